What follows belongs to an exercise in optimizing a design on an open flow for small area, a short achievable clock period and few clock cycles per item; a production flow would make more cautious choices.
Where RTL was checked, it was by simulation tests only, not by an equivalence proof against the original.
Order is by start time. A run may have started before the one above it ended, and the first run may already hold edits.
The series may have gaps, and a smaller design here may also do less where the tests do not look.
No functional check of the RTL was part of run 7.
Power and IR drop assume default switching activity.

==> design.v <==
module modinv(clk, reset, number, prime, finished, gcd, inverse);
    input [31:0] number, prime;
    input wire clk,reset;
    output reg[31:0] gcd, inverse;
    output reg finished;
    parameter [2:0] IDLE = 3'b001, COMPUTING = 3'b010, COMPUTED = 3'b100;
    reg [2:0] state, state_next;
    integer a, b, c, q, p, r;
    integer a_next, b_next, p_next, r_next;
    always @ (posedge clk, posedge reset)
    begin
        if (reset == 1)
            begin
                state <= IDLE;
                a <= 0;
                b <= 0;
                p <= 0;
                r <= 0;
            end
        else
            begin              
                state <= state_next;
                a     <= a_next;
                b     <= b_next;
                p     <= p_next;
                r     <= r_next;
            end
    end
    always @*
    begin
        finished = 0;
        gcd = a;
        inverse = (p + prime) % prime;
        state_next = state;
        a_next = a;
        b_next = b;
        p_next = p;
        r_next = r;
        c = 0;
        q = 0;
        case (state)
            IDLE:
                begin
                    a_next = number;
                    b_next = prime;
                    p_next = 1;
                    r_next = 0;
                    state_next = COMPUTING;
                end
            COMPUTING:
                begin
                    c = a % b;
                    q = a / b;
                    a_next = b;
                    b_next = c;
                    r_next = p - q * r;
                    p_next = r;
                    if (b_next == 0)
                        begin
                            state_next = COMPUTED;
                        end
                    else
                        begin
                            state_next = COMPUTING;
                        end
                end
            COMPUTED:
                begin
                    finished = 1;
                end
            default:
                begin
                    state_next = state;
                end
        endcase
    end
endmodule
==> run.sh <==
#!/bin/bash
# synth_recipe.tcl (not shown) runs the flow's synth.tcl, then flattens the netlist and writes it again
# the make line also repeats each setting of config.mk as NAME=value (left out here)
make -C /OpenROAD-flow-scripts/flow DESIGN_CONFIG=/design/flow/config.mk WORK_HOME=/design/flow/orfs CLKGATE_MAP_FILE= SYNTH_SCRIPT=/design/flow/synth_recipe.tcl finish
==> config.mk <==
export PLATFORM = sky130hd
export DESIGN_NAME = modinv
export DESIGN_NICKNAME = modinv
export VERILOG_FILES = /design/flow/design.v
export SDC_FILE = /design/flow/constraint.sdc
export NUM_CORES = 4
export LEC_CHECK = 0
export CAP_MARGIN = 20
export CORE_MARGIN = 2
export CORE_UTILIZATION = 40
export SLEW_MARGIN = 20
==> constraint.sdc <==
create_clock -name core_clock -period 140.0 [get_ports {clk}]
set_input_delay 28.0000 -clock core_clock [delete_from_list [all_inputs] [get_ports {clk}]]
set_output_delay 28.0000 -clock core_clock [all_outputs]
set_load 0.01 [all_outputs]
==> summary.md, run 1 <==
| Metric | Value |
|---|---|
| H-tree lvl count | `4` |
| Main synth FF type | `dfrtp_1` |
| Final wirelength | `~390000 um` |
| Vias per cell | `about 6.2` |
| Critical path required time | `112.00 ns` |
| Clock power frac | `0.175` |
| Fin. max-slew vios | `0` |
| Clk buf depth | `2` |
| Placer Congestion | `approximately 1` |
| Sequential power share | `0.127` |
| # port buffers | `130` |
| Clock skew | `roughly 0.016 ns` |
| DP Worst Slack | `-2.11 ns` |
| Yosys top cell area share | `0.183` |
| Post-synthesis sequential area ratio | `0.0382` |
| Switching Fraction | `0.472` |
| RR Startpoint | `b[0]` |
| Top Ports | `131` |
| Synth top area cells | `ha_1 (18%), fa_1 (10%), nand2_1 (6.3%)` |
| Avg WL per Cell | `25.9 um` |
| Share of cells above drive strength 1 | `0.0855` |
| Number of synthesized flops with an enable pin | `0` |
| Hold Crit Start | `r[7]` |
| Pre-antenna DRT Iters | `7` |
| Maxcap violations | `0` |
| Int Power | `0.158 mW` |
| Most common cell in the netlist | `nand2_1` |
| DP Wirelength | `313000 um` |
| Ys async rst share | `1.00` |
| Worst Tran Pin Value | `1.25 ns` |
| Core Area | `around 210000 um^2` |
| WP data arrival | `107.11 ns` |
| Setup TNS | `0 ns` |
| Worst hold path class | `reg2reg` |
| Clock Latency Late Sink | `~0.45 ns` |
| Number of synthesized register bits | `131` |
| # fillers | `about 22k` |
| Synth Cell Area | `85800 um^2` |
| Switching power | `0.141 mW` |
| Top cells by count, synth | `nand2_1 (1439), ha_1 (1256), nor2_1 (1097)` |
| Min-Delay Path Depth | `2` |
| R2R setup slack | `around 31 ns` |
| Achievable frequency | `7.40 MHz` |
| Die area | `218000 um^2` |
| Die Ht | `467 um` |
| Worst hold endpoint | `r[7]` |
| # DRC | `0` |
| Worst R2R End | `r[30]` |
| Clock root cell | `clkbuf_16` |
| Initial DRC count | `8897` |
| Relative slew slack | `0.158` |
| Gate power share | `0.697` |
| Yosys warns | `1` |
| Cell Pwr Density | `3.16 nW/um^2` |
| CTS Buf Count | `17` |
| Die width | `467 um` |
| Initial antenna violation count | `16` |
| Avg Inst Size Synth | `around 7.1 um^2` |
| Endpoints failing setup | `0` |
| Number of global-route vias before repair | `90.0k` |
| Max VDD drop | `roughly 0.000012 V` |
| GRT Util Overall | `0.344` |
| Critical path class | `in2out` |
| Final Hold Viols | `0` |
| CTS sink cnt | `131` |
| CTS tree | `built` |
| Global route total overflow | `0` |
| Largest net degree at the start of global routing | `81` |
| Global-route wire length before repair | `574000 um` |
| R2R cell count | `about 360` |
| Most used cell, CP | `o21a_1` |
| Post-CTS Hold Buffers | `0` |
| Final Power | `0.299 mW` |
| Largest area contributor in the netlist | `ha_1` |
| Clk slew on worst S/H paths | `0.06 ns` |
| Max incr delay on CP | `0.62 ns` |
| Slowest cell on crit path | `or4b_2` |
| Row count | `between 150 and 200` |
| Period minus WS final | `135.11 ns` |
| Tcrit/Tclk final | `0.965` |
| Worst-path maximum fanout | `31` |
| Initial Util | `0.404` |
| Synth cell types | `about 120` |
| Setup WS post-layout | `4.89 ns` |
| Outcome | `no timing/DRC/antenna violations` |
| Static Leak | `between 40 and 50 nW` |
| Startpoint Class | `primary input` |
| Remaining antenna violation count | `0` |
| NumNets Final | `14.0k` |
| Vias | `93.2k` |
| Cells after synthesis | `12.0k` |
| Critical Path End Type | `output port` |
| Area grow syn2layout | `10.2%` |
[cells in the final DEF (no fill, tap or decap), types with 135 or more instances in the layout]
master / count
a21o_1: 335
a21oi_1: 824
a31oi_1: 183
and2_1: 251
buf_4: 447
fa_1: 443
ha_1: 1247
inv_1: 928
mux2_2: 135
nand2_1: 1439
nand3_1: 264
nor2_1: 1089
nor3_1: 382
o21a_1: 304
o21ai_0: 584
or3_1: 139
xnor2_1: 552
xor2_1: 311
[worst max-delay path by stage]
| stage | end | depth (start not counted) | startpoint |
|---|---|---|---|
| after global placement | inverse[31] | 389 | prime[18] |
| after global routing | inverse[24] | 401 | prime[21] |
| after detailed placement | inverse[31] | 384 | prime[18] |
| final | inverse[31] | 389 | prime[21] |
| after floorplan | inverse[12] | 413 | prime[18] |
| after CTS | inverse[25] | 394 | prime[17] |
[critical path: cells and delay by family]
kind | cells | cell delay (ns)
AND/OR/NAND/NOR | 64 | 12.53
XOR/XNOR | 1 | 0.19
buffers and inverters | 28 | 5.36
multiplexers | 10 | 2.48
AO/OA/AOI/OAI | 253 | 48.44
adder cells (fa/ha/maj) | 33 | 9.86
[per-layer routing]
layer | vias to the layer above | part of all wire | global-route usage
li1 | 43100 | - | -
met1 | 45400 | 0.43 | 0.466
met2 | 3973 | 0.44 | 0.551
met3 | 766 | 0.073 | 0.0393
met4 | 2 | 0.052 | 0.144
met5 | - | 0.000031 | 0
[cells by family (layout without fill, tap and decap cells)]
logic type                 Yosys count  after routing  synth area share
other                                0              4                 0
xor gates and xnor gates           901            901            0.0922
adders and majority gates         1699           1699             0.287
buffers and inverters             1374           1565            0.0609
AOI/OAI and AO/OA                 3372           3372             0.258
and+or+nand+nor                   4346           4347             0.239
muxes                              200            200            0.0254
DFF                                131            131            0.0382
[final cells by class]
class                      count  area, um^2  area share
sequential                   131        3280      0.0347
tap                         2821        3530      0.0374
clock inverter                15         229     0.00242
timing repair buffer         592        4890      0.0518
multi-input combinational  10500       78600       0.832
antenna                        4        10.0    0.000106
clock buffer                  17         425     0.00450
inverter                     941        3540      0.0374
[power by group through the flow]
| stage | logic [mW] | clock network, mW | registers [mW] |
|---|---|---|---|
| floorplan | 0.131 | 0 | 0.0386 |
| global placement | 0.197 | 0 | 0.0387 |
| detailed placement | 0.198 | 0 | 0.0387 |
| CTS | 0.200 | 0.0524 | 0.0380 |
| global route | 0.227 | 0.0541 | 0.0380 |
| finish | 0.208 | 0.0524 | 0.0380 |
[timing repair]
item	4_1_cts	5_1_grt
cloned	0	3
buffers inserted	0	18
gates resized for setup	35	209
pin swaps	1	33
setup endpoints to repair	32	32
[stage by stage]
step | util | std cells | hold slack (ns) | instance area, um^2
4_1_cts | 0.441 | 15000 | 0.485 | 93600
5_1_grt | 0.445 | 15000 | 0.533 | 94500
2_1_floorplan | - | 12000 | 0.485 | 85800
6_report | 0.445 | 15000 | 0.482 | 94500
3_3_place_gp | 0.437 | 15000 | 0.466 | 92800
3_5_place_dp | 0.437 | 15000 | 0.472 | 92800
[registers in the layout (all words and copies together), names as in the netlist]
| name | count |
|---|---|
| b | 32 |
| a | 32 |
| r | 32 |
| state | 3 |
| p | 32 |
Testbench counts, summed over its fixed seeds: cycles 7,218, items 480.
==> inputs of run 2 (changes only) <==
==> design.v (replaced) <==
module modinv(clk, reset, number, prime, finished, gcd, inverse);
    input [31:0] number, prime;
    input wire clk, reset;
    output [31:0] gcd, inverse;
    output finished;
    reg [30:0] A, B, PA, PB, P0;
    reg par;
    reg done;
    function [4:0] blen;
        input [30:0] v;
        integer i;
        begin
            blen = 0;
            for (i = 0; i < 31; i = i + 1)
                if (v[i]) blen = i + 1;
        end
    endfunction
    wire [4:0] la = blen(A);
    wire [4:0] lb = blen(B);
    wire [5:0] kd = {1'b0, la} - {1'b0, lb};
    wire [4:0] k = kd[4:0];
    wire [30:0] Bk = B << k;
    wire [31:0] PBk = {1'b0, PB} << k;
    wire [31:0] d1 = {1'b0, A} - {1'b0, Bk};
    wire [31:0] d0 = {1'b0, A} - {2'b0, Bk[30:1]};
    wire sel1 = ~d1[31];
    wire lt = kd[5] | ((la == lb) & d1[31]);    
    wire [30:0] nA = lt ? A : (sel1 ? d1[30:0] : d0[30:0]);
    wire [30:0] nPA = PA + (sel1 ? PBk[30:0] : PBk[31:1]);
    wire swap = lt | (nA < B);
    wire fin = swap & (nA == 0);
    wire [30:0] inv = par ? PB : ((PB == 0) ? 31'd0 : P0 - PB);
    always @(posedge clk) begin
        if (reset) begin
            A <= number[30:0];
            B <= prime[30:0];
            PA <= 31'd1;
            PB <= 31'd0;
            P0 <= prime[30:0];
            par <= 1'b0;
        end else if (!done) begin
            if (swap) begin
                A <= B;
                B <= nA;
                PA <= fin ? inv : PB;
                PB <= lt ? PA : nPA;
                par <= ~par;
            end else begin
                A <= nA;
                PA <= nPA;
            end
        end
    end
    always @(posedge clk or posedge reset) begin
        if (reset)
            done <= 1'b0;
        else if (fin)
            done <= 1'b1;
    end
    assign finished = done;
    assign gcd = {1'b0, A};
    assign inverse = {1'b0, PA};
endmodule
==> run 2 against run 1 <==
  * Via count decreased by 79%
  * Synthesized area decreased by 78%
  * Critical path depth shrank 387
  * Critical endpoint is now finished
  * Critical path type is now reg2out
  * First-iteration DRC count shrank 73%
  * Fmax grew to 4.5 times the previous value
==> summary.md, run 2 <==
| Metric | Value |
|---|---|
| Clock root cell | `clkbuf_16` |
| Die Ht | `roughly 220 um` |
| Final Hold Viols | `0` |
| Top Ports | `approximately 130` |
| # fillers | `4655` |
| Row count | `approximately 80` |
| Worst Tran Pin Value | `1.08 ns` |
| Hold Crit Start | `PA[16]` |
| Maxcap violations | `0` |
| Pre-antenna DRT Iters | `6` |
| Number of global-route vias before repair | `around 19k` |
| Met3 routed WL | `between 6000 and 7000 um` |
| Most common cell in the netlist | `nand2_1` |
| Yosys top cell area share | `0.148` |
| Post-synthesis sequential area ratio | `0.216` |
| Startpoint Class | `flip-flop` |
| Avg Inst Size Synth | `7.84 um^2` |
| Global route total overflow | `0` |
| Synth cell types | `96` |
| Core Area | `roughly 47000 um^2` |
| Remaining antenna violation count | `0` |
| WP data arrival | `1.98 ns` |
| R2R cell count | `47` |
| H-tree lvl count | `4` |
| Clk buf depth | `2` |
| Avg WL per Cell | `24.4 um` |
| RR Startpoint | `B[2]` |
| Worst hold endpoint | `PA[16]` |
| NumNets Final | `approximately 2.7k` |
| Setup TNS | `0 ns` |
| Post-cts sizing count | `0` |
| CTS Buf Count | `17` |
| R2R setup slack | `around 130 ns` |
| Area grow syn2layout | `12.8%` |
| Metal2 WL | `34200 um` |
| Die area | `just under 50000 um^2` |
| Post-CTS Hold Buffers | `0` |
| Number of synthesized flops with an enable pin | `93` |
| CTS tree | `built` |
| Tcrit/Tclk final | `0.214` |
| Ant diodes | `0` |
| Global-route wire length before repair | `about 110000 um` |
| # DRC | `0` |
| Clk slew on worst S/H paths | `~0.070 ns` |
| GRT Util Overall | `0.298` |
| DP Wirelength | `55900 um` |
| Critical path required time | `~110 ns` |
| Initial Util | `0.406` |
| CTS sink cnt | `157` |
| Post-Route M1 WL | `32300 um` |
| RSZ-0062 raised after global routing | `no` |
| Most frequent cells in the layout | `nand2_1 (299), nor2_1 (198), a21oi_1 (190)` |
| Largest net degree at the start of global routing | `roughly 90` |
| Largest area contributor in the netlist | `edfxtp_1` |
| Critical path class | `reg2out` |
| Initial antenna violation count | `0` |
| Main synth FF type | `edfxtp_1` |
| Die width | `about 220 um` |
| # port buffers | `126` |
| Outcome | `no timing/DRC/antenna violations` |
| Min-Delay Path Depth | `2` |
| Worst hold path class | `reg2reg` |
| Commonest non-fill, non-tap cell in the layout | `nand2_1` |
| Cells after synthesis | `approximately 2.4k` |
| Clock Latency Late Sink | `approximately 0.50 ns` |
| Top cells by count, synth | `nand2_1 (299), nor2_1 (200), a21oi_1 (191)` |
| Relative slew slack | `0.277` |
| Achievable frequency | `33.4 MHz` |
| Synth top area cells | `edfxtp_1 (15%), ha_1 (10%), dfxtp_1 (6.7%)` |
| Fin. max-slew vios | `0` |
| Vias | `19.9k` |
| Post-CTS Repair Setup Buffers | `0` |
| Initial DRC count | `2437` |
| Critical Path End Type | `output port` |
| Vias per cell | `6.49` |
| Endpoints failing setup | `0` |
| Number of synthesized register bits | `roughly 160` |
| Worst-path maximum fanout | `40` |
| Period minus WS final | `approximately 30 ns` |
| Launch point of the worst path | `done` |
| Worst R2R End | `B[3]` |
| Max layer used | `met4` |
| Ys async rst share | `0.00637` |
| Placer Congestion | `roughly 0.96` |
| Share of cells above drive strength 1 | `0.0692` |
| Clock skew | `0.00948 ns` |
| Final wirelength | `roughly 75000 um` |
| Synth Cell Area | `18900 um^2` |
| Yosys warns | `1` |
-- run 2: cell count changes after synthesis, moves of 438 or more --
cell     delta
nand2_1  -1140
ha_1     -1100
nor2_1    -897
inv_1     -834
a21oi_1   -661
xnor2_1   -504
o21ai_0   -458
fa_1      -438
-- run 2: how the worst max path moves through the flow --
stage	end	slack, ns	depth (start not counted)
2_1_floorplan	B[0]	109.79	4
3_3_place_gp	B[17]	109.87	5
3_5_place_dp	A[29]	109.84	4
4_1_cts	finished	109.99	2
5_1_grt	finished	109.97	2
6_report	finished	110.02	2
-- run 2: cell type report --
| class | count | area, um^2 | area share |
|---|---|---|---|
| Sequential cell | 157 | 4080 | 0.191 |
| Timing Repair Buffer | 154 | 1490 | 0.0700 |
| Tap cell | 607 | 759 | 0.0356 |
| Multi-Input combinational cell | 2009 | 14000 | 0.656 |
| Clock inverter | 7 | 71.3 | 0.00334 |
| Clock buffer | 25 | 531 | 0.0249 |
| Inverter | 105 | 394 | 0.0185 |
-- run 2: logic make-up (layout without fill, tap and decap cells) --
| kind of cell | after synthesis | after routing | share of synthesized area |
|---|---|---|---|
| compound gates | 811 | 811 | 0.284 |
| simple gates | 787 | 787 | 0.191 |
| buf+inv | 245 | 291 | 0.0504 |
| fa+ha+maj | 161 | 161 | 0.109 |
| flops | 157 | 157 | 0.216 |
| mux | 140 | 140 | 0.0998 |
| xor+xnor | 108 | 108 | 0.0500 |
| other cells | 1 | 2 | 0.000198 |
-- run 2: per-stage QoR --
step | instance area, um^2 | setup WS (ns) | utilization | cells | hold slack (ns)
floorplan | 18900 | 109.79 | - | 2411 | 0.486
global placement | 20700 | 109.87 | 0.445 | 3031 | 0.506
detailed placement | 20700 | 109.84 | 0.445 | 3032 | 0.518
CTS | 21300 | 109.99 | 0.458 | 3064 | 0.526
global route | 21300 | 109.97 | 0.458 | 3064 | 0.544
finish | 21300 | 110.02 | 0.458 | 3064 | 0.525
-- run 2: worst max-delay path, cell delays in order, from the launching register on --
cell and delay [ns]:
dfrtp_1 0.32, buf_4 0.47, clkdlybuf4s50_1 0.65
-- run 2: metal layers --
layer  GRT usage  vias up
met1       0.405     9672
met2       0.476      930
li1            -     9156
met5           0        -
met4       0.104        0
met3      0.0538      122
Testbench counts for the RTL of run 2, summed over its fixed seeds: cycles 11,263, items 480.
Power of run 2 is not shown: default switching activity piles up to over one toggle a cycle in this logic, so the estimate is an artifact.
==> inputs of run 3 (changes only) <==
==> design.v (replaced) <==
module modinv(clk, reset, number, prime, finished, gcd, inverse);
    input [31:0] number, prime;
    input wire clk, reset;
    output [31:0] gcd, inverse;
    output finished;
    reg [30:0] A, B, PA, PB, P0;
    reg par;
    reg done;
    function [4:0] blen;
        input [30:0] v;
        integer i;
        begin
            blen = 0;
            for (i = 0; i < 31; i = i + 1)
                if (v[i]) blen = i + 1;
        end
    endfunction
    function [32:0] radd;
        input [31:0] a, b;
        input ci;
        integer i;
        reg c;
        begin
            c = ci;
            for (i = 0; i < 32; i = i + 1) begin
                radd[i] = a[i] ^ b[i] ^ c;
                c = (a[i] & b[i]) | (c & (a[i] ^ b[i]));
            end
            radd[32] = c;
        end
    endfunction
    wire [4:0] la = blen(A);
    wire [4:0] lb = blen(B);
    wire [5:0] kd = {1'b0, la} - {1'b0, lb};
    wire [4:0] k = kd[4:0];
    wire [30:0] Bk = B << k;
    wire [31:0] PBk = {1'b0, PB} << k;
    wire [32:0] gex = radd({1'b0, A}, ~{1'b0, Bk}, 1'b1);
    wire ge1 = gex[32];                        
    wire lt = kd[5] | ((kd[4:0] == 0) & ~ge1);   
    wire [30:0] Bs = lt ? 31'd0 : (ge1 ? Bk : {1'b0, Bk[30:1]});
    wire [30:0] PBs = (lt | done) ? 31'd0 : (ge1 ? PBk[30:0] : PBk[31:1]);
    wire [32:0] nAx = radd({1'b0, A}, ~{1'b0, Bs}, 1'b1);
    wire [30:0] nA = nAx[30:0];
    wire [32:0] nPAx = radd({1'b0, PA}, {1'b0, PBs}, 1'b0);
    wire [30:0] nPA = nPAx[30:0];
    wire swap = nA < B;
    wire fin = swap & (nA == 0);
    wire [32:0] p0x = radd({1'b0, P0}, ~{1'b0, PB}, 1'b1);
    wire [30:0] inv = par ? PB : ((PB == 0) ? 31'd0 : p0x[30:0]);
    always @(posedge clk) begin
        if (reset) begin
            A <= number[30:0];
            B <= prime[30:0];
            PA <= 31'd1;
            PB <= 31'd0;
            P0 <= prime[30:0];
            par <= 1'b0;
        end else if (swap) begin
            A <= B;
            B <= nA;
            PA <= fin ? inv : PB;
            PB <= nPA;
            par <= ~par;
        end else begin
            A <= nA;
            PA <= nPA;
        end
    end
    always @(posedge clk or posedge reset) begin
        if (reset)
            done <= 1'b0;
        else if (fin)
            done <= 1'b1;
    end
    assign finished = done;
    assign gcd = {1'b0, A};
    assign inverse = {1'b0, PA};
endmodule
==> run 3 against run 2 <==
  * Synthesized area fell by 25%
  * Clock skew up 0.0047 ns
  * Sequential share of layout area grew 3.8 points
  * Count of clock-buffer cells in the layout decreased by 7
  * Fmax increased by 0.11%
  * Flip-flop and latch count is the same
  * Cell area shrank 23%
  * Still clean
  * Core utilization grew 0.72 points
  * Critical endpoint is now B[5]
  * Synthesized cell count is 36% lower
  * Register-to-register slack worse by 13 ns
==> summary.md, run 3 <==
| Metric | Value |
|---|---|
| Outcome | `no timing/DRC/antenna violations` |
| Vias per cell | `5.93` |
| Global route total overflow | `0` |
| DP Wirelength | `roughly 35000 um` |
| Achievable frequency | `33.4 MHz` |
| Final Hold Viols | `0` |
| Remaining antenna violation count | `0` |
| Dpl cell area | `15800 um^2` |
| Relative slew slack | `0.245` |
| Slowest cell on crit path | `buf_4` |
| CTS sink cnt | `157` |
| Max incr delay on CP | `roughly 0.67 ns` |
| Area grow syn2layout | `15.6%` |
| Die area | `37100 um^2` |
| Endpoints failing setup | `0` |
| Clock root cell | `clkbuf_16` |
| Synth Cell Area | `approximately 14000 um^2` |
| # port buffers | `126` |
| Placer Congestion | `~0.93` |
| Initial antenna violation count | `0` |
| Commonest non-fill, non-tap cell in the layout | `nand2_1` |
| Initial DRC count | `between 1k and 1.5k` |
| Period minus WS final | `29.95 ns` |
| Worst-path maximum fanout | `70` |
| Top cells by count, synth | `nand2_1 (234), nor2_1 (123), inv_1 (113)` |
| Crit-path cells | `buf_4 -> buf_4 -> buf_4 -> mux2_2` |
| Vias | `12.3k` |
| Clock skew | `between 0.01 and 0.015 ns` |
| Top Ports | `131` |
| Synth cell types | `73` |
| Post-CTS Repair Setup Buffers | `0` |
| Main synth FF type | `dfxtp_1` |
| Delay-heaviest family, CP | `buffers and inverters` |
| Number of global-route vias before repair | `11.9k` |
| # fillers | `3443` |
| Number of synthesized register bits | `157` |
| Cells after synthesis | `between 1.5k and 2k` |
| Post-Route Utilization | `0.465` |
| Row count | `69` |
| # DRC | `0` |
| Synth top area cells | `dfxtp_1 (13%), edfxtp_1 (13%), fa_1 (12%)` |
| Final wirelength | `46600 um` |
| Critical path class | `in2reg` |
| Most common cell in the netlist | `nand2_1` |
| RSZ-0062 raised after global routing | `no` |
| Maxcap violations | `0` |
| Worst hold path class | `reg2reg` |
| Largest area contributor in the netlist | `dfxtp_1` |
| Avg WL per Cell | `22.4 um` |
| Yosys top cell area share | `0.132` |
| Tcrit/Tclk final | `0.214` |
| Startpoint Class | `primary input` |
| CTS tree | `built` |
| Post-CTS Hold Buffers | `0` |
| Share of cells above drive strength 1 | `0.103` |
| Fin. max-slew vios | `0` |
| Critical path required time | `140.21 ns` |
| Die Ht | `between 150 and 200 um` |
| WP data arrival | `30.16 ns` |
| Setup TNS | `0 ns` |
| Pre-antenna DRT Iters | `6` |
| Post-synthesis sequential area ratio | `0.265` |
| Clk buf depth | `2` |
| Post-cts sizing count | `0` |
| Initial Util | `0.403` |
| Most frequent cells in the layout | `nand2_1 (234), clkdlybuf4s50_1 (125), nor2_1 (123)` |
| Buf/Inv on CP | `3` |
| Ant diodes | `0` |
| Most used cell, CP | `buf_4` |
| Ys async rst share | `0.00637` |
| Clk slew on worst S/H paths | `0.07 ns` |
| Post-route cell area | `16400 um^2` |
| Number of synthesized flops with an enable pin | `between 60 and 70` |
| CTS Buf Count | `17` |
| Avg Inst Size Synth | `9.18 um^2` |
| NumNets Final | `1831` |
| Worst Tran Pin Value | `1.13 ns` |
| Die width | `193 um` |
| GRT Util Overall | `0.258` |
| Core Area | `35300 um^2` |
| Global-route wire length before repair | `71800 um` |
| Critical Path End Type | `flip-flop` |
| Yosys warns | `1` |
| Clock Latency Late Sink | `approximately 0.46 ns` |
| H-tree lvl count | `4` |
| Largest net degree at the start of global routing | `71` |
## run 3: cell types whose count changed after synthesis, moves of 65 or more
cell     change
a21oi_1    -139
xnor2_1     -66
nor2_1      -77
fa_1        +83
o21ai_0    -110
nand2_1     -65
ha_1        -88
## run 3: per-layer routing
layer | GRT usage | routed length [um]
met1 | 0.346 | 20000
met2 | 0.432 | 22700
met3 | 0.0426 | 2850
met4 | 0.0690 | 1030
met5 | 0 | 0
## run 3: worst paths after layout
path | from | slack, ns | to | depth (start not counted)
max | reset | 110.05 | B[5] | 4
min | PB[21] | 0.58 | PB[21] | 2
max reg2reg | B[1] | 114.14 | PA[22] | 69
min reg2reg | PB[21] | 0.58 | PB[21] | 2
max in group asynchronous | reset | 112.04 | done | 2
min in group asynchronous | reset | 27.75 | done | 2
## run 3: final cells by class
class / count / area [um^2] / area share
clock buffers: 18 / 429 / 0.0261
clock inverters: 13 / 168 / 0.0102
inverters: 115 / 432 / 0.0263
multi-input cells: 1171 / 9640 / 0.587
flip-flops and latches: 157 / 3770 / 0.229
well taps: 461 / 577 / 0.0351
repair buffers: 147 / 1420 / 0.0862
## run 3: kinds of logic (layout without fill, tap and decap cells)
family | Yosys count | count (layout) | share of synthesized area
simple gates | 519 | 519 | 0.161
compound gates | 309 | 309 | 0.145
buf+inv | 222 | 293 | 0.0632
mux | 174 | 174 | 0.174
flops | 157 | 157 | 0.265
fa+ha+maj | 156 | 156 | 0.184
xor+xnor | 11 | 11 | 0.00783
other cells | 1 | 2 | 0.000264
## run 3: worst reg2reg max path, delay by kind of cell (launching register included)
family / cells / cell delay [ns]
AOI/OAI and AO/OA: 16 / 4.49
DFF: 1 / 0.52
xor gates and xnor gates: 1 / 0.43
muxes: 4 / 1.36
and+or+nand+nor: 9 / 3.13
buffers and inverters: 7 / 2.07
adders and majority gates: 32 / 13.76
## run 3: per-stage QoR
stage / hold WS [ns] / cells / setup WS, ns
global placement: 0.552 / 2051 / 109.55
CTS: 0.580 / 2082 / 109.99
global route: 0.598 / 2082 / 109.90
detailed placement: 0.561 / 2051 / 109.49
floorplan: 0.507 / 1550 / 110.05
finish: 0.583 / 2082 / 110.05
Testbench counts for the RTL of run 3, summed over its fixed seeds: cycles 11,263, items 480.
Power of run 3 is left out for the same reason.
==> inputs of run 4 (changes only) <==
==> flow/run.sh (new file) <==
#!/bin/bash
set -euo pipefail
cd "$(dirname "$0")/.."
export BUFFER_PORTS_ARGS="-buffer_cell sky130_fd_sc_hd__buf_1"
bash standard.sh > standard.log 2>&1
==> standard.sh (new file) <==
#!/bin/bash
# synth_recipe.tcl (not shown) runs the flow's synth.tcl, then flattens the netlist and writes it again
# the make line also repeats each setting of config.mk as NAME=value (left out here)
make -C /OpenROAD-flow-scripts/flow DESIGN_CONFIG=/design/flow/config.mk WORK_HOME=/design/flow/orfs CLKGATE_MAP_FILE= SYNTH_SCRIPT=/design/flow/synth_recipe.tcl "${@:-finish}"
removed: run.sh
==> run 4 against run 3 <==
  * First-iteration DRC count rose by 3.7%
  * Count of clock-buffer cells in the layout grew 2
  * Non-clock buffer count fell by 1
  * Core utilization decreased by 2.3 points
  * Via count down 0.38%
  * Critical path depth did not move
  * Worst setup slack lost 0.041 ns
  * Wire length fell by 3.0%
  * Cell count did not move
  * Register-to-register slack better by 0.03 ns
  * Hold slack worse by 0.0094 ns
==> summary.md, run 4 <==
| Metric | Value |
|---|---|
| Worst-path maximum fanout | `85` |
| Startpoint Class | `primary input` |
| Critical path class | `in2reg` |
| Largest net degree at the start of global routing | `86` |
| Post-synthesis sequential area ratio | `0.265` |
| Yosys top cell area share | `0.132` |
| Clock root cell | `clkbuf_16` |
| Endpoints failing setup | `0` |
| Ys async rst share | `0.00637` |
| Dpl cell area | `between 15000 and 20000 um^2` |
| Core Area | `35300 um^2` |
| Top Ports | `131` |
| Die Ht | `193 um` |
| Clk slew on worst S/H paths | `0.08 ns` |
| Ant diodes | `0` |
| Largest area contributor in the netlist | `dfxtp_1` |
| Avg Inst Size Synth | `9.18 um^2` |
| Post-route cell area | `15600 um^2` |
| Number of global-route vias before repair | `between 10k and 15k` |
| Worst Tran Pin Value | `~1.0 ns` |
| DP Wirelength | `approximately 35000 um` |
| Global-route wire length before repair | `70200 um` |
| Critical path required time | `140.21 ns` |
| Synth Cell Area | `14200 um^2` |
| Synth cell types | `between 70 and 80` |
| Initial Util | `0.403` |
| Post-CTS Hold Buffers | `0` |
| Maxcap violations | `0` |
| Synth top area cells | `dfxtp_1 (13%), edfxtp_1 (13%), fa_1 (12%)` |
| Relative slew slack | `0.301` |
| Number of synthesized register bits | `157` |
| Final Hold Viols | `0` |
| Number of synthesized flops with an enable pin | `62` |
| Initial antenna violation count | `0` |
| Avg WL per Cell | `21.7 um` |
| RSZ-0062 raised after global routing | `no` |
| Vias per cell | `5.90` |
| Most used cell, CP | `buf_4` |
| Die area | `around 37000 um^2` |
| Outcome | `no timing/DRC/antenna violations` |
| NumNets Final | `1830` |
| Post-CTS Repair Setup Buffers | `0` |
| Pre-antenna DRT Iters | `5` |
| H-tree lvl count | `4` |
| Row count | `69` |
| CTS Buf Count | `17` |
| Share of cells above drive strength 1 | `0.103` |
| Fin. max-slew vios | `0` |
| Crit-path cells | `clkbuf_4 -> buf_4 -> buf_4 -> mux2_2` |
| Remaining antenna violation count | `0` |
| Yosys warns | `1` |
| WP data arrival | `30.19 ns` |
| Global route total overflow | `0` |
| Cells after synthesis | `about 1.5k` |
| # port buffers | `around 130` |
| Clk buf depth | `2` |
| Slowest cell on crit path | `buf_4` |
| Final wirelength | `45200 um` |
| Max incr delay on CP | `0.73 ns` |
| # DRC | `0` |
| Die width | `193 um` |
| Initial DRC count | `1217` |
| Critical Path End Type | `flip-flop` |
| Vias | `12.3k` |
| GRT Util Overall | `0.252` |
| Achievable frequency | `about 33 MHz` |
| Delay-heaviest family, CP | `buffers and inverters` |
| CTS sink cnt | `157` |
| Tcrit/Tclk final | `0.214` |
| Commonest non-fill, non-tap cell in the layout | `nand2_1` |
| Worst hold path class | `reg2reg` |
| Placer Congestion | `0.942` |
| Clock skew | `0.0168 ns` |
| Top cells by count, synth | `nand2_1 (234), nor2_1 (123), inv_1 (113)` |
| Period minus WS final | `roughly 30 ns` |
| Most frequent cells in the layout | `nand2_1 (234), buf_1 (125), nor2_1 (122)` |
| Main synth FF type | `dfxtp_1` |
| Setup TNS | `0 ns` |
| Clock Latency Late Sink | `0.47 ns` |
| Area grow syn2layout | `9.87%` |
| CTS tree | `built` |
| Buf/Inv on CP | `3` |
| Post-cts sizing count | `0` |
| Most common cell in the netlist | `nand2_1` |
run 4: cell counts after synthesis:
No cell type changed its count.
run 4: kinds of logic after synthesis:
| kind of cell | Yosys count | share of synthesized area |
|---|---|---|
| and+or+nand+nor | 519 | 0.161 |
| AOI/OAI and AO/OA | 309 | 0.145 |
| buffers and inverters | 222 | 0.0632 |
| muxes | 174 | 0.174 |
| DFF | 157 | 0.265 |
| adders and majority gates | 156 | 0.184 |
| xor gates and xnor gates | 11 | 0.00783 |
| other | 1 | 0.000264 |
run 4: stage by stage:
| step | std cells | worst slack [ns] | utilization | hold slack [ns] |
|---|---|---|---|---|
| 2_1_floorplan | 1550 | 110.05 | - | 0.507 |
| 3_3_place_gp | 2050 | 109.55 | 0.426 | 0.553 |
| 3_5_place_dp | 2050 | 109.50 | 0.426 | 0.564 |
| 4_1_cts | 2082 | 110.00 | 0.442 | 0.576 |
| 5_1_grt | 2082 | 109.86 | 0.442 | 0.592 |
| 6_report | 2082 | 110.01 | 0.442 | 0.574 |
run 4: worst reg2reg max path, delay by kind of cell (launching register included):
kind	cells	cell delay, ns
xor+xnor	2	0.59
fa+ha+maj	33	14.04
flops	1	0.53
compound gates	15	4.22
simple gates	9	3.39
mux	2	0.94
buf+inv	7	2.03
run 4: worst paths after layout:
| kind | startpoint | end | slack (ns) | cells after the start |
|---|---|---|---|---|
| max in group asynchronous | reset | done | 111.96 | 2 |
| min in group asynchronous | reset | done | 27.82 | 2 |
| worst min-delay path | par | par | 0.57 | 2 |
| worst max register to register | B[1] | PA[18] | 114.17 | 68 |
| worst min register to register | par | par | 0.57 | 2 |
| worst max-delay path | reset | B[24] | 110.01 | 4 |
run 4: final cells by class:
cell class	instances	area [um^2]
Clock buffer	20	458
Clock inverter	12	111
Fill cell	3495	19700
Inverter	115	432
Multi-Input combinational cell	1171	9650
Sequential cell	157	3770
Tap cell	461	577
Timing Repair Buffer	146	627
run 4: routing by layer:
metal / global-route usage / share of wire
met5: 0 / 0
met4: 0.0784 / 0.026
met3: 0.0486 / 0.066
met2: 0.410 / 0.48
met1: 0.339 / 0.43
Power of run 4 is left out for the same reason.
==> inputs of run 5 (changes only) <==
--- a/design.v
+++ b/design.v
@@ -54,7 +54,6 @@
             B <= prime[30:0];
             PA <= 31'd1;
             PB <= 31'd0;
-            P0 <= prime[30:0];
             par <= 1'b0;
         end else if (swap) begin
             A <= B;
@@ -67,6 +66,8 @@
             PA <= nPA;
         end
     end
+    always @(posedge clk)
+        P0 <= prime[30:0];
     always @(posedge clk or posedge reset) begin
         if (reset)
             done <= 1'b0;
==> flow/run.sh (replaced) <==
#!/bin/bash
# The standard layout with three changes, none to the design or constraints:
#  - ABC maps for area (flow/abc_area.script replaces the speed script),
#    and adders are left to ABC instead of being mapped to full-adder cells
#    first (ADDER_MAP_FILE empty); registers are mapped exactly as before;
#  - the port buffers are the smallest buffer (buf_1).
set -euo pipefail
cd "$(dirname "$0")/.."
rm -rf scripts_area
cp -r "$FLOW_HOME/scripts" scripts_area
cp flow/abc_area.script scripts_area/abc_speed.script
export SCRIPTS_DIR="$PWD/scripts_area"
export BUFFER_PORTS_ARGS="-buffer_cell sky130_fd_sc_hd__buf_1"
bash standard.sh ADDER_MAP_FILE= finish > standard.log 2>&1
==> flow/abc_area.script (new file) <==
strash
dch
amap
topo
stime -c
upsize -c -D 22000
dnsize -c -D 22000
stime -c
==> run 5 against run 4 <==
  * Worst setup slack worse by 0.038 ns
  * Register-to-register slack better by 6.6 ns
  * Hold slack got worse by 0.13 ns
  * Cell area down 13%
  * Critical path depth increased by 3
  * Sequential share of layout area rose by 1.4 points
  * Still clean
==> summary.md, run 5 <==
| Metric | Value |
|---|---|
| CTS sink cnt | `157` |
| Most common cell in the netlist | `nor2_1` |
| Register area | `3460 um^2` |
| Ant diodes | `0` |
| R2R cell count | `137` |
| Fin. max-slew vios | `0` |
| CTS Buf Count | `17` |
| Global route total overflow | `0` |
| Final Hold Viols | `0` |
| GRT Util Overall | `0.278` |
| Vias | `13.9k` |
| H-tree lvl count | `4` |
| Hold Crit Start | `par` |
| Post-cts sizing count | `0` |
| Commonest non-fill, non-tap cell in the layout | `nor2_1` |
| Top cells by count, synth | `nor2_1 (274), o21ai_0 (197), nand2_1 (181)` |
| Top Ports | `131` |
| Core Area | `28900 um^2` |
| CTS tree | `built` |
| Maxcap violations | `0` |
| Largest area contributor in the netlist | `dfxtp_1` |
| Critical Path End Type | `flip-flop` |
| Number of synthesized register bits | `157` |
| Avg Inst Size Synth | `between 7 and 8 um^2` |
| Synth top area cells | `dfxtp_1 (21%), nor2_1 (8.7%), o21ai_0 (8.3%)` |
| M2 GR Usage | `0.485` |
| Setup WS post-layout | `approximately 110 ns` |
| # fillers | `3116` |
| Clk buf depth | `2` |
| GRT busiest layer | `met2` |
| Worst Tran Pin Value | `about 0.83 ns` |
| Post-CTS Repair Setup Buffers | `0` |
| # DRC | `0` |
| Global-route wire length before repair | `68400 um` |
| Clock skew | `0.0136 ns` |
| Met3 Track Usage GR | `0.0349` |
| Post-CTS Hold Buffers | `0` |
| Relative slew slack | `0.441` |
| Row count | `62` |
| Remaining antenna violation count | `0` |
| Synth Cell Area | `between 10000 and 15000 um^2` |
| Initial Util | `0.409` |
| Outcome | `no timing/DRC/antenna violations` |
| RR Startpoint | `B[1]` |
| Area grow syn2layout | `14.3%` |
| Endpoints failing setup | `0` |
| Critical path required time | `about 140 ns` |
| Synth cell types | `46` |
| Multi-input logic area | `7760 um^2` |
| Critical path class | `in2reg` |
| Worst R2R End | `PA[25]` |
| Startpoint Class | `primary input` |
| Achievable frequency | `33.3 MHz` |
| Number of synthesized flops with an enable pin | `31` |
| Cells after synthesis | `1690` |
| RSZ-0062 raised after global routing | `no` |
| Initial antenna violation count | `1` |
| Die width | `~180 um` |
| R2R setup slack | `roughly 120 ns` |
| Placer Congestion | `0.959` |
| Clk slew on worst S/H paths | `0.07 ns` |
| # port buffers | `between 100 and 150` |
| DP Wirelength | `31900 um` |
| Period minus WS final | `roughly 30 ns` |
| Ys async rst share | `0.00637` |
| Min-Delay Path Depth | `1` |
| Worst hold endpoint | `par` |
| Vias per cell | `6.16` |
| WP data arrival | `30.36 ns` |
| Pre-antenna DRT Iters | `6` |
| Yosys warns | `1` |
| Worst-path maximum fanout | `62` |
| NumNets Final | `1919` |
| Main synth FF type | `dfxtp_1` |
| Post-synthesis sequential area ratio | `0.292` |
| Final wirelength | `43300 um` |
| M1 GR Usage | `0.361` |
| Share of cells above drive strength 1 | `0.0322` |
| Worst hold path class | `reg2reg` |
| Die Ht | `176 um` |
| Setup TNS | `0 ns` |
| Largest net degree at the start of global routing | `64` |
| Clock root cell | `clkbuf_16` |
| Yosys top cell area share | `0.211` |
| Die area | `31000 um^2` |
| Tcrit/Tclk final | `0.214` |
| Avg WL per Cell | `19.3 um` |
| Number of global-route vias before repair | `12.8k` |
| Initial DRC count | `1082` |
| Most frequent cells in the layout | `nor2_1 (272), o21ai_0 (196), nand2_1 (180)` |
| Clock Latency Late Sink | `0.45 ns` |
| DP Worst Slack | `approximately 110 ns` |
==> run 5: changes by cell type in the layout (fill, tap and decap cells not counted), sizes merged, moves of 56 or more <==
cell    delta
ha        -68
o22ai    +133
nor2     +151
fa        -88
clkinv   +178
o22a      +56
mux2i     -78
a22oi     +76
o221ai    +62
o21ai    +137
inv      -112
==> run 5: critical path, cell delays in order <==
cell	delay (ns)
clkbuf_4	0.44
clkinv_1	0.31
nand2_4	0.43
buf_4	0.70
clkinv_1	0.25
nand2_1	0.12
nand2_1	0.05
==> run 5: worst max-delay path by stage <==
stage	start	to	slack (ns)	depth (start not counted)
2_1_floorplan	reset	PA[0]	109.66	4
3_3_place_gp	reset	PA[0]	109.60	6
3_5_place_dp	reset	PA[0]	109.53	6
4_1_cts	reset	PA[0]	109.98	6
5_1_grt	reset	PA[1]	109.77	7
6_report	reset	PA[1]	109.97	7
==> run 5: cell families (layout without fill, tap and decap cells) <==
| family | after synthesis | count (layout) | share of synthesized area |
|---|---|---|---|
| compound gates | 823 | 823 | 0.469 |
| simple gates | 529 | 529 | 0.180 |
| buf+inv | 180 | 355 | 0.0582 |
| flops | 157 | 157 | 0.292 |
| other cells | 1 | 2 | 0.000317 |
==> run 5: layer usage <==
metal	part of all wire	wire [um]
met1	0.44	19100
met2	0.49	21300
met3	0.050	2150
met4	0.018	777
met5	0	0
==> run 5: area by class of cell <==
cell class	count	area share
clock buffer	19	0.0320
clock inverter	13	0.00731
inverter	178	0.0498
multi-input combinational	1354	0.574
sequential	157	0.256
tap	384	0.0355
timing repair buffer	145	0.0458
==> run 5: stage by stage <==
stage / hold slack [ns] / area (um^2) / utilization / instances
floorplan: 0.423 / 11800 / - / 1691
global placement: 0.433 / 13000 / 0.449 / 2218
detailed placement: 0.440 / 13000 / 0.449 / 2218
CTS: 0.451 / 13500 / 0.467 / 2250
global route: 0.483 / 13500 / 0.467 / 2250
finish: 0.446 / 13500 / 0.467 / 2250
Testbench counts for the RTL of run 5, summed over its fixed seeds: cycles 11,263, items 480.
Power of run 5 is left out for the same reason.
==> inputs of run 6 (changes only) <==
--- a/config.mk
+++ b/config.mk
@@ -8,4 +8,5 @@
 export CAP_MARGIN = 20
 export CORE_MARGIN = 2
 export CORE_UTILIZATION = 40
+export CTS_BUF_LIST = sky130_fd_sc_hd__clkbuf_8
 export SLEW_MARGIN = 20
==> run 6 against run 5 <==
  * Core utilization shrank 0.66 points
  * Via count hardly changed
  * Worst setup slack worse by 0.010 ns
  * Fmax about the same
  * Register-to-register slack worse by 0.03 ns
  * Sequential share of layout area rose by 0.37 points
  * Wire length is essentially flat
  * Synthesized cell count is the same
  * Critical path depth is the same
  * Critical path type unchanged
  * Largest cell class unchanged
==> summary.md, run 6 <==
| Metric | Value |
|---|---|
| # DRC | `0` |
| Top Ports | `131` |
| Remaining antenna violation count | `0` |
| Post-synthesis sequential area ratio | `0.292` |
| Synth Cell Area | `about 12000 um^2` |
| GRT Util Overall | `0.277` |
| Worst hold path class | `reg2reg` |
| Worst Tran Pin Value | `roughly 0.86 ns` |
| Avg Inst Size Synth | `7.00 um^2` |
| H-tree lvl count | `4` |
| CTS Buf Count | `17` |
| Clk buf depth | `2` |
| # port buffers | `126` |
| Ant diodes | `0` |
| Largest net degree at the start of global routing | `64` |
| Setup WS post-layout | `109.96 ns` |
| Outcome | `no timing/DRC/antenna violations` |
| Vias | `13.8k` |
| RSZ-0062 raised after global routing | `no` |
| Setup TNS | `0 ns` |
| NumNets Final | `~1.9k` |
| Final Hold Viols | `0` |
| Core Area | `28900 um^2` |
| DP Wirelength | `31900 um` |
| Most frequent cells in the layout | `nor2_1 (272), o21ai_0 (196), nand2_1 (180)` |
| DP Worst Slack | `109.53 ns` |
| Global-route wire length before repair | `68300 um` |
| Relative slew slack | `0.426` |
| Critical path class | `in2reg` |
| Period minus WS final | `30.04 ns` |
| CTS tree | `built` |
| Area grow syn2layout | `12.7%` |
| Crit-path cells | `clkbuf_4 -> clkinv_1 -> nand2_4 -> buf_4 -> clkinv_1 -> nand2_1 -> nand2_1` |
| Buf/Inv on CP | `4` |
| Largest area contributor in the netlist | `dfxtp_1` |
| Final wirelength | `43400 um` |
| Critical Path End Type | `flip-flop` |
| Vias per cell | `roughly 6.2` |
| Post-cts sizing count | `0` |
| Clk slew on worst S/H paths | `roughly 0.1 ns` |
| Post-CTS Repair Setup Buffers | `0` |
| Most common cell in the netlist | `nor2_1` |
| Initial DRC count | `1031` |
| Slowest cell on crit path | `buf_4` |
| Commonest non-fill, non-tap cell in the layout | `nor2_1` |
| Yosys warns | `1` |
| Avg WL per Cell | `19.3 um` |
| Number of global-route vias before repair | `12.8k` |
| Top cells by count, synth | `nor2_1 (274), o21ai_0 (197), nand2_1 (181)` |
| Fin. max-slew vios | `0` |
| Initial Util | `0.409` |
| Share of cells above drive strength 1 | `0.0322` |
| CTS sink cnt | `157` |
| Yosys top cell area share | `0.211` |
| Clock root cell | `clkbuf_8` |
| Post-CTS Hold Buffers | `0` |
| Max incr delay on CP | `about 0.71 ns` |
| Row count | `62` |
| Startpoint Class | `primary input` |
| Post-route cell area | `13300 um^2` |
| Critical path required time | `140.38 ns` |
| Cells after synthesis | `between 1.5k and 2k` |
| Global route total overflow | `0` |
| Die area | `just over 30000 um^2` |
| Synth cell types | `between 40 and 50` |
| Die width | `176 um` |
| Synth top area cells | `dfxtp_1 (21%), nor2_1 (8.7%), o21ai_0 (8.3%)` |
| Maxcap violations | `0` |
| Main synth FF type | `dfxtp_1` |
| WP data arrival | `between 30 and 40 ns` |
| Endpoints failing setup | `0` |
| Dpl cell area | `13000 um^2` |
| Clock Latency Late Sink | `roughly 0.48 ns` |
| Achievable frequency | `33.3 MHz` |
| Pre-antenna DRT Iters | `7` |
| Placer Congestion | `0.959` |
| Number of synthesized flops with an enable pin | `31` |
| Number of synthesized register bits | `between 150 and 200` |
| Ys async rst share | `0.00637` |
| Die Ht | `176 um` |
| Delay-heaviest family, CP | `buffers and inverters` |
| Tcrit/Tclk final | `0.215` |
| Initial antenna violation count | `1` |
| Clock skew | `0.0186 ns` |
| Worst-path maximum fanout | `62` |
| Post-Route Utilization | `0.461` |
## run 6: cells by family after synthesis
logic type | Yosys count | share of synthesized area
AOI/OAI and AO/OA | 823 | 0.469
buffers and inverters | 180 | 0.0582
DFF | 157 | 0.292
other | 1 | 0.000317
and+or+nand+nor | 529 | 0.180
## run 6: stage by stage
stage	instances	hold slack [ns]
after CTS	2250	0.456
after detailed placement	2218	0.440
after global routing	2250	0.488
final	2250	0.450
after floorplan	1691	0.423
after global placement	2218	0.433
## run 6: metal layers
metal | vias to the layer above | part of all wire | global-route usage
met1 | 6464 | 0.44 | 0.361
met4 | 0 | 0.016 | 0.0761
met2 | 455 | 0.49 | 0.486
met5 | - | 0 | 0
li1 | 6868 | - | -
met3 | 54 | 0.049 | 0.0317
## run 6: final cells by class
class | count | area (um^2)
clock buffers | 17 | 234
clock inverters | 15 | 106
fillers | 3133 | 15600
inverters | 178 | 673
multi-input cells | 1354 | 7760
flip-flops and latches | 157 | 3460
well taps | 384 | 480
repair buffers | 145 | 619
## run 6: final timing paths
path	startpoint	to	slack (ns)	cells after the start
setup / recovery	reset	PA[1]	109.96	7
hold / removal	par	par	0.45	1
setup reg to reg	B[1]	PA[25]	120.77	137
hold reg to reg	par	par	0.45	1
max in group asynchronous	reset	done	112.13	2
min in group asynchronous	reset	done	27.72	2
## run 6: worst register-to-register path: cells and delay by family (launching register included)
family / cells / cell delay [ns]
AO/OA/AOI/OAI: 77 / 10.88
buffers and inverters: 10 / 3.52
flip-flops: 1 / 0.41
AND/OR/NAND/NOR: 50 / 4.27
Power of run 6 is left out for the same reason.
==> inputs of run 7 (changes only) <==
--- a/design.v
+++ b/design.v
@@ -52,17 +52,23 @@
         if (reset) begin
             A <= number[30:0];
             B <= prime[30:0];
+        end else if (swap) begin
+            A <= B;
+            B <= nA;
+        end else begin
+            A <= nA;
+        end
+    end
+    always @(posedge clk or posedge reset) begin
+        if (reset) begin
             PA <= 31'd1;
             PB <= 31'd0;
             par <= 1'b0;
         end else if (swap) begin
-            A <= B;
-            B <= nA;
             PA <= fin ? inv : PB;
             PB <= nPA;
             par <= ~par;
         end else begin
-            A <= nA;
             PA <= nPA;
         end
     end
==> run 7 against run 6 <==
  * Clock skew shrank 0.0030 ns
  * Cell count up 1.9%
  * Critical path depth decreased by 1
  * Global-route usage fell by 1.1 points
  * Sequential share of layout area grew 1.7 points
  * Cell area rose by 2.3%
  * Synthesized area grew 2.8%
  * Hold slack better by 0.084 ns
  * First-iteration DRC count rose by 0.48%
  * Count of clock-buffer cells in the layout up 1
  * Worst setup slack gained 0.26 ns
  * Largest cell class unchanged
==> summary.md, run 7 <==
| Metric | Value |
|---|---|
| Cells after synthesis | `1727` |
| Period minus WS final | `between 20 and 30 ns` |
| Crit-path cells | `clkbuf_2 -> buf_4 -> inv_4 -> buf_4 -> nand2_1 -> buf_4` |
| Vias | `13.9k` |
| Avg WL per Cell | `about 18 um` |
| Tcrit/Tclk final | `0.213` |
| # DRC | `0` |
| Final wirelength | `42200 um` |
| Slowest cell on crit path | `buf_4` |
| Placer Congestion | `between 0.9 and 1` |
| Final Hold Viols | `0` |
| Critical path required time | `140.13 ns` |
| CTS Buf Count | `17` |
| # port buffers | `126` |
| Ys async rst share | `0.408` |
| Initial Util | `0.408` |
| CTS sink cnt | `approximately 160` |
| Largest area contributor in the netlist | `dfrtp_1` |
| Clock root cell | `clkbuf_8` |
| RSZ-0062 raised after global routing | `no` |
| Post-CTS Hold Buffers | `0` |
| DP Wirelength | `31000 um` |
| Setup TNS | `0 ns` |
| Multiplexer share of the synthesized area | `0` |
| Worst-path maximum fanout | `63` |
| WP data arrival | `29.90 ns` |
| Avg Inst Size Synth | `about 7 um^2` |
| Endpoints failing setup | `0` |
| Clk buf depth | `2` |
| Remaining antenna violation count | `0` |
| GRT Util Overall | `0.266` |
| Die width | `between 150 and 200 um` |
| Die area | `31800 um^2` |
| Post-synthesis compound-gate area fraction | `0.437` |
| Pre-antenna DRT Iters | `6` |
| Outcome | `no timing/DRC/antenna violations` |
| Number of synthesized flops with an enable pin | `31` |
| Row count | `63` |
| Vias per cell | `6.08` |
| CTS tree | `built` |
| Startpoint Class | `primary input` |
| Post-CTS Repair Setup Buffers | `0` |
| Core Area | `a little under 30000 um^2` |
| Synth Cell Area | `12200 um^2` |
| Ant diodes | `0` |
| Max incr delay on CP | `0.48 ns` |
| Worst Tran Pin Value | `1.07 ns` |
| Relative slew slack | `0.284` |
| Critical Path End Type | `flip-flop` |
| Top cells by count, synth | `nor2_1 (257), nand2_1 (216), o21ai_0 (194)` |
| Post-cts sizing count | `0` |
| Yosys warns | `1` |
| Critical path class | `in2reg` |
| Die Ht | `178 um` |
| Post-synthesis sequential area ratio | `0.310` |
| H-tree lvl count | `4` |
| Worst hold path class | `reg2reg` |
| Share of cells above drive strength 1 | `0.0358` |
| Achievable frequency | `between 30 and 40 MHz` |
| Synth cell types | `50` |
| Global-route wire length before repair | `66500 um` |
| Number of global-route vias before repair | `12.7k` |
| Synth top area cells | `dfrtp_1 (13%), dfxtp_1 (10%), o22ai_1 (9.4%)` |
| Fin. max-slew vios | `0` |
| Initial DRC count | `1036` |
| Clk slew on worst S/H paths | `0.09 ns` |
| Main synth FF type | `dfrtp_1` |
| Clock Latency Late Sink | `0.49 ns` |
| Commonest non-fill, non-tap cell in the layout | `nor2_1` |
| Top Ports | `~130` |
| Most common cell in the netlist | `nor2_1` |
| Number of synthesized register bits | `157` |
| Maxcap violations | `0` |
| Area grow syn2layout | `12.1%` |
| Adder-cell share of the synthesized area | `0` |
| Most frequent cells in the layout | `nor2_1 (256), nand2_1 (216), o21ai_0 (190)` |
| Post-synthesis xor/xnor area fraction | `0` |
| Main combinational cell family by area after synthesis | `compound AO/OA/AOI/OAI gates` |
| Area share of and/or/nand/nor cells after synthesis | `0.198` |
| Yosys top cell area share | `0.130` |
| Clock skew | `0.0155 ns` |
| Global route total overflow | `0` |
| Most used cell, CP | `buf_4` |
| NumNets Final | `1955` |
| Largest net degree at the start of global routing | `94` |
| Initial antenna violation count | `1` |
-- run 7: cell families (layout without fill, tap and decap cells) --
kind of cell / after synthesis / in the layout
DFF: 157 / 157
buffers and inverters: 171 / 345
AOI/OAI and AO/OA: 813 / 813
and+or+nand+nor: 585 / 585
other: 1 / 2
-- run 7: per-stage QoR --
step           area, um^2  setup WS [ns]  hold slack [ns]   util  instances
4_1_cts             13600         110.22            0.508  0.458       2292
6_report            13600         110.22            0.534  0.458       2292
3_5_place_dp        13300         109.68            0.492  0.447       2260
3_3_place_gp        13300         109.72            0.478  0.447       2260
5_1_grt             13600         110.05            0.558  0.458       2292
2_1_floorplan       12200         107.57            0.462      -       1728
-- run 7: final cells by class --
cell class                 instances  area, um^2
clock buffer                      18         248
clock inverter                    14        80.1
fill                            3159       16200
inverter                         169         647
multi-input combinational       1400        7780
sequential                       157        3770
tap                              390         488
timing repair buffer             144         609
-- run 7: worst max-delay path: cells and delay by family --
family / cells / cell delay, ns
buffers and inverters: 5 / 1.69
AND/OR/NAND/NOR: 1 / 0.12
-- run 7: worst paths after layout --
path / cells past startpoint / from / slack (ns) / end
worst max-delay path: 6 / reset / 110.22 / B[28]
worst min-delay path: 1 / par / 0.53 / par
worst max register to register: 127 / B[2] / 120.92 / PA[30]
worst min register to register: 1 / par / 0.53 / par
max in group asynchronous: 4 / reset / 111.19 / PB[11]
min in group asynchronous: 3 / reset / 27.88 / done
-- run 7: per-layer routing --
layer	track usage	share of wire	up-vias
li1	-	-	6963
met1	0.356	0.45	6464
met5	0	0	-
met3	0.0324	0.053	69
met4	0.0959	0.026	0
met2	0.441	0.47	450
Power of run 7 is left out for the same reason.
==> inputs of run 8 (changes only) <==
--- a/design.v
+++ b/design.v
@@ -52,23 +52,17 @@
         if (reset) begin
             A <= number[30:0];
             B <= prime[30:0];
-        end else if (swap) begin
-            A <= B;
-            B <= nA;
-        end else begin
-            A <= nA;
-        end
-    end
-    always @(posedge clk or posedge reset) begin
-        if (reset) begin
             PA <= 31'd1;
             PB <= 31'd0;
             par <= 1'b0;
         end else if (swap) begin
+            A <= B;
+            B <= nA;
             PA <= fin ? inv : PB;
             PB <= nPA;
             par <= ~par;
         end else begin
+            A <= nA;
             PA <= nPA;
         end
     end
--- a/config.mk
+++ b/config.mk
@@ -9,4 +9,6 @@
 export CORE_MARGIN = 2
 export CORE_UTILIZATION = 40
 export CTS_BUF_LIST = sky130_fd_sc_hd__clkbuf_8
+export CTS_CLUSTER_DIAMETER = 100
+export CTS_CLUSTER_SIZE = 40
 export SLEW_MARGIN = 20
==> run 8 against run 7 <==
  * Hold slack got worse by 0.084 ns
  * Synthesized cell count fell by 2.1%
  * Cell area fell by 2.2%
  * Via count fell by 0.75%
  * Global-route usage rose by 1.1 points
  * Largest cell class unchanged
  * First-iteration DRC count fell by 0.48%
==> summary.md, run 8 <==
| Metric | Value |
|---|---|
| Outcome | `no timing/DRC/antenna violations` |
| Post-synthesis xor/xnor area fraction | `0` |
| Clock skew | `between 0.015 and 0.02 ns` |
| Vias | `around 14k` |
| Area grow syn2layout | `12.7%` |
| Period minus WS final | `30.04 ns` |
| Tcrit/Tclk final | `0.215` |
| Crit-path cells | `clkbuf_4 -> clkinv_1 -> nand2_4 -> buf_4 -> clkinv_1 -> nand2_1 -> nand2_1` |
| Most common cell in the netlist | `nor2_1` |
| Global-route wire length before repair | `68300 um` |
| RSZ-0062 raised after global routing | `no` |
| Area share of and/or/nand/nor cells after synthesis | `0.180` |
| Cells after synthesis | `1690` |
| Final Hold Viols | `0` |
| Endpoints failing setup | `0` |
| Top cells by count, synth | `nor2_1 (274), o21ai_0 (197), nand2_1 (181)` |
| Worst hold path class | `reg2reg` |
| Synth top area cells | `dfxtp_1 (21%), nor2_1 (8.7%), o21ai_0 (8.3%)` |
| Post-cts sizing count | `0` |
| Critical Path End Type | `flip-flop` |
| Main synth FF type | `dfxtp_1` |
| Vias per cell | `6.15` |
| Multiplexer share of the synthesized area | `0` |
| Fin Hold WS | `0.450 ns` |
| Clock root cell | `clkbuf_8` |
| Row count | `62` |
| WP data arrival | `between 30 and 40 ns` |
| Post-synthesis sequential area ratio | `0.292` |
| Largest area contributor in the netlist | `dfxtp_1` |
| CTS sink cnt | `between 150 and 200` |
| Slowest cell on crit path | `buf_4` |
| RR Startpoint | `B[1]` |
| Ys async rst share | `0.00637` |
| CTS Buf Count | `17` |
| Fin. max-slew vios | `0` |
| Worst-path maximum fanout | `62` |
| Global route total overflow | `0` |
| Number of synthesized flops with an enable pin | `31` |
| Relative slew slack | `0.426` |
| Number of global-route vias before repair | `12.8k` |
| Achievable frequency | `33.3 MHz` |
| Worst Tran Pin Value | `0.856 ns` |
| Largest net degree at the start of global routing | `64` |
| Max incr delay on CP | `0.71 ns` |
| Yosys top cell area share | `0.211` |
| Avg Inst Size Synth | `7.00 um^2` |
| Clk slew on worst S/H paths | `0.10 ns` |
| Post-CTS Repair Setup Buffers | `0` |
| Commonest non-fill, non-tap cell in the layout | `nor2_1` |
| Yosys warns | `1` |
| Share of cells above drive strength 1 | `0.0322` |
| Remaining antenna violation count | `0` |
| H-tree lvl count | `4` |
| Launch point of the worst path | `reset` |
| Initial antenna violation count | `1` |
| Maxcap violations | `0` |
| Post-CTS Hold Buffers | `0` |
| Adder-cell share of the synthesized area | `0` |
| # port buffers | `126` |
| Die width | `176 um` |
| Initial Util | `0.409` |
| Startpoint Class | `primary input` |
| Main combinational cell family by area after synthesis | `compound AO/OA/AOI/OAI gates` |
| DP Wirelength | `between 30000 and 40000 um` |
| Placer Congestion | `0.959` |
| Core Area | `28900 um^2` |
| Initial DRC count | `slightly above 1k` |
| Synth cell types | `46` |
| NumNets Final | `1919` |
| Final wirelength | `43400 um` |
| GRT Util Overall | `0.277` |
| Avg WL per Cell | `19.3 um` |
| Top Ports | `~130` |
| Critical path required time | `140.38 ns` |
| Buf/Inv on CP | `4` |
| Pre-antenna DRT Iters | `7` |
| Die Ht | `~180 um` |
| Post-synthesis compound-gate area fraction | `0.469` |
| Die area | `31000 um^2` |
| Critical path class | `in2reg` |
| Hold Crit Start | `par` |
| # DRC | `0` |
| CTS tree | `built` |
| Number of synthesized register bits | `157` |
| # fillers | `3133` |
| Delay-heaviest family, CP | `buffers and inverters` |
| Clk buf depth | `2` |
| Setup TNS | `0 ns` |
| Clock Latency Late Sink | `0.48 ns` |
| Synth Cell Area | `11800 um^2` |
| Ant diodes | `0` |
| Most frequent cells in the layout | `nor2_1 (272), o21ai_0 (196), nand2_1 (180)` |
run 8: area by class of cell:
cell class,instances,area (um^2),area share
timing repair buffer,145,619,0.0465
inverter,178,673,0.0505
tap,384,480,0.0360
sequential,157,3460,0.259
multi-input combinational,1354,7760,0.582
clock inverter,15,106,0.00798
clock buffer,17,234,0.0176
run 8: final timing paths:
kind | to | slack (ns) | depth (start not counted)
min in group asynchronous | done | 27.72 | 2
worst min register to register | par | 0.45 | 1
worst max register to register | PA[25] | 120.77 | 137
worst max-delay path | PA[1] | 109.96 | 7
worst min-delay path | par | 0.45 | 1
max in group asynchronous | done | 112.13 | 2
run 8: stage by stage:
step	cell area [um^2]	setup WS, ns	instances	utilization
final	13300	109.96	2250	0.461
after global routing	13300	109.83	2250	0.461
after CTS	13300	110.04	2250	0.461
after detailed placement	13000	109.53	2218	0.449
after global placement	13000	109.60	2218	0.449
after floorplan	11800	109.66	1691	-
run 8: worst reg2reg max path: cells and delay by family, from the launching register on:
kind / cells / cell delay [ns]
AOI/OAI and AO/OA: 77 / 10.88
DFF: 1 / 0.41
buffers and inverters: 10 / 3.52
and+or+nand+nor: 50 / 4.27
run 8: logic make-up after synthesis:
logic type | Yosys count
AOI/OAI and AO/OA | 823
other | 1
DFF | 157
buffers and inverters | 180
and+or+nand+nor | 529
run 8: metal layers:
metal | global-route usage | vias up | wire length, um
met4 | 0.0761 | 0 | 690
met3 | 0.0317 | 54 | 2140
met2 | 0.486 | 455 | 21400
met5 | 0 | - | 0
met1 | 0.361 | 6464 | 19200
li1 | - | 6868 | -
Testbench counts for the RTL of run 8, summed over its fixed seeds: cycles 11,263, items 480.
Power of run 8 is left out for the same reason.
==> inputs of run 9 (changes only) <==
--- a/config.mk
+++ b/config.mk
@@ -7,8 +7,6 @@
 export LEC_CHECK = 0
 export CAP_MARGIN = 20
 export CORE_MARGIN = 2
-export CORE_UTILIZATION = 40
+export CORE_UTILIZATION = 65
 export CTS_BUF_LIST = sky130_fd_sc_hd__clkbuf_8
-export CTS_CLUSTER_DIAMETER = 100
-export CTS_CLUSTER_SIZE = 40
 export SLEW_MARGIN = 20
==> run 9 against run 8 <==
  * Sequential share of layout area is 0.20 points higher
  * Cell count is 6.9% lower
  * Via count is 5.5% higher
  * Global-route usage is 13 points higher
  * Non-clock buffer count stayed put
  * Critical endpoint is now PA[0]
  * Worst setup slack better by 0.47 ns
  * Still clean on timing, DRC and antenna
  * Wire length is 6.9% lower
  * Hold slack better by 0.065 ns
  * Clock skew is 0.0018 ns lower
==> summary.md, run 9 <==
| Metric | Value |
|---|---|
| Buf/Inv on CP | `4` |
| Largest net degree at the start of global routing | `94` |
| Top cells by count, synth | `nor2_1 (274), o21ai_0 (197), nand2_1 (181)` |
| Largest area contributor in the netlist | `dfxtp_1` |
| Worst Tran Pin Value | `0.808 ns` |
| Post-CTS Hold Buffers | `0` |
| Clk slew on worst S/H paths | `0.09 ns` |
| Number of synthesized flops with an enable pin | `31` |
| Delay-heaviest family, CP | `buffers and inverters` |
| Period minus WS final | `29.57 ns` |
| RSZ-0062 raised after global routing | `no` |
| Critical Path End Type | `flip-flop` |
| Pre-antenna DRT Iters | `8` |
| Most common cell in the netlist | `nor2_1` |
| Die width | `139 um` |
| Area grow syn2layout | `11.8%` |
| Synth cell types | `46` |
| Clk buf depth | `2` |
| Initial DRC count | `1632` |
| Main synth FF type | `dfxtp_1` |
| Yosys warns | `1` |
| WP data arrival | `29.95 ns` |
| Endpoints failing setup | `0` |
| Final Hold Viols | `0` |
| Setup TNS | `0 ns` |
| Global route total overflow | `0` |
| Number of global-route vias before repair | `13.6k` |
| NumNets Final | `1919` |
| Number of synthesized register bits | `157` |
| Worst-path maximum fanout | `93` |
| Tcrit/Tclk final | `0.211` |
| Startpoint Class | `primary input` |
| Post-cts sizing count | `0` |
| Global-route wire length before repair | `between 60000 and 70000 um` |
| Die Ht | `between 100 and 150 um` |
| # DRC | `0` |
| CTS sink cnt | `157` |
| Synth Cell Area | `11800 um^2` |
| Post-synthesis sequential area ratio | `0.292` |
| Die area | `19300 um^2` |
| Critical path required time | `140.39 ns` |
| Avg Inst Size Synth | `7.00 um^2` |
| Maxcap violations | `0` |
| Most used cell, CP | `clkinv_1` |
| Post-CTS Repair Setup Buffers | `0` |
| Ant diodes | `0` |
| Critical path class | `in2reg` |
| Cells after synthesis | `1690` |
| Final wirelength | `40300 um` |
| Clock Latency Late Sink | `0.47 ns` |
| Vias per cell | `6.97` |
| Crit-path cells | `buf_2 -> buf_4 -> clkinv_1 -> nand2_8 -> clkinv_1 -> a32oi_1` |
| Yosys top cell area share | `0.211` |
| Fin. max-slew vios | `0` |
| # port buffers | `126` |
| H-tree lvl count | `4` |
| Remaining antenna violation count | `0` |
| CTS tree | `built` |
| Max incr delay on CP | `0.55 ns` |
| Slowest cell on crit path | `nand2_8` |
| Outcome | `no timing/DRC/antenna violations` |
| Initial Util | `0.661` |
| Avg WL per Cell | `a little under 20 um` |
| Row count | `49` |
| Clock skew | `0.0167 ns` |
| Share of cells above drive strength 1 | `0.0349` |
| CTS Buf Count | `17` |
| Core Area | `17900 um^2` |
| Vias | `14.6k` |
| Ys async rst share | `0.00637` |
| Worst hold path class | `reg2reg` |
| DP Wirelength | `a little under 30000 um` |
| Initial antenna violation count | `0` |
| GRT Util Overall | `0.406` |
| Synth top area cells | `dfxtp_1 (21%), nor2_1 (8.7%), o21ai_0 (8.3%)` |
| Most frequent cells in the layout | `nor2_1 (272), o21ai_0 (196), nand2_1 (180)` |
| Placer Congestion | `approximately 1` |
| Top Ports | `about 130` |
| Achievable frequency | `33.8 MHz` |
| Commonest non-fill, non-tap cell in the layout | `nor2_1` |
| Clock root cell | `clkbuf_8` |
| Relative slew slack | `0.458` |
-- run 9: cell counts after synthesis --
No cell type changed its count.
-- run 9: stage by stage --
| step | hold slack (ns) | setup slack, ns | util | area [um^2] | instances |
|---|---|---|---|---|---|
| 2_1_floorplan | 0.423 | 109.66 | - | 11800 | 1691 |
| 3_3_place_gp | 0.433 | 109.83 | 0.715 | 12800 | 2063 |
| 3_5_place_dp | 0.490 | 109.76 | 0.715 | 12800 | 2063 |
| 4_1_cts | 0.505 | 110.14 | 0.738 | 13200 | 2094 |
| 5_1_grt | 0.527 | 110.30 | 0.739 | 13200 | 2094 |
| 6_report | 0.515 | 110.43 | 0.739 | 13200 | 2094 |
-- run 9: layout make-up --
class / instances / area (um^2)
multi-input combinational: 1354 / 7770
sequential: 157 / 3460
clock inverter: 13 / 178
tap: 229 / 287
inverter: 178 / 673
clock buffer: 18 / 248
timing repair buffer: 145 / 617
fill: 1524 / 4670
-- run 9: kinds of logic after synthesis --
logic type	Yosys count	share of synthesized area
compound gates	823	0.469
simple gates	529	0.180
other cells	1	0.000317
buf+inv	180	0.0582
flops	157	0.292
-- run 9: path summary, 6_finish.rpt --
kind	start	to	slack [ns]	depth (start not counted)
setup / recovery	reset	PA[0]	110.43	6
hold / removal	par	par	0.51	1
setup reg to reg	B[1]	PA[17]	120.52	139
hold reg to reg	par	par	0.51	1
max in group asynchronous	reset	done	112.08	3
min in group asynchronous	reset	done	27.76	3
-- run 9: metal layers --
layer  part of all wire  track usage  vias up
met5                  0            0        -
met4              0.041        0.186        0
met3              0.090       0.0711      176
met2               0.48        0.701      847
met1               0.39        0.495     6707
li1                   -            -     6866
Power of run 9 is left out for the same reason.
==> inputs of run 10 (changes only) <==
==> flow/run.sh (replaced) <==
#!/bin/bash
# The standard layout with three changes, none to the design or constraints:
#  - ABC maps for area (flow/abc_area.script replaces the speed script),
#    and adders are left to ABC instead of being mapped to full-adder cells
#    first (ADDER_MAP_FILE empty); registers are mapped exactly as before;
#  - the port buffers are the smallest buffer (buf_1);
#  - clock tree synthesis inserts no dummy loads.
set -euo pipefail
cd "$(dirname "$0")/.."
rm -rf scripts_area
cp -r "$FLOW_HOME/scripts" scripts_area
cp flow/abc_area.script scripts_area/abc_speed.script
export SCRIPTS_DIR="$PWD/scripts_area"
export BUFFER_PORTS_ARGS="-buffer_cell sky130_fd_sc_hd__buf_1"
export CTS_ARGS="-sink_clustering_enable -repair_clock_nets -buf_list sky130_fd_sc_hd__clkbuf_8 -dont_use_dummy_load"
bash standard.sh ADDER_MAP_FILE= finish > standard.log 2>&1
==> run 10 against run 9 <==
  * Critical path depth stayed put
  * Sequential share of layout area is 0.38 points higher
  * Wire length is 1.4% lower
  * Count of clock-buffer cells in the layout is 1 lower
  * Cell count is 0.67% lower
  * Worst setup slack better by 0.041 ns
  * Largest cell class unchanged
  * Hold slack worse by 0.0028 ns
  * Clock skew is 0.025 ns higher
  * Global-route usage is 0.59 points lower
  * Fmax is 0.14% higher
  * Non-clock buffer count stayed put
==> summary.md, run 10 <==
| Metric | Value |
|---|---|
| Global-route wire length before repair | `63800 um` |
| Maxcap violations | `0` |
| Critical path class | `in2reg` |
| Clock skew | `0.0422 ns` |
| GRT Util Overall | `0.400` |
| NumNets Final | `1919` |
| Core Area | `between 15000 and 20000 um^2` |
| Vias per cell | `6.95` |
| Placer Congestion | `0.987` |
| Global route total overflow | `0` |
| Most common cell in the netlist | `nor2_1` |
| Critical Path End Type | `flip-flop` |
| Commonest non-fill, non-tap cell in the layout | `nor2_1` |
| Relative slew slack | `0.468` |
| Period minus WS final | `29.53 ns` |
| Main synth FF type | `dfxtp_1` |
| Row count | `49` |
| Clock Latency Late Sink | `0.48 ns` |
| Worst hold path class | `reg2reg` |
| Post-CTS Repair Setup Buffers | `0` |
| Adder-cell share of the synthesized area | `0` |
| Area share of and/or/nand/nor cells after synthesis | `0.180` |
| Die Ht | `139 um` |
| Post-cts sizing count | `0` |
| Critical path required time | `140.38 ns` |
| Startpoint Class | `primary input` |
| Share of cells above drive strength 1 | `0.0276` |
| Number of synthesized register bits | `157` |
| Tcrit/Tclk final | `0.211` |
| Cells after synthesis | `1690` |
| Top cells by count, synth | `nor2_1 (274), o21ai_0 (197), nand2_1 (181)` |
| Outcome | `no timing/DRC/antenna violations` |
| Initial antenna violation count | `0` |
| Fin. max-slew vios | `0` |
| Achievable frequency | `approximately 34 MHz` |
| Ys async rst share | `0.00637` |
| Post-synthesis xor/xnor area fraction | `0` |
| Remaining antenna violation count | `0` |
| Post-CTS Hold Buffers | `0` |
| Most frequent cells in the layout | `nor2_1 (272), o21ai_0 (196), nand2_1 (180)` |
| Synth top area cells | `dfxtp_1 (21%), nor2_1 (8.7%), o21ai_0 (8.3%)` |
| Initial Util | `0.661` |
| Endpoints failing setup | `0` |
| Number of global-route vias before repair | `13.4k` |
| Clk buf depth | `2` |
| Synth cell types | `46` |
| Yosys warns | `1` |
| Die width | `139 um` |
| Largest area contributor in the netlist | `dfxtp_1` |
| Pre-antenna DRT Iters | `8` |
| R2R setup slack | `around 120 ns` |
| Largest net degree at the start of global routing | `94` |
| # DRC | `0` |
| Worst Tran Pin Value | `0.793 ns` |
| Avg Inst Size Synth | `between 7 and 8 um^2` |
| DP Wirelength | `28800 um` |
| Yosys top cell area share | `0.211` |
| Final Hold Viols | `0` |
| Multiplexer share of the synthesized area | `0` |
| Clock root cell | `clkbuf_8` |
| Setup TNS | `0 ns` |
| CTS sink cnt | `~160` |
| Synth Cell Area | `11800 um^2` |
| Post-synthesis compound-gate area fraction | `0.469` |
| Number of synthesized flops with an enable pin | `31` |
| Main combinational cell family by area after synthesis | `compound AO/OA/AOI/OAI gates` |
| Area grow syn2layout | `10.2%` |
| WP data arrival | `29.91 ns` |
| Avg WL per Cell | `19.1 um` |
| Initial DRC count | `1623` |
| RSZ-0062 raised after global routing | `no` |
| CTS tree | `built` |
| # fillers | `1547` |
| Ant diodes | `0` |
| Top Ports | `between 100 and 150` |
| Vias | `roughly 14k` |
| Post-synthesis sequential area ratio | `0.292` |
| # port buffers | `126` |
| H-tree lvl count | `4` |
| Final wirelength | `39800 um` |
| Clk slew on worst S/H paths | `0.08 ns` |
| Worst-path maximum fanout | `93` |
| Die area | `19300 um^2` |
| CTS Buf Count | `17` |
==> run 10: changes by cell type in the layout (fill, tap and decap cells not counted), sizes merged <==
cell / before / now
inv: 11 / 5
clkinv: 177 / 173
bufinv: 3 / 0
clkbuf: 18 / 17
==> run 10: kinds of logic after synthesis <==
logic type,after synthesis
compound gates,823
simple gates,529
flops,157
other cells,1
buf+inv,180
==> run 10: area by class of cell <==
class | count | area (um^2) | area share
multi-input combinational | 1354 | 7770 | 0.596
tap | 229 | 287 | 0.0220
clock buffer | 17 | 234 | 0.0179
timing repair buffer | 145 | 617 | 0.0473
sequential | 157 | 3460 | 0.265
inverter | 178 | 673 | 0.0516
==> run 10: layer usage <==
metal / track usage / wire, um
met1: 0.493 / 15400
met2: 0.692 / 19300
met3: 0.0701 / 3580
met4: 0.167 / 1490
met5: 0 / 0
==> run 10: worst paths after layout <==
kind | startpoint | to | depth (start not counted)
max in group asynchronous | reset | done | 3
min in group asynchronous | reset | done | 3
max reg2reg | B[1] | PA[17] | 139
max | reset | PA[0] | 6
min reg2reg | par | par | 1
min | par | par | 1
==> run 10: per-stage QoR <==
stage | utilization | instance area, um^2 | hold slack [ns] | std cells | setup WS (ns)
5_1_grt | 0.728 | 13000 | 0.526 | 2080 | 110.34
2_1_floorplan | - | 11800 | 0.423 | 1691 | 109.66
6_report | 0.728 | 13000 | 0.512 | 2080 | 110.48
4_1_cts | 0.728 | 13000 | 0.503 | 2080 | 110.21
3_5_place_dp | 0.715 | 12800 | 0.490 | 2063 | 109.76
3_3_place_gp | 0.715 | 12800 | 0.433 | 2063 | 109.83
==> run 10: worst max-delay path, cell delays in order <==
cell and delay (ns):
buf_2 0.08, buf_4 0.39, clkinv_1 0.36, nand2_8 0.55, clkinv_1 0.24, a32oi_1 0.20
Power of run 10 is left out for the same reason.
==> inputs of run 11 (changes only) <==
--- a/design.v
+++ b/design.v
@@ -40,9 +40,20 @@
     wire lt = kd[5] | ((kd[4:0] == 0) & ~ge1);   
     wire [30:0] Bs = lt ? 31'd0 : (ge1 ? Bk : {1'b0, Bk[30:1]});
     wire [30:0] PBs = (lt | done) ? 31'd0 : (ge1 ? PBk[30:0] : PBk[31:1]);
-    wire [32:0] nAx = radd({1'b0, A}, ~{1'b0, Bs}, 1'b1);
-    wire [30:0] nA = nAx[30:0];
-    wire [32:0] nPAx = radd({1'b0, PA}, {1'b0, PBs}, 1'b0);
+    wire kk0 = ge1 ? (k == 0) : (k == 1);       
+    wire [30:0] Bh = {1'b0, Bs[30:1]};
+    wire [30:0] PBh = {1'b0, PBs[30:1]};
+    wire [32:0] r1x = radd({1'b0, A}, ~{1'b0, Bs}, 1'b1);
+    wire [31:0] t1 = {1'b0, A}, t2 = ~{1'b0, Bs}, t3 = ~{1'b0, Bh};
+    wire [31:0] ts = t1 ^ t2 ^ t3;
+    wire [31:0] tc = (t1 & t2) | (t1 & t3) | (t2 & t3);
+    wire [32:0] r2x = radd(ts, {tc[30:0], 1'b1}, 1'b1);
+    wire q2 = ~r2x[31] & ~kk0 & ~lt;
+    wire [30:0] nA = q2 ? r2x[30:0] : r1x[30:0];
+    wire [31:0] u1 = {1'b0, PA}, u2 = {1'b0, PBs}, u3 = q2 ? {1'b0, PBh} : 32'd0;
+    wire [31:0] us = u1 ^ u2 ^ u3;
+    wire [31:0] uc = (u1 & u2) | (u1 & u3) | (u2 & u3);
+    wire [32:0] nPAx = radd(us, {uc[30:0], 1'b0}, 1'b0);
     wire [30:0] nPA = nPAx[30:0];
     wire swap = nA < B;
     wire fin = swap & (nA == 0);
--- a/flow/run.sh
+++ b/flow/run.sh
@@ -1,5 +1,5 @@
 #!/bin/bash
-# The standard layout with three changes, none to the design or constraints:
+# The standard layout with these changes, none to the design or constraints:
 #  - ABC maps for area (flow/abc_area.script replaces the speed script),
 #    and adders are left to ABC instead of being mapped to full-adder cells
 #    first (ADDER_MAP_FILE empty); registers are mapped exactly as before;
==> flow/abc_area.script (replaced) <==
strash
dch
amap
topo
stime -c
upsize -c -D 27000
dnsize -c -D 27000
stime -c
==> run 11 against run 10 <==
  * Still clean on timing, DRC and antenna
  * Cell area increased by 20%
  * Synthesized cell count up 29%
  * Non-clock buffer count is 3 lower
  * Synthesized area is 22% higher
  * Count of clock-buffer cells in the layout is the same
  * Fmax fell by 3.0%
  * Worst setup slack worse by 0.90 ns
  * Global-route usage is 0.059 points lower
  * Clock skew is 0.015 ns lower
  * Via count increased by 25%
  * Register-to-register slack lost 4.3 ns
  * Wire length grew 23%
  * Largest cell class unchanged
==> summary.md, run 11 <==
| Metric | Value |
|---|---|
| Outcome | `no timing/DRC/antenna violations` |
| Initial antenna violation count | `0` |
| Post-cts sizing count | `0` |
| Initial DRC count | `~2.3k` |
| Slowest cell on crit path | `clkinv_1` |
| Setup WS post-layout | `109.57 ns` |
| Critical Path End Type | `flip-flop` |
| H-tree lvl count | `4` |
| Main synth FF type | `dfxtp_1` |
| # DRC | `0` |
| CTS Buf Count | `17` |
| Most used cell, CP | `buf_4` |
| Vias | `18.1k` |
| Clk buf depth | `2` |
| Critical path class | `in2reg` |
| GRT Util Overall | `0.400` |
| Die width | `153 um` |
| Initial Util | `0.662` |
| Worst R2R End | `PA[30]` |
| Vias per cell | `6.91` |
| Worst-path maximum fanout | `36` |
| Largest area contributor in the netlist | `dfxtp_1` |
| Core Area | `around 22000 um^2` |
| Ant diodes | `0` |
| Critical path required time | `140.33 ns` |
| Avg Inst Size Synth | `6.63 um^2` |
| Final Hold Viols | `0` |
| Clock root cell | `clkbuf_8` |
| WP data arrival | `30.76 ns` |
| Final wirelength | `between 40000 and 50000 um` |
| Setup TNS | `0 ns` |
| Row count | `54` |
| Global route total overflow | `0` |
| Synth cell types | `54` |
| Die area | `around 23000 um^2` |
| Avg WL per Cell | `18.7 um` |
| Max incr delay on CP | `about 0.87 ns` |
| CTS sink cnt | `157` |
| Top Ports | `131` |
| Global-route wire length before repair | `around 77000 um` |
| Most common cell in the netlist | `nor2_1` |
| Post-CTS Repair Setup Buffers | `0` |
| Share of cells above drive strength 1 | `0.0252` |
| R2R setup slack | `~120 ns` |
| Endpoints failing setup | `0` |
| Die Ht | `153 um` |
| Worst hold path class | `reg2reg` |
| Clock skew | `0.0268 ns` |
| Synth top area cells | `dfxtp_1 (17%), nor2_1 (9.9%), o22ai_1 (8.3%)` |
| Tcrit/Tclk final | `0.217` |
| Yosys warns | `1` |
| Number of synthesized flops with an enable pin | `31` |
| Commonest non-fill, non-tap cell in the layout | `nor2_1` |
| DP Worst Slack | `approximately 110 ns` |
| Cells after synthesis | `2179` |
| Number of synthesized register bits | `around 160` |
| RR Startpoint | `B[2]` |
| Post-CTS Hold Buffers | `0` |
| R2R cell count | `about 160` |
| Relative slew slack | `0.295` |
| Achievable frequency | `32.9 MHz` |
| CTS tree | `built` |
| Remaining antenna violation count | `0` |
| # fillers | `1915` |
| Largest net degree at the start of global routing | `95` |
| Yosys top cell area share | `0.173` |
| Ys async rst share | `0.00637` |
| # port buffers | `around 130` |
| Fin. max-slew vios | `0` |
| Clock Latency Late Sink | `0.48 ns` |
| Most frequent cells in the layout | `nor2_1 (378), nand2_1 (282), o21ai_0 (214)` |
| Number of global-route vias before repair | `16.0k` |
| Pre-antenna DRT Iters | `7` |
| NumNets Final | `around 2.4k` |
| Launch point of the worst path | `reset` |
| Setup crit end | `A[19]` |
| Top cells by count, synth | `nor2_1 (379), nand2_1 (283), o21ai_0 (218)` |
| Post-synthesis sequential area ratio | `0.240` |
| Placer Congestion | `0.998` |
| Maxcap violations | `0` |
| DP Wirelength | `36500 um` |
| Synth Cell Area | `14400 um^2` |
| RSZ-0062 raised after global routing | `no` |
| Period minus WS final | `30.43 ns` |
| Area grow syn2layout | `8.79%` |
| Crit-path cells | `buf_2 -> nor2_2 -> buf_4 -> clkinv_1 -> buf_4 -> o21ai_0` |
| Clk slew on worst S/H paths | `0.07 ns` |
| Worst Tran Pin Value | `approximately 1.1 ns` |
| Startpoint Class | `primary input` |
run 11: cell type report:
type                            instances  area (um^2)  share of cell area
Tap cell                              280          350              0.0223
Clock buffer                           17          234              0.0149
Inverter                              214          813              0.0518
Sequential cell                       157         3460               0.220
Timing Repair Buffer                  142          594              0.0378
Multi-Input combinational cell       1807        10300               0.653
run 11: how the worst min path moves through the flow:
| stage | startpoint | to | slack [ns] | depth (start not counted) |
|---|---|---|---|---|
| global placement | par | par | 0.44 | 1 |
| detailed placement | par | par | 0.45 | 1 |
| CTS | par | par | 0.46 | 1 |
| floorplan | par | par | 0.43 | 1 |
| global route | par | par | 0.50 | 1 |
| finish | par | par | 0.46 | 1 |
run 11: through the flow:
step / cell area (um^2) / utilization / hold slack [ns] / instances
after floorplan: 14400 / - / 0.434 / 2180
after global placement: 15500 / 0.708 / 0.443 / 2600
after detailed placement: 15500 / 0.708 / 0.450 / 2600
after CTS: 15700 / 0.719 / 0.462 / 2617
after global routing: 15700 / 0.720 / 0.498 / 2617
final: 15700 / 0.720 / 0.464 / 2617
run 11: layer usage:
| layer | vias up | share of wire | wire, um | GRT usage |
|---|---|---|---|---|
| met4 | 0 | 0.049 | 2390 | 0.190 |
| met5 | - | 0 | 0 | 0 |
| met2 | 1039 | 0.46 | 22700 | 0.675 |
| met1 | 8170 | 0.39 | 19200 | 0.510 |
| li1 | 8659 | - | - | - |
| met3 | 204 | 0.094 | 4580 | 0.0462 |
run 11: kinds of logic after synthesis:
| logic type | count (synthesis) | share of synthesized area |
|---|---|---|
| flip-flops | 157 | 0.240 |
| AO/OA/AOI/OAI | 1031 | 0.484 |
| buffers and inverters | 216 | 0.0574 |
| AND/OR/NAND/NOR | 774 | 0.219 |
| other | 1 | 0.000260 |
run 11: worst max-delay path: cells and delay by family:
family,cells,cell delay (ns)
AO/OA/AOI/OAI,1,0.40
buffers and inverters,4,2.14
AND/OR/NAND/NOR,1,0.18
Testbench counts for the RTL of run 11, summed over its fixed seeds: cycles 9,142, items 480.
Power of run 11 is left out for the same reason.
==> inputs of run 12 (changes only) <==
--- a/design.v
+++ b/design.v
@@ -40,20 +40,9 @@
     wire lt = kd[5] | ((kd[4:0] == 0) & ~ge1);   
     wire [30:0] Bs = lt ? 31'd0 : (ge1 ? Bk : {1'b0, Bk[30:1]});
     wire [30:0] PBs = (lt | done) ? 31'd0 : (ge1 ? PBk[30:0] : PBk[31:1]);
-    wire kk0 = ge1 ? (k == 0) : (k == 1);       
-    wire [30:0] Bh = {1'b0, Bs[30:1]};
-    wire [30:0] PBh = {1'b0, PBs[30:1]};
-    wire [32:0] r1x = radd({1'b0, A}, ~{1'b0, Bs}, 1'b1);
-    wire [31:0] t1 = {1'b0, A}, t2 = ~{1'b0, Bs}, t3 = ~{1'b0, Bh};
-    wire [31:0] ts = t1 ^ t2 ^ t3;
-    wire [31:0] tc = (t1 & t2) | (t1 & t3) | (t2 & t3);
-    wire [32:0] r2x = radd(ts, {tc[30:0], 1'b1}, 1'b1);
-    wire q2 = ~r2x[31] & ~kk0 & ~lt;
-    wire [30:0] nA = q2 ? r2x[30:0] : r1x[30:0];
-    wire [31:0] u1 = {1'b0, PA}, u2 = {1'b0, PBs}, u3 = q2 ? {1'b0, PBh} : 32'd0;
-    wire [31:0] us = u1 ^ u2 ^ u3;
-    wire [31:0] uc = (u1 & u2) | (u1 & u3) | (u2 & u3);
-    wire [32:0] nPAx = radd(us, {uc[30:0], 1'b0}, 1'b0);
+    wire [32:0] nAx = radd({1'b0, A}, ~{1'b0, Bs}, 1'b1);
+    wire [30:0] nA = nAx[30:0];
+    wire [32:0] nPAx = radd({1'b0, PA}, {1'b0, PBs}, 1'b0);
     wire [30:0] nPA = nPAx[30:0];
     wire swap = nA < B;
     wire fin = swap & (nA == 0);
==> flow/abc_area.script (replaced) <==
strash
dch
amap
topo
stime -c
upsize -c -D 22000
dnsize -c -D 22000
stime -c
==> run 12 against run 11 <==
  * Core utilization grew 0.84 points
  * Flip-flop and latch count unchanged
  * Register-to-register slack improved by 4.3 ns
  * Wire length is 19% lower
  * Synthesized cell count down 22%
  * Via count is 20% lower
  * Synthesized area is 18% lower
  * Critical endpoint is now PA[0]
  * Largest cell class unchanged
  * Highest routed layer unchanged
==> summary.md, run 12 <==
| Metric | Value |
|---|---|
| Most common cell in the netlist | `nor2_1` |
| # fillers | `1547` |
| Number of synthesized register bits | `about 160` |
| Top Ports | `131` |
| Setup TNS | `0 ns` |
| Largest area contributor in the netlist | `dfxtp_1` |
| Die area | `19300 um^2` |
| Post-cts sizing count | `0` |
| Worst Tran Pin Value | `0.793 ns` |
| Clk slew on worst S/H paths | `0.08 ns` |
| Post-CTS Hold Buffers | `0` |
| Dpl cell area | `12800 um^2` |
| Main synth FF type | `dfxtp_1` |
| Row count | `about 50` |
| GRT Util Overall | `0.400` |
| RSZ-0062 raised after global routing | `no` |
| Largest net degree at the start of global routing | `94` |
| Synth top area cells | `dfxtp_1 (21%), nor2_1 (8.7%), o21ai_0 (8.3%)` |
| Startpoint Class | `primary input` |
| Critical path class | `in2reg` |
| Post-CTS Repair Setup Buffers | `0` |
| Ys async rst share | `0.00637` |
| Final wirelength | `approximately 40000 um` |
| Vias per cell | `roughly 7.0` |
| Critical Path End Type | `flip-flop` |
| Period minus WS final | `around 30 ns` |
| Top cells by count, synth | `nor2_1 (274), o21ai_0 (197), nand2_1 (181)` |
| Die width | `139 um` |
| Register area | `3460 um^2` |
| Commonest non-fill, non-tap cell in the layout | `nor2_1` |
| Global-route wire length before repair | `between 60000 and 70000 um` |
| NumNets Final | `1919` |
| Tcrit/Tclk final | `0.211` |
| Yosys top cell area share | `0.211` |
| DP Wirelength | `28800 um` |
| Max incr delay on CP | `0.55 ns` |
| Clock root cell | `clkbuf_8` |
| Achievable frequency | `33.9 MHz` |
| Relative slew slack | `0.468` |
| Core Area | `approximately 18000 um^2` |
| Clk buf depth | `2` |
| Maxcap violations | `0` |
| Buf/Inv on CP | `4` |
| Yosys warns | `1` |
| Initial DRC count | `1623` |
| Post-route cell area | `13000 um^2` |
| Vias | `14.5k` |
| Multi-input logic area | `between 7000 and 8000 um^2` |
| Share of cells above drive strength 1 | `0.0276` |
| Clock skew | `0.0422 ns` |
| Endpoints failing setup | `0` |
| Most frequent cells in the layout | `nor2_1 (272), o21ai_0 (196), nand2_1 (180)` |
| Clock Latency Late Sink | `0.48 ns` |
| Number of synthesized flops with an enable pin | `31` |
| # port buffers | `126` |
| # DRC | `0` |
| Delay-heaviest family, CP | `buffers and inverters` |
| Crit-path cells | `buf_2 -> buf_4 -> clkinv_1 -> nand2_8 -> clkinv_1 -> a32oi_1` |
| Avg WL per Cell | `19.1 um` |
| Slowest cell on crit path | `nand2_8` |
| H-tree lvl count | `4` |
| CTS sink cnt | `~160` |
| Critical path required time | `140.38 ns` |
| Die Ht | `139 um` |
| Number of global-route vias before repair | `around 13k` |
| Most used cell, CP | `clkinv_1` |
| Remaining antenna violation count | `0` |
| Fin. max-slew vios | `0` |
| Initial Util | `0.661` |
| Post-Route Utilization | `0.728` |
| Ant diodes | `0` |
| Post-synthesis sequential area ratio | `0.292` |
| Worst hold path class | `reg2reg` |
| Placer Congestion | `0.987` |
| CTS tree | `built` |
| Synth Cell Area | `11800 um^2` |
| Synth cell types | `46` |
| Global route total overflow | `0` |
| Initial antenna violation count | `0` |
| Outcome | `no timing/DRC/antenna violations` |
| Area grow syn2layout | `10.2%` |
| Final Hold Viols | `0` |
| WP data arrival | `29.91 ns` |
| CTS Buf Count | `17` |
| Cells after synthesis | `1690` |
| Pre-antenna DRT Iters | `8` |
| Avg Inst Size Synth | `~7 um^2` |
| Worst-path maximum fanout | `93` |
-- run 12: worst paths after layout --
kind                            startpoint      to  slack [ns]  cells past startpoint
max in group asynchronous            reset    done      112.04                      3
worst min-delay path                   par     par        0.51                      1
worst max register to register        B[1]  PA[17]      120.64                    139
worst min register to register         par     par        0.51                      1
worst max-delay path                 reset   PA[0]      110.48                      6
min in group asynchronous            reset    done       27.79                      3
-- run 12: logic make-up after synthesis --
| logic type | Yosys count | synth area share |
|---|---|---|
| buffers and inverters | 180 | 0.0582 |
| and+or+nand+nor | 529 | 0.180 |
| AOI/OAI and AO/OA | 823 | 0.469 |
| other | 1 | 0.000317 |
| DFF | 157 | 0.292 |
-- run 12: worst reg2reg max path, delay by kind of cell, from the launching register on --
family	cells	cell delay (ns)
buf+inv	9	3.37
simple gates	56	5.13
compound gates	74	10.36
flops	1	0.40
-- run 12: final cells by class --
cell class                 instances  area share
multi-input combinational       1354       0.596
inverter                         178      0.0516
timing repair buffer             145      0.0473
tap                              229      0.0220
sequential                       157       0.265
clock buffer                      17      0.0179
-- run 12: through the flow --
stage / hold slack [ns] / worst slack (ns) / std cells
6_report: 0.512 / 110.48 / 2080
5_1_grt: 0.526 / 110.34 / 2080
4_1_cts: 0.503 / 110.21 / 2080
3_5_place_dp: 0.490 / 109.76 / 2063
3_3_place_gp: 0.433 / 109.83 / 2063
2_1_floorplan: 0.423 / 109.66 / 1691
-- run 12: metal layers --
| layer | global-route usage | wire length (um) |
|---|---|---|
| met5 | 0 | 0 |
| met2 | 0.692 | 19300 |
| met3 | 0.0701 | 3580 |
| met4 | 0.167 | 1490 |
| met1 | 0.493 | 15400 |
Testbench counts for the RTL of run 12, summed over its fixed seeds: cycles 11,263, items 480.
Power of run 12 is left out for the same reason.
==> inputs of run 13 (changes only) <==
--- a/design.v
+++ b/design.v
@@ -40,9 +40,20 @@
     wire lt = kd[5] | ((kd[4:0] == 0) & ~ge1);   
     wire [30:0] Bs = lt ? 31'd0 : (ge1 ? Bk : {1'b0, Bk[30:1]});
     wire [30:0] PBs = (lt | done) ? 31'd0 : (ge1 ? PBk[30:0] : PBk[31:1]);
-    wire [32:0] nAx = radd({1'b0, A}, ~{1'b0, Bs}, 1'b1);
-    wire [30:0] nA = nAx[30:0];
-    wire [32:0] nPAx = radd({1'b0, PA}, {1'b0, PBs}, 1'b0);
+    wire kk0 = ge1 ? (k == 0) : (k == 1);       
+    wire [30:0] Bh = {1'b0, Bs[30:1]};
+    wire [30:0] PBh = {1'b0, PBs[30:1]};
+    wire [32:0] r1x = radd({1'b0, A}, ~{1'b0, Bs}, 1'b1);
+    wire [31:0] t1 = {1'b0, A}, t2 = ~{1'b0, Bs}, t3 = ~{1'b0, Bh};
+    wire [31:0] ts = t1 ^ t2 ^ t3;
+    wire [31:0] tc = (t1 & t2) | (t1 & t3) | (t2 & t3);
+    wire [32:0] r2x = radd(ts, {tc[30:0], 1'b1}, 1'b1);
+    wire q2 = ~r2x[31] & ~kk0 & ~lt;
+    wire [30:0] nA = q2 ? r2x[30:0] : r1x[30:0];
+    wire [31:0] u1 = {1'b0, PA}, u2 = {1'b0, PBs}, u3 = q2 ? {1'b0, PBh} : 32'd0;
+    wire [31:0] us = u1 ^ u2 ^ u3;
+    wire [31:0] uc = (u1 & u2) | (u1 & u3) | (u2 & u3);
+    wire [32:0] nPAx = radd(us, {uc[30:0], 1'b0}, 1'b0);
     wire [30:0] nPA = nPAx[30:0];
     wire swap = nA < B;
     wire fin = swap & (nA == 0);
==> flow/abc_area.script (replaced) <==
strash
dch
amap
topo
stime -c
upsize -c -D 27000
dnsize -c -D 27000
stime -c
--- a/config.mk
+++ b/config.mk
@@ -9,4 +9,4 @@
 export CORE_MARGIN = 2
 export CORE_UTILIZATION = 65
 export CTS_BUF_LIST = sky130_fd_sc_hd__clkbuf_8
-export SLEW_MARGIN = 20
+export SLEW_MARGIN = 60
==> run 13 against run 12 <==
  * Clock skew is 0.011 ns lower
  * Cell count is 26% higher
  * Flip-flop and latch count stayed put
  * Count of clock-buffer cells in the layout stayed put
  * Fmax is 0.99% lower
  * Non-clock buffer count stayed put
  * Critical path depth stayed put
  * Global-route usage hardly changed
  * Sequential share of layout area is 4.7 points lower
  * Core utilization is 0.17 points lower
  * Cell area is 22% higher
==> summary.md, run 13 <==
| Metric | Value |
|---|---|
| Outcome | `no timing/DRC/antenna violations` |
| # port buffers | `126` |
| Buf/Inv on CP | `4` |
| Tcrit/Tclk final | `0.213` |
| Largest net degree at the start of global routing | `79` |
| Global-route wire length before repair | `approximately 77000 um` |
| Clk slew on worst S/H paths | `0.09 ns` |
| Global route total overflow | `0` |
| DP Wirelength | `36600 um` |
| Top Ports | `131` |
| Die width | `153 um` |
| Die Ht | `approximately 150 um` |
| Relative slew slack | `0.539` |
| Cells after synthesis | `2179` |
| Yosys warns | `1` |
| CTS tree | `built` |
| Post-CTS Repair Setup Buffers | `0` |
| CTS Buf Count | `17` |
| H-tree lvl count | `4` |
| Endpoints failing setup | `0` |
| Clock skew | `~0.031 ns` |
| Area grow syn2layout | `9.80%` |
| Remaining antenna violation count | `0` |
| Worst hold path class | `reg2reg` |
| Synth top area cells | `dfxtp_1 (17%), nor2_1 (9.9%), o22ai_1 (8.3%)` |
| Maxcap violations | `0` |
| Main combinational cell family by area after synthesis | `compound AO/OA/AOI/OAI gates` |
| Synth cell types | `54` |
| Number of global-route vias before repair | `16.1k` |
| Clock Latency Late Sink | `between 0.4 and 0.5 ns` |
| Vias per cell | `6.86` |
| Initial Util | `0.662` |
| Post-synthesis xor/xnor area fraction | `0` |
| Setup TNS | `0 ns` |
| RSZ-0062 raised after global routing | `no` |
| Number of synthesized register bits | `157` |
| Most frequent cells in the layout | `nor2_1 (378), nand2_1 (282), o21ai_0 (213)` |
| Main synth FF type | `dfxtp_1` |
| Final Hold Viols | `0` |
| Worst Tran Pin Value | `0.691 ns` |
| Fin. max-slew vios | `0` |
| Clock root cell | `clkbuf_8` |
| Adder-cell share of the synthesized area | `0` |
| Avg WL per Cell | `18.6 um` |
| Largest area contributor in the netlist | `dfxtp_1` |
| R2R setup slack | `116.78 ns` |
| Placer Congestion | `0.998` |
| Post-CTS Hold Buffers | `0` |
| GRT Util Overall | `0.400` |
| Most used cell, CP | `buf_4` |
| Number of synthesized flops with an enable pin | `31` |
| Initial antenna violation count | `1` |
| Area share of and/or/nand/nor cells after synthesis | `0.219` |
| Achievable frequency | `33.5 MHz` |
| Delay-heaviest family, CP | `buffers and inverters` |
| Share of cells above drive strength 1 | `0.0316` |
| WP data arrival | `30.18 ns` |
| Final wirelength | `48800 um` |
| Yosys top cell area share | `0.173` |
| Period minus WS final | `29.82 ns` |
| Critical path required time | `140.36 ns` |
| Slowest cell on crit path | `clkinv_2` |
| Die area | `23400 um^2` |
| # DRC | `0` |
| CTS sink cnt | `157` |
| Hold Crit Start | `par` |
| Post-synthesis sequential area ratio | `0.240` |
| Multiplexer share of the synthesized area | `0` |
| NumNets Final | `2408` |
| Max incr delay on CP | `0.51 ns` |
| Row count | `54` |
| Post-cts sizing count | `0` |
| Critical path class | `in2reg` |
| Vias | `roughly 18k` |
| Ys async rst share | `0.00637` |
| Core Area | `between 20000 and 25000 um^2` |
| Clk buf depth | `2` |
| Ant diodes | `0` |
| Most common cell in the netlist | `nor2_1` |
| RR Startpoint | `B[2]` |
| Critical Path End Type | `flip-flop` |
| Top cells by count, synth | `nor2_1 (379), nand2_1 (283), o21ai_0 (218)` |
| Launch point of the worst path | `reset` |
| Commonest non-fill, non-tap cell in the layout | `nor2_1` |
| Synth Cell Area | `14400 um^2` |
| # fillers | `1860` |
| Post-synthesis compound-gate area fraction | `0.484` |
| Startpoint Class | `primary input` |
| Crit-path cells | `buf_4 -> nor2_2 -> buf_4 -> clkinv_2 -> buf_4 -> o21ai_0` |
| Worst-path maximum fanout | `36` |
| Avg Inst Size Synth | `6.63 um^2` |
| Pre-antenna DRT Iters | `8` |
| Initial DRC count | `roughly 2.2k` |
==> run 13: worst reg2reg max path: cells and delay by family, from the launching register on <==
family | cells | cell delay (ns)
and+or+nand+nor | 99 | 9.17
DFF | 1 | 0.40
buffers and inverters | 12 | 3.75
AOI/OAI and AO/OA | 51 | 9.72
==> run 13: routing by layer <==
layer	vias to the layer above	routed length [um]	GRT usage	part of all wire
met2	967	22500	0.666	0.46
li1	8660	-	-	-
met4	2	2420	0.208	0.050
met3	193	4680	0.0658	0.096
met5	-	11	0	0.00023
met1	8141	19100	0.500	0.39
==> run 13: path summary, 6_finish.rpt <==
check,end,cells after the start
max,A[22],6
min,par,1
max reg2reg,PB[30],162
min reg2reg,par,1
max in group asynchronous,done,2
min in group asynchronous,done,2
==> run 13: per-stage QoR <==
stage / setup WS [ns] / utilization / instances / cell area (um^2) / hold slack (ns)
floorplan: 109.56 / - / 2180 / 14400 / 0.434
global placement: 109.24 / 0.708 / 2600 / 15500 / 0.443
detailed placement: 109.70 / 0.713 / 2603 / 15600 / 0.449
CTS: 110.19 / 0.724 / 2620 / 15800 / 0.464
global route: 110.16 / 0.726 / 2620 / 15900 / 0.497
finish: 110.18 / 0.726 / 2620 / 15900 / 0.464
==> run 13: cells by family (layout without fill, tap and decap cells) <==
group	Yosys count	after routing
compound gates	1031	1031
simple gates	774	774
buf+inv	216	376
flops	157	157
other cells	1	2
==> run 13: layout make-up <==
class	count	area, um^2	area share
multi-input cells	1807	10300	0.651
flip-flops and latches	157	3460	0.218
inverters	214	825	0.0520
repair buffers	145	667	0.0421
well taps	280	350	0.0221
clock buffers	17	234	0.0148
Testbench counts for the RTL of run 13, summed over its fixed seeds: cycles 9,142, items 480.
Power of run 13 is left out for the same reason.
==> inputs of run 14 (changes only) <==
--- a/design.v
+++ b/design.v
@@ -40,20 +40,9 @@
     wire lt = kd[5] | ((kd[4:0] == 0) & ~ge1);   
     wire [30:0] Bs = lt ? 31'd0 : (ge1 ? Bk : {1'b0, Bk[30:1]});
     wire [30:0] PBs = (lt | done) ? 31'd0 : (ge1 ? PBk[30:0] : PBk[31:1]);
-    wire kk0 = ge1 ? (k == 0) : (k == 1);       
-    wire [30:0] Bh = {1'b0, Bs[30:1]};
-    wire [30:0] PBh = {1'b0, PBs[30:1]};
-    wire [32:0] r1x = radd({1'b0, A}, ~{1'b0, Bs}, 1'b1);
-    wire [31:0] t1 = {1'b0, A}, t2 = ~{1'b0, Bs}, t3 = ~{1'b0, Bh};
-    wire [31:0] ts = t1 ^ t2 ^ t3;
-    wire [31:0] tc = (t1 & t2) | (t1 & t3) | (t2 & t3);
-    wire [32:0] r2x = radd(ts, {tc[30:0], 1'b1}, 1'b1);
-    wire q2 = ~r2x[31] & ~kk0 & ~lt;
-    wire [30:0] nA = q2 ? r2x[30:0] : r1x[30:0];
-    wire [31:0] u1 = {1'b0, PA}, u2 = {1'b0, PBs}, u3 = q2 ? {1'b0, PBh} : 32'd0;
-    wire [31:0] us = u1 ^ u2 ^ u3;
-    wire [31:0] uc = (u1 & u2) | (u1 & u3) | (u2 & u3);
-    wire [32:0] nPAx = radd(us, {uc[30:0], 1'b0}, 1'b0);
+    wire [32:0] nAx = radd({1'b0, A}, ~{1'b0, Bs}, 1'b1);
+    wire [30:0] nA = nAx[30:0];
+    wire [32:0] nPAx = radd({1'b0, PA}, {1'b0, PBs}, 1'b0);
     wire [30:0] nPA = nPAx[30:0];
     wire swap = nA < B;
     wire fin = swap & (nA == 0);
==> flow/abc_area.script (replaced) <==
strash
dch
amap
topo
stime -c
upsize -c -D 22000
dnsize -c -D 22000
stime -c
==> run 14 against run 13 <==
  * Non-clock buffer count increased by 7
  * Synthesized area decreased by 18%
  * Sequential share of layout area increased by 4.5 points
  * Count of clock-buffer cells in the layout unchanged
  * Via count decreased by 20%
  * Core utilization increased by 0.75 points
  * Hold slack improved by 0.038 ns
  * Global-route usage decreased by 0.19 points
  * Cell area decreased by 17%
  * Register-to-register slack improved by 4.1 ns
  * Critical endpoint is now PA[1]
  * Critical path depth increased by 3
  * Critical path type unchanged
  * Largest cell class unchanged
==> summary.md, run 14 <==
| Metric | Value |
|---|---|
| Delay-heaviest family, CP | `buffers and inverters` |
| Die Ht | `139 um` |
| Die area | `19300 um^2` |
| Number of synthesized register bits | `~160` |
| Ant diodes | `0` |
| Outcome | `no timing/DRC/antenna violations` |
| Achievable frequency | `approximately 34 MHz` |
| Worst Tran Pin Value | `0.577 ns` |
| Fin. max-slew vios | `0` |
| DP Wirelength | `~29000 um` |
| Pre-antenna DRT Iters | `8` |
| Adder-cell share of the synthesized area | `0` |
| NumNets Final | `1926` |
| Synth top area cells | `dfxtp_1 (21%), nor2_1 (8.7%), o21ai_0 (8.3%)` |
| Worst hold path class | `reg2reg` |
| R2R setup slack | `about 120 ns` |
| Tcrit/Tclk final | `0.211` |
| Clock root cell | `clkbuf_8` |
| # fillers | `between 1.5k and 2k` |
| Post-CTS Hold Buffers | `0` |
| Remaining antenna violation count | `0` |
| Critical Path End Type | `flip-flop` |
| Largest net degree at the start of global routing | `68` |
| Number of synthesized flops with an enable pin | `31` |
| Yosys warns | `1` |
| GRT Util Overall | `0.398` |
| Register area | `3460 um^2` |
| Period minus WS final | `29.53 ns` |
| Clk buf depth | `2` |
| Clock skew | `around 0.047 ns` |
| Initial antenna violation count | `0` |
| Main combinational cell family by area after synthesis | `compound AO/OA/AOI/OAI gates` |
| Crit-path cells | `buf_2 -> buf_4 -> clkinv_1 -> nand2_8 -> buf_12 -> buf_12 -> clkinv_1 -> nand2_1 -> nand2_1` |
| Slowest cell on crit path | `buf_4` |
| Worst hold endpoint | `par` |
| Synth Cell Area | `around 12000 um^2` |
| CTS Buf Count | `17` |
| Vias | `14.4k` |
| Post-cts sizing count | `0` |
| Relative slew slack | `0.614` |
| Global route total overflow | `0` |
| Post-synthesis xor/xnor area fraction | `0` |
| CTS sink cnt | `157` |
| Fin Hold WS | `~0.5 ns` |
| Avg WL per Cell | `19.0 um` |
| # port buffers | `between 100 and 150` |
| # DRC | `0` |
| Final Hold Viols | `0` |
| Cells after synthesis | `approximately 1.7k` |
| Area grow syn2layout | `11.0%` |
| Number of global-route vias before repair | `13.3k` |
| Clock Latency Late Sink | `0.50 ns` |
| Placer Congestion | `0.987` |
| H-tree lvl count | `4` |
| R2R cell count | `141` |
| Post-synthesis compound-gate area fraction | `0.469` |
| Worst R2R End | `PA[17]` |
| DP Worst Slack | `110.05 ns` |
| Most common cell in the netlist | `nor2_1` |
| Post-CTS Repair Setup Buffers | `0` |
| Synth cell types | `46` |
| RR Startpoint | `B[1]` |
| Post-synthesis sequential area ratio | `0.292` |
| Ys async rst share | `0.00637` |
| Avg Inst Size Synth | `7.00 um^2` |
| Row count | `between 40 and 50` |
| Min-Delay Path Depth | `1` |
| Worst-path maximum fanout | `48` |
| Main synth FF type | `dfxtp_1` |
| Multi-input logic area | `slightly below 8000 um^2` |
| Top Ports | `131` |
| CTS tree | `built` |
| Critical path required time | `140.36 ns` |
| Startpoint Class | `primary input` |
| Buf/Inv on CP | `6` |
| Area share of and/or/nand/nor cells after synthesis | `0.180` |
| Final wirelength | `roughly 40000 um` |
| Setup TNS | `0 ns` |
| Max incr delay on CP | `0.39 ns` |
| Post-Route Utilization | `0.734` |
| Commonest non-fill, non-tap cell in the layout | `nor2_1` |
| WP data arrival | `29.89 ns` |
| Hold Crit Start | `par` |
| Share of cells above drive strength 1 | `0.0312` |
| Global-route wire length before repair | `between 60000 and 70000 um` |
| Critical path class | `in2reg` |
| Largest area contributor in the netlist | `dfxtp_1` |
| Initial Util | `0.661` |
| Clk slew on worst S/H paths | `0.08 ns` |
| Top cells by count, synth | `nor2_1 (274), o21ai_0 (197), nand2_1 (181)` |
| Initial DRC count | `1690` |
| Setup WS post-layout | `110.47 ns` |
| RSZ-0062 raised after global routing | `no` |
| Vias per cell | `6.91` |
| Endpoints failing setup | `0` |
| Most frequent cells in the layout | `nor2_1 (271), o21ai_0 (194), nand2_1 (180)` |
| Maxcap violations | `0` |
| Core Area | `17900 um^2` |
| Multiplexer share of the synthesized area | `0` |
| Die width | `139 um` |
| Yosys top cell area share | `0.211` |
-- run 14: cell types whose count changed after synthesis, sizes merged, moves of 15 or more --
cell	delta
a21oi	-27
o22ai	-54
nand2	-102
a21o	-15
nor2	-106
o32ai	-16
o21ai	-26
clkinv	-26
o211a	-28
nor2b	-17
o21a	-24
-- run 14: how the worst max path moves through the flow --
stage | from | endpoint | slack, ns | depth (start not counted)
floorplan | reset | PA[0] | 109.66 | 4
global placement | reset | PA[1] | 109.83 | 7
detailed placement | reset | PA[1] | 110.05 | 9
CTS | reset | PA[0] | 110.50 | 8
global route | reset | PA[1] | 110.36 | 9
finish | reset | PA[1] | 110.47 | 9
-- run 14: final cells by class --
type / instances / area share
Timing Repair Buffer: 152 / 0.0529
Sequential cell: 157 / 0.263
Inverter: 178 / 0.0518
Tap cell: 229 / 0.0218
Multi-Input combinational cell: 1354 / 0.592
Clock buffer: 17 / 0.0178
-- run 14: cells by family after synthesis --
family / Yosys count
AO/OA/AOI/OAI: 823
buffers and inverters: 180
other: 1
AND/OR/NAND/NOR: 529
flip-flops: 157
-- run 14: worst reg2reg max path, delay by kind of cell, from the launching register on --
family | cells | cell delay (ns)
flip-flops | 1 | 0.41
AND/OR/NAND/NOR | 56 | 5.10
AO/OA/AOI/OAI | 75 | 10.38
buffers and inverters | 10 | 3.11
-- run 14: per-layer routing --
| metal | routed length, um | track usage | vias to the layer above |
|---|---|---|---|
| li1 | - | - | 6871 |
| met1 | 15700 | 0.497 | 6588 |
| met2 | 19100 | 0.684 | 798 |
| met3 | 3380 | 0.0625 | 159 |
| met4 | 1570 | 0.173 | 0 |
| met5 | 0 | 0 | - |
-- run 14: stage by stage --
stage,instance area (um^2),instances
floorplan,11800,1691
global placement,12800,2063
detailed placement,12900,2068
CTS,13100,2085
global route,13100,2087
finish,13100,2087
Testbench counts for the RTL of run 14, summed over its fixed seeds: cycles 11,263, items 480.
Power of run 14 is left out for the same reason.
==> inputs of run 15 (changes only) <==
--- a/design.v
+++ b/design.v
@@ -40,9 +40,20 @@
     wire lt = kd[5] | ((kd[4:0] == 0) & ~ge1);   
     wire [30:0] Bs = lt ? 31'd0 : (ge1 ? Bk : {1'b0, Bk[30:1]});
     wire [30:0] PBs = (lt | done) ? 31'd0 : (ge1 ? PBk[30:0] : PBk[31:1]);
-    wire [32:0] nAx = radd({1'b0, A}, ~{1'b0, Bs}, 1'b1);
-    wire [30:0] nA = nAx[30:0];
-    wire [32:0] nPAx = radd({1'b0, PA}, {1'b0, PBs}, 1'b0);
+    wire kk0 = ge1 ? (k == 0) : (k == 1);       
+    wire [30:0] Bh = {1'b0, Bs[30:1]};
+    wire [30:0] PBh = {1'b0, PBs[30:1]};
+    wire [32:0] r1x = radd({1'b0, A}, ~{1'b0, Bs}, 1'b1);
+    wire [31:0] t1 = {1'b0, A}, t2 = ~{1'b0, Bs}, t3 = ~{1'b0, Bh};
+    wire [31:0] ts = t1 ^ t2 ^ t3;
+    wire [31:0] tc = (t1 & t2) | (t1 & t3) | (t2 & t3);
+    wire [32:0] r2x = radd(ts, {tc[30:0], 1'b1}, 1'b1);
+    wire q2 = ~r2x[31] & ~kk0 & ~lt;
+    wire [30:0] nA = q2 ? r2x[30:0] : r1x[30:0];
+    wire [31:0] u1 = {1'b0, PA}, u2 = {1'b0, PBs}, u3 = q2 ? {1'b0, PBh} : 32'd0;
+    wire [31:0] us = u1 ^ u2 ^ u3;
+    wire [31:0] uc = (u1 & u2) | (u1 & u3) | (u2 & u3);
+    wire [32:0] nPAx = radd(us, {uc[30:0], 1'b0}, 1'b0);
     wire [30:0] nPA = nPAx[30:0];
     wire swap = nA < B;
     wire fin = swap & (nA == 0);
--- a/flow/run.sh
+++ b/flow/run.sh
@@ -4,7 +4,10 @@
 #    and adders are left to ABC instead of being mapped to full-adder cells
 #    first (ADDER_MAP_FILE empty); registers are mapped exactly as before;
 #  - the port buffers are the smallest buffer (buf_1);
-#  - clock tree synthesis inserts no dummy loads.
+#  - clock tree synthesis inserts no dummy loads;
+#  - repair_timing aims for 110.6 ns of setup slack (paths within 29.4 ns),
+#    which it only needs on the paths from the reset input; it does not clone
+#    gates, so the registers stay those of the standard synthesis.
 set -euo pipefail
 cd "$(dirname "$0")/.."
 rm -rf scripts_area
@@ -13,4 +16,6 @@
 export SCRIPTS_DIR="$PWD/scripts_area"
 export BUFFER_PORTS_ARGS="-buffer_cell sky130_fd_sc_hd__buf_1"
 export CTS_ARGS="-sink_clustering_enable -repair_clock_nets -buf_list sky130_fd_sc_hd__clkbuf_8 -dont_use_dummy_load"
+export SETUP_SLACK_MARGIN=110.6
+export SKIP_GATE_CLONING=1
 bash standard.sh ADDER_MAP_FILE= finish > standard.log 2>&1
==> flow/abc_area.script (replaced) <==
strash
dch
amap
topo
stime -c
upsize -c -D 27000
dnsize -c -D 27000
stime -c
==> run 15 against run 14 <==
  * Synthesized area rose by 22%
  * Fmax grew 1.0%
  * Critical path depth down 4
  * Still clean on timing, DRC and antenna
  * Sequential share of layout area is 4.5 points lower
  * Synthesized cell count increased by 29%
  * Clock skew decreased by 0.014 ns
  * Die area rose by 21%
  * Non-clock buffer count decreased by 8
  * Global-route usage decreased by 0.75 points
  * Count of clock-buffer cells in the layout did not move
  * Core utilization decreased by 0.74 points
==> summary.md, run 15 <==
| Metric | Value |
|---|---|
| Post-CTS Hold Buffers | `0` |
| CTS Buf Count | `17` |
| Largest net degree at the start of global routing | `94` |
| Yosys top cell area share | `0.173` |
| Number of global-route vias before repair | `16.1k` |
| Synth Cell Area | `about 14000 um^2` |
| Post-CTS Repair Setup Buffers | `0` |
| Critical Path End Type | `flip-flop` |
| Top cells by count, synth | `nor2_1 (379), nand2_1 (283), o21ai_0 (218)` |
| Worst Tran Pin Value | `0.587 ns` |
| Commonest non-fill, non-tap cell in the layout | `nor2_1` |
| Avg Inst Size Synth | `6.63 um^2` |
| Clock skew | `0.0325 ns` |
| Placer Congestion | `0.979` |
| Remaining antenna violation count | `0` |
| Vias | `18.0k` |
| Critical path required time | `140.14 ns` |
| Row count | `54` |
| Worst hold path class | `reg2reg` |
| Synth top area cells | `dfxtp_1 (17%), nor2_1 (9.9%), o22ai_1 (8.3%)` |
| Setup TNS | `0 ns` |
| Number of synthesized register bits | `between 150 and 200` |
| Fin. max-slew vios | `0` |
| Main synth FF type | `dfxtp_1` |
| Global route total overflow | `0` |
| Avg WL per Cell | `18.4 um` |
| # DRC | `0` |
| Core Area | `around 22000 um^2` |
| Cells after synthesis | `2179` |
| Initial Util | `0.662` |
| RSZ-0062 raised after global routing | `no` |
| Pre-antenna DRT Iters | `9` |
| CTS sink cnt | `157` |
| Achievable frequency | `34.2 MHz` |
| Global-route wire length before repair | `76200 um` |
| Relative slew slack | `0.607` |
| Share of cells above drive strength 1 | `0.0316` |
| Yosys warns | `1` |
| Outcome | `no timing/DRC/antenna violations` |
| Final Hold Viols | `0` |
| Die width | `153 um` |
| Top Ports | `approximately 130` |
| Most frequent cells in the layout | `nor2_1 (378), nand2_1 (282), o21ai_0 (198)` |
| Die area | `23400 um^2` |
| Initial DRC count | `2142` |
| DP Wirelength | `35900 um` |
| Clk slew on worst S/H paths | `0.07 ns` |
| Ant diodes | `0` |
| Number of synthesized flops with an enable pin | `31` |
| CTS tree | `built` |
| WP data arrival | `29.37 ns` |
| Endpoints failing setup | `0` |
| Maxcap violations | `0` |
| Vias per cell | `between 6 and 7` |
| Worst-path maximum fanout | `93` |
| Post-cts sizing count | `0` |
| Critical path class | `in2reg` |
| Initial antenna violation count | `1` |
| Clock root cell | `clkbuf_8` |
| Area grow syn2layout | `9.82%` |
| Startpoint Class | `primary input` |
| Clk buf depth | `2` |
| Post-synthesis sequential area ratio | `0.240` |
| # port buffers | `126` |
| GRT Util Overall | `0.391` |
| NumNets Final | `roughly 2.4k` |
| Most common cell in the netlist | `nor2_1` |
| Final wirelength | `48200 um` |
| Clock Latency Late Sink | `roughly 0.48 ns` |
| Largest area contributor in the netlist | `dfxtp_1` |
| Die Ht | `153 um` |
| Tcrit/Tclk final | `0.209` |
| Ys async rst share | `0.00637` |
| Period minus WS final | `just under 30 ns` |
| H-tree lvl count | `4` |
| Synth cell types | `54` |
[run 15: changes by cell type after synthesis, moves of 24 or more]
cell      before  now
a21oi_1       85  113
clkinv_1     173  199
nand2_1      181  283
nor2_1       274  379
o211a_1        0   28
o21a_1        31   55
o22ai_1      138  192
[run 15: metal layers]
metal	wire (um)	track usage	part of all wire	vias up
li1	-	-	-	8684
met2	22800	0.672	0.47	982
met1	19100	0.487	0.40	8130
met5	0	0	0	-
met3	4340	0.0488	0.090	177
met4	2050	0.183	0.043	0
[run 15: path summary, 6_finish.rpt]
check	slack, ns	from	endpoint	cells after the start
max	110.77	reset	B[1]	5
min	0.47	par	par	1
max reg2reg	117.59	B[2]	PA[30]	163
min reg2reg	0.47	par	par	1
max in group asynchronous	112.12	reset	done	3
min in group asynchronous	27.77	reset	done	3
[run 15: cell type report]
cell class,instances,area [um^2]
multi-input combinational,1807,10300
fill,1934,5970
sequential,157,3460
inverter,214,841
timing repair buffer,144,648
tap,280,350
clock buffer,17,234
[run 15: critical path, stage by stage]
cell	delay [ns]
buf_2	0.13
buf_8	0.42
clkinv_8	0.16
nand2_8	0.29
buf_12	0.29
[run 15: cell families after synthesis]
kind of cell | Yosys count | share of synthesized area
AO/OA/AOI/OAI | 1031 | 0.484
flip-flops | 157 | 0.240
other | 1 | 0.000260
buffers and inverters | 216 | 0.0574
AND/OR/NAND/NOR | 774 | 0.219
[run 15: per-stage QoR]
stage | instance area (um^2) | hold WS [ns] | util | setup slack [ns] | std cells
after floorplan | 14500 | 0.431 | - | 109.97 | 2180
after global placement | 15500 | 0.441 | 0.709 | 109.80 | 2600
after global routing | 15900 | 0.477 | 0.727 | 110.70 | 2619
final | 15900 | 0.473 | 0.727 | 110.77 | 2619
after detailed placement | 15600 | 0.455 | 0.713 | 110.21 | 2601
after CTS | 15800 | 0.465 | 0.723 | 110.68 | 2618
Testbench counts for the RTL of run 15, summed over its fixed seeds: cycles 9,142, items 480.
Power of run 15 is left out for the same reason.
==> inputs of run 16 (changes only) <==
--- a/flow/run.sh
+++ b/flow/run.sh
@@ -5,8 +5,8 @@
 #    first (ADDER_MAP_FILE empty); registers are mapped exactly as before;
 #  - the port buffers are the smallest buffer (buf_1);
 #  - clock tree synthesis inserts no dummy loads;
-#  - repair_timing aims for 110.6 ns of setup slack (paths within 29.4 ns),
-#    which it only needs on the paths from the reset input; it does not clone
+#  - repair_timing aims for 111.2 ns of setup slack (paths within 28.8 ns),
+#    which it only needs on the paths from the inputs and to the outputs; it does not clone
 #    gates, so the registers stay those of the standard synthesis.
 set -euo pipefail
 cd "$(dirname "$0")/.."
@@ -16,6 +16,6 @@
 export SCRIPTS_DIR="$PWD/scripts_area"
 export BUFFER_PORTS_ARGS="-buffer_cell sky130_fd_sc_hd__buf_1"
 export CTS_ARGS="-sink_clustering_enable -repair_clock_nets -buf_list sky130_fd_sc_hd__clkbuf_8 -dont_use_dummy_load"
-export SETUP_SLACK_MARGIN=110.6
+export SETUP_SLACK_MARGIN=111.2
 export SKIP_GATE_CLONING=1
 bash standard.sh ADDER_MAP_FILE= finish > standard.log 2>&1
==> run 16 against run 15 <==
  * Still clean on timing, DRC and antenna
  * Clock skew is 0.0068 ns higher
  * First-iteration DRC count is 23% higher
  * Sequential share of layout area is 1.2 points lower
  * Wire length is 13% higher
  * Synthesized area stayed put
  * Cell count is 3.1% higher
  * Critical path type is now reg2out
  * Highest routed layer unchanged
==> summary.md, run 16 <==
| Metric | Value |
|---|---|
| Critical Path End Type | `output port` |
| Clk slew on worst S/H paths | `about 0.10 ns` |
| Die area | `23400 um^2` |
| Vias | `19.2k` |
| Startpoint Class | `flip-flop` |
| Number of synthesized register bits | `157` |
| Clk buf depth | `2` |
| CTS sink cnt | `approximately 160` |
| R2R cell count | `164` |
| # port buffers | `126` |
| Achievable frequency | `34.4 MHz` |
| CTS Buf Count | `17` |
| Top cells by count, synth | `nor2_1 (379), nand2_1 (283), o21ai_0 (218)` |
| H-tree lvl count | `4` |
| Period minus WS final | `29.05 ns` |
| Number of global-route vias before repair | `between 15k and 20k` |
| R2R setup slack | `around 120 ns` |
| Initial antenna violation count | `1` |
| Slowest cell on crit path | `dfrtp_2` |
| Die Ht | `between 150 and 200 um` |
| Maxcap violations | `0` |
| RSZ-0062 raised after global routing | `yes` |
| Worst R2R End | `PA[30]` |
| Synth Cell Area | `14400 um^2` |
| Yosys top cell area share | `0.173` |
| RR Startpoint | `B[2]` |
| Initial Util | `0.662` |
| Crit. path cell count | `1` |
| Most frequent cells in the layout | `nor2_1 (378), nand2_1 (282), o21ai_0 (197)` |
| Share of cells above drive strength 1 | `0.118` |
| Post-synthesis sequential area ratio | `0.240` |
| Worst hold path class | `reg2reg` |
| Vias per cell | `7.10` |
| Area grow syn2layout | `19.4%` |
| Most common cell in the netlist | `nor2_1` |
| Initial DRC count | `about 2.6k` |
| Worst hold endpoint | `par` |
| Ant diodes | `0` |
| Clock skew | `around 0.039 ns` |
| # DRC | `0` |
| Core Area | `21800 um^2` |
| Max incr delay on CP | `roughly 0.43 ns` |
| Yosys warns | `1` |
| Commonest non-fill, non-tap cell in the layout | `nor2_1` |
| GRT Util Overall | `0.427` |
| Clock root cell | `clkbuf_8` |
| Outcome | `no timing/DRC/antenna violations` |
| Cells after synthesis | `2179` |
| Remaining antenna violation count | `0` |
| Pre-antenna DRT Iters | `7` |
| Global route total overflow | `0` |
| Post-CTS Hold Buffers | `0` |
| Fin. max-slew vios | `0` |
| Worst Tran Pin Value | `around 0.6 ns` |
| Row count | `54` |
| Top Ports | `between 100 and 150` |
| Final wirelength | `54400 um` |
| Critical path class | `reg2out` |
| Avg Inst Size Synth | `6.63 um^2` |
| Critical path required time | `112.00 ns` |
| Post-route cell area | `17200 um^2` |
| Endpoints failing setup | `0` |
| Buf/Inv on CP | `1` |
| Post-Route Utilization | `0.790` |
| Synth top area cells | `dfxtp_1 (17%), nor2_1 (9.9%), o22ai_1 (8.3%)` |
| Crit-path cells | `buf_1` |
| Relative slew slack | `0.593` |
| Placer Congestion | `0.953` |
| Clock Latency Late Sink | `0.49 ns` |
| Avg WL per Cell | `20.1 um` |
| Setup TNS | `0 ns` |
| Main synth FF type | `dfxtp_1` |
| Number of synthesized flops with an enable pin | `31` |
| Delay-heaviest family, CP | `flip-flops` |
| Die width | `about 150 um` |
| CTS tree | `built` |
| Worst-path maximum fanout | `2` |
| Global-route wire length before repair | `82400 um` |
| NumNets Final | `between 2k and 2.5k` |
| Ys async rst share | `0.00637` |
| Largest area contributor in the netlist | `dfxtp_1` |
| Dpl cell area | `15600 um^2` |
| Synth cell types | `between 50 and 60` |
| Final Hold Viols | `0` |
| Tcrit/Tclk final | `0.207` |
| Largest net degree at the start of global routing | `79` |
| Min-Delay Path Depth | `1` |
| Hold Crit Start | `par` |
| DP Wirelength | `36300 um` |
| WP data arrival | `1.05 ns` |
## run 16: cell counts after synthesis
Identical to the previous run, type by type.
## run 16: repair_timing
item | CTS | global route
buffers inserted | 62 | 15
cloned | 0 | 0
endpoints found under the setup margin | 178 | 112
gates resized for setup | 201 | 3
## run 16: logic make-up after synthesis
kind of cell	share of synthesized area
other	0.000260
buffers and inverters	0.0574
AO/OA/AOI/OAI	0.484
flip-flops	0.240
AND/OR/NAND/NOR	0.219
## run 16: final cells by class
| class | instances | area [um^2] |
|---|---|---|
| multi-input cells | 1807 | 10400 |
| fillers | 1613 | 4590 |
| flip-flops and latches | 157 | 3550 |
| repair buffers | 225 | 1880 |
| inverters | 214 | 865 |
| well taps | 280 | 350 |
| clock buffers | 17 | 234 |
## run 16: through the flow
stage | setup WS, ns | hold slack (ns) | cells
after floorplan | 109.97 | 0.431 | 2180
after global placement | 109.78 | 0.441 | 2600
after detailed placement | 109.88 | 0.453 | 2602
after CTS | 110.95 | 0.465 | 2681
after global routing | 110.94 | 0.504 | 2700
final | 110.95 | 0.470 | 2700
## run 16: worst max-delay path by stage
stage          startpoint       end  slack (ns)
6_report             done  finished      110.95
5_1_grt              done  finished      110.94
4_1_cts              done  finished      110.95
3_5_place_dp        reset     PA[0]      109.88
3_3_place_gp        reset     PA[0]      109.78
2_1_floorplan       reset      B[0]      109.97
## run 16: layer usage
| metal | track usage | vias up | routed length, um |
|---|---|---|---|
| li1 | - | 8845 | - |
| met1 | 0.513 | 8652 | 19600 |
| met2 | 0.722 | 1338 | 25100 |
| met3 | 0.0749 | 331 | 6200 |
| met4 | 0.241 | 0 | 3440 |
| met5 | 0 | - | 0 |
Power of run 16 is left out for the same reason.
==> inputs of run 17 (changes only) <==
--- a/flow/run.sh
+++ b/flow/run.sh
@@ -5,8 +5,8 @@
 #    first (ADDER_MAP_FILE empty); registers are mapped exactly as before;
 #  - the port buffers are the smallest buffer (buf_1);
 #  - clock tree synthesis inserts no dummy loads;
-#  - repair_timing aims for 111.2 ns of setup slack (paths within 28.8 ns),
-#    which it only needs on the paths from the inputs and to the outputs; it does not clone
+#  - repair_timing aims for 110.6 ns of setup slack (paths within 29.4 ns),
+#    which it only needs on the paths from the reset input; it does not clone
 #    gates, so the registers stay those of the standard synthesis.
 set -euo pipefail
 cd "$(dirname "$0")/.."
@@ -16,6 +16,6 @@
 export SCRIPTS_DIR="$PWD/scripts_area"
 export BUFFER_PORTS_ARGS="-buffer_cell sky130_fd_sc_hd__buf_1"
 export CTS_ARGS="-sink_clustering_enable -repair_clock_nets -buf_list sky130_fd_sc_hd__clkbuf_8 -dont_use_dummy_load"
-export SETUP_SLACK_MARGIN=111.2
+export SETUP_SLACK_MARGIN=110.6
 export SKIP_GATE_CLONING=1
 bash standard.sh ADDER_MAP_FILE= finish > standard.log 2>&1
--- a/config.mk
+++ b/config.mk
@@ -7,6 +7,6 @@
 export LEC_CHECK = 0
 export CAP_MARGIN = 20
 export CORE_MARGIN = 2
-export CORE_UTILIZATION = 65
+export CORE_UTILIZATION = 75
 export CTS_BUF_LIST = sky130_fd_sc_hd__clkbuf_8
-export SLEW_MARGIN = 60
+export SLEW_MARGIN = 20
==> run 17 against run 16 <==
  * Die area is 13% lower
  * Cell count is 4.7% lower
  * Synthesized area stayed put
  * Count of clock-buffer cells in the layout stayed put
  * Global-route usage is 4.8 points higher
  * Hold slack worse by 0.0081 ns
  * Wire length is 8.3% lower
  * Fmax is 0.41% lower
  * Sequential share of layout area is 1.4 points higher
  * Critical endpoint is now A[18]
  * Critical path depth is 4 higher
==> summary.md, run 17 <==
| Metric | Value |
|---|---|
| Remaining antenna violation count | `0` |
| Number of synthesized register bits | `157` |
| Global-route wire length before repair | `78100 um` |
| Number of global-route vias before repair | `16.7k` |
| Largest area contributor in the netlist | `dfxtp_1` |
| Post-synthesis xor/xnor area fraction | `0` |
| Main combinational cell family by area after synthesis | `compound AO/OA/AOI/OAI gates` |
| Worst hold path class | `reg2reg` |
| Clk buf depth | `2` |
| Post-synthesis sequential area ratio | `0.240` |
| Yosys top cell area share | `0.173` |
| Achievable frequency | `34.3 MHz` |
| Relative slew slack | `0.273` |
| WP data arrival | `29.49 ns` |
| # DRC | `0` |
| Pre-antenna DRT Iters | `10` |
| CTS tree | `built` |
| Multiplexer share of the synthesized area | `0` |
| GRT Util Overall | `0.475` |
| Critical Path End Type | `flip-flop` |
| Largest net degree at the start of global routing | `95` |
| # fillers | `about 1.3k` |
| Clock Latency Late Sink | `about 0.5 ns` |
| Main synth FF type | `dfxtp_1` |
| Post-CTS Hold Buffers | `0` |
| Adder-cell share of the synthesized area | `0` |
| Avg Inst Size Synth | `6.63 um^2` |
| Core Area | `18800 um^2` |
| Ys async rst share | `0.00637` |
| Initial Util | `0.769` |
| DP Wirelength | `35700 um` |
| CTS Buf Count | `17` |
| CTS sink cnt | `157` |
| Number of synthesized flops with an enable pin | `31` |
| Outcome | `no timing/DRC/antenna violations` |
| Vias | `roughly 19k` |
| Global route total overflow | `0` |
| Yosys warns | `1` |
| Area grow syn2layout | `8.81%` |
| Final wirelength | `around 50000 um` |
| Die Ht | `143 um` |
| Clock root cell | `clkbuf_8` |
| Period minus WS final | `around 30 ns` |
| Most common cell in the netlist | `nor2_1` |
| Post-CTS Repair Setup Buffers | `0` |
| Clk slew on worst S/H paths | `0.08 ns` |
| Startpoint Class | `primary input` |
| Endpoints failing setup | `0` |
| NumNets Final | `2407` |
| Final Hold Viols | `0` |
| Top cells by count, synth | `nor2_1 (379), nand2_1 (283), o21ai_0 (218)` |
| Row count | `50` |
| Critical path class | `in2reg` |
| Synth cell types | `54` |
| Avg WL per Cell | `19.4 um` |
| Commonest non-fill, non-tap cell in the layout | `nor2_1` |
| RSZ-0062 raised after global routing | `no` |
| Top Ports | `131` |
| Post-synthesis compound-gate area fraction | `0.484` |
| Die area | `just over 20000 um^2` |
| Tcrit/Tclk final | `0.208` |
| R2R setup slack | `116.70 ns` |
| Most frequent cells in the layout | `nor2_1 (378), nand2_1 (282), o21ai_0 (198)` |
| Worst-path maximum fanout | `92` |
| Placer Congestion | `1.02` |
| Clock skew | `0.0407 ns` |
| Critical path required time | `roughly 140 ns` |
| # port buffers | `126` |
| Synth top area cells | `dfxtp_1 (17%), nor2_1 (9.9%), o22ai_1 (8.3%)` |
| Synth Cell Area | `between 10000 and 15000 um^2` |
| Share of cells above drive strength 1 | `0.0269` |
| Setup TNS | `0 ns` |
| Fin. max-slew vios | `0` |
| H-tree lvl count | `4` |
| Initial DRC count | `~3.3k` |
| Worst Tran Pin Value | `roughly 1.1 ns` |
| Cells after synthesis | `2179` |
| Area share of and/or/nand/nor cells after synthesis | `0.219` |
| Vias per cell | `7.38` |
| Maxcap violations | `0` |
| Initial antenna violation count | `0` |
| Die width | `143 um` |
run 17: cell counts after synthesis:
No cell type changed its count.
run 17: per-layer routing:
metal | GRT usage | wire length [um] | part of all wire
met1 | 0.570 | 17400 | 0.35
met2 | 0.783 | 22500 | 0.45
met3 | 0.101 | 6480 | 0.13
met4 | 0.287 | 3420 | 0.069
met5 | 0 | 0 | 0
run 17: per-stage QoR:
stage | cell area [um^2] | worst slack [ns] | utilization | std cells | hold slack (ns)
after detailed placement | 15400 | 110.13 | 0.822 | 2554 | 0.446
final | 15700 | 110.83 | 0.837 | 2574 | 0.462
after CTS | 15700 | 110.62 | 0.834 | 2571 | 0.458
after global placement | 15400 | 110.26 | 0.822 | 2554 | 0.441
after floorplan | 14500 | 109.97 | - | 2180 | 0.431
after global routing | 15700 | 110.78 | 0.837 | 2573 | 0.466
run 17: layout make-up:
cell class | count | area, um^2 | share of cell area
multi-input cells | 1807 | 10200 | 0.652
flip-flops and latches | 157 | 3460 | 0.220
inverters | 214 | 833 | 0.0530
repair buffers | 144 | 642 | 0.0409
well taps | 234 | 293 | 0.0186
clock buffers | 17 | 234 | 0.0149
diodes | 1 | 2.50 | 0.000159
run 17: worst paths after layout:
path / from / end / depth (start not counted)
worst max-delay path: reset / A[18] / 5
worst min-delay path: par / par / 1
worst max register to register: B[1] / PA[30] / 178
worst min register to register: par / par / 1
max in group asynchronous: reset / done / 2
min in group asynchronous: reset / done / 2
run 17: critical path: stages:
cell and delay (ns):
buf_2 0.19, buf_4 0.73, nor2b_1 0.18, a22oi_1 0.19
o21ai_1 0.16
run 17: logic make-up after synthesis:
kind of cell / Yosys count
other: 1
AOI/OAI and AO/OA: 1031
and+or+nand+nor: 774
buffers and inverters: 216
DFF: 157
run 17: timing repair:
| action | 4_1_cts | 5_1_grt |
|---|---|---|
| hold endpoints to repair | 0 | 0 |
| resized for setup | 0 | 1 |
| setup endpoints to repair | 0 | 1 |
Power of run 17 is left out for the same reason.
==> inputs of run 18 (changes only) <==
--- a/config.mk
+++ b/config.mk
@@ -7,6 +7,6 @@
 export LEC_CHECK = 0
 export CAP_MARGIN = 20
 export CORE_MARGIN = 2
-export CORE_UTILIZATION = 75
+export CORE_UTILIZATION = 65
 export CTS_BUF_LIST = sky130_fd_sc_hd__clkbuf_8
 export SLEW_MARGIN = 20
==> run 18 against run 17 <==
  * Still clean on timing, DRC and antenna
  * Register-to-register slack better by 0.56 ns
  * Die area increased by 15%
  * Synthesized cell count did not move
  * Global-route usage down 8.2 points
  * Highest routed layer unchanged
  * Non-clock buffer count fell by 1
  * Critical endpoint is now B[18]
==> summary.md, run 18 <==
| Metric | Value |
|---|---|
| Avg Inst Size Synth | `6.63 um^2` |
| CTS Buf Count | `17` |
| Global route total overflow | `0` |
| Global-route wire length before repair | `76700 um` |
| Top Ports | `roughly 130` |
| Remaining antenna violation count | `0` |
| Worst-path maximum fanout | `94` |
| RSZ-0062 raised after global routing | `no` |
| CTS sink cnt | `157` |
| Placer Congestion | `0.979` |
| Synth Cell Area | `14400 um^2` |
| Setup TNS | `0 ns` |
| Crit-path cells | `buf_2 -> buf_6 -> clkinv_8 -> nand2_8` |
| Outcome | `no timing/DRC/antenna violations` |
| Max incr delay on CP | `between 0.5 and 0.6 ns` |
| Ant diodes | `0` |
| Largest net degree at the start of global routing | `95` |
| Ys async rst share | `0.00637` |
| Clk slew on worst S/H paths | `around 0.070 ns` |
| WP data arrival | `29.39 ns` |
| Most common cell in the netlist | `nor2_1` |
| Die width | `153 um` |
| Critical path class | `in2reg` |
| Yosys warns | `1` |
| # port buffers | `126` |
| # DRC | `0` |
| Number of global-route vias before repair | `16.0k` |
| Final Hold Viols | `0` |
| Yosys top cell area share | `0.173` |
| Avg WL per Cell | `18.4 um` |
| Vias per cell | `roughly 6.8` |
| Largest area contributor in the netlist | `dfxtp_1` |
| Startpoint Class | `primary input` |
| Number of synthesized register bits | `around 160` |
| Fin. max-slew vios | `0` |
| Vias | `17.9k` |
| Clock skew | `approximately 0.037 ns` |
| Achievable frequency | `34.1 MHz` |
| Critical Path End Type | `flip-flop` |
| Clock root cell | `clkbuf_8` |
| Buf/Inv on CP | `3` |
| Initial antenna violation count | `0` |
| Number of synthesized flops with an enable pin | `31` |
| Synth top area cells | `dfxtp_1 (17%), nor2_1 (9.9%), o22ai_1 (8.3%)` |
| Maxcap violations | `0` |
| Initial Util | `0.662` |
| Post-CTS Hold Buffers | `0` |
| # fillers | `1929` |
| GRT Util Overall | `0.394` |
| Post-synthesis sequential area ratio | `0.240` |
| Period minus WS final | `29.31 ns` |
| Clk buf depth | `2` |
| NumNets Final | `2406` |
| Main synth FF type | `dfxtp_1` |
| Pre-antenna DRT Iters | `8` |
| Die Ht | `between 150 and 200 um` |
| Commonest non-fill, non-tap cell in the layout | `nor2_1` |
| Synth cell types | `54` |
| Most frequent cells in the layout | `nor2_1 (378), nand2_1 (282), o21ai_0 (199)` |
| Initial DRC count | `1880` |
| Relative slew slack | `0.288` |
| Share of cells above drive strength 1 | `0.0265` |
| Slowest cell on crit path | `buf_6` |
| Final wirelength | `48300 um` |
| Row count | `54` |
| Top cells by count, synth | `nor2_1 (379), nand2_1 (283), o21ai_0 (218)` |
| Clock Latency Late Sink | `around 0.47 ns` |
| Endpoints failing setup | `0` |
| CTS tree | `built` |
| Area grow syn2layout | `9.03%` |
| Worst Tran Pin Value | `around 1.1 ns` |
| Core Area | `21800 um^2` |
| Die area | `around 23000 um^2` |
| Worst hold path class | `reg2reg` |
| DP Wirelength | `35700 um` |
| Delay-heaviest family, CP | `buffers and inverters` |
| Critical path required time | `about 140 ns` |
| Cells after synthesis | `2179` |
| Tcrit/Tclk final | `0.209` |
| H-tree lvl count | `4` |
-- run 18: cell counts after synthesis --
Identical to the previous run, type by type.
-- run 18: final timing paths --
path	from	end	slack [ns]	cells after the start
setup / recovery	reset	B[18]	110.69	4
hold / removal	par	par	0.47	1
setup reg to reg	B[2]	PA[30]	117.26	162
hold reg to reg	par	par	0.47	1
max in group asynchronous	reset	done	112.07	3
min in group asynchronous	reset	done	27.81	3
-- run 18: cell type report --
class	count	area (um^2)	share of cell area
clock buffer	17	234	0.0149
inverter	214	833	0.0529
multi-input combinational	1807	10300	0.652
sequential	157	3460	0.220
tap	280	350	0.0223
timing repair buffer	143	609	0.0387
-- run 18: logic make-up (layout without fill, tap and decap cells) --
| group | count (synthesis) | after routing | synth area share |
|---|---|---|---|
| compound gates | 1031 | 1031 | 0.484 |
| buf+inv | 216 | 374 | 0.0574 |
| flops | 157 | 157 | 0.240 |
| other cells | 1 | 2 | 0.000260 |
| simple gates | 774 | 774 | 0.219 |
-- run 18: per-stage QoR --
step | worst slack, ns | std cells | util | area [um^2] | hold WS, ns
floorplan | 109.97 | 2180 | - | 14500 | 0.431
global placement | 109.80 | 2600 | 0.709 | 15500 | 0.441
detailed placement | 109.72 | 2600 | 0.709 | 15500 | 0.463
CTS | 110.67 | 2617 | 0.721 | 15700 | 0.473
global route | 110.61 | 2618 | 0.721 | 15700 | 0.479
finish | 110.69 | 2618 | 0.721 | 15700 | 0.471
-- run 18: what timing repair did --
item,CTS,global route
setup buffers,0,0
endpoints found under the setup margin,94,1
resized for setup,2,1
-- run 18: layer usage --
metal  GRT usage  vias to the layer above  share of wire
li1            -                     8671              -
met1       0.497                     8135           0.40
met2       0.670                      932           0.47
met3      0.0553                      173          0.089
met4       0.173                        0          0.045
met5           0                        -              0
Power of run 18 is left out for the same reason.
==> inputs of run 19 (changes only) <==
--- a/config.mk
+++ b/config.mk
@@ -9,4 +9,5 @@
 export CORE_MARGIN = 2
 export CORE_UTILIZATION = 65
 export CTS_BUF_LIST = sky130_fd_sc_hd__clkbuf_8
+export GPL_TIMING_DRIVEN = 0
 export SLEW_MARGIN = 20
==> run 19 against run 18 <==
  * Cell count is 0.27% higher
  * Non-clock buffer count is 7 higher
  * Highest routed layer unchanged
  * Global-route usage is 0.58 points higher
  * Largest cell class unchanged
  * Critical path type unchanged
  * Synthesized area stayed put
  * Register-to-register slack worse by 0.70 ns
  * Critical path depth is 5 higher
  * Sequential share of layout area is 0.40 points lower
  * Die area stayed put
  * Still clean on timing, DRC and antenna
  * Cell area is 1.9% higher
  * Core utilization is 1.3 points higher
==> summary.md, run 19 <==
| Metric | Value |
|---|---|
| Clk buf depth | `2` |
| Endpoints failing setup | `0` |
| Cells after synthesis | `roughly 2.2k` |
| Critical path class | `in2reg` |
| Top cells by count, synth | `nor2_1 (379), nand2_1 (283), o21ai_0 (218)` |
| Final wirelength | `48400 um` |
| Synth cell types | `54` |
| Largest area contributor in the netlist | `dfxtp_1` |
| Most frequent cells in the layout | `nor2_1 (378), nand2_1 (281), o21ai_0 (199)` |
| Number of synthesized flops with an enable pin | `31` |
| Crit-path cells | `buf_2 -> buf_12 -> buf_12 -> nor2_4 -> buf_16 -> inv_12 -> a31oi_1 -> o21ai_0 -> o21a_1` |
| Fin. max-slew vios | `0` |
| Number of global-route vias before repair | `16.3k` |
| Area grow syn2layout | `11.1%` |
| Clock Latency Late Sink | `0.48 ns` |
| Post-CTS Hold Buffers | `0` |
| Post-route cell area | `16000 um^2` |
| Yosys top cell area share | `0.173` |
| Relative slew slack | `0.227` |
| Clock root cell | `clkbuf_8` |
| Die width | `153 um` |
| WP data arrival | `29.63 ns` |
| Achievable frequency | `34.2 MHz` |
| Placer Congestion | `0.951` |
| Min-Delay Path Depth | `1` |
| Yosys warns | `1` |
| Ant diodes | `0` |
| Delay-heaviest family, CP | `buffers and inverters` |
| Die Ht | `153 um` |
| Maxcap violations | `0` |
| Worst hold path class | `reg2reg` |
| Critical path required time | `140.36 ns` |
| CTS tree | `built` |
| Period minus WS final | `29.27 ns` |
| # DRC | `0` |
| Outcome | `no timing/DRC/antenna violations` |
| Number of synthesized register bits | `157` |
| Vias per cell | `6.91` |
| GRT Util Overall | `0.399` |
| Share of cells above drive strength 1 | `0.0311` |
| Worst-path maximum fanout | `62` |
| Commonest non-fill, non-tap cell in the layout | `nor2_1` |
| Final Hold Viols | `0` |
| Initial Util | `0.662` |
| Setup TNS | `0 ns` |
| Top Ports | `~130` |
| R2R cell count | `136` |
| Row count | `54` |
| Tcrit/Tclk final | `0.209` |
| Post-synthesis sequential area ratio | `0.240` |
| Clk slew on worst S/H paths | `roughly 0.070 ns` |
| Dpl cell area | `15800 um^2` |
| Critical Path End Type | `flip-flop` |
| Post-Place Cells | `around 2.6k` |
| Most used cell, CP | `buf_12` |
| Startpoint Class | `primary input` |
| Worst Tran Pin Value | `1.15 ns` |
| RSZ-0062 raised after global routing | `no` |
| Largest net degree at the start of global routing | `64` |
| Avg Inst Size Synth | `6.63 um^2` |
| Main synth FF type | `dfxtp_1` |
| CTS Buf Count | `17` |
| CTS sink cnt | `157` |
| Global route total overflow | `0` |
| Clock skew | `about 0.027 ns` |
| Ys async rst share | `0.00637` |
| # port buffers | `126` |
| Initial antenna violation count | `0` |
| Initial DRC count | `~2.2k` |
| Global-route wire length before repair | `77900 um` |
| Pre-antenna DRT Iters | `8` |
| Core Area | `21800 um^2` |
| Vias | `between 15k and 20k` |
| Avg WL per Cell | `18.4 um` |
| Slowest cell on crit path | `buf_12` |
| Max incr delay on CP | `approximately 0.21 ns` |
| Most common cell in the netlist | `nor2_1` |
| H-tree lvl count | `4` |
| Synth top area cells | `dfxtp_1 (17%), nor2_1 (9.9%), o22ai_1 (8.3%)` |
| NumNets Final | `2413` |
| Buf/Inv on CP | `5` |
| Non-Filler Instances | `roughly 2.6k` |
| Die area | `23400 um^2` |
| Synth Cell Area | `14400 um^2` |
| Crit. path cell count | `9` |
| DP Wirelength | `roughly 37000 um` |
| Remaining antenna violation count | `0` |
[run 19: changes by cell type in the layout (fill, tap and decap cells not counted), moves of 2 or more]
cell and change:
buf_16 +9, buf_4 -7, buf_12 +3, buf_6 +2, clkinv_1 -2, clkinv_2 +2
[run 19: kinds of logic after synthesis]
family                 after synthesis  synth area share
AO/OA/AOI/OAI                     1031             0.484
AND/OR/NAND/NOR                    774             0.219
buffers and inverters              216            0.0574
flip-flops                         157             0.240
other                                1          0.000260
[run 19: worst paths after layout]
path | start | end | slack (ns)
max | reset | PA[0] | 110.73
min | par | par | 0.46
max reg2reg | B[1] | PA[5] | 116.56
min reg2reg | par | par | 0.46
max in group asynchronous | reset | done | 112.20
min in group asynchronous | reset | done | 27.70
[run 19: what timing repair did]
item / in CTS / in global routing
resized for setup: 1 / 1
pin swaps: 1 / 0
buffers inserted: 1 / 0
endpoints found under the setup margin: 40 / 1
[run 19: cell type report]
cell class / instances / area (um^2)
flip-flops and latches: 157 / 3460
clock buffers: 17 / 234
fillers: 1886 / 5790
plain buffers: 2 / 15.0
repair buffers: 148 / 872
multi-input cells: 1807 / 10300
well taps: 280 / 350
inverters: 214 / 841
[run 19: stage by stage]
step           hold slack, ns  setup slack (ns)  utilization
6_report                0.463            110.73        0.735
5_1_grt                 0.491            110.67        0.735
4_1_cts                 0.462            110.65        0.734
3_5_place_dp            0.448            109.78        0.723
3_3_place_gp            0.441            104.26        0.700
2_1_floorplan           0.431            109.97            -
[run 19: routing by layer]
layer / wire length, um / vias to the layer above / track usage
met2: 22500 / 1053 / 0.663
li1: - / 8711 / -
met5: 0 / - / 0
met4: 2470 / 0 / 0.221
met1: 19100 / 8160 / 0.506
met3: 4320 / 204 / 0.0456
Power of run 19 is left out for the same reason.
==> inputs of run 20 (changes only) <==
==> flow/abc_area.script (replaced) <==
strash
dch
amap -m
topo
stime -c
upsize -c -D 27000
dnsize -c -D 27000
stime -c
--- a/config.mk
+++ b/config.mk
@@ -9,5 +9,4 @@
 export CORE_MARGIN = 2
 export CORE_UTILIZATION = 65
 export CTS_BUF_LIST = sky130_fd_sc_hd__clkbuf_8
-export GPL_TIMING_DRIVEN = 0
 export SLEW_MARGIN = 20
==> run 20 against run 19 <==
  * Largest cell class unchanged
  * Register-to-register slack gained 0.62 ns
  * First-iteration DRC count grew 1.5%
  * Cell area shrank 3.1%
  * Flip-flop and latch count is the same
  * Wire length shrank 1.1%
  * Via count shrank 1.6%
  * Cell count shrank 1.4%
  * Count of clock-buffer cells in the layout is the same
  * Global-route usage shrank 0.23 points
==> summary.md, run 20 <==
| Metric | Value |
|---|---|
| Outcome | `no timing/DRC/antenna violations` |
| Maxcap violations | `0` |
| Ys async rst share | `0.00637` |
| Clock Latency Late Sink | `between 0.4 and 0.5 ns` |
| Synth cell types | `around 50` |
| Crit-path cells | `buf_4 -> buf_6 -> nor2_2 -> buf_12 -> clkinv_16 -> a31oi_1 -> o21ai_0 -> o21a_1` |
| Vias per cell | `6.89` |
| Delay-heaviest family, CP | `buffers and inverters` |
| Clock skew | `0.0223 ns` |
| Number of synthesized flops with an enable pin | `31` |
| Critical path class | `in2reg` |
| RSZ-0062 raised after global routing | `yes` |
| Largest net degree at the start of global routing | `95` |
| Placer Congestion | `0.986` |
| Row count | `54` |
| Critical path required time | `140.36 ns` |
| Initial antenna violation count | `0` |
| Area grow syn2layout | `9.23%` |
| Main synth FF type | `dfxtp_1` |
| Buf/Inv on CP | `4` |
| Clock root cell | `clkbuf_8` |
| Die area | `23100 um^2` |
| H-tree lvl count | `4` |
| Die width | `152 um` |
| Post-CTS Repair Setup Buffers | `0` |
| Die Ht | `152 um` |
| Fin Hold WS | `0.463 ns` |
| Remaining antenna violation count | `0` |
| CTS tree | `built` |
| Number of synthesized register bits | `157` |
| Endpoints failing setup | `0` |
| Setup TNS | `0 ns` |
| # DRC | `0` |
| Tcrit/Tclk final | `0.210` |
| Post-CTS Hold Buffers | `0` |
| Core Area | `21700 um^2` |
| Startpoint Class | `primary input` |
| Synth Cell Area | `14200 um^2` |
| Post-synthesis sequential area ratio | `0.243` |
| Largest area contributor in the netlist | `dfxtp_1` |
| Yosys warns | `1` |
| Most common cell in the netlist | `nor2_1` |
| Yosys top cell area share | `0.176` |
| Period minus WS final | `29.35 ns` |
| Worst hold path class | `reg2reg` |
| Top cells by count, synth | `nor2_1 (340), o21ai_0 (286), nand2_1 (282)` |
| Clk buf depth | `2` |
| # port buffers | `around 130` |
| GRT Util Overall | `0.397` |
| Initial Util | `0.656` |
| Slowest cell on crit path | `buf_6` |
| Number of global-route vias before repair | `16.1k` |
| Global-route wire length before repair | `76800 um` |
| Ant diodes | `0` |
| CTS Buf Count | `17` |
| Most frequent cells in the layout | `nor2_1 (339), nand2_1 (281), o21ai_0 (267)` |
| Achievable frequency | `34.1 MHz` |
| Non-Filler Instances | `2587` |
| Synth top area cells | `dfxtp_1 (18%), o21ai_0 (10%), nor2_1 (9.0%)` |
| Max incr delay on CP | `0.28 ns` |
| Final Hold Viols | `0` |
| # fillers | `1917` |
| Commonest non-fill, non-tap cell in the layout | `nor2_1` |
| DP Wirelength | `around 35000 um` |
| Vias | `17.8k` |
| Avg Inst Size Synth | `6.62 um^2` |
| Critical Path End Type | `flip-flop` |
| Share of cells above drive strength 1 | `0.0243` |
| Top Ports | `131` |
| Worst-path maximum fanout | `62` |
| Fin. max-slew vios | `0` |
| Final wirelength | `47800 um` |
| Initial DRC count | `2195` |
| CTS sink cnt | `157` |
| WP data arrival | `29.71 ns` |
| Pre-antenna DRT Iters | `8` |
| Worst Tran Pin Value | `~1.1 ns` |
| Global route total overflow | `0` |
| Relative slew slack | `0.289` |
| Cells after synthesis | `approximately 2.2k` |
| Post-Place Cells | `2570` |
| Clk slew on worst S/H paths | `approximately 0.07 ns` |
| NumNets Final | `2375` |
| Avg WL per Cell | `18.5 um` |
## run 20: routing by layer
metal | part of all wire | up-vias | GRT usage
met5 | 0 | - | 0
met4 | 0.052 | 0 | 0.219
met3 | 0.088 | 190 | 0.0539
met2 | 0.46 | 935 | 0.662
met1 | 0.40 | 8066 | 0.497
li1 | - | 8642 | -
## run 20: final timing paths
check	start	to	slack, ns	depth (start not counted)
min in group asynchronous	reset	done	27.86	3
max	reset	PA[0]	110.65	8
min reg2reg	par	par	0.46	1
min	par	par	0.46	1
max in group asynchronous	reset	done	112.03	3
max reg2reg	A[1]	PA[30]	117.18	193
## run 20: kinds of logic (layout without fill, tap and decap cells)
logic type             after synthesis  after routing  share of synthesized area
AO/OA/AOI/OAI                     1075           1075                      0.497
other                                1              2                   0.000264
flip-flops                         157            157                      0.243
buffers and inverters              189            345                     0.0509
AND/OR/NAND/NOR                    728            728                      0.209
## run 20: timing repair
action | CTS | global route
endpoints found under the hold margin | 0 | 0
setup endpoints to repair | 124 | 44
resized for setup | 6 | 3
## run 20: layout make-up
| cell class | count | area (um^2) | share of cell area |
|---|---|---|---|
| sequential | 157 | 3460 | 0.222 |
| tap | 280 | 350 | 0.0225 |
| timing repair buffer | 141 | 606 | 0.0390 |
| inverter | 187 | 748 | 0.0481 |
| multi-input combinational | 1805 | 10100 | 0.653 |
| clock buffer | 17 | 234 | 0.0151 |
## run 20: stage by stage
step / worst slack (ns) / instance area [um^2] / util
2_1_floorplan: 110.03 / 14300 / -
3_3_place_gp: 109.54 / 15300 / 0.704
3_5_place_dp: 109.46 / 15300 / 0.704
4_1_cts: 110.64 / 15500 / 0.716
5_1_grt: 110.56 / 15500 / 0.717
6_report: 110.65 / 15500 / 0.717
Power of run 20 is left out for the same reason.

-- re-timing with driven ports --
The flow's constraints put no driver on any port. The routed layouts listed below were extracted and timed again, unchanged, in two steps.
Step 1, drivers: a clkbuf_16 drives clk and a buf_2 each remaining input, both assumed.
Step 2 also shifts input and output timing later by t, the mid clock arrival at the registers, as if the neighbouring blocks saw the same clock.
Three values: no drivers, after step 1, after step 2; two values: the first two.
run | t (ns) | slack for setup (ns) | worst hold slack (ns) | worst setup path after step 2 | clock arrival spread, ns
run 1 | 0.505 | 4.889 / 4.797 / 4.797 | 0.482 / 0.482 / 0.482 | input to output | 0.016 / 0.016
run 2 | 0.548 | 110.022 / 109.966 / 109.867 | 0.525 / 0.525 / 0.525 | input to register | 0.009 / 0.009
run 3 | 0.506 | 110.053 / 110.082 / 109.576 | 0.583 / 0.583 / 0.583 | input to register | 0.015 / 0.014
run 4 | 0.516 | 110.012 / 110.032 / 109.516 | 0.574 / 0.574 / 0.574 | input to register | 0.017 / 0.017
run 5 | 0.495 | 109.974 / 110.000 / 109.505 | 0.446 / 0.446 / 0.446 | input to register | 0.014 / 0.014
run 6 | 0.524 | 109.964 / 109.986 / 109.462 | 0.450 / 0.450 / 0.450 | input to register | 0.018 / 0.018
run 7 | 0.530 | 110.221 / 110.247 / 109.717 | 0.534 / 0.534 / 0.534 | input to register | 0.015 / 0.015
run 8 | 0.524 | 109.964 / 109.986 / 109.462 | 0.450 / 0.450 / 0.450 | input to register | 0.018 / 0.018
run 9 | 0.506 | 110.434 / 110.453 / 109.947 | 0.515 / 0.515 / 0.515 | input to register | 0.017 / 0.017
run 10 | 0.503 | 110.475 / 110.492 / 109.989 | 0.512 / 0.512 / 0.512 | input to register | 0.043 / 0.042
run 11 | 0.508 | 109.572 / 109.598 / 109.091 | 0.464 / 0.464 / 0.464 | input to register | 0.027 / 0.027
run 12 | 0.503 | 110.475 / 110.492 / 109.989 | 0.512 / 0.512 / 0.512 | input to register | 0.043 / 0.042
run 13 | 0.516 | 110.179 / 110.198 / 109.682 | 0.464 / 0.464 / 0.464 | input to register | 0.032 / 0.032
run 14 | 0.518 | 110.469 / 110.488 / 109.970 | 0.502 / 0.502 / 0.502 | input to register | 0.046 / 0.047
run 15 | 0.497 | 110.767 / 110.781 / 110.284 | 0.473 / 0.473 / 0.473 | input to register | 0.033 / 0.033
run 16 | 0.517 | 110.952 / 110.908 / 110.722 | 0.470 / 0.470 / 0.470 | input to register | 0.039 / 0.040
run 17 | 0.518 | 110.834 / 110.791 / 110.321 | 0.462 / 0.462 / 0.462 | input to register | 0.040 / 0.040
run 18 | 0.495 | 110.685 / 110.704 / 110.208 | 0.471 / 0.471 / 0.471 | input to register | 0.037 / 0.037
run 19 | 0.506 | 110.728 / 110.749 / 110.244 | 0.463 / 0.463 / 0.463 | input to register | 0.027 / 0.027
run 20 | 0.512 | 110.649 / 110.671 / 110.159 | 0.463 / 0.463 / 0.463 | input to register | 0.023 / 0.022
After both steps setup and hold are still met in every run listed. The setup slack of run 17, which loses most, moves by -0.043 ns with the drivers and by -0.513 ns with both steps.
